This is an optimization exercise on Yosys and OpenROAD, whose aim is a short achievable clock period and few clock cycles, not a production implementation. At most, simulation tests tie the RTL to the original design; equivalence was not proved. The runs stand in the order in which they began. Some may have run side by side, so a run need not build on the results above it, and the first need not be the original design. Some runs may be left out. An edit can pass the tests and still lose a function that they never use. Only the layout flow was run in runs 1 to 6 and 8; the RTL was not checked for function there. No activity file was given, so power comes from the tool's default toggle rates.

## config.mk

```make
export PLATFORM = sky130hd
export DESIGN_NAME = top
export DESIGN_NICKNAME = top
export VERILOG_FILES = /design/flow/design.v
export SDC_FILE = /design/flow/constraint.sdc
export NUM_CORES = 4
export LEC_CHECK = 0
export CAP_MARGIN = 20
export CORE_MARGIN = 2
export CORE_UTILIZATION = 40
export PLACE_DENSITY = 0.6
export SLEW_MARGIN = 20
```

## constraint.sdc

```tcl
create_clock -name core_clock -period 13.0 [get_ports {clk}]
set_input_delay 2.6000 -clock core_clock [delete_from_list [all_inputs] [get_ports {clk}]]
set_output_delay 2.6000 -clock core_clock [all_outputs]
set_load 0.01 [all_outputs]
```

## design.v

```verilog
module top (
    input  wire        clk,
    input  wire        rst,
    output wire [31:0] imem_addr,
    input  wire [31:0] imem_rdata,
    output wire [31:0] dmem_addr,
    output wire [31:0] dmem_wdata,
    output wire [3:0]  dmem_wmask,
    output wire        dmem_wen,
    input  wire [31:0] dmem_rdata
);
    reg  [31:0] pc_f;
    reg         v_d;
    reg  [31:0] ir_d;
    reg  [31:0] pc_d;
    reg         v_e;
    reg  [31:0] a_e, b_e, sd_e, link_e, alt_e;
    reg         fa_e, fb_e, fs_e;
    reg         we_e, ld_e, st_e, br_e, jalr_e, link_sel_e, pred_e;
    reg  [4:0]  rd_e;
    reg  [2:0]  f3_e;
    reg         sub_e, s_add_e, s_slt_e, s_sltu_e, s_xor_e, s_or_e, s_and_e, s_sll_e, s_srl_e, sra_e;
    reg         v_m;
    reg  [31:0] res_m, sd_m;
    reg  [3:0]  mask_m;
    reg         we_m, ld_m, st_m;
    reg  [4:0]  rd_m;
    reg  [2:0]  f3_m;
    reg  [31:0] rf [0:31];
    wire [31:0] mw = dmem_rdata;
    wire [1:0]  ma = res_m[1:0];
    wire [7:0]  lbyte = ma[1] ? (ma[0] ? mw[31:24] : mw[23:16]) : (ma[0] ? mw[15:8] : mw[7:0]);
    wire [15:0] lhalf = ma[1] ? mw[31:16] : mw[15:0];
    reg  [31:0] ldata;
    always @(*) begin
        case (f3_m[1:0])
            2'b00:   ldata = {{24{lbyte[7] & ~f3_m[2]}}, lbyte};
            2'b01:   ldata = {{16{lhalf[15] & ~f3_m[2]}}, lhalf};
            default: ldata = mw;
        endcase
    end
    wire [31:0] wb_m  = ld_m ? ldata : res_m;
    wire        wen_m = v_m & we_m;
    assign dmem_addr  = res_m;
    assign dmem_wdata = sd_m;
    assign dmem_wmask = mask_m;
    assign dmem_wen   = v_m & st_m;
    always @(posedge clk) begin
        if (wen_m) rf[rd_m] <= wb_m;
    end
    wire [31:0] a  = fa_e ? res_m : a_e;
    wire [31:0] b  = fb_e ? res_m : b_e;
    wire [31:0] sd = fs_e ? res_m : sd_e;
    wire [31:0] sum  = sub_e ? a - b : a + b;
    wire        eq   = a == b;
    wire        ltu  = a < b;
    wire        lt   = $signed(a) < $signed(b);
    wire [31:0] sll  = a << b[4:0];
    wire [31:0] srl  = sra_e ? $unsigned($signed(a) >>> b[4:0]) : a >> b[4:0];
    wire [31:0] res_e =
        ({32{s_add_e}}  & sum) |
        ({32{s_slt_e}}  & {31'b0, lt}) |
        ({32{s_sltu_e}} & {31'b0, ltu}) |
        ({32{s_xor_e}}  & (a ^ b)) |
        ({32{s_or_e}}   & (a | b)) |
        ({32{s_and_e}}  & (a & b)) |
        ({32{s_sll_e}}  & sll) |
        ({32{s_srl_e}}  & srl) |
        ({32{link_sel_e}} & link_e);
    wire        cond    = f3_e[2] ? (f3_e[1] ? ltu : lt) : eq;
    wire        taken   = cond ^ f3_e[0];
    wire        mis_e   = v_e & ((br_e & (taken != pred_e)) | jalr_e);
    wire [31:0] tgt_e   = jalr_e ? {sum[31:1], 1'b0} : alt_e;
    wire [1:0]  ea = sum[1:0];
    wire [3:0]  mask_e = f3_e[1] ? 4'b1111 :
                         f3_e[0] ? (ea[1] ? 4'b1100 : 4'b0011) :
                         (4'b0001 << ea);
    wire [31:0] sdata_e = f3_e[1] ? sd : f3_e[0] ? {2{sd[15:0]}} : {4{sd[7:0]}};
    wire [4:0] op  = ir_d[6:2];
    wire [2:0] f3  = ir_d[14:12];
    wire [4:0] rd  = ir_d[11:7];
    wire [4:0] rs1 = ir_d[19:15];
    wire [4:0] rs2 = ir_d[24:20];
    wire d_ctl   = op[4];                        
    wire d_jal   = op[4] & op[1];
    wire d_jalr  = op[4] & ~op[1] & op[0];
    wire d_br    = op[4] & ~op[0];
    wire d_ld    = ~op[4] & ~op[2] & ~op[3];
    wire d_st    = ~op[4] & ~op[2] & op[3];
    wire d_upper = ~op[4] & op[2] & op[0];       
    wire d_lui   = d_upper & op[3];
    wire d_auipc = d_upper & ~op[3];
    wire d_opi   = ~op[4] & op[2] & ~op[0] & ~op[3];
    wire d_op    = ~op[4] & op[2] & ~op[0] & op[3];
    wire use1 = ~d_upper & ~d_jal;
    wire use2 = d_br | d_st | d_op;
    wire d_we = ~d_br & ~d_st & (rd != 5'd0);
    wire [31:0] imm_i = {{20{ir_d[31]}}, ir_d[31:20]};
    wire [31:0] imm_s = {{20{ir_d[31]}}, ir_d[31:25], ir_d[11:7]};
    wire [31:0] imm_b = {{19{ir_d[31]}}, ir_d[31], ir_d[7], ir_d[30:25], ir_d[11:8], 1'b0};
    wire [31:0] imm_u = {ir_d[31:12], 12'b0};
    wire [31:0] imm_j = {{11{ir_d[31]}}, ir_d[31], ir_d[19:12], ir_d[20], ir_d[30:21], 1'b0};
    wire [31:0] imm   = d_st ? imm_s : d_upper ? imm_u : imm_i;
    wire [31:0] r1 = (rs1 == 5'd0) ? 32'd0 : (wen_m && rd_m == rs1) ? wb_m : rf[rs1];
    wire [31:0] r2 = (rs2 == 5'd0) ? 32'd0 : (wen_m && rd_m == rs2) ? wb_m : rf[rs2];
    wire hz1 = use1 && we_e && rd_e == rs1;
    wire hz2 = use2 && we_e && rd_e == rs2;
    wire stall = v_d && v_e && ld_e && (hz1 || hz2);
    wire [31:0] pc4_d  = pc_d + 32'd4;
    wire [31:0] bt_d   = pc_d + (d_jal ? imm_j : imm_b);
    wire        pred_d = d_br & ir_d[31];
    wire        red_d  = v_d & (d_jal | pred_d);
    wire arith  = d_op | d_opi;
    wire fsub   = d_op & ir_d[30] & (f3 == 3'b000);
    assign imem_addr = pc_f;
    wire [31:0] pc4_f = pc_f + 32'd4;
    always @(posedge clk or posedge rst) begin
        if (rst) begin
            pc_f <= 32'h80000000;
            v_d  <= 1'b0;
            v_e  <= 1'b0;
            v_m  <= 1'b0;
        end else begin
            v_m <= v_e & ~ (1'b0);
            if (mis_e) begin
                pc_f <= tgt_e;
                v_d  <= 1'b0;
                v_e  <= 1'b0;
            end else if (stall) begin
                v_e  <= 1'b0;
            end else begin
                v_e  <= v_d;
                if (red_d) begin
                    pc_f <= bt_d;
                    v_d  <= 1'b0;
                end else begin
                    pc_f <= pc4_f;
                    v_d  <= 1'b1;
                end
            end
        end
    end
    always @(posedge clk) begin
        if (!stall || mis_e) begin
            ir_d <= imem_rdata;
            pc_d <= pc_f;
        end
        if (!stall) begin
            a_e    <= d_auipc ? pc_d : d_lui ? 32'd0 : r1;
            b_e    <= (d_op | d_br) ? r2 : imm;
            sd_e   <= r2;
            fa_e   <= use1 & v_e & we_e & (rd_e == rs1);
            fb_e   <= (d_op | d_br) & v_e & we_e & (rd_e == rs2);
            fs_e   <= d_st & v_e & we_e & (rd_e == rs2);
            link_e <= pc4_d;
            alt_e  <= pred_d ? pc4_d : bt_d;
            we_e   <= d_we;
            ld_e   <= d_ld;
            st_e   <= d_st;
            br_e   <= d_br;
            jalr_e <= d_jalr;
            pred_e <= pred_d;
            link_sel_e <= d_jal | d_jalr;
            rd_e   <= rd;
            f3_e   <= f3;
            sub_e    <= fsub;
            s_add_e  <= d_ld | d_st | d_upper | (arith & f3 == 3'b000);
            s_slt_e  <= arith & f3 == 3'b010;
            s_sltu_e <= arith & f3 == 3'b011;
            s_xor_e  <= arith & f3 == 3'b100;
            s_or_e   <= arith & f3 == 3'b110;
            s_and_e  <= arith & f3 == 3'b111;
            s_sll_e  <= arith & f3 == 3'b001;
            s_srl_e  <= arith & f3 == 3'b101;
            sra_e    <= ir_d[30];
        end
        res_m  <= res_e;
        sd_m   <= sdata_e;
        mask_m <= mask_e;
        we_m   <= we_e;
        ld_m   <= ld_e;
        st_m   <= st_e;
        rd_m   <= rd_e;
        f3_m   <= f3_e;
    end
endmodule
```

## run.sh

```bash
#!/bin/bash
# synth_recipe.tcl (not shown) runs the flow's synth.tcl, then flattens the netlist and writes it again
# the make line also repeats each setting of config.mk as NAME=value (left out here)
make -C /OpenROAD-flow-scripts/flow DESIGN_CONFIG=/design/flow/config.mk WORK_HOME=/design/flow/orfs CLKGATE_MAP_FILE= SYNTH_SCRIPT=/design/flow/synth_recipe.tcl finish
```

==> key figures, run 1 <==
Run status
  • Status: finished clean

Power and ir drop
  • Leak: 27.9 nW
  • Total power: 14.6 mW
  • Worst IR Drop VDD: 0.165 mV
  • Power Dens Cells: 176 nW/um2

Drt
  • DRC: 0
  • DR WL/cell: 34.8 um
  • DR vias: 49300
  • Initial DRC count: 6786
  • Number of routed nets with antenna violations: 0
  • DRT Wirelength: 266000 um
  • Avg Vias per Cell: 6.44
  • Pre-antenna DRT Iters: 7

STA
  • RSZ-0062 raised after global routing: no
  • Post-route setup TNS: 0 ns
  • Final Hold Slack: 0.373 ns
  • Tcrit/Tclk final: 47.6%
  • Final setup violation count: 0
  • Worst Max-Slew Pin Slew: 1.23 ns
  • Clock skew: 0.0394 ns
  • Final min period: 6.19 ns
  • Final Hold Fails: 0
  • Worst slew margin: 17.3%
  • Highest Clock Rate: 162 MHz
  • Max-slew violations: 0

Die
  • Starting density of the core: 40.2%
  • Core ar.: 183000 um2
  • Row count: 157
  • DIE AREA: 187000 um2
  • Die height: 432 um
  • Chip Width: 432 um
  • I/O pins: 167

Worst setup path
  • Worst path required time: 13.68 ns
  • FF-to-FF Start: fb_e
  • CP Class: flop to flop
  • Crit start category: flop
  • CP most frequent cell: buf_4
  • Worst path max stage delay: 0.78 ns
  • CP max-delay cell: buf_4
  • Critical path fanouts, max: 77
  • CP arrival: 6.86 ns
  • Endpoint class of the critical path: flop
  • Critical path, cell by cell: buf_4, mux2i_4, clkinv_1, buf_4, ha_1, fa_1, o21bai_1, o211ai_1, a211oi_1, o31ai_1, nand4_1, nand3b_1, nand3_4, buf_4, mux2_2
  • Worst R2R Path Depth: 15
  • R2r setup slk: 6.81 ns

Clock tree
  • CTS tree: yes
  • CTS root buffer: clkbuf_16
  • Clock transition at path regs: 0.06 ns
  • Clk buf depth: 3
  • CTS Hold Bufs: 0
  • Clk latency of the worst-skew pair: 0.82 ns
  • PostCTS Resize Cnt: 0
  • CTS buffer count: 151
  • TritonCTS Sinks: 1397
  • Post-CTS setup buffer count: 0
  • H-tree depth: 4

Global route
  • Number of global-route vias before repair: 48200
  • Global-route usage over all layers: 28.3%
  • Initial antenna violation count: 2
  • M1 GR Usage: 36.6%
  • Busiest grt layer: met2
  • First-pass GRT wire length: 370000 um
  • Met2 Usage GRT: 44.9%
  • Global routing usage on met3: 5.31%
  • Largest net degree at the start of global routing: 146
  • Remaining Overflow, GRT: 0

Placement
  • Placed cell areas: 78300 um2
  • RD Place Congestion: 0.998
  • IO buf count: 164
  • Dpl hpwl: 173000 um
  • Placed insts: 7372

Synth
  • Syn Area/Cell: 14.5 um2
  • Cell Area, Synth: 73400 um2
  • Post-synth cell types: 94
  • Synth Register Bits: 1397
  • Post-synth EDFFs: 1273
  • Prevailing post-synth register cell: edfxtp_1
  • Register area share after synthesis: 55.7%
  • Synth warn: 1
  • Post-synthesis cell count: 5048
  • Synth async-reset ratio: 2.51%

Finish
  • Leading cell type in the layout, fill and taps excluded: edfxtp_1
  • Synth-to-layout area growth: 13.2%
  • Sequential cell area: 40900 um2
  • # fillers: 16000
  • Multi-input gate area: 31100 um2
  • Layout Nets: 5341
  • Layout cell share with drive strength beyond 1: 22.2%
  • Final instance area: 83200 um2
  • Non-Filler Instances: 7654
  • Commonest cells after routing, fill and taps aside: edfxtp_1 (1273), mux4_2 (646), nand2_1 (378)

Hold path
  • Hold endpoint: st_m
  • Worst Hold Depth: 0
  • Hold path startpoint: st_e
  • HP Class: flop to flop

Flow run
  • Max Cap Viol: 0
how the worst max path moves through the flow:
stage          slack, ns       to     from
6_report            6.81     flop     fb_e
5_1_grt             6.65     flop     fb_e
4_1_cts             6.82     flop     fb_e
3_5_place_dp        6.84     flop     fb_e
3_3_place_gp        6.89     flop     fb_e
2_1_floorplan       4.97  pc_f[6]  ir_d[2]
cell families after synthesis:
kind of cell / synth area share [%]
buf+inv: 2.63
fa+ha+maj: 2.31
simple gates: 6.24
mux: 22.8
compound gates: 8.96
xor+xnor: 1.34
flops: 55.7
area by class of cell:
class	count	area share (%)
Multi-Input combinational cell	3159	37.4
Antenna cell	4	0.0120
Inverter	119	0.546
Tap cell	2385	3.59
Clock inverter	89	1.05
Sequential cell	1397	49.2
Clock buffer	188	4.80
Timing Repair Buffer	313	3.38
routing by layer:
layer | up-vias | routed length [um]
li1 | 20500 | -
met1 | 25500 | 99100
met2 | 2783 | 126000
met3 | 548 | 24100
met4 | 0 | 17600
met5 | - | 0
Yosys cell counts (39+ instances only):
cell	n	share of area, %
edfxtp_1	1273	52
mux4_2	646	20
nand2_1	378	1.9
nor2_1	374	1.9
a21oi_1	287	2.0
clkbuf_1	271	1.4
o21ai_0	220	1.5
mux2i_1	189	2.6
ha_1	131	2.2
inv_1	113	0.58
dfxtp_1	89	2.4
nand3_1	78	0.53
buf_1	77	0.39
xnor2_1	76	0.91
a211oi_1	72	0.74
nor3_1	49	0.33
a221o_1	39	0.53
o211ai_1	39	0.40
worst max-delay path: cells and delay by family (launching register included):
kind | cells | cell delay, ns
buffers and inverters | 4 | 1.70
adder cells (fa/ha/maj) | 2 | 0.78
multiplexers | 2 | 0.93
AND/OR/NAND/NOR | 3 | 0.51
flip-flops | 1 | 0.33
AO/OA/AOI/OAI | 4 | 1.63
power by group:
group          switching (mW)  leakage [nW]  internal (mW)  total (mW)
logic                    2.62          12.4           1.38        4.00
clock network            1.90          2.36           2.37        4.26
registers               0.650          13.1           5.72        6.37
total                    5.16          27.9           9.46        14.6
metrics by stage:
step                setup slack [ns]  util [%]
floorplan                       4.97         -
global placement                6.89      42.8
detailed placement              6.84      42.8
CTS                             6.82      45.5
global route                    6.65      45.5
finish                          6.81      45.5
flip-flops by register name, summed over array words and instances (netlist names), 3 cells and up, named ones only:
signal  cells
f3_e        3
ir_d       30
res_m      32
rf       1024
rd_e        5
a_e        32
sd_m       32
link_e     32
pc_d       32
b_e        32
mask_m      4
pc_f       32
alt_e      31
sd_e       32
rd_m        5
f3_m        3
==> inputs of run 2 (changes only) <==
--- a/design.v
+++ b/design.v
@@ -11,4 +11,18 @@
 );
     reg  [31:0] pc_f;
+    localparam IB = 5;
+    localparam NB = 1 << IB;
+    reg             bv   [0:NB-1];
+    reg  [29-IB:0]  btag [0:NB-1];
+    reg  [29:0]     btgt [0:NB-1];
+    reg  [1:0]      bctr [0:NB-1];
+    reg         hit_d, pf_d;
+    reg  [1:0]  ctr_d;
+    reg         hit_e, jal_e;
+    reg  [1:0]  ctr_e;
+    reg  [31:0] pc_e, bt_e;
+    reg         upd_m, hit_m, tk_m;
+    reg  [1:0]  ctr_m;
+    reg  [31:0] pc_m, bt_m;
     reg         v_d;
     reg  [31:0] ir_d;
@@ -16,5 +30,4 @@
     reg         v_e;
     reg  [31:0] a_e, b_e, sd_e, link_e, alt_e;
-    reg         fa_e, fb_e, fs_e;
     reg         we_e, ld_e, st_e, br_e, jalr_e, link_sel_e, pred_e;
     reg  [4:0]  rd_e;
@@ -49,7 +62,7 @@
         if (wen_m) rf[rd_m] <= wb_m;
     end
-    wire [31:0] a  = fa_e ? res_m : a_e;
-    wire [31:0] b  = fb_e ? res_m : b_e;
-    wire [31:0] sd = fs_e ? res_m : sd_e;
+    wire [31:0] a  = a_e;
+    wire [31:0] b  = b_e;
+    wire [31:0] sd = sd_e;
     wire [31:0] sum  = sub_e ? a - b : a + b;
     wire        eq   = a == b;
@@ -104,4 +117,7 @@
     wire [31:0] r1 = (rs1 == 5'd0) ? 32'd0 : (wen_m && rd_m == rs1) ? wb_m : rf[rs1];
     wire [31:0] r2 = (rs2 == 5'd0) ? 32'd0 : (wen_m && rd_m == rs2) ? wb_m : rf[rs2];
+    wire fa_d = use1 & v_e & we_e & (rd_e == rs1);
+    wire fb_d = (d_op | d_br) & v_e & we_e & (rd_e == rs2);
+    wire fs_d = d_st & v_e & we_e & (rd_e == rs2);
     wire hz1 = use1 && we_e && rd_e == rs1;
     wire hz2 = use2 && we_e && rd_e == rs2;
@@ -109,10 +125,35 @@
     wire [31:0] pc4_d  = pc_d + 32'd4;
     wire [31:0] bt_d   = pc_d + (d_jal ? imm_j : imm_b);
-    wire        pred_d = d_br & ir_d[31];
-    wire        red_d  = v_d & (d_jal | pred_d);
+    wire        ctl_d  = d_br | d_jal;
+    wire        stat_d = d_jal | (d_br & ir_d[31]);
+    wire        pred_d = ctl_d & (hit_d ? pf_d : stat_d);
+    wire        red_d  = v_d & (hit_d ? (pf_d & ~ctl_d) : stat_d);
+    wire [31:0] rt_d   = hit_d ? pc4_d : bt_d;
     wire arith  = d_op | d_opi;
     wire fsub   = d_op & ir_d[30] & (f3 == 3'b000);
     assign imem_addr = pc_f;
     wire [31:0] pc4_f = pc_f + 32'd4;
+    wire [IB-1:0] idx_f = pc_f[IB+1:2];
+    wire        hit_f = bv[idx_f] && btag[idx_f] == pc_f[31:IB+2];
+    wire [1:0]  ctr_f = bctr[idx_f];
+    wire        pt_f  = hit_f & ctr_f[1];
+    wire [31:0] npc_f = pt_f ? {btgt[idx_f], 2'b00} : pc4_f;
+    wire [1:0]  ctr_up = tk_m ? (ctr_m == 2'b11 ? 2'b11 : ctr_m + 2'b01)
+                              : (ctr_m == 2'b00 ? 2'b00 : ctr_m - 2'b01);
+    integer bi;
+    always @(posedge clk or posedge rst) begin
+        if (rst) begin
+            for (bi = 0; bi < NB; bi = bi + 1) bv[bi] <= 1'b0;
+        end else if (v_m && upd_m && (tk_m || hit_m)) begin
+            bv[pc_m[IB+1:2]] <= 1'b1;
+        end
+    end
+    always @(posedge clk) begin
+        if (v_m && upd_m && (tk_m || hit_m)) begin
+            btag[pc_m[IB+1:2]] <= pc_m[31:IB+2];
+            btgt[pc_m[IB+1:2]] <= bt_m[31:2];
+            bctr[pc_m[IB+1:2]] <= hit_m ? ctr_up : 2'b10;
+        end
+    end
     always @(posedge clk or posedge rst) begin
         if (rst) begin
@@ -132,8 +173,8 @@
                 v_e  <= v_d;
                 if (red_d) begin
-                    pc_f <= bt_d;
+                    pc_f <= rt_d;
                     v_d  <= 1'b0;
                 end else begin
-                    pc_f <= pc4_f;
+                    pc_f <= npc_f;
                     v_d  <= 1'b1;
                 end
@@ -145,12 +186,12 @@
             ir_d <= imem_rdata;
             pc_d <= pc_f;
+            hit_d <= hit_f;
+            pf_d  <= pt_f;
+            ctr_d <= ctr_f;
         end
         if (!stall) begin
-            a_e    <= d_auipc ? pc_d : d_lui ? 32'd0 : r1;
-            b_e    <= (d_op | d_br) ? r2 : imm;
-            sd_e   <= r2;
-            fa_e   <= use1 & v_e & we_e & (rd_e == rs1);
-            fb_e   <= (d_op | d_br) & v_e & we_e & (rd_e == rs2);
-            fs_e   <= d_st & v_e & we_e & (rd_e == rs2);
+            a_e    <= fa_d ? res_e : (d_auipc ? pc_d : d_lui ? 32'd0 : r1);
+            b_e    <= fb_d ? res_e : ((d_op | d_br) ? r2 : imm);
+            sd_e   <= fs_d ? res_e : r2;
             link_e <= pc4_d;
             alt_e  <= pred_d ? pc4_d : bt_d;
@@ -161,4 +202,9 @@
             jalr_e <= d_jalr;
             pred_e <= pred_d;
+            hit_e  <= hit_d;
+            ctr_e  <= ctr_d;
+            jal_e  <= d_jal;
+            pc_e   <= pc_d;
+            bt_e   <= bt_d;
             link_sel_e <= d_jal | d_jalr;
             rd_e   <= rd;
@@ -183,4 +229,10 @@
         rd_m   <= rd_e;
         f3_m   <= f3_e;
+        upd_m  <= br_e | jal_e;
+        tk_m   <= jal_e | taken;
+        hit_m  <= hit_e;
+        ctr_m  <= ctr_e;
+        pc_m   <= pc_e;
+        bt_m   <= bt_e;
     end
 endmodule
==> flow/run.sh (new file) <==
#!/bin/bash
# Standard ORFS layout (standard.sh) with synthesis mapped for speed
# and timing repair aimed at a tighter internal target. The SDC is unchanged.
bash standard.sh finish ABC_CLOCK_PERIOD_IN_PS=3500 SETUP_SLACK_MARGIN=9 > standard.log 2>&1
==> standard.sh (new file) <==
#!/bin/bash
# synth_recipe.tcl (not shown) runs the flow's synth.tcl, then flattens the netlist and writes it again
# the make line also repeats each setting of config.mk as NAME=value (left out here)
make -C /OpenROAD-flow-scripts/flow DESIGN_CONFIG=/design/flow/config.mk WORK_HOME=/design/flow/orfs CLKGATE_MAP_FILE= SYNTH_SCRIPT=/design/flow/synth_recipe.tcl "${@:-finish}"
removed: run.sh
==> key figures, run 2 <==
Power and ir drop
  • Total power: 37.3 mW (+160%)
  • Power Dens Cells: 210 nW/um2 (+19%)
  • Worst IR Drop VDD: 0.123 mV (-25%)
  • Leak: 59.4 nW (+110%)

Finish
  • Most flop-heavy register: rf
  • Multi-input gate area: 49800 um2 (+60%)
  • Non-Filler Instances: 14300 (+86%)
  • Leading cell type in the layout, fill and taps excluded: edfxtp_1
  • Layout cell share with drive strength beyond 1: 35.2% (+13 points)
  • # fillers: 30500 (+90%)
  • Commonest cells after routing, fill and taps aside: edfxtp_1 (3162), mux4_2 (1173), buf_4 (500)
  • Synth-to-layout area growth: 19.8%
  • Sequential cell area: 100000 um2 (+140%)
  • Max reg flops: 1024 (unchanged)
  • Layout Nets: 9208 (+72%)

STA
  • RSZ-0062 raised after global routing: yes
  • Final min period: 4.48 ns (-1.70 ns)
  • Highest Clock Rate: 223 MHz (+38%)
  • Tcrit/Tclk final: 34.5% (-13 points)
  • Post-route setup TNS: 0 ns (unchanged)
  • Max-slew violations: 0 (unchanged)
  • Clock skew: 0.132 ns (+0.0922 ns)
  • Final Hold Fails: 0 (unchanged)
  • Final setup violation count: 0 (unchanged)
  • Worst slew margin: 14.9% (-2.4 points)
  • Final Hold Slack: 0.333 ns (-0.0406 ns)
  • Worst Max-Slew Pin Slew: 1.27 ns (+0.0400 ns)
  • Final WS setup: 8.52 ns (+1.70 ns)

Synth
  • Cell Area, Synth: 149000 um2 (+100%)
  • Post-synthesis cell count: 8265 (+64%)
  • Cell with the most instances after synthesis: edfxtp_1
  • Synth Register Bits: 3383 (+140%)
  • Synth area leaders: edfxtp_1 (64%), mux4_2 (18%), dfxtp_1 (2.1%)
  • Post-Synth Adder-Cell Area: 1.19% (-1.1 points)
  • Dominant cell type by area after synthesis: edfxtp_1
  • Synth async-reset ratio: 1.98% (-0.52 points)
  • Top post-synthesis cells by count: edfxtp_1 (3162), mux4_2 (1172), nand2_1 (442)
  • Xor/xnor share of the synthesized area: 0.902% (-0.44 points)
  • Synth Area in Compound Gates: 5.01% (-4.0 points)
  • Post-Synth Simple-Gate Area: 3.88% (-2.4 points)
  • Syn Area/Cell: 18.0 um2 (+24%)
  • Synth top area share: 63.9% (+12 points)
  • Largest family of logic cells by synthesized area: multiplexers
  • Prevailing post-synth register cell: edfxtp_1
  • Multiplexer share of the synthesized area: 19.9% (-2.9 points)
  • Register area share after synthesis: 67.1% (+11 points)
  • Post-synth cell types: 91 (-3.2%)
  • Synth warn: 2 (+1)
  • Post-synth EDFFs: 3162 (+150%)

Global route
  • First-pass GRT wire length: 717000 um (+94%)
  • Global-route usage over all layers: 27.5% (-0.81 points)
  • Remaining Overflow, GRT: 0 (unchanged)
  • Number of global-route vias before repair: 88600 (+84%)
  • Initial antenna violation count: 32 (+30)
  • Largest net degree at the start of global routing: 110 (-25%)

Drt
  • DRT Wirelength: 527000 um (+98%)
  • DRC: 0 (unchanged)
  • Avg Vias per Cell: 6.32 (-1.9%)
  • Pre-antenna DRT Iters: 8 (+1)
  • Number of routed nets with antenna violations: 0 (unchanged)
  • DR vias: 90200 (+83%)
  • DR WL/cell: 36.9 um (+6.1%)
  • Initial DRC count: 12500 (+84%)

Worst setup path
  • Critical path, cell by cell: buf_16, buf_4, buf_6
  • CP max-delay cell: dfrtp_4
  • Crit start category: flop
  • Worst setup path start: pc_f[2]
  • Worst path required time: 10.40 ns (-3.28 ns)
  • Endpoint class of the critical path: primary output
  • CP arrival: 1.88 ns (-4.98 ns)
  • Crit path capture: imem_addr[2]
  • CP Class: flop to primary output
  • Reg-to-Reg End: pc_f[14]
  • R2r setup slk: 8.52 ns (+1.70 ns)
  • Worst path max stage delay: 0.54 ns (-0.24 ns)
  • Worst R2R Path Depth: 19 (+4)
  • Critical path fanouts, max: 3 (-96%)
  • FF-to-FF Start: pc_f[2]

Clock tree
  • Clk buf depth: 4 (+1)
  • CTS buffer count: 356 (+140%)
  • CTS Hold Bufs: 0 (unchanged)
  • CTS root buffer: clkbuf_16
  • H-tree depth: 5 (+1)
  • CTS tree: yes
  • TritonCTS Sinks: 3383 (+140%)
  • Clk latency of the worst-skew pair: 0.97 ns (+0.15 ns)
  • Clock transition at path regs: 0.06 ns (about the same)

Flow run
  • Max Cap Viol: 0 (unchanged)

Placement
  • IO buf count: 164 (unchanged)
  • RD Place Congestion: 0.951 (-4.7%)
  • Placed insts: 13100 (+78%)
  • Dpl hpwl: 289000 um (+67%)
  • Pre-CTS WS: 6.34 ns (-0.495 ns)

Die
  • Die height: 613 um (+42%)
  • Core ar.: 369000 um2 (+100%)
  • Starting density of the core: 40.2% (about the same)
  • Row count: 223 (+42%)
  • DIE AREA: 376000 um2 (+100%)
  • I/O pins: 167 (unchanged)
  • Chip Width: 613 um (+42%)

Run status
  • Status: finished clean

Hold path
  • HP Class: flop to flop
run 2: changes by cell type after synthesis, moves of 53 or more:
cell      change
inv_1        +57
nand2_1      +64
nor2_1       +53
dfxtp_1      +65
mux2i_1      +62
clkbuf_1     +66
edfxtp_1   +1889
mux4_2      +526
run 2: critical path: cells and delay by family, from the launching register on:
kind	cells	cell delay [ns]
flip-flops	1	0.54
buffers and inverters	3	0.42
run 2: how the worst min path moves through the flow:
stage	from	endpoint	cells after the start
final	pc_e[30]	pc_m[30]	0
after global routing	pc_e[30]	pc_m[30]	0
after CTS	pc_e[30]	pc_m[30]	0
after detailed placement	st_e	st_m	0
after global placement	hit_e	hit_m	0
after floorplan	bt_e[10]	bt_m[10]	0
run 2: cells by family after synthesis:
family / after synthesis
mux: 1482
buf+inv: 707
fa+ha+maj: 139
xor+xnor: 153
compound gates: 1123
simple gates: 1278
flops: 3383
run 2: power breakdown:
| part | total [mW] | internal, mW | switching (mW) | leakage (nW) |
|---|---|---|---|---|
| clock network | 10.1 | 5.69 | 4.40 | 5.60 |
| logic | 11.7 | 4.83 | 6.88 | 22.6 |
| registers | 15.5 | 14.1 | 1.46 | 31.1 |
run 2: area by class of cell:
cell class	count	area share, %
Clock buffer	440	5.30
Clock inverter	212	1.13
Inverter	175	0.410
Sequential cell	3383	56.2
Antenna cell	25	0.0352
Timing Repair Buffer	875	5.40
Timing Repair inverter	4	0.0436
Tap cell	4950	3.48
Multi-Input combinational cell	4208	28.0
run 2: per-stage QoR:
stage	util, %	cell area, um2
after global routing	48.2	178000
after global placement	42.6	157000
final	48.2	178000
after floorplan	-	149000
after CTS	47.7	176000
after detailed placement	42.6	157000
run 2: timing repair:
action,CTS,global route
cloned,75,8
buffers inserted,338,71
endpoints found under the setup margin,1101,365
pin swaps,142,115
resized for setup,1169,251
run 2: metal layers:
metal	global-route usage (%)	part of all wire, %
met1	36.7	38
met2	42.1	45
met3	6.12	10
met4	14.8	6.5
met5	0	0.050
==> inputs of run 3 (changes only) <==
--- a/design.v
+++ b/design.v
@@ -11,5 +11,5 @@
 );
     reg  [31:0] pc_f;
-    localparam IB = 5;
+    localparam IB = 3;
     localparam NB = 1 << IB;
     reg             bv   [0:NB-1];
@@ -37,5 +37,5 @@
     reg  [31:0] res_m, sd_m;
     reg  [3:0]  mask_m;
-    reg         we_m, ld_m, st_m;
+    reg         we_m, ld_m, swen_m;
     reg  [4:0]  rd_m;
     reg  [2:0]  f3_m;
@@ -58,5 +58,5 @@
     assign dmem_wdata = sd_m;
     assign dmem_wmask = mask_m;
-    assign dmem_wen   = v_m & st_m;
+    assign dmem_wen   = swen_m;
     always @(posedge clk) begin
         if (wen_m) rf[rd_m] <= wb_m;
@@ -142,5 +142,5 @@
                               : (ctr_m == 2'b00 ? 2'b00 : ctr_m - 2'b01);
     integer bi;
-    always @(posedge clk or posedge rst) begin
+    always @(posedge clk) begin
         if (rst) begin
             for (bi = 0; bi < NB; bi = bi + 1) bv[bi] <= 1'b0;
@@ -156,12 +156,14 @@
         end
     end
-    always @(posedge clk or posedge rst) begin
+    always @(posedge clk) begin
         if (rst) begin
-            pc_f <= 32'h80000000;
-            v_d  <= 1'b0;
-            v_e  <= 1'b0;
-            v_m  <= 1'b0;
+            pc_f  <= 32'h80000000;
+            v_d   <= 1'b0;
+            v_e   <= 1'b0;
+            v_m   <= 1'b0;
+            swen_m <= 1'b0;
         end else begin
-            v_m <= v_e & ~ (1'b0);
+            v_m   <= v_e;
+            swen_m <= v_e & st_e;
             if (mis_e) begin
                 pc_f <= tgt_e;
@@ -226,5 +228,4 @@
         we_m   <= we_e;
         ld_m   <= ld_e;
-        st_m   <= st_e;
         rd_m   <= rd_e;
         f3_m   <= f3_e;
==> key figures, run 3 <==
Run status
  • Status: finished clean

Clock tree
  • H-tree depth: 4 (-1)
  • Clk latency of the worst-skew pair: 0.89 ns (-0.08 ns)
  • TritonCTS Sinks: 2010 (-41%)
  • CTS tree: yes
  • CTS root buffer: clkbuf_16
  • Clock transition at path regs: 0.06 ns (about the same)
  • Clk buf depth: 3 (-1)
  • CTS Hold Bufs: 0 (unchanged)
  • CTS buffer count: 208 (-42%)

Worst setup path
  • R2r setup slk: 8.75 ns (+0.23 ns)
  • Worst path depth: 13 (+10)
  • Critical path fanouts, max: 10 (+7)
  • CP arrival: 5.02 ns (+3.14 ns)
  • Worst path max stage delay: 0.57 ns (+0.03 ns)
  • Crit-path leading delay family: simple AND/OR/NAND/NOR gates
  • CP Class: flop to flop
  • FF-to-FF Start: b_e[24]
  • CP max-delay cell: edfxtp_1
  • Crit start category: flop
  • Worst R2R Path Depth: 13 (-6)
  • Endpoint class of the critical path: flop
  • Worst Path Buf+Inv: 2 (-1)
  • CP most frequent cell: mux2_4
  • Worst setup path start: b_e[24]
  • Critical path, cell by cell: inv_2, ha_4, nor4_4, nand2_1, or4_4, nor3_4, nor3b_2, mux2_4, o211a_1, or2_4, buf_6, or3_4, mux2_4
  • Worst path required time: 13.76 ns (+3.36 ns)

Placement
  • Dpl hpwl: 203000 um (-30%)
  • Placed insts: 9157 (-30%)
  • IO buf count: 164 (unchanged)
  • RD Place Congestion: 0.975 (+2.5%)

STA
  • Max-slew violations: 0 (unchanged)
  • Final setup violation count: 0 (unchanged)
  • Final Hold Fails: 0 (unchanged)
  • Worst Max-Slew Pin Slew: 1.16 ns (-0.108 ns)
  • RSZ-0062 raised after global routing: yes
  • Post-route setup TNS: 0 ns (unchanged)
  • Tcrit/Tclk final: 32.7% (-1.8 points)
  • Worst slew margin: 22.1% (+7.2 points)
  • Clock skew: 0.0634 ns (-0.0682 ns)
  • Final min period: 4.25 ns (-0.233 ns)
  • Highest Clock Rate: 235 MHz (+5.5%)

Drt
  • DR vias: 63300 (-30%)
  • Avg Vias per Cell: 6.37 (+0.77%)
  • DRC: 0 (unchanged)
  • Initial DRC count: 9004 (-28%)
  • Pre-antenna DRT Iters: 6 (-2)
  • DRT Wirelength: 351000 um (-33%)
  • DR WL/cell: 35.4 um (-4.1%)
  • Number of routed nets with antenna violations: 0 (unchanged)

Synth
  • Syn Area/Cell: 15.8 um2 (-12%)
  • Synth top area share: 56.7% (-7.3 points)
  • Post-Synth Simple-Gate Area: 5.00% (+1.1 points)
  • Register area share after synthesis: 60.8% (-6.3 points)
  • Post-Synth Adder-Cell Area: 1.77% (+0.58 points)
  • Prevailing post-synth register cell: edfxtp_1
  • Synth Register Bits: 2010 (-41%)
  • Cell Area, Synth: 95900 um2 (-35%)
  • Cell with the most instances after synthesis: edfxtp_1
  • Xor/xnor share of the synthesized area: 1.36% (+0.46 points)
  • Synth async-reset ratio: 0% (-2.0 points)
  • Post-synth EDFFs: 1810 (-43%)
  • Largest family of logic cells by synthesized area: multiplexers
  • Synth warn: 1 (-1)
  • Synth area leaders: edfxtp_1 (57%), mux4_2 (19%), dfxtp_1 (4.2%)
  • Multiplexer share of the synthesized area: 21.6% (+1.7 points)
  • Post-synth cell types: 94 (+3.3%)
  • Top post-synthesis cells by count: edfxtp_1 (1810), mux4_2 (789), nor2_1 (388)
  • Synth Area in Compound Gates: 7.09% (+2.1 points)
  • Dominant cell type by area after synthesis: edfxtp_1
  • Post-synthesis cell count: 6081 (-26%)

Power and ir drop
  • Sw Ratio: 29.7% (-4.4 points)
  • Leak: 39.7 nW (-33%)
  • Clk pwr share: 33.6% (+6.6 points)
  • P_sw: 5.31 mW (-58%)
  • Flop pwr share: 44.6% (+3.0 points)
  • Power Dens Cells: 154 nW/um2 (-27%)
  • Combinational cell fraction of total power: 21.8% (-9.6 points)
  • Total power: 17.9 mW (-52%)
  • Internal: 12.6 mW (-49%)
  • Worst IR Drop VDD: 0.130 mV (+5.1%)

Global route
  • Global-route usage over all layers: 28.0% (+0.54 points)
  • Number of global-route vias before repair: 60900 (-31%)
  • First-pass GRT wire length: 479000 um (-33%)
  • Remaining Overflow, GRT: 0 (unchanged)
  • Busiest grt layer: met2
  • Global routing usage on met3: 6.44% (+0.32 points)
  • Largest net degree at the start of global routing: 95 (-14%)
  • Initial antenna violation count: 19 (-41%)
  • M1 GR Usage: 35.9% (-0.74 points)
  • Met2 Usage GRT: 43.6% (+1.5 points)

Finish
  • Commonest cells after routing, fill and taps aside: edfxtp_1 (1810), mux4_2 (789), nand2_1 (366)
  • # fillers: 19900 (-35%)
  • Synth-to-layout area growth: 21.0%
  • Layout Nets: 6773 (-26%)
  • Layout cell share with drive strength beyond 1: 34.3% (-0.92 points)
  • Max reg flops: 1024 (unchanged)
  • Non-Filler Instances: 9930 (-30%)
  • Leading cell type in the layout, fill and taps excluded: edfxtp_1
  • Most flop-heavy register: rf

Die
  • Chip Width: 494 um (-19%)
  • Die height: 494 um (-19%)
  • Row count: 179 (-20%)
  • DIE AREA: 244000 um2 (-35%)
  • I/O pins: 167 (unchanged)
  • Core ar.: 238000 um2 (-36%)
  • Starting density of the core: 40.3% (+0.064 points)

Flow run
  • Max Cap Viol: 0 (unchanged)

Hold path
  • Worst Hold Depth: 0 (unchanged)
  • HP Class: flop to flop
## run 3: cell count changes after synthesis, sizes merged, moves of 26 or more
cell	before	now
buf	195	132
a31oi	51	25
dfxtp	154	200
clkbuf	337	291
nor2	427	388
or2	44	11
edfxtp	3162	1810
mux4	1173	789
nand2	443	375
dfrtp	66	0
a21oi	264	306
## run 3: worst min-delay path by stage
stage             start       end  slack [ns]
2_1_floorplan  bt_e[10]  bt_m[10]        0.32
3_3_place_gp   bt_e[23]  bt_m[23]        0.32
3_5_place_dp    pc_e[6]   pc_m[6]        0.33
4_1_cts        pc_e[19]  pc_m[19]        0.34
5_1_grt        pc_e[19]  pc_m[19]        0.34
6_report       bt_e[29]  bt_m[29]        0.34
## run 3: cell type report
| type | instances | area, um2 | share of cell area, % |
|---|---|---|---|
| flip-flops and latches | 2010 | 58600 | 50.5 |
| multi-input cells | 3512 | 38700 | 33.4 |
| repair buffers | 676 | 7180 | 6.19 |
| clock buffers | 271 | 5660 | 4.88 |
| well taps | 3167 | 3960 | 3.41 |
| clock inverters | 121 | 1160 | 1.00 |
| inverters | 162 | 679 | 0.585 |
| repair inverters | 3 | 28.8 | 0.0248 |
| diodes | 8 | 20.0 | 0.0173 |
## run 3: logic make-up (layout without fill, tap and decap cells)
family,after synthesis,count (layout)
compound gates,1049,1059
flops,2010,2010
simple gates,1080,1091
other cells,0,8
mux,1074,1079
buf+inv,585,1233
fa+ha+maj,134,134
xor+xnor,149,149
## run 3: worst reg2reg max path, cell delays in order (launching register included)
cell,delay [ns]
edfxtp_1,0.57
inv_2,0.11
ha_4,0.29
nor4_4,0.41
nand2_1,0.11
or4_4,0.56
nor3_4,0.24
nor3b_2,0.08
mux2_4,0.32
o211a_1,0.25
or2_4,0.32
buf_6,0.17
or3_4,0.39
mux2_4,0.32
## run 3: metrics by stage
step                area [um2]  hold WS [ns]  utilization, %  worst slack, ns
floorplan                96300         0.323               -             8.28
global placement        102000         0.324            42.8             6.26
detailed placement      102000         0.327            42.8             6.24
CTS                     113000         0.340            47.7             8.74
global route            116000         0.340            48.7             8.72
finish                  116000         0.339            48.7             8.75
## run 3: timing repair
| item | CTS | global route |
|---|---|---|
| hold endpoints to repair | 0 | 0 |
| buffers inserted | 203 | 112 |
| resized for setup | 1080 | 295 |
| setup endpoints to repair | 1137 | 274 |
| pin swaps | 111 | 147 |
| cloned | 47 | 10 |
## run 3: layer usage
layer | vias up | wire (um)
met4 | 4 | 24900
met2 | 3776 | 162000
met5 | - | 22
li1 | 25600 | -
met3 | 912 | 35900
met1 | 33000 | 129000
## run 3: power by group through the flow
stage               Sequential [mW]  Combinational (mW)  Clock (mW)
floorplan                      7.93                1.75           0
global placement               8.13                2.85           0
detailed placement             8.14                2.87           0
CTS                            7.96                3.49        6.08
global route                   7.98                4.03        6.32
finish                         7.97                3.89        6.01
==> inputs of run 4 (changes only) <==
--- a/design.v
+++ b/design.v
@@ -126,8 +126,7 @@
     wire [31:0] bt_d   = pc_d + (d_jal ? imm_j : imm_b);
     wire        ctl_d  = d_br | d_jal;
-    wire        stat_d = d_jal | (d_br & ir_d[31]);
-    wire        pred_d = ctl_d & (hit_d ? pf_d : stat_d);
-    wire        red_d  = v_d & (hit_d ? (pf_d & ~ctl_d) : stat_d);
-    wire [31:0] rt_d   = hit_d ? pc4_d : bt_d;
+    wire        pred_d = ctl_d & pf_d;
+    wire        red_d  = v_d & pf_d & ~ctl_d;
+    wire [31:0] rt_d   = pc4_d;
     wire arith  = d_op | d_opi;
     wire fsub   = d_op & ir_d[30] & (f3 == 3'b000);
@@ -138,5 +137,12 @@
     wire [1:0]  ctr_f = bctr[idx_f];
     wire        pt_f  = hit_f & ctr_f[1];
-    wire [31:0] npc_f = pt_f ? {btgt[idx_f], 2'b00} : pc4_f;
+    wire [31:0] fi    = imem_rdata;
+    wire        f_jal = fi[6] & fi[3];
+    wire        f_bb  = fi[6] & ~fi[2] & fi[31];
+    wire [31:0] f_imm = fi[3] ? {{11{fi[31]}}, fi[31], fi[19:12], fi[20], fi[30:21], 1'b0}
+                              : {{19{fi[31]}}, fi[31], fi[7], fi[30:25], fi[11:8], 1'b0};
+    wire [31:0] f_tgt = pc_f + f_imm;
+    wire        st_f  = ~hit_f & (f_jal | f_bb);
+    wire [31:0] npc_f = pt_f ? {btgt[idx_f], 2'b00} : st_f ? f_tgt : pc4_f;
     wire [1:0]  ctr_up = tk_m ? (ctr_m == 2'b11 ? 2'b11 : ctr_m + 2'b01)
                               : (ctr_m == 2'b00 ? 2'b00 : ctr_m - 2'b01);
@@ -189,5 +195,5 @@
             pc_d <= pc_f;
             hit_d <= hit_f;
-            pf_d  <= pt_f;
+            pf_d  <= pt_f | st_f;
             ctr_d <= ctr_f;
         end
==> key figures, run 4 <==
Synth
  • Synth warn: 1 (unchanged)
  • Synth async-reset ratio: 0% (unchanged)
  • Synth Register Bits: 2010 (unchanged)
  • Post-synthesis cell count: 6349 (+4.4%)
  • Dominant cell type by area after synthesis: edfxtp_1
  • Synth area leaders: edfxtp_1 (55%), mux4_2 (18%), dfxtp_1 (4.1%)
  • Prevailing post-synth register cell: edfxtp_1
  • Cell Area, Synth: 98100 um2 (+2.3%)
  • Register area share after synthesis: 59.5% (-1.3 points)
  • Top post-synthesis cells by count: edfxtp_1 (1810), mux4_2 (792), nand2_1 (440)
  • Post-synth cell types: 90 (-4.3%)
  • Cell with the most instances after synthesis: edfxtp_1
  • Synth top area share: 55.4% (-1.3 points)
  • Post-synth EDFFs: 1810 (unchanged)
  • Syn Area/Cell: 15.5 um2 (-2.1%)

Worst setup path
  • Crit start category: input pin
  • Worst path required time: 13.74 ns (-0.02 ns)
  • Worst R2R Path Depth: 17 (+4)
  • CP Class: input pin to flop
  • FF-to-FF Start: b_e[2]
  • CP arrival: 5.57 ns (+0.55 ns)
  • Reg-to-Reg End: pc_f[29]
  • Endpoint class of the critical path: flop
  • R2r setup slk: 8.79 ns (+0.04 ns)
  • Critical path fanouts, max: 6 (-4)

Die
  • I/O pins: 167 (unchanged)
  • Row count: 181 (+1.1%)
  • Chip Width: 499 um (+1.1%)
  • Starting density of the core: 40.3% (about the same)
  • DIE AREA: 249000 um2 (+2.2%)
  • Die height: 499 um (+1.1%)
  • Core ar.: 243000 um2 (+2.3%)

Global route
  • First-pass GRT wire length: 501000 um (+4.5%)
  • M1 GR Usage: 36.8% (+0.84 points)
  • Global-route usage over all layers: 28.7% (+0.63 points)
  • Busiest grt layer: met2
  • Largest net degree at the start of global routing: 104 (+9.5%)
  • Initial antenna violation count: 17 (-2)
  • Met2 Usage GRT: 45.1% (+1.5 points)
  • Global routing usage on met3: 6.07% (-0.37 points)
  • Number of global-route vias before repair: 63800 (+4.7%)
  • Remaining Overflow, GRT: 0 (unchanged)

Placement
  • IO buf count: 164 (unchanged)
  • Dpl hpwl: 218000 um (+7.3%)
  • RD Place Congestion: 0.962 (-1.4%)

Drt
  • Pre-antenna DRT Iters: 6 (unchanged)
  • DRC: 0 (unchanged)
  • DR WL/cell: 36.2 um (+2.2%)
  • DRT Wirelength: 369000 um (+5.1%)
  • Initial DRC count: 9093 (+0.99%)
  • DR vias: 66000 (+4.3%)
  • Avg Vias per Cell: 6.46 (+1.5%)
  • Number of routed nets with antenna violations: 0 (unchanged)

Finish
  • Layout cell share with drive strength beyond 1: 33.9% (-0.35 points)
  • # fillers: 20500 (+3.1%)
  • Max reg flops: 1024 (unchanged)
  • Most flop-heavy register: rf
  • Layout Nets: 7051 (+4.1%)
  • Commonest cells after routing, fill and taps aside: edfxtp_1 (1810), mux4_2 (792), nand2_1 (417)
  • Synth-to-layout area growth: 20.4%
  • Leading cell type in the layout, fill and taps excluded: edfxtp_1

Hold path
  • Hold path startpoint: pc_e[8]
  • Hold endpoint: pc_m[8]
  • HP Class: flop to flop
  • Worst Hold Depth: 0 (unchanged)

STA
  • Max-slew violations: 0 (unchanged)
  • RSZ-0062 raised after global routing: yes
  • Worst slew margin: 21.5% (-0.67 points)
  • Clock skew: 0.0706 ns (+0.00715 ns)
  • Highest Clock Rate: 207 MHz (-12%)
  • Final Hold Fails: 0 (unchanged)
  • Final setup violation count: 0 (unchanged)
  • Tcrit/Tclk final: 37.2% (+4.5 points)
  • Post-route setup TNS: 0 ns (unchanged)
  • Final min period: 4.83 ns (+0.579 ns)
  • Worst Max-Slew Pin Slew: 1.17 ns (+0.00996 ns)

Clock tree
  • Clock transition at path regs: 0.07 ns (about the same)
  • Clk buf depth: 3 (unchanged)
  • CTS buffer count: 208 (unchanged)
  • Clk latency of the worst-skew pair: 0.91 ns (+0.02 ns)
  • CTS tree: yes
  • TritonCTS Sinks: 2010 (unchanged)
  • CTS root buffer: clkbuf_16
  • H-tree depth: 4 (unchanged)

Flow run
  • Max Cap Viol: 0 (unchanged)

Power and ir drop
  • Power Dens Cells: 157 nW/um2 (+2.1%)
  • Worst IR Drop VDD: 0.152 mV (+17%)
  • Total power: 18.6 mW (+4.0%)
  • Leak: 40.7 nW (+2.5%)

Run status
  • Status: finished clean
## run 4: changes by cell type after synthesis, moves of 20 or more
cell,change
ha_1,+29
a22oi_1,-20
a21oi_1,-53
nand2_1,+65
a21o_1,+30
mux2_2,+27
o221ai_1,+26
o21ai_0,+40
## run 4: final cells by class
cell class | instances | area, um2 | share of cell area [%]
Tap cell | 3202 | 4010 | 3.39
Clock inverter | 102 | 1180 | 1.00
Timing Repair Buffer | 646 | 6650 | 5.62
Multi-Input combinational cell | 3786 | 41200 | 34.9
Sequential cell | 2010 | 58600 | 49.6
Timing Repair inverter | 2 | 13.8 | 0.0116
Antenna cell | 9 | 22.5 | 0.0191
Inverter | 167 | 701 | 0.593
Clock buffer | 288 | 5770 | 4.89
## run 4: kinds of logic (layout without fill, tap and decap cells)
family | after synthesis | after routing | synth area share [%]
compound gates | 1119 | 1149 | 7.59
xor+xnor | 171 | 171 | 1.53
fa+ha+maj | 164 | 164 | 2.12
buf+inv | 587 | 1205 | 2.36
flops | 2010 | 2010 | 59.5
mux | 1105 | 1106 | 21.5
other cells | 0 | 9 | 0
simple gates | 1193 | 1196 | 5.46
## run 4: how the worst max path moves through the flow
stage                         startpoint  endpoint  depth (start not counted)
final                      imem_rdata[3]  pc_f[25]                         15
after global routing       imem_rdata[3]  pc_f[25]                         15
after CTS                 imem_rdata[31]  pc_f[27]                         14
after detailed placement  imem_rdata[31]  pc_f[27]                         13
after global placement    imem_rdata[31]  pc_f[27]                         13
after floorplan            imem_rdata[3]  pc_f[26]                         15
## run 4: stage by stage
step	instances	setup WS, ns	hold WS [ns]	area [um2]	utilization, %
after floorplan	6349	7.68	0.323	98900	-
after global placement	9448	6.02	0.326	104000	42.9
after detailed placement	9448	5.97	0.327	104000	42.9
after CTS	10100	8.28	0.330	116000	47.5
after global routing	10200	8.13	0.338	118000	48.5
final	10200	8.17	0.334	118000	48.5
## run 4: layer usage
metal / part of all wire (%) / vias to the layer above
li1: - / 26700
met1: 37 / 34400
met2: 46 / 3992
met3: 10 / 944
met4: 7.2 / 12
met5: 0.019 / -
## run 4: worst max-delay path, stage by stage
cell	delay [ns]
buf_16	0.12
mux2_4	0.31
ha_4	0.17
inv_2	0.05
fa_2	0.19
nand2b_4	0.14
a21oi_4	0.06
o211ai_1	0.45
a21oi_4	0.15
o311a_1	0.34
or3_1	0.33
a21oi_2	0.21
o31ai_4	0.11
a211oi_2	0.23
o31ai_1	0.10
## run 4: report_power, final
group	internal, mW	switching (mW)	total (mW)
clock	3.38	2.66	6.04
sequential	7.75	0.432	8.18
combinational	1.66	2.69	4.35
total	12.8	5.78	18.6
## run 4: what timing repair did
item / 4_1_cts / 5_1_grt
pin swaps: 150 / 173
cloned: 51 / 10
endpoints found under the setup margin: 1135 / 296
setup buffers: 191 / 112
hold buffers: 0 / 0
resized for setup: 1068 / 305
==> inputs of run 5 (changes only) <==
--- a/design.v
+++ b/design.v
@@ -71,6 +71,5 @@
     wire [31:0] sll  = a << b[4:0];
     wire [31:0] srl  = sra_e ? $unsigned($signed(a) >>> b[4:0]) : a >> b[4:0];
-    wire [31:0] res_e =
-        ({32{s_add_e}}  & sum) |
+    wire [31:0] res_o =
         ({32{s_slt_e}}  & {31'b0, lt}) |
         ({32{s_sltu_e}} & {31'b0, ltu}) |
@@ -81,4 +80,5 @@
         ({32{s_srl_e}}  & srl) |
         ({32{link_sel_e}} & link_e);
+    wire [31:0] res_e = s_add_e ? sum : res_o;
     wire        cond    = f3_e[2] ? (f3_e[1] ? ltu : lt) : eq;
     wire        taken   = cond ^ f3_e[0];
@@ -115,6 +115,10 @@
     wire [31:0] imm_j = {{11{ir_d[31]}}, ir_d[31], ir_d[19:12], ir_d[20], ir_d[30:21], 1'b0};
     wire [31:0] imm   = d_st ? imm_s : d_upper ? imm_u : imm_i;
-    wire [31:0] r1 = (rs1 == 5'd0) ? 32'd0 : (wen_m && rd_m == rs1) ? wb_m : rf[rs1];
-    wire [31:0] r2 = (rs2 == 5'd0) ? 32'd0 : (wen_m && rd_m == rs2) ? wb_m : rf[rs2];
+    wire        bm1 = wen_m && rd_m == rs1 && rs1 != 5'd0;
+    wire        bm2 = wen_m && rd_m == rs2 && rs2 != 5'd0;
+    wire [31:0] r1 = (rs1 == 5'd0) ? 32'd0 : bm1 ? res_m : rf[rs1];
+    wire [31:0] r2 = (rs2 == 5'd0) ? 32'd0 : bm2 ? res_m : rf[rs2];
+    wire        bl1 = bm1 & ld_m;
+    wire        bl2 = bm2 & ld_m;
     wire fa_d = use1 & v_e & we_e & (rd_e == rs1);
     wire fb_d = (d_op | d_br) & v_e & we_e & (rd_e == rs2);
@@ -126,7 +130,8 @@
     wire [31:0] bt_d   = pc_d + (d_jal ? imm_j : imm_b);
     wire        ctl_d  = d_br | d_jal;
-    wire        pred_d = ctl_d & pf_d;
-    wire        red_d  = v_d & pf_d & ~ctl_d;
-    wire [31:0] rt_d   = pc4_d;
+    wire        stat_d = d_jal | (d_br & ir_d[31]);
+    wire        pred_d = ctl_d & (hit_d ? pf_d : stat_d);
+    wire        red_d  = v_d & (hit_d ? (pf_d & ~ctl_d) : stat_d);
+    wire [31:0] rt_d   = hit_d ? pc4_d : bt_d;
     wire arith  = d_op | d_opi;
     wire fsub   = d_op & ir_d[30] & (f3 == 3'b000);
@@ -137,12 +142,5 @@
     wire [1:0]  ctr_f = bctr[idx_f];
     wire        pt_f  = hit_f & ctr_f[1];
-    wire [31:0] fi    = imem_rdata;
-    wire        f_jal = fi[6] & fi[3];
-    wire        f_bb  = fi[6] & ~fi[2] & fi[31];
-    wire [31:0] f_imm = fi[3] ? {{11{fi[31]}}, fi[31], fi[19:12], fi[20], fi[30:21], 1'b0}
-                              : {{19{fi[31]}}, fi[31], fi[7], fi[30:25], fi[11:8], 1'b0};
-    wire [31:0] f_tgt = pc_f + f_imm;
-    wire        st_f  = ~hit_f & (f_jal | f_bb);
-    wire [31:0] npc_f = pt_f ? {btgt[idx_f], 2'b00} : st_f ? f_tgt : pc4_f;
+    wire [31:0] npc_f = pt_f ? {btgt[idx_f], 2'b00} : pc4_f;
     wire [1:0]  ctr_up = tk_m ? (ctr_m == 2'b11 ? 2'b11 : ctr_m + 2'b01)
                               : (ctr_m == 2'b00 ? 2'b00 : ctr_m - 2'b01);
@@ -191,15 +189,21 @@
     end
     always @(posedge clk) begin
-        if (!stall || mis_e) begin
+        if (!stall) begin
             ir_d <= imem_rdata;
             pc_d <= pc_f;
             hit_d <= hit_f;
-            pf_d  <= pt_f | st_f;
+            pf_d  <= pt_f;
             ctr_d <= ctr_f;
         end
-        if (!stall) begin
-            a_e    <= fa_d ? res_e : (d_auipc ? pc_d : d_lui ? 32'd0 : r1);
-            b_e    <= fb_d ? res_e : ((d_op | d_br) ? r2 : imm);
-            sd_e   <= fs_d ? res_e : r2;
+        begin
+            a_e    <= ({32{fa_d & s_add_e}} & sum) | ({32{fa_d & ~s_add_e}} & res_o) |
+                      ({32{~fa_d & ~d_upper & bl1}} & ldata) |
+                      ({32{~fa_d & ~(~d_upper & bl1)}} & (d_auipc ? pc_d : d_lui ? 32'd0 : r1));
+            b_e    <= ({32{fb_d & s_add_e}} & sum) | ({32{fb_d & ~s_add_e}} & res_o) |
+                      ({32{~fb_d & (d_op | d_br) & bl2}} & ldata) |
+                      ({32{~fb_d & ~((d_op | d_br) & bl2)}} & ((d_op | d_br) ? r2 : imm));
+            sd_e   <= ({32{fs_d & s_add_e}} & sum) | ({32{fs_d & ~s_add_e}} & res_o) |
+                      ({32{~fs_d & bl2}} & ldata) |
+                      ({32{~fs_d & ~bl2}} & r2);
             link_e <= pc4_d;
             alt_e  <= pred_d ? pc4_d : bt_d;
--- a/config.mk
+++ b/config.mk
@@ -8,5 +8,5 @@
 export CAP_MARGIN = 20
 export CORE_MARGIN = 2
-export CORE_UTILIZATION = 40
-export PLACE_DENSITY = 0.6
+export CORE_UTILIZATION = 55
+export PLACE_DENSITY = 0.65
 export SLEW_MARGIN = 20
==> key figures, run 5 <==
Run status
  • Status: finished clean

Power and ir drop
  • Leak: 38.1 nW (-6.3%)
  • Clk pwr share: 34.5% (+2.0 points)
  • Power Dens Cells: 155 nW/um2 (-1.6%)
  • Combinational cell fraction of total power: 20.0% (-3.4 points)
  • Sw Ratio: 29.3% (-1.8 points)
  • Internal: 12.1 mW (-5.3%)
  • Flop pwr share: 45.5% (+1.5 points)
  • Worst IR Drop VDD: 0.151 mV (-0.88%)
  • Total power: 17.1 mW (-7.7%)
  • P_sw: 5.02 mW (-13%)

Finish
  • Synth-to-layout area growth: 17.4%
  • Multi-input gate area: 38500 um2 (-6.5%)
  • Leading cell type in the layout, fill and taps excluded: edfxtp_1
  • Layout cell share with drive strength beyond 1: 31.5% (-2.5 points)
  • Most flop-heavy register: rf
  • Sequential cell area: 56200 um2 (-4.0%)
  • # fillers: 12200 (-40%)
  • Commonest cells after routing, fill and taps aside: edfxtp_1 (1562), mux4_2 (800), nand2_1 (435)
  • Max reg flops: 1024 (unchanged)
  • Layout Nets: 6819 (-3.3%)

Worst setup path
  • CP Class: input pin to flop
  • Critical path fanouts, max: 16 (+10)
  • Crit start category: input pin
  • CP arrival: 4.65 ns (-0.92 ns)
  • Endpoint class of the critical path: flop
  • Worst path required time: 13.56 ns (-0.18 ns)

STA
  • Final Hold Fails: 0 (unchanged)
  • RSZ-0062 raised after global routing: yes
  • Final setup violation count: 0 (unchanged)
  • Tcrit/Tclk final: 31.4% (-5.7 points)
  • Worst Max-Slew Pin Slew: 1.29 ns (+0.119 ns)
  • Final min period: 4.09 ns (-0.743 ns)
  • Worst slew margin: 13.5% (-8.0 points)
  • Post-route setup TNS: 0 ns (unchanged)
  • Clock skew: 0.0740 ns (+0.00345 ns)
  • Max-slew violations: 0 (unchanged)
  • Highest Clock Rate: 245 MHz (+18%)

Drt
  • Number of routed nets with antenna violations: 0 (unchanged)
  • Initial DRC count: 9196 (+1.1%)
  • Avg Vias per Cell: 7.02 (+8.7%)
  • DRT Wirelength: 336000 um (-8.9%)
  • Pre-antenna DRT Iters: 17 (+11)
  • DR vias: 63400 (-4.0%)
  • DRC: 0 (unchanged)
  • DR WL/cell: 37.3 um (+3.1%)

Die
  • Starting density of the core: 55.2% (+15 points)
  • DIE AREA: 175000 um2 (-30%)
  • Core ar.: 171000 um2 (-30%)
  • Die height: 418 um (-16%)
  • Chip Width: 418 um (-16%)
  • Row count: 152 (-16%)
  • I/O pins: 167 (unchanged)

Global route
  • Global-route usage over all layers: 38.0% (+9.4 points)
  • Number of global-route vias before repair: 60700 (-4.8%)
  • Remaining Overflow, GRT: 0 (unchanged)
  • First-pass GRT wire length: 462000 um (-7.8%)
  • Largest net degree at the start of global routing: 138 (+33%)
  • Initial antenna violation count: 14 (-3)

Clock tree
  • Clock transition at path regs: 0.06 ns (about the same)
  • CTS buffer count: 200 (-3.8%)
  • Clk buf depth: 3 (unchanged)
  • CTS root buffer: clkbuf_16
  • H-tree depth: 4 (unchanged)
  • Clk latency of the worst-skew pair: 0.88 ns (-0.03 ns)
  • CTS tree: yes
  • TritonCTS Sinks: 2010 (unchanged)
  • CTS Hold Bufs: 0 (unchanged)

Synth
  • Post-synth cell types: 81 (-10%)
  • Synth warn: 1 (unchanged)
  • Multiplexer share of the synthesized area: 22.3% (+0.83 points)
  • Cell Area, Synth: 94400 um2 (-3.8%)
  • Prevailing post-synth register cell: edfxtp_1
  • Syn Area/Cell: 15.1 um2 (-2.1%)
  • Post-Synth Adder-Cell Area: 1.77% (-0.35 points)
  • Synth Register Bits: 2010 (unchanged)
  • Synth top area share: 49.7% (-5.7 points)
  • Synth async-reset ratio: 0% (unchanged)
  • Synth Area in Compound Gates: 7.36% (-0.23 points)
  • Post-synthesis cell count: 6241 (-1.7%)
  • Post-Synth Simple-Gate Area: 5.61% (+0.15 points)
  • Register area share after synthesis: 59.2% (-0.28 points)
  • Post-synth EDFFs: 1562 (-14%)
  • Xor/xnor share of the synthesized area: 1.32% (-0.21 points)
  • Cell with the most instances after synthesis: edfxtp_1
  • Largest family of logic cells by synthesized area: multiplexers
  • Dominant cell type by area after synthesis: edfxtp_1
  • Top post-synthesis cells by count: edfxtp_1 (1562), mux4_2 (800), dfxtp_1 (448)
  • Synth area leaders: edfxtp_1 (50%), mux4_2 (19%), dfxtp_1 (9.5%)

Hold path
  • HP Class: flop to flop

Placement
  • RD Place Congestion: 1.02 (+5.7%)
  • Dpl hpwl: 202000 um (-7.2%)
  • IO buf count: 164 (unchanged)

Flow run
  • Max Cap Viol: 0 (unchanged)
==> run 5: changes by cell type in the layout (fill, tap and decap cells not counted), sizes merged, moves of 26 or more <==
cell and delta:
buf -80, clkdlybuf4s50 +36, edfxtp -248, ha -31, a31oi -26, o211ai -28, clkbuf -35, a21oi +60
dfxtp +248
==> run 5: layer usage <==
metal  up-vias  GRT usage, %  part of all wire [%]
met1     32500          49.7                    36
met3       958          8.73                    11
met5         -         0.695                 0.073
met2      4272          57.6                    46
met4        16          24.9                   7.6
li1      25700             -                     -
==> run 5: cell type report <==
class	instances	share of cell area [%]
Sequential cell	2010	50.8
Multi-Input combinational cell	3669	34.8
Timing Repair Buffer	580	5.29
Clock buffer	254	4.87
Tap cell	2233	2.52
Clock inverter	119	1.21
Inverter	160	0.563
Antenna cell	1	0.00226
==> run 5: kinds of logic after synthesis <==
logic type / count (synthesis)
compound gates: 1081
xor+xnor: 142
fa+ha+maj: 132
buf+inv: 592
flops: 2010
mux: 1093
simple gates: 1191
==> run 5: final timing paths <==
check / to / slack, ns / start / depth (start not counted)
max: rf[22][31] / 8.91 / dmem_rdata[31] / 8
min reg2reg: bt_m[30] / 0.31 / bt_e[30] / 0
max reg2reg: pc_f[30] / 8.98 / flop / 14
min: bt_m[30] / 0.31 / bt_e[30] / 0
==> run 5: power groups by stage <==
stage / clock, mW / combinational (mW) / sequential [mW]
global placement: 0 / 2.70 / 7.96
finish: 5.92 / 3.42 / 7.80
detailed placement: 0 / 2.72 / 7.97
CTS: 5.95 / 3.19 / 7.79
global route: 6.21 / 3.54 / 7.81
floorplan: 0 / 1.72 / 7.72
==> run 5: timing repair <==
action | CTS | global route
pin swaps | 59 | 25
gates cloned | 36 | 9
buffers inserted | 180 | 59
endpoints found under the setup margin | 1205 | 571
gates resized for setup | 841 | 156
==> run 5: metrics by stage <==
step | worst slack [ns] | util (%) | std cells | hold slack, ns | area, um2
2_1_floorplan | 8.56 | - | 6241 | 0.310 | 94900
3_3_place_gp | 7.23 | 58.0 | 8366 | 0.311 | 99200
3_5_place_dp | 7.15 | 58.0 | 8366 | 0.312 | 99200
4_1_cts | 8.76 | 63.9 | 8955 | 0.308 | 109000
5_1_grt | 8.83 | 64.8 | 9025 | 0.318 | 111000
6_report | 8.91 | 64.8 | 9026 | 0.306 | 111000
==> run 5: critical path, cell delays in order <==
cell and delay (ns):
dlygate4sd2_1 0.32, mux2_4 0.24, nor2_2 0.05, a2111oi_4 0.37
buf_12 0.23, a21oi_4 0.11, buf_4 0.25, o21bai_4 0.45
==> inputs of run 6 (changes only) <==
--- a/config.mk
+++ b/config.mk
@@ -8,5 +8,5 @@
 export CAP_MARGIN = 20
 export CORE_MARGIN = 2
-export CORE_UTILIZATION = 55
-export PLACE_DENSITY = 0.65
+export CORE_UTILIZATION = 40
+export PLACE_DENSITY = 0.6
 export SLEW_MARGIN = 20
==> key figures, run 6 <==
Worst setup path
  • CP Class: input pin to flop
  • Critical path fanouts, max: 16 (unchanged)
  • Worst path required time: 13.51 ns (-0.05 ns)
  • CP arrival: 4.55 ns (-0.10 ns)
  • Endpoint class of the critical path: flop
  • Crit start category: input pin

STA
  • RSZ-0062 raised after global routing: yes
  • Post-route setup TNS: 0 ns (unchanged)
  • Tcrit/Tclk final: 31.1% (-0.36 points)
  • Final min period: 4.04 ns (-0.0472 ns)
  • Highest Clock Rate: 248 MHz (+1.2%)
  • Max-slew violations: 0 (unchanged)
  • Final setup violation count: 0 (unchanged)
  • Worst slew margin: 19.7% (+6.3 points)
  • Clock skew: 0.0900 ns (+0.0160 ns)
  • Worst Max-Slew Pin Slew: 1.20 ns (-0.0936 ns)
  • Final Hold Fails: 0 (unchanged)

Synth
  • Prevailing post-synth register cell: edfxtp_1
  • Dominant cell type by area after synthesis: edfxtp_1
  • Cell Area, Synth: 94400 um2 (unchanged)
  • Post-synth cell types: 81 (unchanged)
  • Post-synth EDFFs: 1562 (unchanged)
  • Synth area leaders: edfxtp_1 (50%), mux4_2 (19%), dfxtp_1 (9.5%)
  • Syn Area/Cell: 15.1 um2 (unchanged)
  • Post-synthesis cell count: 6241 (unchanged)
  • Synth async-reset ratio: 0% (unchanged)
  • Synth warn: 1 (unchanged)
  • Cell with the most instances after synthesis: edfxtp_1
  • Register area share after synthesis: 59.2% (unchanged)
  • Synth Register Bits: 2010 (unchanged)
  • Top post-synthesis cells by count: edfxtp_1 (1562), mux4_2 (800), dfxtp_1 (448)
  • Synth top area share: 49.7% (unchanged)

Clock tree
  • CTS buffer count: 206 (+3.0%)
  • CTS Hold Bufs: 0 (unchanged)
  • Clock transition at path regs: 0.07 ns (about the same)
  • CTS tree: yes
  • Clk buf depth: 3 (unchanged)
  • TritonCTS Sinks: 2010 (unchanged)
  • H-tree depth: 4 (unchanged)
  • Clk latency of the worst-skew pair: 0.90 ns (+0.02 ns)
  • CTS root buffer: clkbuf_16

Global route
  • Largest net degree at the start of global routing: 85 (-38%)
  • Met2 Usage GRT: 44.3% (-13 points)
  • Busiest grt layer: met2
  • Number of global-route vias before repair: 60900 (+0.33%)
  • Initial antenna violation count: 23 (+9)
  • M1 GR Usage: 36.4% (-13 points)
  • First-pass GRT wire length: 475000 um (+2.8%)
  • Global-route usage over all layers: 28.4% (-9.7 points)
  • Remaining Overflow, GRT: 0 (unchanged)
  • Global routing usage on met3: 6.45% (-2.3 points)

Die
  • Chip Width: 490 um (+17%)
  • DIE AREA: 240000 um2 (+37%)
  • I/O pins: 167 (unchanged)
  • Starting density of the core: 40.2% (-15 points)
  • Row count: 178 (+17%)
  • Core ar.: 235000 um2 (+37%)
  • Die height: 490 um (+17%)

Finish
  • Layout cell share with drive strength beyond 1: 31.1% (-0.38 points)
  • Final instance area: 112000 um2 (+1.1%)
  • Commonest cells after routing, fill and taps aside: edfxtp_1 (1562), mux4_2 (800), nand2_1 (433)
  • Leading cell type in the layout, fill and taps excluded: edfxtp_1
  • Finished Core Util: 47.7% (-17 points)
  • # fillers: 19900 (+63%)
  • Most flop-heavy register: rf
  • Synth-to-layout area growth: 18.7%
  • Max reg flops: 1024 (unchanged)
  • Layout Nets: 6786 (-0.48%)

Drt
  • Avg Vias per Cell: 6.33 (-9.9%)
  • DRT Wirelength: 347000 um (+3.0%)
  • Pre-antenna DRT Iters: 8 (-9)
  • DR WL/cell: 34.9 um (-6.4%)
  • Initial DRC count: 8779 (-4.5%)
  • DR vias: 62800 (-0.90%)
  • Number of routed nets with antenna violations: 0 (unchanged)
  • DRC: 0 (unchanged)

Power and ir drop
  • Leak: 38.1 nW (-0.10%)
  • Power Dens Cells: 155 nW/um2 (+0.19%)
  • Total power: 17.4 mW (+1.3%)
  • Worst IR Drop VDD: 0.123 mV (-18%)

Placement
  • Placed cell areas: 101000 um2 (+1.3%)
  • RD Place Congestion: 0.996 (-2.0%)
  • IO buf count: 164 (unchanged)
  • Dpl hpwl: 212000 um (+4.9%)

Flow run
  • Max Cap Viol: 0 (unchanged)

Run status
  • Status: finished clean

Hold path
  • HP Class: flop to flop
run 6: changes by cell type in the layout (fill, tap and decap cells not counted), sizes merged, moves of 4 or more:
| cell | before | now |
|---|---|---|
| buf | 502 | 464 |
| diode | 1 | 18 |
| clkbuf | 264 | 276 |
| clkinv | 82 | 70 |
| inv | 162 | 168 |
| bufbuf | 6 | 10 |
run 6: repair_timing:
item | 4_1_cts | 5_1_grt
pin swaps | 50 | 40
resized for setup | 912 | 138
setup buffers | 148 | 39
endpoints found under the setup margin | 1250 | 480
cloned | 36 | 7
run 6: cells by family after synthesis:
logic type               synth area share [%]
multiplexers                             22.3
flip-flops                               59.2
AND/OR/NAND/NOR                          5.61
XOR/XNOR                                 1.32
AO/OA/AOI/OAI                            7.36
buffers and inverters                    2.44
adder cells (fa/ha/maj)                  1.77
run 6: area by class of cell:
class	instances	area (um2)	area share, %
antenna	18	45.0	0.0402
clock buffer	266	5610	5.01
clock inverter	117	1440	1.29
inverter	160	617	0.551
multi-input combinational	3664	38500	34.4
sequential	2010	56200	50.2
tap	3150	3940	3.52
timing repair buffer	546	5630	5.03
run 6: metrics by stage:
step	cells	hold WS, ns	setup slack [ns]
after floorplan	6241	0.310	8.56
after global placement	9299	0.311	7.09
after detailed placement	9300	0.312	7.04
after CTS	9867	0.277	8.80
after global routing	9918	0.283	8.82
final	9931	0.284	8.96
run 6: final timing paths:
check | startpoint | endpoint | slack (ns) | cells past startpoint
hold / removal | bt_e[21] | bt_m[21] | 0.28 | 0
setup reg to reg | flop | sd_e[15] | 8.97 | 8
hold reg to reg | bt_e[21] | bt_m[21] | 0.28 | 0
setup / recovery | dmem_rdata[15] | rf[14][30] | 8.96 | 7
run 6: routing by layer:
metal | up-vias | share of wire [%]
met5 | - | 0.024
met4 | 12 | 6.6
met3 | 870 | 10
met2 | 3802 | 46
met1 | 32500 | 37
li1 | 25600 | -
run 6: power by group:
part,internal [mW],leakage (nW),switching (mW),total [mW]
Combinational,1.30,16.6,2.13,3.43
Clock,3.53,3.42,2.62,6.15
Sequential,7.42,18.1,0.362,7.79
Total,12.3,38.1,5.12,17.4
run 6: critical path, cell delays in order:
cell           delay [ns]
dlygate4sd2_1        0.29
mux2_4               0.33
nor2_2               0.14
a2111oi_4            0.07
buf_8                0.23
a21oi_4              0.56
a21oi_4              0.29
==> inputs of run 7 (changes only) <==
--- a/design.v
+++ b/design.v
@@ -41,4 +41,7 @@
     reg  [2:0]  f3_m;
     reg  [31:0] rf [0:31];
+    reg  [31:0] wb_w;
+    reg  [4:0]  rd_w;
+    reg         wen_w;
     wire [31:0] mw = dmem_rdata;
     wire [1:0]  ma = res_m[1:0];
@@ -60,5 +63,8 @@
     assign dmem_wen   = swen_m;
     always @(posedge clk) begin
-        if (wen_m) rf[rd_m] <= wb_m;
+        wb_w  <= wb_m;
+        rd_w  <= rd_m;
+        wen_w <= wen_m;
+        if (wen_w) rf[rd_w] <= wb_w;
     end
     wire [31:0] a  = a_e;
@@ -70,5 +76,6 @@
     wire        lt   = $signed(a) < $signed(b);
     wire [31:0] sll  = a << b[4:0];
-    wire [31:0] srl  = sra_e ? $unsigned($signed(a) >>> b[4:0]) : a >> b[4:0];
+    wire [31:0] sra  = $signed(a) >>> b[4:0];
+    wire [31:0] srl  = sra_e ? sra : a >> b[4:0];
     wire [31:0] res_o =
         ({32{s_slt_e}}  & {31'b0, lt}) |
@@ -117,6 +124,8 @@
     wire        bm1 = wen_m && rd_m == rs1 && rs1 != 5'd0;
     wire        bm2 = wen_m && rd_m == rs2 && rs2 != 5'd0;
-    wire [31:0] r1 = (rs1 == 5'd0) ? 32'd0 : bm1 ? res_m : rf[rs1];
-    wire [31:0] r2 = (rs2 == 5'd0) ? 32'd0 : bm2 ? res_m : rf[rs2];
+    wire        bw1 = wen_w && rd_w == rs1;
+    wire        bw2 = wen_w && rd_w == rs2;
+    wire [31:0] r1 = (rs1 == 5'd0) ? 32'd0 : bm1 ? res_m : bw1 ? wb_w : rf[rs1];
+    wire [31:0] r2 = (rs2 == 5'd0) ? 32'd0 : bm2 ? res_m : bw2 ? wb_w : rf[rs2];
     wire        bl1 = bm1 & ld_m;
     wire        bl2 = bm2 & ld_m;
@@ -138,9 +147,24 @@
     assign imem_addr = pc_f;
     wire [31:0] pc4_f = pc_f + 32'd4;
-    wire [IB-1:0] idx_f = pc_f[IB+1:2];
-    wire        hit_f = bv[idx_f] && btag[idx_f] == pc_f[31:IB+2];
-    wire [1:0]  ctr_f = bctr[idx_f];
-    wire        pt_f  = hit_f & ctr_f[1];
-    wire [31:0] npc_f = pt_f ? {btgt[idx_f], 2'b00} : pc4_f;
+    reg  [NB-1:0] ioh_f;
+    reg  [NB-1:0] ehit;
+    reg           hit_f, pt_f;
+    reg  [1:0]    ctr_f;
+    reg  [29:0]   bsel;
+    integer ei;
+    always @(*) begin
+        hit_f = 1'b0;
+        pt_f  = 1'b0;
+        ctr_f = 2'b00;
+        bsel  = 30'd0;
+        for (ei = 0; ei < NB; ei = ei + 1) begin
+            ehit[ei] = bv[ei] && btag[ei] == pc_f[31:IB+2];
+            hit_f = hit_f | (ioh_f[ei] & ehit[ei]);
+            pt_f  = pt_f  | (ioh_f[ei] & ehit[ei] & bctr[ei][1]);
+            ctr_f = ctr_f | ({2{ioh_f[ei]}} & bctr[ei]);
+            bsel  = bsel  | ({30{ioh_f[ei]}} & btgt[ei]);
+        end
+    end
+    wire [31:0] npc_f = pt_f ? {bsel, 2'b00} : pc4_f;
     wire [1:0]  ctr_up = tk_m ? (ctr_m == 2'b11 ? 2'b11 : ctr_m + 2'b01)
                               : (ctr_m == 2'b00 ? 2'b00 : ctr_m - 2'b01);
@@ -160,7 +184,22 @@
         end
     end
-    always @(posedge clk) begin
+    function [NB-1:0] onehot(input [IB-1:0] x);
+        onehot = {{(NB-1){1'b0}}, 1'b1} << x;
+    endfunction
+    wire        s_mis = mis_e;
+    wire        s_hld = ~mis_e & stall;
+    wire        s_red = ~mis_e & ~stall & red_d;
+    wire        s_seq = ~mis_e & ~stall & ~red_d;
+    wire [31:0] pc_next = rst ? 32'h80000000 :
+        ({32{s_mis}} & tgt_e) | ({32{s_hld}} & pc_f) | ({32{s_red}} & rt_d) |
+        ({32{s_seq & pt_f}} & {bsel, 2'b00}) | ({32{s_seq & ~pt_f}} & pc4_f);
+    wire [NB-1:0] ioh_next = rst ? onehot(0) :
+        ({NB{s_mis}} & onehot(tgt_e[IB+1:2])) | ({NB{s_hld}} & ioh_f) |
+        ({NB{s_red}} & onehot(rt_d[IB+1:2])) |
+        ({NB{s_seq & pt_f}} & onehot(bsel[IB-1:0])) | ({NB{s_seq & ~pt_f}} & onehot(pc4_f[IB+1:2]));
+    always @(posedge clk) begin
+        pc_f  <= pc_next;
+        ioh_f <= ioh_next;
         if (rst) begin
-            pc_f  <= 32'h80000000;
             v_d   <= 1'b0;
             v_e   <= 1'b0;
@@ -171,5 +210,4 @@
             swen_m <= v_e & st_e;
             if (mis_e) begin
-                pc_f <= tgt_e;
                 v_d  <= 1'b0;
                 v_e  <= 1'b0;
@@ -178,11 +216,5 @@
             end else begin
                 v_e  <= v_d;
-                if (red_d) begin
-                    pc_f <= rt_d;
-                    v_d  <= 1'b0;
-                end else begin
-                    pc_f <= npc_f;
-                    v_d  <= 1'b1;
-                end
+                v_d  <= ~red_d;
             end
         end
==> key figures, run 7 <==
Worst setup path
  • Worst setup path start: b_e[23]
  • Crit-path leading delay family: simple AND/OR/NAND/NOR gates
  • Crit path capture: pc_f[1]
  • FF-to-FF Start: b_e[23]
  • CP most frequent cell: buf_6
  • R2r setup slk: 8.84 ns (-0.13 ns)
  • Worst path depth: 18 (+11)
  • Endpoint class of the critical path: flop
  • CP Class: flop to flop
  • CP max-delay cell: or4_4
  • Worst Path Buf+Inv: 6 (+4)
  • Reg-to-Reg End: pc_f[1]
  • CP arrival: 4.85 ns (+0.30 ns)
  • Worst path max stage delay: 0.57 ns (about the same)
  • Critical path, cell by cell: inv_2, ha_4, or4_4, nor4_4, buf_4, nand4_1, buf_6, nand3_2, nor2_2, or2_4, o2111a_2, nor3_4, buf_6, buf_6, buf_16, a211oi_2, a31oi_1, a21oi_1
  • Worst R2R Path Depth: 18 (+10)
  • Critical path fanouts, max: 5 (-11)
  • Crit start category: flop
  • Worst path required time: 13.69 ns (+0.18 ns)

Clock tree
  • TritonCTS Sinks: 2053 (+2.1%)
  • CTS Hold Bufs: 0 (unchanged)
  • Clk buf depth: 3 (unchanged)
  • CTS tree: yes
  • Clock transition at path regs: 0.06 ns (about the same)
  • H-tree depth: 4 (unchanged)
  • Clk latency of the worst-skew pair: 0.90 ns (about the same)
  • CTS buffer count: 213 (+3.4%)
  • CTS root buffer: clkbuf_16

STA
  • Post-route setup TNS: 0 ns (unchanged)
  • RSZ-0062 raised after global routing: yes
  • Highest Clock Rate: 240 MHz (-3.0%)
  • Tcrit/Tclk final: 32.0% (+0.97 points)
  • Worst slew margin: 25.8% (+6.1 points)
  • Max-slew violations: 0 (unchanged)
  • Final Hold Fails: 0 (unchanged)
  • Final setup violation count: 0 (unchanged)
  • Clock skew: 0.0992 ns (+0.00917 ns)
  • Worst Max-Slew Pin Slew: 1.11 ns (-0.0885 ns)
  • Final min period: 4.16 ns (+0.125 ns)

Die
  • Starting density of the core: 40.2% (about the same)
  • Row count: 180 (+1.1%)
  • Die height: 496 um (+1.2%)
  • Core ar.: 241000 um2 (+2.4%)
  • DIE AREA: 246000 um2 (+2.4%)
  • Chip Width: 496 um (+1.2%)
  • I/O pins: 167 (unchanged)

Finish
  • Commonest cells after routing, fill and taps aside: edfxtp_1 (1562), mux4_2 (684), nand2_1 (396)
  • Non-Filler Instances: 10500 (+5.3%)
  • # fillers: 20800 (+4.3%)
  • Max reg flops: 1024 (unchanged)
  • Synth-to-layout area growth: 18.8% (about the same)
  • Leading cell type in the layout, fill and taps excluded: edfxtp_1
  • Most flop-heavy register: rf
  • Layout cell share with drive strength beyond 1: 29.3% (-1.8 points)
  • Layout Nets: 7288 (+7.4%)

Drt
  • DR vias: 66300 (+5.6%)
  • DR WL/cell: 34.3 um (-1.7%)
  • DRT Wirelength: 359000 um (+3.5%)
  • DRC: 0 (unchanged)
  • Avg Vias per Cell: 6.34 (+0.22%)
  • Initial DRC count: 8596 (-2.1%)
  • Number of routed nets with antenna violations: 0 (unchanged)
  • Pre-antenna DRT Iters: 8 (unchanged)

Run status
  • Status: finished clean

Global route
  • Number of global-route vias before repair: 64200 (+5.4%)
  • Initial antenna violation count: 21 (-8.7%)
  • Global-route usage over all layers: 28.5% (+0.11 points)
  • Largest net degree at the start of global routing: 72 (-15%)
  • Remaining Overflow, GRT: 0 (unchanged)
  • First-pass GRT wire length: 494000 um (+4.0%)

Hold path
  • HP Class: flop to flop
  • Hold path startpoint: pc_e[19]

Synth
  • Syn Area/Cell: 14.3 um2 (-5.3%)
  • Top post-synthesis cells by count: edfxtp_1 (1562), mux4_2 (684), dfxtp_1 (491)
  • Synth warn: 1 (unchanged)
  • Synth top area share: 48.5% (-1.2 points)
  • Synth area leaders: edfxtp_1 (49%), mux4_2 (16%), dfxtp_1 (10%)
  • Prevailing post-synth register cell: edfxtp_1
  • Register area share after synthesis: 58.7% (-0.52 points)
  • Synth async-reset ratio: 0% (unchanged)
  • Dominant cell type by area after synthesis: edfxtp_1
  • Post-synth cell types: 89 (+9.9%)
  • Synth Register Bits: 2053 (+2.1%)
  • Post-synth EDFFs: 1562 (unchanged)
  • Cell with the most instances after synthesis: edfxtp_1
  • Post-synthesis cell count: 6749 (+8.1%)
  • Cell Area, Synth: 96700 um2 (+2.4%)

Placement
  • IO buf count: 164 (unchanged)
  • Dpl hpwl: 225000 um (+6.3%)
  • Placed insts: 9789 (+5.3%)
  • RD Place Congestion: 0.996 (about the same)

Power and ir drop
  • Worst IR Drop VDD: 0.139 mV (+13%)
  • Power Dens Cells: 151 nW/um2 (-2.7%)
  • Leak: 39.4 nW (+3.4%)

Flow run
  • Max Cap Viol: 0 (unchanged)
[run 7: cell types whose count changed in the layout (fill, tap and decap cells not counted), sizes merged, moves of 25 or more]
cell,previous run,this run
a221o,5,30
xor2,48,176
buf,464,514
mux2i,226,180
o221ai,43,13
a21oi,321,369
a22oi,46,192
xnor2,94,176
mux4,800,684
nand4,26,86
dfxtp,448,491
a31oi,26,57
nand2,438,405
nor4,19,77
[run 7: layout make-up]
type	instances	area, um2	area share [%]
clock inverters	128	1370	1.20
multi-input cells	4045	39800	34.7
well taps	3185	3990	3.47
repair buffers	595	6050	5.27
clock buffers	271	5720	4.98
flip-flops and latches	2053	57200	49.8
diodes	7	17.5	0.0153
inverters	178	697	0.607
[run 7: cells by family after synthesis]
group,synth area share (%)
flip-flops,58.7
AND/OR/NAND/NOR,6.47
AO/OA/AOI/OAI,8.64
multiplexers,18.6
buffers and inverters,2.59
XOR/XNOR,3.19
adder cells (fa/ha/maj),1.78
[run 7: worst min-delay path by stage]
stage / endpoint / slack (ns) / depth (start not counted)
after global placement: pc_m[30] / 0.31 / 0
final: pc_m[19] / 0.31 / 0
after detailed placement: bt_m[30] / 0.31 / 0
after global routing: pc_m[19] / 0.31 / 0
after floorplan: bt_m[10] / 0.31 / 0
after CTS: pc_m[19] / 0.30 / 0
[run 7: where the power goes]
group	internal, mW	leakage, nW	total, mW	switching (mW)
logic	1.20	17.5	3.08	1.88
clock network	3.46	3.45	6.15	2.69
registers	7.54	18.5	8.08	0.539
[run 7: what timing repair did]
item                                    in CTS  in global routing
pin swaps                                   47                 92
cloned                                      18                 10
resized for setup                         1044                190
setup buffers                              166                 72
endpoints found under the setup margin     314                157
[run 7: per-stage QoR]
stage          util (%)  power, mW  setup WS (ns)  instance area, um2  hold slack [ns]
3_3_place_gp       42.5       10.7           6.85              102000            0.310
5_1_grt            47.7       17.8           8.79              115000            0.305
4_1_cts            47.0       17.2           8.84              113000            0.297
2_1_floorplan         -       9.45           9.01               96800            0.310
3_5_place_dp       42.5       10.8           6.88              102000            0.312
6_report           47.7       17.3           8.84              115000            0.309
[run 7: worst reg2reg max path, stage by stage, from the launching register on]
cell and delay, ns:
dfxtp_4 0.41, inv_2 0.08, ha_4 0.27, or4_4 0.57, nor4_4 0.29, buf_4 0.18
nand4_1 0.11, buf_6 0.17, nand3_2 0.12, nor2_2 0.07, or2_4 0.31, o2111a_2 0.35
nor3_4 0.30, buf_6 0.17, buf_6 0.11, buf_16 0.13, a211oi_2 0.04, a31oi_1 0.24
a21oi_1 0.10
[run 7: layer usage]
layer	vias up	GRT usage, %	share of wire (%)
met5	-	0	0.011
met4	6	16.1	6.7
met3	857	5.55	9.5
met2	3922	45.3	47
met1	34200	36.7	37
li1	27300	-	-
Testbench counts for the RTL of run 7, summed over its fixed seeds: cycles 49,807.
==> inputs of run 8 (changes only) <==
--- a/design.v
+++ b/design.v
@@ -30,5 +30,5 @@
     reg         v_e;
     reg  [31:0] a_e, b_e, sd_e, link_e, alt_e;
-    reg         we_e, ld_e, st_e, br_e, jalr_e, link_sel_e, pred_e;
+    reg         we_e, ld_e, st_e, br_e, jalr_e, link_sel_e, pred_e, auipc_e, jf_e;
     reg  [4:0]  rd_e;
     reg  [2:0]  f3_e;
@@ -90,5 +90,5 @@
     wire        cond    = f3_e[2] ? (f3_e[1] ? ltu : lt) : eq;
     wire        taken   = cond ^ f3_e[0];
-    wire        mis_e   = v_e & ((br_e & (taken != pred_e)) | jalr_e);
+    wire        mis_e   = v_e & ((br_e & (taken != pred_e)) | (jalr_e & ~jf_e));
     wire [31:0] tgt_e   = jalr_e ? {sum[31:1], 1'b0} : alt_e;
     wire [1:0]  ea = sum[1:0];
@@ -137,10 +137,16 @@
     wire stall = v_d && v_e && ld_e && (hz1 || hz2);
     wire [31:0] pc4_d  = pc_d + 32'd4;
-    wire [31:0] bt_d   = pc_d + (d_jal ? imm_j : imm_b);
+    wire [31:0] bj_d   = pc_d + imm_j;
+    wire [31:0] bb_d   = pc_d + imm_b;
+    wire [31:0] bt_d   = d_jal ? bj_d : bb_d;
     wire        ctl_d  = d_br | d_jal;
     wire        stat_d = d_jal | (d_br & ir_d[31]);
     wire        pred_d = ctl_d & (hit_d ? pf_d : stat_d);
-    wire        red_d  = v_d & (hit_d ? (pf_d & ~ctl_d) : stat_d);
-    wire [31:0] rt_d   = hit_d ? pc4_d : bt_d;
+    wire        jf_d   = d_jalr & v_e & auipc_e & (rd_e == rs1) & (rs1 != 5'd0);
+    wire [31:0] jx_d   = a_e ^ b_e ^ imm_i;
+    wire [31:0] jc_d   = (a_e & b_e) | (a_e & imm_i) | (b_e & imm_i);
+    wire [31:0] jt_d   = jx_d + {jc_d[30:0], 1'b0};
+    wire        red_d  = v_d & (jf_d | (hit_d ? (pf_d & ~ctl_d) : stat_d));
+    wire [31:0] rt_d   = jf_d ? {jt_d[31:1], 1'b0} : hit_d ? pc4_d : bt_d;
     wire arith  = d_op | d_opi;
     wire fsub   = d_op & ir_d[30] & (f3 == 3'b000);
@@ -245,4 +251,6 @@
             br_e   <= d_br;
             jalr_e <= d_jalr;
+            jf_e   <= jf_d;
+            auipc_e <= d_auipc;
             pred_e <= pred_d;
             hit_e  <= hit_d;
==> key figures, run 8 <==
Drt
  • DRC: 0 (unchanged)
  • DR WL/cell: 34.1 um (-0.48%)
  • Avg Vias per Cell: 6.36 (+0.31%)
  • DR vias: 69600 (+4.9%)
  • Number of routed nets with antenna violations: 0 (unchanged)
  • Pre-antenna DRT Iters: 6 (-2)
  • DRT Wirelength: 373000 um (+4.0%)
  • Initial DRC count: 9775 (+14%)

STA
  • Max-slew violations: 0 (unchanged)
  • Final setup violation count: 0 (unchanged)
  • Post-route setup TNS: 0 ns (unchanged)
  • Highest Clock Rate: 238 MHz (-0.80%)
  • Worst slew margin: 19.2% (-6.7 points)
  • Worst Max-Slew Pin Slew: 1.21 ns (+0.100 ns)
  • Final min period: 4.20 ns (+0.0334 ns)
  • Final WS setup: 8.80 ns (-0.0334 ns)
  • Final Hold Fails: 0 (unchanged)
  • RSZ-0062 raised after global routing: yes
  • Clock skew: 0.0761 ns (-0.0230 ns)
  • Tcrit/Tclk final: 32.3% (+0.26 points)

Hold path
  • HP Class: flop to flop

Placement
  • RD Place Congestion: 1.00 (+0.82%)
  • Dpl hpwl: 238000 um (+5.6%)
  • IO buf count: 164 (unchanged)
  • Pre-CTS WS: 6.89 ns (+0.0128 ns)

Synth
  • Register area share after synthesis: 57.3% (-1.4 points)
  • Multiplexer share of the synthesized area: 18.0% (-0.64 points)
  • Largest family of logic cells by synthesized area: multiplexers
  • Post-Synth Simple-Gate Area: 6.91% (+0.44 points)
  • Synth warn: 1 (unchanged)
  • Syn Area/Cell: 14.0 um2 (-2.2%)
  • Synth area leaders: edfxtp_1 (47%), mux4_2 (16%), dfxtp_1 (10%)
  • Post-synth EDFFs: 1562 (unchanged)
  • Cell Area, Synth: 99200 um2 (+2.6%)
  • Prevailing post-synth register cell: edfxtp_1
  • Post-Synth Adder-Cell Area: 2.74% (+0.96 points)
  • Post-synth cell types: 93 (+4.5%)
  • Dominant cell type by area after synthesis: edfxtp_1
  • Synth Area in Compound Gates: 9.15% (+0.52 points)
  • Xor/xnor share of the synthesized area: 3.39% (+0.20 points)
  • Synth async-reset ratio: 0% (unchanged)
  • Top post-synthesis cells by count: edfxtp_1 (1562), mux4_2 (685), dfxtp_1 (493)
  • Synth top area share: 47.3% (-1.2 points)
  • Cell with the most instances after synthesis: edfxtp_1
  • Synth Register Bits: 2055 (+0.097%)
  • Post-synthesis cell count: 7080 (+4.9%)

Clock tree
  • Clock transition at path regs: 0.06 ns (about the same)
  • CTS root buffer: clkbuf_16
  • Clk buf depth: 3 (unchanged)
  • Clk latency of the worst-skew pair: 0.89 ns (about the same)
  • TritonCTS Sinks: 2055 (+0.097%)
  • CTS buffer count: 208 (-2.3%)
  • CTS tree: yes
  • H-tree depth: 4 (unchanged)

Worst setup path
  • Critical path fanouts, max: 13 (+8)
  • Endpoint class of the critical path: flop
  • CP arrival: 4.87 ns (+0.02 ns)
  • Worst path required time: 13.68 ns (about the same)
  • Crit start category: flop
  • CP Class: flop to flop

Die
  • Starting density of the core: 40.3% (+0.089 points)
  • I/O pins: 167 (unchanged)
  • Core ar.: 246000 um2 (+2.3%)
  • Die height: 502 um (+1.3%)
  • Chip Width: 502 um (+1.3%)
  • Row count: 182 (+1.1%)
  • DIE AREA: 252000 um2 (+2.5%)

Finish
  • # fillers: 21100 (+1.8%)
  • Max reg flops: 1024 (unchanged)
  • Synth-to-layout area growth: 18.4%
  • Leading cell type in the layout, fill and taps excluded: edfxtp_1
  • Multi-input gate area: 41800 um2 (+5.0%)
  • Layout Nets: 7698 (+5.6%)
  • Commonest cells after routing, fill and taps aside: edfxtp_1 (1562), mux4_2 (685), nand2_1 (456)
  • Sequential cell area: 57200 um2 (about the same)
  • Most flop-heavy register: rf
  • Layout cell share with drive strength beyond 1: 27.6% (-1.7 points)

Global route
  • Initial antenna violation count: 18 (-14%)
  • First-pass GRT wire length: 518000 um (+4.9%)
  • Global-route usage over all layers: 29.1% (+0.56 points)
  • Largest net degree at the start of global routing: 99 (+38%)
  • Remaining Overflow, GRT: 0 (unchanged)
  • Number of global-route vias before repair: 67200 (+4.7%)

Flow run
  • Max Cap Viol: 0 (unchanged)

Power and ir drop
  • Leak: 40.1 nW (+1.8%)
  • Worst IR Drop VDD: 0.128 mV (-7.8%)
  • Power Dens Cells: 152 nW/um2 (+0.72%)

Run status
  • Status: finished clean
[run 8: cell families after synthesis]
family                     Yosys count
AOI/OAI and AO/OA                 1389
xor gates and xnor gates           384
adders and majority gates          197
buffers and inverters              656
DFF                               2055
muxes                              917
and+or+nand+nor                   1482
[run 8: area by class of cell]
| cell class | count | share of cell area [%] |
|---|---|---|
| repair inverters | 1 | 0.0139 |
| flip-flops and latches | 2055 | 48.7 |
| well taps | 3312 | 3.53 |
| multi-input cells | 4370 | 35.6 |
| clock buffers | 270 | 4.75 |
| inverters | 166 | 0.573 |
| clock inverters | 124 | 1.17 |
| repair buffers | 633 | 5.62 |
| diodes | 7 | 0.0149 |
[run 8: worst max-delay path: stages (launching register included)]
cell and delay [ns]:
dfxtp_4 0.44, inv_1 0.09, ha_2 0.37, or4_4 0.61, nor3_4 0.22, o211ai_1 0.19, a31o_2 0.29, nand4_1 0.16
a21oi_4 0.05, buf_12 0.14, mux2_4 0.32, a21oi_4 0.19, buf_12 0.18, nor2_4 0.04, buf_6 0.16, buf_8 0.14
a222oi_1 0.26, a31oi_1 0.14
[run 8: report_power, final]
part	switching [mW]	leakage [nW]	total, mW	internal, mW
combinational	2.22	18.3	3.63	1.42
sequential	0.542	18.4	8.10	7.55
clock	2.67	3.35	6.10	3.43
[run 8: worst paths after layout]
path | start | endpoint | slack, ns | depth (start not counted)
worst max register to register | b_e[25] | pc_f[13] | 8.80 | 17
worst max-delay path | b_e[25] | pc_f[13] | 8.80 | 17
worst min-delay path | bt_e[9] | bt_m[9] | 0.30 | 0
worst min register to register | bt_e[9] | bt_m[9] | 0.30 | 0
[run 8: repair_timing]
| item | in CTS | in global routing |
|---|---|---|
| hold buffers | 0 | 0 |
| resized for setup | 1021 | 126 |
| pin swaps | 72 | 53 |
| endpoints found under the setup margin | 312 | 164 |
| buffers inserted | 194 | 48 |
| cloned | 19 | 5 |
[run 8: metal layers]
layer	vias to the layer above	global-route usage [%]	part of all wire, %
li1	28500	-	-
met1	35900	38.1	38
met2	4306	45.8	46
met3	886	5.17	9.5
met4	4	16.0	6.5
met5	-	0	0.0072
[run 8: metrics by stage]
| stage | power, mW | std cells | area (um2) | utilization, % | hold WS (ns) |
|---|---|---|---|---|---|
| 6_report | 17.8 | 10900 | 117000 | 47.7 | 0.302 |
| 5_1_grt | 18.3 | 10900 | 117000 | 47.7 | 0.303 |
| 4_1_cts | 17.7 | 10900 | 116000 | 47.2 | 0.298 |
| 3_5_place_dp | 11.3 | 10300 | 105000 | 42.7 | 0.312 |
| 3_3_place_gp | 11.3 | 10300 | 105000 | 42.7 | 0.310 |
| 2_1_floorplan | 9.81 | 7080 | 99300 | - | 0.310 |
==> inputs of run 9 (changes only) <==
--- a/design.v
+++ b/design.v
@@ -31,4 +31,5 @@
     reg  [31:0] a_e, b_e, sd_e, link_e, alt_e;
     reg         we_e, ld_e, st_e, br_e, jalr_e, link_sel_e, pred_e, auipc_e, jf_e;
+    reg         k_e, c_eq_e, c_lt_e, c_ltu_e, jm_e;
     reg  [4:0]  rd_e;
     reg  [2:0]  f3_e;
@@ -90,5 +91,6 @@
     wire        cond    = f3_e[2] ? (f3_e[1] ? ltu : lt) : eq;
     wire        taken   = cond ^ f3_e[0];
-    wire        mis_e   = v_e & ((br_e & (taken != pred_e)) | (jalr_e & ~jf_e));
+    wire        mis_e   = v_e & ((c_eq_e & (eq ^ k_e)) | (c_lt_e & (lt ^ k_e)) |
+                                 (c_ltu_e & (ltu ^ k_e)) | jm_e);
     wire [31:0] tgt_e   = jalr_e ? {sum[31:1], 1'b0} : alt_e;
     wire [1:0]  ea = sum[1:0];
@@ -194,14 +196,18 @@
     endfunction
     wire        s_mis = mis_e;
-    wire        s_hld = ~mis_e & stall;
-    wire        s_red = ~mis_e & ~stall & red_d;
-    wire        s_seq = ~mis_e & ~stall & ~red_d;
-    wire [31:0] pc_next = rst ? 32'h80000000 :
-        ({32{s_mis}} & tgt_e) | ({32{s_hld}} & pc_f) | ({32{s_red}} & rt_d) |
+    wire        s_hld = stall;
+    wire        s_red = ~stall & red_d;
+    wire        s_seq = ~stall & ~red_d;
+    wire [31:0] pc_nm = rst ? 32'h80000000 :
+        ({32{s_hld}} & pc_f) | ({32{s_red}} & rt_d) |
         ({32{s_seq & pt_f}} & {bsel, 2'b00}) | ({32{s_seq & ~pt_f}} & pc4_f);
-    wire [NB-1:0] ioh_next = rst ? onehot(0) :
-        ({NB{s_mis}} & onehot(tgt_e[IB+1:2])) | ({NB{s_hld}} & ioh_f) |
-        ({NB{s_red}} & onehot(rt_d[IB+1:2])) |
+    wire [31:0] pc_mt = rst ? 32'h80000000 : tgt_e;
+    wire [31:0] pc_nx = mis_e ? pc_mt : pc_nm;
+    wire [31:0] pc_next = {pc_nx[31:2], 2'b00};
+    wire [NB-1:0] ioh_nm = rst ? onehot(0) :
+        ({NB{s_hld}} & ioh_f) | ({NB{s_red}} & onehot(rt_d[IB+1:2])) |
         ({NB{s_seq & pt_f}} & onehot(bsel[IB-1:0])) | ({NB{s_seq & ~pt_f}} & onehot(pc4_f[IB+1:2]));
+    wire [NB-1:0] ioh_mt = rst ? onehot(0) : onehot(tgt_e[IB+1:2]);
+    wire [NB-1:0] ioh_next = mis_e ? ioh_mt : ioh_nm;
     always @(posedge clk) begin
         pc_f  <= pc_next;
@@ -251,4 +257,9 @@
             br_e   <= d_br;
             jalr_e <= d_jalr;
+            k_e    <= f3[0] ^ pred_d;
+            c_eq_e <= d_br & ~f3[2];
+            c_lt_e <= d_br & f3[2] & ~f3[1];
+            c_ltu_e <= d_br & f3[2] & f3[1];
+            jm_e   <= d_jalr & ~jf_d;
             jf_e   <= jf_d;
             auipc_e <= d_auipc;
==> key figures, run 9 <==
Global route
  • Number of global-route vias before repair: 67200 (+0.028%)
  • Global routing usage on met3: 6.00% (+0.83 points)
  • Remaining Overflow, GRT: 0 (unchanged)
  • Busiest grt layer: met2
  • Global-route usage over all layers: 29.1% (+0.062 points)
  • Largest net degree at the start of global routing: 69 (-30%)
  • Met2 Usage GRT: 46.2% (+0.38 points)
  • M1 GR Usage: 37.6% (-0.48 points)
  • First-pass GRT wire length: 518000 um (-0.11%)
  • Initial antenna violation count: 18 (unchanged)

Clock tree
  • Clk latency of the worst-skew pair: 0.90 ns (about the same)
  • CTS tree: yes
  • Clock transition at path regs: 0.06 ns (about the same)
  • Clk buf depth: 3 (unchanged)
  • H-tree depth: 4 (unchanged)
  • TritonCTS Sinks: 2051 (-0.19%)
  • CTS root buffer: clkbuf_16
  • CTS buffer count: 210 (+0.96%)

Power and ir drop
  • Flop pwr share: 45.0% (-0.4 points)
  • Leak: 40.3 nW (+0.47%)
  • Worst IR Drop VDD: 0.152 mV (+19%)
  • Clk pwr share: 35.2% (+1.0 points)
  • P_sw: 5.47 mW (+0.68%)
  • Combinational cell fraction of total power: 19.8% (-0.6 points)
  • Power Dens Cells: 155 nW/um2 (+1.7%)
  • Total power: 18.0 mW (+0.96%)
  • Internal: 12.5 mW (+1.1%)
  • Sw Ratio: 30.4% (-0.083 points)

Drt
  • Number of routed nets with antenna violations: 0 (unchanged)
  • DR WL/cell: 34.5 um (+1.2%)
  • DRT Wirelength: 377000 um (+1.0%)
  • DRC: 0 (unchanged)
  • Avg Vias per Cell: 6.39 (+0.40%)
  • Pre-antenna DRT Iters: 7 (+1)
  • DR vias: 69700 (+0.23%)
  • Initial DRC count: 9875 (+1.0%)

STA
  • Post-route setup TNS: 0 ns (unchanged)
  • Worst Max-Slew Pin Slew: 1.11 ns (-0.0966 ns)
  • Worst slew margin: 25.6% (+6.4 points)
  • Final WS setup: 8.91 ns (+0.104 ns)
  • Final Hold Slack: 0.282 ns (-0.0198 ns)
  • Highest Clock Rate: 244 MHz (+2.5%)
  • Final Hold Fails: 0 (unchanged)
  • Clock skew: 0.0774 ns (+0.00129 ns)
  • Final min period: 4.09 ns (-0.104 ns)
  • Tcrit/Tclk final: 31.5% (-0.80 points)
  • Max-slew violations: 0 (unchanged)
  • RSZ-0062 raised after global routing: yes
  • Final setup violation count: 0 (unchanged)

Finish
  • Commonest cells after routing, fill and taps aside: edfxtp_1 (1560), mux4_2 (690), nand2_1 (485)
  • Final instance area: 116000 um2 (-0.76%)
  • Layout cell share with drive strength beyond 1: 26.1% (-1.6 points)
  • Max reg flops: 1024 (unchanged)
  • Most flop-heavy register: rf
  • # fillers: 21500 (+1.5%)
  • Synth-to-layout area growth: 17.2%
  • Sequential cell area: 57000 um2 (-0.28%)
  • Multi-input gate area: 41600 um2 (-0.48%)
  • Layout Nets: 7673 (-0.32%)
  • Leading cell type in the layout, fill and taps excluded: edfxtp_1

Die
  • Core ar.: 246000 um2 (about the same)
  • I/O pins: 167 (unchanged)
  • Chip Width: 502 um (+0.11%)
  • Row count: 182 (unchanged)
  • DIE AREA: 252000 um2 (+0.23%)
  • Die height: 502 um (+0.11%)
  • Starting density of the core: 40.3% (+0.056 points)

Worst setup path
  • Worst path required time: 10.40 ns (-3.28 ns)
  • CP Class: flop to primary output
  • CP arrival: 1.49 ns (-3.38 ns)
  • Endpoint class of the critical path: primary output
  • Critical path fanouts, max: 2 (-11)
  • Crit start category: flop
  • Worst R2R Path Depth: 13 (-4)

Synth
  • Cell with the most instances after synthesis: edfxtp_1
  • Register area share after synthesis: 57.0% (-0.23 points)
  • Syn Area/Cell: 13.9 um2 (-0.64%)
  • Synth warn: 1 (unchanged)
  • Prevailing post-synth register cell: edfxtp_1
  • Synth area leaders: edfxtp_1 (47%), mux4_2 (16%), dfxtp_1 (9.9%)
  • Dominant cell type by area after synthesis: edfxtp_1
  • Top post-synthesis cells by count: edfxtp_1 (1560), mux4_2 (690), dfxtp_1 (491)
  • Synth top area share: 47.1% (-0.17 points)
  • Cell Area, Synth: 99400 um2 (+0.23%)
  • Synth async-reset ratio: 0% (unchanged)
  • Synth Register Bits: 2051 (-0.19%)
  • Post-synth EDFFs: 1560 (-0.13%)
  • Post-synth cell types: 95 (+2.2%)
  • Post-synthesis cell count: 7142 (+0.88%)

Hold path
  • HP Class: flop to flop
  • Worst Hold Depth: 0 (unchanged)

Placement
  • Dpl hpwl: 239000 um (+0.30%)
  • IO buf count: 162 (-1.2%)
  • RD Place Congestion: 1.01 (+1.1%)
  • Placed cell areas: 105000 um2 (about the same)
  • Pre-CTS WS: 7.46 ns (+0.576 ns)

Run status
  • Status: finished clean

Flow run
  • Max Cap Viol: 0 (unchanged)
[run 9: cell types whose count changed after synthesis, sizes merged, moves of 26 or more]
cell,delta
a22oi,-35
nor4,+55
xor2,+80
o22ai,+39
nand2,+27
buf,+26
xnor2,-106
nand4,-35
a221o,-26
mux2,-41
[run 9: cell families after synthesis]
group                    after synthesis  synth area share (%)
XOR/XNOR                             358                  3.15
AND/OR/NAND/NOR                     1504                  7.01
buffers and inverters                680                  2.76
AO/OA/AOI/OAI                       1466                  9.67
multiplexers                         887                  17.7
adder cells (fa/ha/maj)              195                  2.71
flip-flops                          2051                  57.0
other                                  1               0.00377
[run 9: worst max-delay path: stages, from the launching register on]
cell,delay (ns)
dfxtp_4,0.38
buf_12,0.14
buf_6,0.11
[run 9: per-stage QoR]
stage / std cells / utilization, %
2_1_floorplan: 7143 / -
6_report: 10900 / 47.3
3_5_place_dp: 10300 / 42.7
3_3_place_gp: 10300 / 42.7
5_1_grt: 10900 / 47.3
4_1_cts: 10900 / 46.7
[run 9: what timing repair did]
item,4_1_cts,5_1_grt
hold buffers,0,0
pin swaps,20,30
endpoints found under the setup margin,292,180
gates cloned,10,8
gates resized for setup,891,153
buffers inserted,119,49
[run 9: layout make-up]
| class | count | area share (%) |
|---|---|---|
| Sequential cell | 2051 | 48.9 |
| Antenna cell | 12 | 0.0258 |
| Multi-Input combinational cell | 4417 | 35.7 |
| Tap cell | 3312 | 3.56 |
| Timing Repair Buffer | 554 | 4.91 |
| Clock inverter | 127 | 1.35 |
| Inverter | 178 | 0.587 |
| Clock buffer | 269 | 4.91 |
[run 9: metal layers]
| metal | share of wire [%] | routed length [um] |
|---|---|---|
| met5 | 0.012 | 47 |
| met1 | 37 | 141000 |
| met4 | 6.2 | 23300 |
| met2 | 47 | 176000 |
| met3 | 9.8 | 37000 |
[run 9: worst paths after layout]
path,from,endpoint,slack (ns)
max,pc_f[15],imem_addr[15],8.91
min,bt_e[31],bt_m[31],0.28
max reg2reg,b_e[30],tk_m,8.94
min reg2reg,bt_e[31],bt_m[31],0.28
[run 9: power groups by stage]
| stage | Sequential (mW) | Combinational [mW] | Clock (mW) |
|---|---|---|---|
| after floorplan | 7.94 | 1.90 | 0 |
| after global placement | 8.21 | 3.08 | 0 |
| final | 8.10 | 3.57 | 6.34 |
| after CTS | 8.08 | 3.36 | 6.40 |
| after detailed placement | 8.23 | 3.08 | 0 |
| after global routing | 8.11 | 3.72 | 6.66 |
Testbench counts for the RTL of run 9, summed over its fixed seeds: cycles 49,440.
==> inputs of run 10 (changes only) <==
--- a/design.v
+++ b/design.v
@@ -10,5 +10,7 @@
     input  wire [31:0] dmem_rdata
 );
-    reg  [31:0] pc_f;
+    reg  [31:2] pco;
+    reg  [31:0] pcn;
+    wire [31:0] pc_f = ~pcn;
     localparam IB = 3;
     localparam NB = 1 << IB;
@@ -36,5 +38,6 @@
     reg         sub_e, s_add_e, s_slt_e, s_sltu_e, s_xor_e, s_or_e, s_and_e, s_sll_e, s_srl_e, sra_e;
     reg         v_m;
-    reg  [31:0] res_m, sd_m;
+    reg  [31:0] addr_o, resn_m, sd_m;
+    wire [31:0] res_m = ~resn_m;
     reg  [3:0]  mask_m;
     reg         we_m, ld_m, swen_m;
@@ -59,5 +62,5 @@
     wire [31:0] wb_m  = ld_m ? ldata : res_m;
     wire        wen_m = v_m & we_m;
-    assign dmem_addr  = res_m;
+    assign dmem_addr  = addr_o;
     assign dmem_wdata = sd_m;
     assign dmem_wmask = mask_m;
@@ -153,5 +156,5 @@
     wire arith  = d_op | d_opi;
     wire fsub   = d_op & ir_d[30] & (f3 == 3'b000);
-    assign imem_addr = pc_f;
+    assign imem_addr = {pco, 2'b00};
     wire [31:0] pc4_f = pc_f + 32'd4;
     reg  [NB-1:0] ioh_f;
@@ -211,5 +214,6 @@
     wire [NB-1:0] ioh_next = mis_e ? ioh_mt : ioh_nm;
     always @(posedge clk) begin
-        pc_f  <= pc_next;
+        pco   <= pc_next[31:2];
+        pcn   <= ~pc_next;
         ioh_f <= ioh_next;
         if (rst) begin
@@ -284,5 +288,6 @@
             sra_e    <= ir_d[30];
         end
-        res_m  <= res_e;
+        addr_o <= res_e;
+        resn_m <= ~res_e;
         sd_m   <= sdata_e;
         mask_m <= mask_e;
==> flow/run.sh (replaced) <==
#!/bin/bash
# Standard ORFS layout (standard.sh) with synthesis mapped for speed,
# timing repair aimed at a tighter internal target, and ports buffered with
# plain buffers (buf_4) rather than the default delay-cell buffers.
# The SDC is unchanged.
bash standard.sh finish ABC_CLOCK_PERIOD_IN_PS=3500 SETUP_SLACK_MARGIN=9 \
  "BUFFER_PORTS_ARGS=-buffer_cell sky130_fd_sc_hd__buf_4" > standard.log 2>&1
==> key figures, run 10 <==
Worst setup path
  • Worst path depth: 17 (+15)
  • Worst path required time: 13.75 ns (+3.35 ns)
  • Crit path capture: pco[13]
  • Crit start category: flop
  • Crit-path leading delay family: compound AO/OA/AOI/OAI gates
  • Critical path, cell by cell: fa_1, o21ai_4, nor2_2, fa_2, a21o_1, a221oi_4, buf_4, buf_6, o31ai_2, a21oi_1, o21a_1, buf_4, xnor2_1, o21ai_0, a21oi_2, nor3_1, nor3_2
  • Worst Path Buf+Inv: 3 (+1)
  • CP arrival: 4.82 ns (+3.33 ns)
  • Endpoint class of the critical path: flop
  • Worst path max stage delay: 0.51 ns (+0.13 ns)
  • FF-to-FF Start: ir_d[21]
  • CP Class: flop to flop
  • Critical path fanouts, max: 2 (unchanged)
  • Worst setup path start: ir_d[21]
  • R2r setup slk: 8.93 ns (about the same)
  • Worst R2R Path Depth: 17 (+4)
  • CP max-delay cell: fa_1
  • Reg-to-Reg End: pco[13]
  • CP most frequent cell: buf_4

Clock tree
  • H-tree depth: 4 (unchanged)
  • Clk latency of the worst-skew pair: 0.91 ns (about the same)
  • Clk buf depth: 3 (unchanged)
  • CTS tree: yes
  • Clock transition at path regs: 0.06 ns (about the same)
  • CTS root buffer: clkbuf_16
  • TritonCTS Sinks: 2113 (+3.0%)
  • CTS buffer count: 215 (+2.4%)
  • CTS Hold Bufs: 0 (unchanged)

Global route
  • Largest net degree at the start of global routing: 104 (+51%)
  • Initial antenna violation count: 21 (+3)
  • Remaining Overflow, GRT: 0 (unchanged)
  • Number of global-route vias before repair: 65500 (-2.6%)
  • First-pass GRT wire length: 501000 um (-3.2%)
  • Global-route usage over all layers: 27.8% (-1.4 points)

Finish
  • Synth-to-layout area growth: 16.7%
  • Leading cell type in the layout, fill and taps excluded: edfxtp_1
  • Layout Nets: 7524 (-1.9%)
  • Most flop-heavy register: rf
  • Sequential cell area: 58200 um2 (+2.1%)
  • Commonest cells after routing, fill and taps aside: edfxtp_1 (1560), mux4_2 (667), nand2_1 (450)
  • Layout cell share with drive strength beyond 1: 26.8% (+0.76 points)
  • # fillers: 21500 (+0.28%)
  • Multi-input gate area: 41400 um2 (-0.59%)
  • Max reg flops: 1024 (unchanged)

Hold path
  • HP Class: flop to flop

Die
  • Row count: 183 (+0.55%)
  • I/O pins: 167 (unchanged)
  • Chip Width: 504 um (+0.24%)
  • Starting density of the core: 40.2% (-0.14 points)
  • Core ar.: 248000 um2 (+0.83%)
  • Die height: 504 um (+0.24%)
  • DIE AREA: 254000 um2 (+0.47%)

Placement
  • RD Place Congestion: 1.01 (-0.15%)
  • IO buf count: 162 (unchanged)
  • Pre-CTS WS: 7.13 ns (-0.332 ns)
  • Dpl hpwl: 233000 um (-2.3%)

Synth
  • Synth warn: 1 (unchanged)
  • Syn Area/Cell: 14.1 um2 (+1.4%)
  • Register area share after synthesis: 58.0% (+0.97 points)
  • Top post-synthesis cells by count: edfxtp_1 (1560), mux4_2 (667), dfxtp_1 (553)
  • Cell with the most instances after synthesis: edfxtp_1
  • Synth top area share: 46.9% (-0.22 points)
  • Synth async-reset ratio: 0% (unchanged)
  • Dominant cell type by area after synthesis: edfxtp_1
  • Post-synth EDFFs: 1560 (unchanged)
  • Post-synthesis cell count: 7074 (-0.95%)
  • Synth area leaders: edfxtp_1 (47%), mux4_2 (15%), dfxtp_1 (11%)
  • Synth Register Bits: 2113 (+3.0%)
  • Cell Area, Synth: 99900 um2 (+0.48%)
  • Prevailing post-synth register cell: edfxtp_1
  • Post-synth cell types: 104 (+9.5%)

STA
  • Final Hold Fails: 0 (unchanged)
  • Final min period: 4.07 ns (-0.0250 ns)
  • Post-route setup TNS: 0 ns (unchanged)
  • Final setup violation count: 0 (unchanged)
  • Worst slew margin: 26.3% (+0.67 points)
  • Final WS setup: 8.93 ns (+0.0250 ns)
  • Worst Max-Slew Pin Slew: 1.10 ns (-0.0101 ns)
  • Highest Clock Rate: 246 MHz (+0.61%)
  • RSZ-0062 raised after global routing: yes
  • Tcrit/Tclk final: 31.3% (-0.19 points)
  • Clock skew: 0.0984 ns (+0.0210 ns)
  • Max-slew violations: 0 (unchanged)

Run status
  • Status: finished clean

Drt
  • DR WL/cell: 33.3 um (-3.5%)
  • Pre-antenna DRT Iters: 8 (+1)
  • DRC: 0 (unchanged)
  • DRT Wirelength: 360000 um (-4.6%)
  • Avg Vias per Cell: 6.26 (-2.0%)
  • DR vias: 67600 (-3.1%)
  • Initial DRC count: 9205 (-6.8%)
  • Number of routed nets with antenna violations: 0 (unchanged)

Flow run
  • Max Cap Viol: 0 (unchanged)

Power and ir drop
  • Leak: 40.0 nW (-0.72%)
  • Power Dens Cells: 159 nW/um2 (+3.0%)
  • Worst IR Drop VDD: 0.145 mV (-4.2%)
## run 10: cell types whose count changed after synthesis, moves of 32 or more
cell,change
nand2_1,-36
a211oi_1,+32
dfxtp_1,+62
xor2_1,-98
a21oi_1,-41
nor2_1,-78
inv_1,+42
nor4_1,-42
buf_2,-48
buf_1,+33
o211ai_1,+62
a221oi_1,-35
xnor2_1,+105
## run 10: kinds of logic after synthesis
group | Yosys count | synth area share [%]
muxes | 873 | 17.2
adders and majority gates | 195 | 2.70
DFF | 2113 | 58.0
and+or+nand+nor | 1313 | 6.08
xor gates and xnor gates | 366 | 3.22
other | 1 | 0.00376
AOI/OAI and AO/OA | 1502 | 10.0
buffers and inverters | 711 | 2.81
## run 10: what timing repair did
action                     4_1_cts  5_1_grt
setup buffers                   66       47
cloned                           9        7
gates resized for setup        384      171
setup endpoints to repair      252      137
pin swaps                       61       63
## run 10: through the flow
step / area [um2] / hold slack (ns) / std cells / util [%] / power (mW)
6_report: 117000 / 0.282 / 10800 / 46.9 / 18.6
5_1_grt: 117000 / 0.290 / 10800 / 46.9 / 19.1
4_1_cts: 115000 / 0.277 / 10700 / 46.4 / 18.4
3_5_place_dp: 105000 / 0.312 / 10200 / 42.3 / 11.5
3_3_place_gp: 105000 / 0.311 / 10200 / 42.3 / 11.5
2_1_floorplan: 100000 / 0.310 / 7075 / - / 10.1
## run 10: area by class of cell
type | count | area share [%]
diodes | 10 | 0.0215
repair buffers | 463 | 3.75
inverters | 218 | 0.720
clock buffers | 287 | 5.05
well taps | 3330 | 3.57
multi-input cells | 4252 | 35.5
flip-flops and latches | 2113 | 49.9
clock inverters | 122 | 1.49
## run 10: per-layer routing
layer | vias up | global-route usage [%] | wire, um
met4 | 6 | 12.6 | 19100
li1 | 28100 | - | -
met1 | 34800 | 36.5 | 137000
met3 | 780 | 5.32 | 34300
met2 | 3903 | 44.7 | 169000
met5 | - | 0 | 51
## run 10: worst min-delay path by stage
stage	startpoint	to	slack (ns)	depth (start not counted)
6_report	pc_e[22]	pc_m[22]	0.28	0
5_1_grt	pc_e[22]	pc_m[22]	0.29	0
4_1_cts	pc_e[22]	pc_m[22]	0.28	0
3_5_place_dp	bt_e[30]	bt_m[30]	0.31	0
3_3_place_gp	ctr_e[0]	ctr_m[0]	0.31	0
2_1_floorplan	bt_e[10]	bt_m[10]	0.31	0
## run 10: power by group
part	leakage (nW)	internal [mW]	switching, mW
Sequential	18.9	7.78	0.633
Combinational	17.4	1.39	2.13
Clock	3.68	3.83	2.79
Total	40.0	13.0	5.55
Testbench counts for the RTL of run 10, summed over its fixed seeds: cycles 49,440.
==> inputs of run 11 (changes only) <==
--- a/flow/run.sh
+++ b/flow/run.sh
@@ -4,4 +4,4 @@
 # plain buffers (buf_4) rather than the default delay-cell buffers.
 # The SDC is unchanged.
-bash standard.sh finish ABC_CLOCK_PERIOD_IN_PS=3500 SETUP_SLACK_MARGIN=9 \
+bash standard.sh finish ABC_CLOCK_PERIOD_IN_PS=3500 SETUP_SLACK_MARGIN=9.5 \
   "BUFFER_PORTS_ARGS=-buffer_cell sky130_fd_sc_hd__buf_4" > standard.log 2>&1
==> key figures, run 11 <==
Global route
  • Met2 Usage GRT: 45.6% (+1.0 points)
  • Number of global-route vias before repair: 67600 (+3.1%)
  • M1 GR Usage: 37.8% (+1.4 points)
  • Global-route usage over all layers: 28.8% (+1.0 points)
  • First-pass GRT wire length: 518000 um (+3.4%)
  • Busiest grt layer: met2
  • Initial antenna violation count: 25 (+19%)
  • Remaining Overflow, GRT: 0 (unchanged)
  • Global routing usage on met3: 5.21% (-0.10 points)
  • Largest net degree at the start of global routing: 65 (-38%)

Worst setup path
  • Worst path max stage delay: 0.45 ns (-0.06 ns)
  • Critical path fanouts, max: 1 (-1)
  • Endpoint class of the critical path: primary output
  • Worst path required time: 10.40 ns (-3.35 ns)
  • Worst path depth: 1 (-16)
  • R2r setup slk: 8.95 ns (+0.02 ns)
  • Crit start category: flop
  • CP Class: flop to primary output
  • CP max-delay cell: dfxtp_4
  • Crit-path leading delay family: flip-flops
  • Worst Path Buf+Inv: 1 (-2)
  • Worst R2R Path Depth: 15 (-2)
  • CP arrival: 1.48 ns (-3.34 ns)
  • Critical path, cell by cell: buf_6

Drt
  • DRC: 0 (unchanged)
  • Avg Vias per Cell: 6.29 (+0.41%)
  • DR vias: 69400 (+2.7%)
  • Number of routed nets with antenna violations: 0 (unchanged)
  • Pre-antenna DRT Iters: 6 (-2)
  • DR WL/cell: 33.8 um (+1.5%)
  • Initial DRC count: 8981 (-2.4%)
  • DRT Wirelength: 374000 um (+3.8%)

Clock tree
  • Clk buf depth: 3 (unchanged)
  • CTS root buffer: clkbuf_16
  • Clock transition at path regs: 0.06 ns (about the same)
  • H-tree depth: 4 (unchanged)
  • Clk latency of the worst-skew pair: 0.91 ns (about the same)
  • CTS buffer count: 216 (+0.47%)
  • CTS tree: yes
  • TritonCTS Sinks: 2113 (unchanged)

STA
  • Clock skew: 0.107 ns (+0.00834 ns)
  • Post-route setup TNS: 0 ns (unchanged)
  • RSZ-0062 raised after global routing: yes
  • Final min period: 4.08 ns (+0.00628 ns)
  • Max-slew violations: 0 (unchanged)
  • Final setup violation count: 0 (unchanged)
  • Highest Clock Rate: 245 MHz (-0.15%)
  • Final Hold Fails: 0 (unchanged)
  • Worst Max-Slew Pin Slew: 1.14 ns (+0.0320 ns)
  • Worst slew margin: 23.7% (-2.6 points)
  • Tcrit/Tclk final: 31.3% (+0.048 points)

Placement
  • IO buf count: 162 (unchanged)
  • Dpl hpwl: 237000 um (+1.9%)
  • Placed cell areas: 106000 um2 (+0.43%)
  • RD Place Congestion: 1.01 (-0.57%)

Die
  • DIE AREA: 254000 um2 (unchanged)
  • I/O pins: 167 (unchanged)
  • Core ar.: 248000 um2 (unchanged)
  • Die height: 504 um (unchanged)
  • Starting density of the core: 40.2% (unchanged)
  • Chip Width: 504 um (unchanged)
  • Row count: 183 (unchanged)

Synth
  • Post-synth EDFFs: 1560 (unchanged)
  • Prevailing post-synth register cell: edfxtp_1
  • Cell Area, Synth: 99900 um2 (unchanged)
  • Top post-synthesis cells by count: edfxtp_1 (1560), mux4_2 (667), dfxtp_1 (553)
  • Synth Register Bits: 2113 (unchanged)
  • Synth area leaders: edfxtp_1 (47%), mux4_2 (15%), dfxtp_1 (11%)
  • Cell with the most instances after synthesis: edfxtp_1
  • Synth async-reset ratio: 0% (unchanged)
  • Syn Area/Cell: 14.1 um2 (unchanged)
  • Register area share after synthesis: 58.0% (unchanged)
  • Post-synthesis cell count: 7074 (unchanged)
  • Dominant cell type by area after synthesis: edfxtp_1
  • Synth warn: 1 (unchanged)
  • Synth top area share: 46.9% (unchanged)
  • Post-synth cell types: 104 (unchanged)

Finish
  • Max reg flops: 1024 (unchanged)
  • # fillers: 20800 (-3.4%)
  • Most flop-heavy register: rf
  • Leading cell type in the layout, fill and taps excluded: edfxtp_1
  • Synth-to-layout area growth: 23.0%
  • Layout Nets: 7775 (+3.3%)
  • Commonest cells after routing, fill and taps aside: edfxtp_1 (1560), mux4_2 (667), nand2_1 (432)
  • Multi-input gate area: 43800 um2 (+5.9%)
  • Layout cell share with drive strength beyond 1: 34.3% (+7.5 points)
  • Sequential cell area: 58300 um2 (+0.28%)
  • Final instance area: 123000 um2 (+5.4%)

Power and ir drop
  • Worst IR Drop VDD: 0.154 mV (+5.7%)
  • Power Dens Cells: 156 nW/um2 (-2.1%)
  • Leak: 42.4 nW (+6.0%)
  • Total power: 19.2 mW (+3.2%)

Hold path
  • HP Class: flop to flop
  • Worst Hold Depth: 0 (unchanged)

Run status
  • Status: finished clean

Flow run
  • Max Cap Viol: 0 (unchanged)
run 11: cell types whose count changed in the layout (fill, tap and decap cells not counted), moves of 24 or more:
| cell | previous run | this run |
|---|---|---|
| clkbuf_1 | 50 | 24 |
| buf_6 | 33 | 196 |
| a21oi_4 | 3 | 28 |
| o21ai_2 | 6 | 30 |
| ha_4 | 8 | 39 |
| dfxtp_2 | 82 | 146 |
| a21oi_1 | 314 | 264 |
| dfxtp_1 | 426 | 340 |
| o21ai_1 | 19 | 69 |
| o21ai_0 | 314 | 227 |
| a21oi_2 | 23 | 48 |
| buf_12 | 18 | 51 |
run 11: timing repair:
action | in CTS | in global routing
pin swaps | 174 | 179
hold buffers | 0 | 0
setup buffers | 225 | 112
gates cloned | 40 | 6
gates resized for setup | 936 | 350
endpoints found under the setup margin | 403 | 304
run 11: power by group:
group | internal (mW) | switching [mW] | total [mW]
combinational | 1.78 | 2.37 | 4.15
sequential | 7.79 | 0.647 | 8.43
clock | 3.76 | 2.81 | 6.57
total | 13.3 | 5.83 | 19.2
run 11: stage by stage:
step                worst slack, ns  cells  hold slack, ns  utilization [%]
floorplan                      8.94   7075           0.310                -
global placement               7.52  10200           0.312             42.5
detailed placement             7.54  10200           0.312             42.5
CTS                            8.90  10900           0.296             48.4
global route                   8.87  11000           0.304             49.5
finish                         8.92  11000           0.301             49.5
run 11: cell families after synthesis:
kind of cell / synth area share [%]
DFF: 58.0
AOI/OAI and AO/OA: 10.0
and+or+nand+nor: 6.08
muxes: 17.2
buffers and inverters: 2.81
xor gates and xnor gates: 3.22
adders and majority gates: 2.70
other: 0.00376
run 11: path summary, 6_finish.rpt:
check / endpoint / start
max: dmem_addr[3] / addr_o[3]
min: pc_m[11] / pc_e[11]
min reg2reg: pc_m[11] / pc_e[11]
max reg2reg: pcn[23] / b_e[2]
run 11: routing by layer:
metal	vias to the layer above	wire [um]
li1	28700	-
met1	35600	141000
met2	4186	174000
met3	946	35100
met4	12	23700
met5	-	91
run 11: final cells by class:
class,count,share of cell area (%)
Timing Repair Buffer,710,6.51
Clock buffer,260,4.75
Tap cell,3330,3.39
Sequential cell,2113,47.5
Inverter,218,0.725
Antenna cell,5,0.0102
Multi-Input combinational cell,4255,35.6
Clock inverter,151,1.48
==> inputs of run 12 (changes only) <==
--- a/design.v
+++ b/design.v
@@ -32,4 +32,5 @@
     reg         v_e;
     reg  [31:0] a_e, b_e, sd_e, link_e, alt_e;
+    reg         fs_e;
     reg         we_e, ld_e, st_e, br_e, jalr_e, link_sel_e, pred_e, auipc_e, jf_e;
     reg         k_e, c_eq_e, c_lt_e, c_ltu_e, jm_e;
@@ -74,5 +75,5 @@
     wire [31:0] a  = a_e;
     wire [31:0] b  = b_e;
-    wire [31:0] sd = sd_e;
+    wire [31:0] sd = fs_e ? res_m : sd_e;
     wire [31:0] sum  = sub_e ? a - b : a + b;
     wire        eq   = a == b;
@@ -251,7 +252,6 @@
                       ({32{~fb_d & (d_op | d_br) & bl2}} & ldata) |
                       ({32{~fb_d & ~((d_op | d_br) & bl2)}} & ((d_op | d_br) ? r2 : imm));
-            sd_e   <= ({32{fs_d & s_add_e}} & sum) | ({32{fs_d & ~s_add_e}} & res_o) |
-                      ({32{~fs_d & bl2}} & ldata) |
-                      ({32{~fs_d & ~bl2}} & r2);
+            sd_e   <= bl2 ? ldata : r2;
+            fs_e   <= fs_d;
             link_e <= pc4_d;
             alt_e  <= pred_d ? pc4_d : bt_d;
--- a/flow/run.sh
+++ b/flow/run.sh
@@ -4,4 +4,4 @@
 # plain buffers (buf_4) rather than the default delay-cell buffers.
 # The SDC is unchanged.
-bash standard.sh finish ABC_CLOCK_PERIOD_IN_PS=3500 SETUP_SLACK_MARGIN=9.5 \
+bash standard.sh finish ABC_CLOCK_PERIOD_IN_PS=3500 SETUP_SLACK_MARGIN=9 \
   "BUFFER_PORTS_ARGS=-buffer_cell sky130_fd_sc_hd__buf_4" > standard.log 2>&1
==> key figures, run 12 <==
Placement
  • Placed insts: 10500 (+2.5%)
  • Dpl hpwl: 243000 um (+2.3%)
  • IO buf count: 162 (unchanged)
  • Pre-CTS WS: 7.05 ns (-0.484 ns)
  • RD Place Congestion: 0.993 (-1.4%)

Finish
  • Most flop-heavy register: rf
  • Max reg flops: 1024 (unchanged)
  • Layout Nets: 7776 (+0.013%)
  • Non-Filler Instances: 11100 (+0.18%)
  • Layout cell share with drive strength beyond 1: 26.0% (-8.3 points)
  • Leading cell type in the layout, fill and taps excluded: edfxtp_1
  • Synth-to-layout area growth: 16.6%
  • Commonest cells after routing, fill and taps aside: edfxtp_1 (1560), mux4_2 (683), dfxtp_1 (427)

Worst setup path
  • CP arrival: 1.46 ns (-0.02 ns)
  • Endpoint class of the critical path: primary output
  • Worst path required time: 10.40 ns (about the same)
  • Critical path fanouts, max: 1 (unchanged)
  • Worst path max stage delay: 0.42 ns (-0.03 ns)
  • Critical path, cell by cell: buf_6
  • CP Class: flop to primary output
  • Crit-path leading delay family: flip-flops
  • R2r setup slk: 8.97 ns (+0.02 ns)
  • CP max-delay cell: dfxtp_4
  • Crit start category: flop
  • Worst Path Buf+Inv: 1 (unchanged)

Power and ir drop
  • Flop pwr share: 45.1% (+1.1 points)
  • Internal: 13.0 mW (-2.7%)
  • P_sw: 5.90 mW (+1.2%)
  • Worst IR Drop VDD: 0.136 mV (-11%)
  • Sw Ratio: 31.3% (+0.85 points)
  • Leak: 40.1 nW (-5.5%)
  • Clk pwr share: 34.4% (about the same)
  • Power Dens Cells: 160 nW/um2 (+2.8%)
  • Combinational cell fraction of total power: 20.5% (-1.2 points)

Drt
  • DRC: 0 (unchanged)
  • DR WL/cell: 34.0 um (+0.42%)
  • Pre-antenna DRT Iters: 7 (+1)
  • Avg Vias per Cell: 6.36 (+1.2%)
  • DRT Wirelength: 376000 um (+0.60%)
  • DR vias: 70400 (+1.4%)
  • Initial DRC count: 10200 (+13%)
  • Number of routed nets with antenna violations: 0 (unchanged)

Die
  • Core ar.: 251000 um2 (+1.1%)
  • Die height: 506 um (+0.54%)
  • Row count: 184 (+0.55%)
  • I/O pins: 167 (unchanged)
  • Starting density of the core: 40.2% (about the same)
  • Chip Width: 506 um (+0.54%)
  • DIE AREA: 256000 um2 (+1.1%)

STA
  • Worst slew margin: 17.4% (-6.3 points)
  • Final WS setup: 8.94 ns (+0.0202 ns)
  • Max-slew violations: 0 (unchanged)
  • Final min period: 4.06 ns (-0.0202 ns)
  • Highest Clock Rate: 247 MHz (+0.50%)
  • Tcrit/Tclk final: 31.2% (-0.16 points)
  • Final setup violation count: 0 (unchanged)
  • RSZ-0062 raised after global routing: yes
  • Final Hold Fails: 0 (unchanged)
  • Clock skew: 0.0996 ns (-0.00708 ns)
  • Worst Max-Slew Pin Slew: 1.23 ns (+0.0900 ns)
  • Post-route setup TNS: 0 ns (unchanged)

Clock tree
  • Clock transition at path regs: 0.06 ns (about the same)
  • CTS Hold Bufs: 0 (unchanged)
  • TritonCTS Sinks: 2114 (+0.047%)
  • Clk buf depth: 3 (unchanged)
  • Clk latency of the worst-skew pair: 0.94 ns (+0.03 ns)
  • CTS root buffer: clkbuf_16
  • H-tree depth: 4 (unchanged)
  • CTS tree: yes
  • CTS buffer count: 216 (unchanged)

Global route
  • Number of global-route vias before repair: 67500 (-0.065%)
  • Initial antenna violation count: 23 (-8.0%)
  • Remaining Overflow, GRT: 0 (unchanged)
  • First-pass GRT wire length: 520000 um (+0.38%)
  • Global-route usage over all layers: 28.4% (-0.36 points)
  • Largest net degree at the start of global routing: 67 (+3.1%)

Synth
  • Dominant cell type by area after synthesis: edfxtp_1
  • Synth area leaders: edfxtp_1 (46%), mux4_2 (15%), dfxtp_1 (11%)
  • Synth Register Bits: 2114 (+0.047%)
  • Synth top area share: 46.4% (-0.51 points)
  • Cell Area, Synth: 101000 um2 (+1.1%)
  • Post-synthesis cell count: 7294 (+3.1%)
  • Post-synth EDFFs: 1560 (unchanged)
  • Cell with the most instances after synthesis: edfxtp_1
  • Register area share after synthesis: 57.4% (-0.61 points)
  • Syn Area/Cell: 13.8 um2 (-2.0%)
  • Prevailing post-synth register cell: edfxtp_1
  • Top post-synthesis cells by count: edfxtp_1 (1560), mux4_2 (683), dfxtp_1 (554)
  • Post-synth cell types: 91 (-13%)
  • Synth warn: 1 (unchanged)
  • Synth async-reset ratio: 0% (unchanged)

Hold path
  • HP Class: flop to flop

Flow run
  • Max Cap Viol: 0 (unchanged)

Run status
  • Status: finished clean
run 12: cell types whose count changed in the layout (fill, tap and decap cells not counted), moves of 49 or more:
cell / change
a21oi_1: +84
buf_6: -139
dfxtp_1: +87
dfxtp_2: -52
inv_1: +49
nor2_1: +64
nor4_1: +79
o21ai_0: +114
run 12: kinds of logic after synthesis:
group           after synthesis  synth area share (%)
compound gates             1536                  9.97
xor+xnor                    363                  3.15
fa+ha+maj                   195                  2.67
buf+inv                     755                  2.93
flops                      2114                  57.4
mux                         874                  17.1
other cells                   1               0.00371
simple gates               1456                  6.75
run 12: path summary, 6_finish.rpt:
path                                      end  startpoint  cells past startpoint
worst min register to register       bt_m[18]    bt_e[18]                      0
worst min-delay path                 bt_m[18]    bt_e[18]                      0
worst max register to register         pcn[9]     pcn[10]                     12
worst max-delay path            dmem_addr[24]  addr_o[24]                      1
run 12: stage by stage:
stage	total power [mW]	area, um2	utilization [%]	hold WS (ns)
6_report	18.9	118000	46.8	0.236
5_1_grt	19.4	118000	46.8	0.239
4_1_cts	18.6	116000	46.3	0.231
3_5_place_dp	12.0	106000	42.4	0.312
3_3_place_gp	12.0	106000	42.4	0.311
2_1_floorplan	10.3	101000	-	0.310
run 12: cell type report:
type | instances | area, um2
inverter | 249 | 956
multi-input combinational | 4428 | 42000
antenna | 9 | 22.5
fill | 21800 | 133000
sequential | 2114 | 58200
timing repair buffer | 506 | 4810
clock inverter | 138 | 1590
clock buffer | 270 | 5900
tap | 3348 | 4190
run 12: per-layer routing:
metal | vias up | part of all wire, % | track usage [%]
li1 | 29100 | - | -
met1 | 36000 | 38 | 37.6
met2 | 4396 | 47 | 45.3
met3 | 885 | 9.6 | 5.21
met4 | 12 | 5.9 | 13.8
met5 | - | 0.023 | 0
run 12: power by group through the flow:
stage                     clock network [mW]  registers, mW  logic [mW]
after CTS                               6.55           8.47        3.62
after detailed placement                   0           8.62        3.36
final                                   6.49           8.50        3.87
after global routing                    6.83           8.53        4.03
after floorplan                            0           8.29        2.05
after global placement                     0           8.60        3.35
run 12: what timing repair did:
action | in CTS | in global routing
cloned | 8 | 5
gates resized for setup | 365 | 194
pin swaps | 34 | 65
buffers inserted | 73 | 55
endpoints found under the setup margin | 273 | 171
Testbench counts for the RTL of run 12, summed over its fixed seeds: cycles 49,440.
==> inputs of run 13 (changes only) <==
--- a/design.v
+++ b/design.v
@@ -29,4 +29,6 @@
     reg         v_d;
     reg  [31:0] ir_d;
+    reg  [11:0] bl_d, jl_d;
+    reg         cb_d, cj_d;
     reg  [31:0] pc_d;
     reg         v_e;
@@ -143,6 +145,10 @@
     wire stall = v_d && v_e && ld_e && (hz1 || hz2);
     wire [31:0] pc4_d  = pc_d + 32'd4;
-    wire [31:0] bj_d   = pc_d + imm_j;
-    wire [31:0] bb_d   = pc_d + imm_b;
+    wire [19:0] hi_p1  = pc_d[31:12] + 20'd1;
+    wire [19:0] hi_m1  = pc_d[31:12] - 20'd1;
+    wire [19:0] bb_hi  = (cb_d == ir_d[31]) ? pc_d[31:12] : cb_d ? hi_p1 : hi_m1;
+    wire [31:0] bb_d   = {bb_hi, bl_d};
+    wire [19:0] bj_hi  = pc_d[31:12] + imm_j[31:12] + {19'd0, cj_d};
+    wire [31:0] bj_d   = {bj_hi, jl_d};
     wire [31:0] bt_d   = d_jal ? bj_d : bb_d;
     wire        ctl_d  = d_br | d_jal;
@@ -240,4 +246,8 @@
         if (!stall) begin
             ir_d <= imem_rdata;
+            {cb_d, bl_d} <= {1'b0, pc_f[11:0]} +
+                {1'b0, imem_rdata[7], imem_rdata[30:25], imem_rdata[11:8], 1'b0};
+            {cj_d, jl_d} <= {1'b0, pc_f[11:0]} +
+                {1'b0, imem_rdata[20], imem_rdata[30:21], 1'b0};
             pc_d <= pc_f;
             hit_d <= hit_f;
--- a/flow/run.sh
+++ b/flow/run.sh
@@ -4,4 +4,4 @@
 # plain buffers (buf_4) rather than the default delay-cell buffers.
 # The SDC is unchanged.
-bash standard.sh finish ABC_CLOCK_PERIOD_IN_PS=3500 SETUP_SLACK_MARGIN=9 \
+bash standard.sh finish ABC_CLOCK_PERIOD_IN_PS=3500 SETUP_SLACK_MARGIN=9.5 \
   "BUFFER_PORTS_ARGS=-buffer_cell sky130_fd_sc_hd__buf_4" > standard.log 2>&1
==> key figures, run 13 <==
Die
  • Row count: 186 (+1.1%)
  • Starting density of the core: 40.1% (-0.075 points)
  • Chip Width: 511 um (+0.85%)
  • Core ar.: 256000 um2 (+1.9%)
  • DIE AREA: 261000 um2 (+1.7%)
  • Die height: 511 um (+0.85%)
  • I/O pins: 167 (unchanged)

Drt
  • Number of routed nets with antenna violations: 0 (unchanged)
  • DRT Wirelength: 389000 um (+3.5%)
  • DRC: 0 (unchanged)
  • Pre-antenna DRT Iters: 8 (+1)
  • Avg Vias per Cell: 6.40 (+0.55%)
  • DR vias: 73000 (+3.7%)
  • DR WL/cell: 34.1 um (+0.37%)
  • Initial DRC count: 9451 (-6.9%)

Synth
  • Post-synthesis cell count: 7327 (+0.45%)
  • Top post-synthesis cells by count: edfxtp_1 (1582), mux4_2 (703), dfxtp_1 (554)
  • Post-synth cell types: 106 (+16%)
  • Syn Area/Cell: 14.0 um2 (+1.3%)
  • Post-synth EDFFs: 1582 (+1.4%)
  • Dominant cell type by area after synthesis: edfxtp_1
  • Prevailing post-synth register cell: edfxtp_1
  • Cell with the most instances after synthesis: edfxtp_1
  • Synth area leaders: edfxtp_1 (46%), mux4_2 (15%), dfxtp_1 (11%)
  • Register area share after synthesis: 57.1% (-0.33 points)
  • Synth warn: 1 (unchanged)
  • Cell Area, Synth: 103000 um2 (+1.7%)
  • Synth top area share: 46.3% (-0.15 points)
  • Synth async-reset ratio: 0% (unchanged)
  • Synth Register Bits: 2136 (+1.0%)

Hold path
  • Worst Hold Depth: 0 (unchanged)
  • Hold path startpoint: ctr_e[1]
  • HP Class: flop to flop
  • Hold endpoint: ctr_m[1]

Worst setup path
  • CP arrival: 1.42 ns (-0.04 ns)
  • R2r setup slk: 8.99 ns (+0.02 ns)
  • CP max-delay cell: dfxtp_2
  • Worst R2R Path Depth: 13 (+1)
  • Worst path required time: 10.40 ns (about the same)
  • Critical path fanouts, max: 1 (unchanged)
  • Crit-path leading delay family: flip-flops
  • Worst Path Buf+Inv: 1 (unchanged)
  • CP Class: flop to primary output
  • Crit start category: flop
  • Worst path max stage delay: 0.35 ns (-0.07 ns)
  • Reg-to-Reg End: pcn[30]
  • Endpoint class of the critical path: primary output
  • Critical path, cell by cell: buf_6
  • FF-to-FF Start: ir_d[31]

Clock tree
  • Clock transition at path regs: 0.07 ns (about the same)
  • H-tree depth: 4 (unchanged)
  • CTS root buffer: clkbuf_16
  • TritonCTS Sinks: 2136 (+1.0%)
  • CTS buffer count: 221 (+2.3%)
  • Clk latency of the worst-skew pair: 0.96 ns (+0.02 ns)
  • CTS tree: yes
  • Clk buf depth: 3 (unchanged)

Placement
  • IO buf count: 162 (unchanged)
  • RD Place Congestion: 0.994 (about the same)
  • Dpl hpwl: 246000 um (+1.5%)

Power and ir drop
  • Power Dens Cells: 156 nW/um2 (-2.7%)
  • Leak: 43.2 nW (+7.7%)
  • Total power: 19.6 mW (+3.9%)
  • Worst IR Drop VDD: 0.158 mV (+16%)

STA
  • Final min period: 4.02 ns (-0.0398 ns)
  • Highest Clock Rate: 249 MHz (+0.99%)
  • Clock skew: 0.132 ns (+0.0325 ns)
  • Final setup violation count: 0 (unchanged)
  • Max-slew violations: 0 (unchanged)
  • Post-route setup TNS: 0 ns (unchanged)
  • Worst slew margin: 17.0% (-0.32 points)
  • Worst Max-Slew Pin Slew: 1.24 ns (+0.0178 ns)
  • Tcrit/Tclk final: 30.9% (-0.31 points)
  • RSZ-0062 raised after global routing: yes
  • Final Hold Fails: 0 (unchanged)

Global route
  • Initial antenna violation count: 26 (+13%)
  • Largest net degree at the start of global routing: 73 (+9.0%)
  • Global-route usage over all layers: 28.7% (+0.27 points)
  • Number of global-route vias before repair: 70300 (+4.1%)
  • First-pass GRT wire length: 536000 um (+3.1%)
  • Remaining Overflow, GRT: 0 (unchanged)

Finish
  • Max reg flops: 1024 (unchanged)
  • Synth-to-layout area growth: 22.3%
  • Commonest cells after routing, fill and taps aside: edfxtp_1 (1582), mux4_2 (703), buf_4 (475)
  • Layout Nets: 8098 (+4.1%)
  • Layout cell share with drive strength beyond 1: 33.5% (+7.5 points)
  • Most flop-heavy register: rf
  • Leading cell type in the layout, fill and taps excluded: edfxtp_1

Run status
  • Status: finished clean

Flow run
  • Max Cap Viol: 0 (unchanged)
[run 13: timing repair]
item	4_1_cts	5_1_grt
endpoints found under the setup margin	445	303
gates cloned	32	14
pin swaps	155	187
buffers inserted	232	134
hold buffers	0	0
gates resized for setup	895	342
[run 13: metal layers]
layer	GRT usage [%]	vias to the layer above	wire, um
li1	-	29900	-
met1	36.9	37400	144000
met2	45.2	4599	180000
met3	6.06	1022	38900
met4	16.3	4	25500
met5	0	-	27
[run 13: how the worst max path moves through the flow]
| stage | cells after the start | from | end |
|---|---|---|---|
| finish | 1 | sd_m[26] | dmem_wdata[26] |
| global route | 15 | ir_d[31] | pcn[26] |
| CTS | 1 | sd_m[26] | dmem_wdata[26] |
| detailed placement | 9 | flop | b_e[23] |
| global placement | 9 | flop | b_e[23] |
| floorplan | 8 | imem_rdata[9] | cb_d |
[run 13: final cells by class]
class | instances | area, um2
diodes | 19 | 47.5
clock buffers | 285 | 6120
clock inverters | 132 | 1450
fillers | 21500 | 130000
inverters | 260 | 1050
multi-input cells | 4440 | 45600
flip-flops and latches | 2136 | 59000
well taps | 3384 | 4230
repair buffers | 750 | 7980
repair inverters | 3 | 26.3
[run 13: power by group]
part,internal (mW),switching [mW]
clock network,3.69,2.83
registers,7.91,0.573
logic,1.88,2.71
[run 13: stage by stage]
stage / hold slack [ns] / setup WS [ns] / area (um2) / util, % / cells
finish: 0.233 / 8.98 / 126000 / 49.1 / 11400
CTS: 0.230 / 8.93 / 123000 / 47.9 / 11200
floorplan: 0.310 / 8.85 / 103000 / - / 7328
global route: 0.249 / 8.94 / 126000 / 49.0 / 11400
global placement: 0.312 / 7.33 / 108000 / 42.4 / 10600
detailed placement: 0.312 / 7.35 / 108000 / 42.4 / 10600
[run 13: cells by family (layout without fill, tap and decap cells)]
group / Yosys count / count (layout) / share of synthesized area (%)
flip-flops: 2136 / 2136 / 57.1
multiplexers: 903 / 903 / 17.4
XOR/XNOR: 378 / 378 / 3.22
AND/OR/NAND/NOR: 1402 / 1406 / 6.49
buffers and inverters: 756 / 1430 / 2.92
AO/OA/AOI/OAI: 1531 / 1531 / 9.98
adder cells (fa/ha/maj): 220 / 220 / 2.96
other: 1 / 21 / 0.00365
Testbench counts for the RTL of run 13, summed over its fixed seeds: cycles 49,440.
==> inputs of run 14 (changes only) <==
--- a/design.v
+++ b/design.v
@@ -97,7 +97,10 @@
     wire        cond    = f3_e[2] ? (f3_e[1] ? ltu : lt) : eq;
     wire        taken   = cond ^ f3_e[0];
-    wire        mis_e   = v_e & ((c_eq_e & (eq ^ k_e)) | (c_lt_e & (lt ^ k_e)) |
-                                 (c_ltu_e & (ltu ^ k_e)) | jm_e);
-    wire [31:0] tgt_e   = jalr_e ? {sum[31:1], 1'b0} : alt_e;
+    reg         jmr;
+    reg  [31:0] jtr;
+    wire        ve      = v_e & ~jmr;
+    wire        mis_e   = ve & ((c_eq_e & (eq ^ k_e)) | (c_lt_e & (lt ^ k_e)) |
+                                (c_ltu_e & (ltu ^ k_e)));
+    wire [31:0] tgt_e   = alt_e;
     wire [1:0]  ea = sum[1:0];
     wire [3:0]  mask_e = f3_e[1] ? 4'b1111 :
@@ -209,5 +212,5 @@
     wire        s_red = ~stall & red_d;
     wire        s_seq = ~stall & ~red_d;
-    wire [31:0] pc_nm = rst ? 32'h80000000 :
+    wire [31:0] pc_nm = rst ? 32'h80000000 : jmr ? jtr :
         ({32{s_hld}} & pc_f) | ({32{s_red}} & rt_d) |
         ({32{s_seq & pt_f}} & {bsel, 2'b00}) | ({32{s_seq & ~pt_f}} & pc4_f);
@@ -215,5 +218,5 @@
     wire [31:0] pc_nx = mis_e ? pc_mt : pc_nm;
     wire [31:0] pc_next = {pc_nx[31:2], 2'b00};
-    wire [NB-1:0] ioh_nm = rst ? onehot(0) :
+    wire [NB-1:0] ioh_nm = rst ? onehot(0) : jmr ? onehot(jtr[IB+1:2]) :
         ({NB{s_hld}} & ioh_f) | ({NB{s_red}} & onehot(rt_d[IB+1:2])) |
         ({NB{s_seq & pt_f}} & onehot(bsel[IB-1:0])) | ({NB{s_seq & ~pt_f}} & onehot(pc4_f[IB+1:2]));
@@ -224,5 +227,7 @@
         pcn   <= ~pc_next;
         ioh_f <= ioh_next;
+        jtr   <= {sum[31:1], 1'b0};
         if (rst) begin
+            jmr   <= 1'b0;
             v_d   <= 1'b0;
             v_e   <= 1'b0;
@@ -230,7 +235,8 @@
             swen_m <= 1'b0;
         end else begin
-            v_m   <= v_e;
-            swen_m <= v_e & st_e;
-            if (mis_e) begin
+            jmr   <= ve & jm_e;
+            v_m   <= ve;
+            swen_m <= ve & st_e;
+            if (mis_e || jmr) begin
                 v_d  <= 1'b0;
                 v_e  <= 1'b0;
==> key figures, run 14 <==
Placement
  • IO buf count: 162 (unchanged)
  • Dpl hpwl: 246000 um (about the same)
  • RD Place Congestion: 0.979 (-1.5%)
  • Placed insts: 10600 (+0.41%)

Die
  • Starting density of the core: 40.3% (+0.14 points)
  • I/O pins: 167 (unchanged)
  • DIE AREA: 263000 um2 (+0.70%)
  • Row count: 186 (unchanged)
  • Core ar.: 257000 um2 (+0.36%)
  • Die height: 513 um (+0.35%)
  • Chip Width: 513 um (+0.35%)

Clock tree
  • CTS root buffer: clkbuf_16
  • CTS tree: yes
  • H-tree depth: 4 (unchanged)
  • TritonCTS Sinks: 2166 (+1.4%)
  • Clock transition at path regs: 0.06 ns (about the same)
  • Clk buf depth: 3 (unchanged)
  • CTS buffer count: 220 (-0.45%)
  • Clk latency of the worst-skew pair: 0.94 ns (-0.02 ns)

Synth
  • Synth area leaders: edfxtp_1 (46%), mux4_2 (15%), dfxtp_1 (11%)
  • Post-synth cell types: 100 (-5.7%)
  • Cell Area, Synth: 103000 um2 (+0.71%)
  • Dominant cell type by area after synthesis: edfxtp_1
  • Prevailing post-synth register cell: edfxtp_1
  • Top post-synthesis cells by count: edfxtp_1 (1582), mux4_2 (702), dfxtp_1 (584)
  • Synth warn: 1 (unchanged)
  • Post-synthesis cell count: 7389 (+0.85%)
  • Syn Area/Cell: 14.0 um2 (-0.14%)
  • Synth async-reset ratio: 0% (unchanged)
  • Register area share after synthesis: 57.2% (+0.18 points)
  • Synth top area share: 45.9% (-0.33 points)
  • Synth Register Bits: 2166 (+1.4%)
  • Cell with the most instances after synthesis: edfxtp_1
  • Post-synth EDFFs: 1582 (unchanged)

Power and ir drop
  • P_sw: 7.97 mW (+30%)
  • Leak: 44.5 nW (+3.0%)
  • Flop pwr share: 41.6% (-1.7 points)
  • Worst IR Drop VDD: 0.151 mV (-4.4%)
  • Combinational cell fraction of total power: 29.9% (+6.5 points)
  • Clk pwr share: 28.5% (-4.8 points)
  • Power Dens Cells: 180 nW/um2 (+15%)
  • Internal: 14.9 mW (+11%)
  • Total power: 22.9 mW (+17%)
  • Sw Ratio: 34.8% (+3.6 points)

STA
  • Max-slew violations: 0 (unchanged)
  • Final setup violation count: 0 (unchanged)
  • Final Hold Fails: 0 (unchanged)
  • Worst slew margin: 20.6% (+3.6 points)
  • Worst Max-Slew Pin Slew: 1.19 ns (-0.0578 ns)
  • Tcrit/Tclk final: 30.9% (+0.056 points)
  • Post-route setup TNS: 0 ns (unchanged)
  • Final min period: 4.02 ns (+0.00728 ns)
  • Highest Clock Rate: 249 MHz (-0.18%)
  • Clock skew: 0.0933 ns (-0.0389 ns)
  • RSZ-0062 raised after global routing: yes

Finish
  • Most flop-heavy register: rf
  • Commonest cells after routing, fill and taps aside: edfxtp_1 (1582), mux4_2 (702), buf_4 (496)
  • Leading cell type in the layout, fill and taps excluded: edfxtp_1
  • Synth-to-layout area growth: 23.2%
  • Max reg flops: 1024 (unchanged)
  • Layout Nets: 8208 (+1.4%)
  • Layout cell share with drive strength beyond 1: 33.9% (+0.38 points)
  • Non-Filler Instances: 11500 (+0.88%)

Hold path
  • HP Class: flop to flop
  • Worst Hold Depth: 0 (unchanged)

Worst setup path
  • Crit-path leading delay family: flip-flops
  • Critical path fanouts, max: 1 (unchanged)
  • CP arrival: 1.42 ns (about the same)
  • Critical path, cell by cell: buf_6
  • R2r setup slk: 9.09 ns (+0.10 ns)
  • Endpoint class of the critical path: primary output
  • Crit start category: flop
  • Worst path depth: 1 (unchanged)
  • Worst path required time: 10.40 ns (about the same)
  • Worst R2R Path Depth: 14 (+1)
  • Worst Path Buf+Inv: 1 (unchanged)
  • Worst path max stage delay: 0.37 ns (+0.02 ns)
  • CP max-delay cell: dfxtp_4
  • CP Class: flop to primary output

Drt
  • DR vias: 73200 (+0.32%)
  • Pre-antenna DRT Iters: 6 (-2)
  • Avg Vias per Cell: 6.36 (-0.56%)
  • Number of routed nets with antenna violations: 0 (unchanged)
  • DR WL/cell: 34.2 um (+0.38%)
  • DRT Wirelength: 394000 um (+1.3%)
  • DRC: 0 (unchanged)
  • Initial DRC count: 10100 (+6.9%)

Global route
  • Remaining Overflow, GRT: 0 (unchanged)
  • Largest net degree at the start of global routing: 68 (-6.8%)
  • First-pass GRT wire length: 538000 um (+0.42%)
  • Initial antenna violation count: 24 (-7.7%)
  • Number of global-route vias before repair: 69900 (-0.55%)
  • Global-route usage over all layers: 28.7% (+0.038 points)

Flow run
  • Max Cap Viol: 0 (unchanged)

Run status
  • Status: finished clean
## run 14: kinds of logic after synthesis
kind of cell	after synthesis	synth area share, %
AOI/OAI and AO/OA	1535	9.96
xor gates and xnor gates	388	3.29
adders and majority gates	220	2.94
buffers and inverters	800	3.02
DFF	2166	57.2
muxes	915	17.4
other	1	0.00363
and+or+nand+nor	1364	6.20
## run 14: final timing paths
| path | from | endpoint |
|---|---|---|
| worst max-delay path | sd_m[29] | dmem_wdata[29] |
| worst min-delay path | pc_e[28] | pc_m[28] |
| worst max register to register | ir_d[28] | pco[17] |
| worst min register to register | pc_e[28] | pc_m[28] |
## run 14: stage by stage
step	instance area (um2)	hold slack [ns]	util, %	setup WS, ns
2_1_floorplan	104000	0.310	-	8.85
3_3_place_gp	109000	0.313	42.4	6.97
3_5_place_dp	109000	0.312	42.5	6.90
4_1_cts	123000	0.325	47.7	8.93
5_1_grt	127000	0.330	49.6	8.94
6_report	127000	0.325	49.6	8.98
## run 14: final cells by class
cell class | count | area [um2]
Timing Repair Buffer | 818 | 8970
Sequential cell | 2166 | 59600
Fill cell | 21600 | 129000
Clock buffer | 276 | 5930
Tap cell | 3384 | 4230
Multi-Input combinational cell | 4427 | 45900
Timing Repair inverter | 3 | 38.8
Clock inverter | 137 | 1580
Inverter | 286 | 1150
Antenna cell | 12 | 30.0
## run 14: layer usage
layer	track usage [%]	part of all wire, %
met3	5.95	10
met1	37.7	37
met4	15.5	6.7
met5	0	0.010
met2	44.8	46
## run 14: timing repair
item	4_1_cts	5_1_grt
pin swaps	128	236
setup buffers	193	228
resized for setup	889	457
endpoints found under the setup margin	464	265
hold buffers	0	0
gates cloned	31	27
## run 14: power groups by stage
| stage | sequential, mW | combinational (mW) | clock (mW) |
|---|---|---|---|
| 3_5_place_dp | 9.66 | 5.07 | 0 |
| 3_3_place_gp | 9.63 | 5.05 | 0 |
| 2_1_floorplan | 9.04 | 3.22 | 0 |
| 5_1_grt | 9.55 | 7.09 | 6.87 |
| 6_report | 9.51 | 6.85 | 6.53 |
| 4_1_cts | 9.51 | 5.90 | 6.59 |
Testbench counts for the RTL of run 14, summed over its fixed seeds: cycles 49,440.
==> inputs of run 15 (changes only) <==
--- a/design.v
+++ b/design.v
@@ -13,5 +13,5 @@
     reg  [31:0] pcn;
     wire [31:0] pc_f = ~pcn;
-    localparam IB = 3;
+    localparam IB = 4;
     localparam NB = 1 << IB;
     reg             bv   [0:NB-1];
==> key figures, run 15 <==
Clock tree
  • CTS root buffer: clkbuf_16
  • TritonCTS Sinks: 2638 (+22%)
  • Clock transition at path regs: 0.06 ns (about the same)
  • Clk latency of the worst-skew pair: 0.93 ns (about the same)
  • CTS tree: yes
  • CTS buffer count: 292 (+33%)
  • H-tree depth: 5 (+1)
  • Clk buf depth: 4 (+1)

Synth
  • Synth top area share: 49.7% (+3.8 points)
  • Top post-synthesis cells by count: edfxtp_1 (2038), mux4_2 (700), dfxtp_1 (600)
  • Dominant cell type by area after synthesis: edfxtp_1
  • Prevailing post-synth register cell: edfxtp_1
  • Post-synth EDFFs: 2038 (+29%)
  • Cell Area, Synth: 123000 um2 (+19%)
  • Synth Register Bits: 2638 (+22%)
  • Post-synth cell types: 107 (+7.0%)
  • Synth warn: 1 (unchanged)
  • Cell with the most instances after synthesis: edfxtp_1
  • Synth async-reset ratio: 0% (unchanged)
  • Register area share after synthesis: 59.5% (+2.3 points)
  • Post-synthesis cell count: 8667 (+17%)
  • Syn Area/Cell: 14.2 um2 (+1.4%)
  • Synth area leaders: edfxtp_1 (50%), mux4_2 (13%), dfxtp_1 (9.8%)

Placement
  • RD Place Congestion: 0.996 (+1.8%)
  • Placed cell areas: 130000 um2 (+19%)
  • IO buf count: 162 (unchanged)
  • Dpl hpwl: 305000 um (+24%)
  • Pre-CTS WS: 7.15 ns (+0.247 ns)

STA
  • Max-slew violations: 0 (unchanged)
  • Highest Clock Rate: 228 MHz (-8.4%)
  • RSZ-0062 raised after global routing: yes
  • Final Hold Fails: 0 (unchanged)
  • Final WS setup: 8.61 ns (-0.368 ns)
  • Tcrit/Tclk final: 33.8% (+2.8 points)
  • Post-route setup TNS: 0 ns (unchanged)
  • Worst slew margin: 14.2% (-6.4 points)
  • Clock skew: 0.0999 ns (+0.00660 ns)
  • Final min period: 4.39 ns (+0.368 ns)
  • Final setup violation count: 0 (unchanged)
  • Worst Max-Slew Pin Slew: 1.28 ns (+0.0982 ns)
  • Final Hold Slack: 0.264 ns (-0.0614 ns)

Finish
  • Layout cell share with drive strength beyond 1: 29.0% (-4.9 points)
  • Layout Nets: 9480 (+15%)
  • # fillers: 26100 (+21%)
  • Most flop-heavy register: rf
  • Synth-to-layout area growth: 20.9%
  • Leading cell type in the layout, fill and taps excluded: edfxtp_1
  • Commonest cells after routing, fill and taps aside: edfxtp_1 (2038), mux4_2 (700), nor2_1 (487)
  • Max reg flops: 1024 (unchanged)
  • Final instance area: 149000 um2 (+17%)

Power and ir drop
  • Total power: 28.9 mW (+26%)
  • Worst IR Drop VDD: 0.160 mV (+5.7%)
  • Power Dens Cells: 194 nW/um2 (+8.0%)
  • Leak: 51.0 nW (+15%)

Worst setup path
  • Endpoint class of the critical path: flop
  • Worst path required time: 13.74 ns (+3.34 ns)
  • Critical path fanouts, max: 4 (+3)
  • CP arrival: 5.13 ns (+3.71 ns)
  • FF-to-FF Start: ir_d[21]
  • Worst setup path start: ir_d[21]
  • Crit start category: flop
  • CP Class: flop to flop

Drt
  • DR vias: 86800 (+19%)
  • Initial DRC count: 12200 (+21%)
  • Number of routed nets with antenna violations: 0 (unchanged)
  • DR WL/cell: 36.1 um (+5.5%)
  • Pre-antenna DRT Iters: 6 (unchanged)
  • DRT Wirelength: 489000 um (+24%)
  • Avg Vias per Cell: 6.40 (+0.67%)
  • DRC: 0 (unchanged)

Die
  • Row count: 203 (+9.1%)
  • Die height: 559 um (+9.0%)
  • Core ar.: 306000 um2 (+19%)
  • DIE AREA: 312000 um2 (+19%)
  • Starting density of the core: 40.2% (-0.056 points)
  • I/O pins: 167 (unchanged)
  • Chip Width: 559 um (+9.0%)

Global route
  • First-pass GRT wire length: 667000 um (+24%)
  • Largest net degree at the start of global routing: 73 (+7.4%)
  • Number of global-route vias before repair: 84000 (+20%)
  • Global-route usage over all layers: 30.5% (+1.8 points)
  • Initial antenna violation count: 43 (+79%)
  • Remaining Overflow, GRT: 0 (unchanged)

Hold path
  • HP Class: flop to flop
  • Hold path startpoint: bt_e[2]

Flow run
  • Max Cap Viol: 0 (unchanged)

Run status
  • Status: finished clean
## run 15: cell count changes after synthesis, moves of 31 or more
cell and delta:
o21ai_0 +41, a22o_1 +92, nand4_1 +118, a221oi_1 +64, a22oi_1 -48, nor2_1 +92, nor4_1 +53, edfxtp_1 +456
xor2_1 +221, nand2_1 +43, buf_2 +31
## run 15: where the power goes
| part | internal (mW) | leakage [nW] | total [mW] | switching (mW) |
|---|---|---|---|---|
| logic | 3.17 | 22.6 | 8.49 | 5.33 |
| registers | 10.5 | 23.7 | 11.9 | 1.43 |
| clock network | 4.94 | 4.72 | 8.49 | 3.55 |
## run 15: critical path, cell delays in order (launching register included)
cell,delay [ns]
edfxtp_1,0.39
buf_6,0.15
fa_2,0.46
a21boi_4,0.17
fa_2,0.40
a21o_1,0.19
a221o_1,0.35
a211o_1,0.35
a22o_4,0.28
a221o_2,0.39
a211oi_2,0.26
nor2_1,0.11
xnor2_2,0.17
o211a_1,0.27
o41a_1,0.32
## run 15: final cells by class
| cell class | count | area (um2) | share of cell area [%] |
|---|---|---|---|
| antenna | 20 | 50.0 | 0.0336 |
| sequential | 2638 | 73700 | 49.5 |
| timing repair inverter | 1 | 7.51 | 0.00504 |
| inverter | 279 | 1110 | 0.748 |
| clock inverter | 137 | 1670 | 1.12 |
| multi-input combinational | 5191 | 50300 | 33.8 |
| tap | 4100 | 5130 | 3.45 |
| timing repair buffer | 791 | 8760 | 5.89 |
| clock buffer | 391 | 8090 | 5.44 |
## run 15: timing repair
item                                    in CTS  in global routing
buffers inserted                           245                103
gates cloned                                42                  8
pin swaps                                  143                126
endpoints found under the hold margin        0                  0
gates resized for setup                    923                265
endpoints found under the setup margin     438                303
hold buffers                                 0                  0
## run 15: cell families after synthesis
kind of cell               synth area share [%]
AOI/OAI and AO/OA                          9.56
xor gates and xnor gates                   4.14
muxes                                      14.5
buffers and inverters                      2.74
adders and majority gates                  2.47
other                                   0.00305
DFF                                        59.5
and+or+nand+nor                            7.04
## run 15: worst paths after layout
kind / slack [ns] / to / depth (start not counted)
max: 8.61 / pco[29] / 14
min: 0.26 / bt_m[2] / 0
max reg2reg: 8.61 / pco[29] / 14
min reg2reg: 0.26 / bt_m[2] / 0
## run 15: stage by stage
| step | utilization, % | instances |
|---|---|---|
| floorplan | - | 8668 |
| global placement | 42.4 | 12600 |
| finish | 48.6 | 13500 |
| global route | 48.6 | 13500 |
| detailed placement | 42.4 | 12600 |
| CTS | 47.9 | 13400 |
## run 15: routing by layer
layer / wire (um) / vias up / GRT usage (%)
li1: - / 35200 / -
met1: 186000 / 44700 / 40.2
met2: 218000 / 5631 / 46.4
met3: 52300 / 1158 / 6.97
met4: 33400 / 16 / 17.6
met5: 151 / - / 0
Testbench counts for the RTL of run 15, summed over its fixed seeds: cycles 49,185.

==> separate check: timing with driven ports <==
Ports are ideal in the flow. The routed layouts listed here were re-timed in OpenROAD.
Step 1 sets driving cells, clkbuf_16 on the clock port and buf_2 on the other inputs (assumed; they add their load-dependent delay and slew).
Step 2 moves the port delays by t, midway between the first and last clock arrival at a register: inputs arrive t later, outputs are due t later. That takes back most of the time a late clock gives input paths.
Three values: ideal, step 1, step 2; two values: the first two.
run	t, ns	slack for setup (ns)	worst data-port slew with drivers (ns)	cell pins on the clock port's net
run 1	0.881	6.812 / 6.812 / 6.812	0.09	1
run 2	1.008	8.517 / 8.415 / 7.807	0.19	1
run 3	0.949	8.749 / 8.749 / 7.888	0.17	1
run 4	0.967	8.170 / 8.079 / 7.112	0.21	1
run 5	0.924	8.913 / 8.870 / 8.052	0.04	1
run 6	0.972	8.961 / 8.851 / 8.076	0.18	1
run 7	0.944	8.835 / 8.809 / 8.107	0.13	1
run 8	0.953	8.802 / 8.802 / 8.063	0.12	1
run 9	0.960	8.906 / 8.807 / 8.101	0.11	1
run 10	0.957	8.931 / 8.919 / 8.182	0.13	1
run 11	0.948	8.925 / 8.833 / 8.408	0.17	1
run 12	0.972	8.945 / 8.852 / 8.137	0.13	1
run 13	0.986	8.985 / 8.891 / 8.372	0.20	1
run 14	0.983	8.978 / 8.887 / 8.386	0.18	1
run 15	0.993	8.610 / 8.610 / 8.168	0.29	1
After both steps every run listed still meets setup and hold. The setup slack of run 4, which loses most, moves by -0.091 ns with the drivers and by -1.058 ns with both steps.
